This design comes from an exercise in tuning for small area and a short achievable clock period on the open sky130 flow, not from production work.
Only simulation tests tie the RTL to the original design; equivalence was not proved.
Runs are listed by start time; runs that overlapped did not see each other's results, and the first one shown may already differ from the original design.
The series may have gaps, and a smaller design here may also do less where the tests do not look.
No activity file was given, so power comes from the tool's default toggle rates.

==> design/flow/design.v <==
module adder(
	a, 
	b, 
	ci, 
	sum,
	N,
	Z,
	C,
	V
);
	input [31:0] a, b;
	input ci;
	output [31:0] sum;
	output N, Z, C, V;
	wire c_msb;
	wire c_30;
	wire [2:0] w_carry;
	cla_8bit CLA_8bit_01 (.a(a[7:0]), .b(b[7:0]), .ci(ci), .s(sum[7:0]), .co(w_carry[0]), .c_30());
	cla_8bit CLA_8bit_02 (.a(a[15:8]),  .b(b[15:8]),  .ci(w_carry[0]), .s(sum[15:8]), .co(w_carry[1]), .c_30());
	cla_8bit CLA_8bit_03 (.a(a[23:16]), .b(b[23:16]), .ci(w_carry[1]), .s(sum[23:16]), .co(w_carry[2]), .c_30());
	cla_8bit CLA_8bit_04 (.a(a[31:24]), .b(b[31:24]), .ci(w_carry[2]), .s(sum[31:24]), .co(c_msb), .c_30(c_30));
	assign N = sum[31];
	assign Z = (sum == 32'h0) ? 1'b1 : 1'b0;
	assign C = c_msb;
	assign V = c_msb ^ c_30;
endmodule
module cla_8bit(
	a, 
	b, 
	ci, 
	s, 
	co,
	c_30
);
	input [7:0] a, b;
	input ci;
	output [7:0] s;
	output co, c_30;
	wire [7:0] g, p;
	wire [7:0] c;
	full_adder fa0(.a(a[0]), .b(b[0]), .ci(ci), .s(s[0]), .g(g[0]), .p(p[0]));
	full_adder fa1(.a(a[1]), .b(b[1]), .ci(c[0]), .s(s[1]), .g(g[1]), .p(p[1]));
	full_adder fa2(.a(a[2]), .b(b[2]), .ci(c[1]), .s(s[2]), .g(g[2]), .p(p[2]));
	full_adder fa3(.a(a[3]), .b(b[3]), .ci(c[2]), .s(s[3]), .g(g[3]), .p(p[3]));
	full_adder fa4(.a(a[4]), .b(b[4]), .ci(c[3]), .s(s[4]), .g(g[4]), .p(p[4]));
	full_adder fa5(.a(a[5]), .b(b[5]), .ci(c[4]), .s(s[5]), .g(g[5]), .p(p[5]));
	full_adder fa6(.a(a[6]), .b(b[6]), .ci(c[5]), .s(s[6]), .g(g[6]), .p(p[6]));
	full_adder fa7(.a(a[7]), .b(b[7]), .ci(c[6]), .s(s[7]), .g(g[7]), .p(p[7]));
	cla_unit_8bit u_cla_unit(
		.g(g), 
		.p(p), 
		.ci(ci), 
		.c(c)
	);
	assign co = c[7];
	assign c_30 = c[6];
endmodule
module cla_unit_8bit(
	g, 
	p, 
	ci, 
	c
);
	input [7:0] g, p;
	input ci;
	output [7:0] c;
	assign c[0] = g[0] | (p[0]&ci);
	assign c[1] = g[1] | (p[1]&c[0]);
	assign c[2] = g[2] | (p[2]&c[1]);
	assign c[3] = g[3] | (p[3]&c[2]);   
	assign c[4] = g[4] | (p[4]&c[3]);   
	assign c[5] = g[5] | (p[5]&c[4]);   
	assign c[6] = g[6] | (p[6]&c[5]);   
	assign c[7] = g[7] | (p[7]&c[6]); 
endmodule 
module full_adder(
	a, 
	b, 
	ci, 
	s, 
	g, 
	p
);
	input a, b, ci;
	output s, g, p;
	assign s = p^ci;
	assign g = a&b;
	assign p = a^b;
endmodule
module alu(
    a_in,
    b_in,
    ALUControl,
    result,
    NZCV
);
    input [31:0] a_in, b_in;
    input [4:0] ALUControl;
    output reg [31:0] result; 
    output [3:0] NZCV;
    reg aN, aZ, aC, aV;            
    wire N, Z, C, V;
    wire [31:0] add_sub_b;
    wire [31:0] adder_result, and_result, or_result, slt_result, xor_result, sll_result, srl_result, sra_result, sltu_result;
    assign add_sub_b = (ALUControl == 5'b1_0000 || ALUControl == 5'b1_1000 || ALUControl == 5'b1_0111) ? ~b_in + 32'h1 : b_in;
    adder u_add_32bit_add(
        .a(a_in),
        .b(add_sub_b),
        .ci(1'b0),
        .sum(adder_result),
        .N(N),
        .Z(Z),
        .C(C),
        .V(V)
    );    
    always@(*)begin
        if (ALUControl == 5'b0_0000 || ALUControl == 5'b1_0111 || ALUControl == 5'b1_1000 || ALUControl == 5'b1_0000) begin
            {aN, aZ, aC, aV} = {N, Z, C, V};
        end
        else if ((ALUControl == 5'b1_0001) || (ALUControl == 5'b1_0010)) begin  
            aN = N;
            aZ = Z;
            aC = (a_in >= b_in) ? 1'b1 : 1'b0;
            aV = 1'b0;
        end
        else if (ALUControl == 5'b0_0001) begin
            aN = and_result[31];
            aZ = (and_result == 32'h0) ? 1'b1 : 1'b0;
            aC = 1'b0;
            aV = 1'b0;
        end
        else if (ALUControl == 5'b0_0010) begin
            aN = or_result[31];
            aZ = (or_result == 32'h0) ? 1'b1 : 1'b0;
            aC = 1'b0;
            aV = 1'b0;
        end
        else if (ALUControl == 5'b0_0011) begin
            aN = xor_result[31];
            aZ = (xor_result == 32'h0) ? 1'b1 : 1'b0;
            aC = 1'b0;
            aV = 1'b0;
        end
        else if (ALUControl == 5'b0_0100) begin
            aN = sll_result[31];
            aZ = (sll_result == 32'h0) ? 1'b1 : 1'b0;
            aC = 1'b0;
            aV = 1'b0;
        end
        else if (ALUControl == 5'b0_0101) begin
            aN = srl_result[31];
            aZ = (srl_result == 32'h0) ? 1'b1 : 1'b0;
            aC = 1'b0;
            aV = 1'b0;
        end
        else if (ALUControl == 5'b0_0110) begin
            aN = sra_result[31];
            aZ = (sra_result == 32'h0) ? 1'b1 : 1'b0;
            aC = 1'b0;
            aV = 1'b0;
        end
        else begin
            {aN, aZ, aC, aV} = 4'h0;	
        end
    end
    assign and_result = a_in & b_in;
    assign or_result = a_in | b_in;
    assign xor_result = a_in ^ b_in;
    assign slt_result = aN ^ aV;
    assign sltu_result = (a_in < b_in)? 32'h1 : 32'h0;
    assign sll_result = a_in << b_in[4:0];
    assign srl_result = a_in >> b_in[4:0];
    assign sra_result = $signed(a_in) >>> b_in[4:0];
    always@(*) begin
        case(ALUControl)
            5'b0_0000 : result = adder_result;         
            5'b1_0000 : result = adder_result;         
            5'b0_0001 : result = and_result;           
            5'b0_0010 : result = or_result;            
            5'b0_0011 : result = xor_result;           
            5'b1_0111 : result = slt_result;           
            5'b1_1000 : result = sltu_result;          
            5'b0_0100 : result = sll_result;           
            5'b0_0101 : result = srl_result;           
            5'b0_0110 : result = sra_result;           
            default : result = 32'h0;
        endcase
    end
    assign NZCV = {aN, aZ, aC, aV};
endmodule
module aludec(
    opcode,
    funct3,
    funct7,
    ALUop,
    ALUControl
);
    input [6:0] opcode;
    input [2:0] funct3;
    input [1:0] ALUop;
    input funct7;
    output reg [4:0] ALUControl;
always@(*)begin                 
        if (ALUop == 2'b00) begin
                ALUControl = 5'b0_0000;
        end
        else if (ALUop == 2'b01) begin           
                if (funct3 == 3'b111)  
                    ALUControl = 5'b1_0001;
                else if (funct3 == 3'b110)  
                    ALUControl = 5'b1_0010;
                else 
                    ALUControl = 5'b1_0000;        
        end
        else if (ALUop == 2'b10) begin
                if (funct3 == 3'b000 && ({opcode[5], funct7} == 2'b00 || {opcode[5], funct7} == 2'b01 || {opcode[5], funct7} == 2'b10))                                             
                    ALUControl = 5'b0_0000;  
                else if (funct3 == 3'b000 && funct7 == 1'b1)	
                    ALUControl = 5'b1_0000;  
                else if (funct3 == 3'b100)
                    ALUControl = 5'b0_0011;  
                else if (funct3 == 3'b001)                     
                    ALUControl = 5'b0_0100;  
                else if (funct3 == 3'b101 && funct7 == 1'b0)
                    ALUControl = 5'b0_0101;  
                else if (funct3 == 3'b101 && funct7 == 1'b1) 
                    ALUControl = 5'b0_0110;  
                else if (funct3 == 3'b010)
                    ALUControl = 5'b1_0111;  
                else if (funct3 == 3'b011)
                    ALUControl = 5'b1_1000;  
                else if (funct3 == 3'b110)
                    ALUControl = 5'b0_0010;  
                else if (funct3 == 3'b111)
                    ALUControl = 5'b0_0001;  
                else if (funct3 == 3'b001 && funct7 == 1'b0)    
                    ALUControl = 5'b0_0100;  
                else 
                    ALUControl = 5'h0;     
        end        
        else begin
            ALUControl = 5'h0;
        end
    end
endmodule
module be_logic(  
    w_d,
    r_d,
    addr_last2,
    funct3,
    be_wd,
    be_rd,
    byte_enable
);
    input [31:0] w_d, r_d;
    input [1:0] addr_last2;
    input [2:0] funct3;
    output reg [31:0] be_wd, be_rd;
    output reg [3:0] byte_enable;
    always @(*) begin
        case (funct3)
            3'b000 : begin  
                case (addr_last2)
                    2'b00 : begin
                        be_rd = {{24{r_d[7]}}, r_d[7:0]};
                        be_wd = {{24'b0}, w_d[7:0]};
                        byte_enable = 4'b0001;
                    end
                    2'b01 : begin
                        be_rd = {{24{r_d[15]}}, r_d[15:8]};
                        be_wd = {{16'b0}, w_d[7:0], {8'b0}};
                        byte_enable = 4'b0010;
                    end
                    2'b10 : begin
                        be_rd = {{24{r_d[23]}}, r_d[23:16]};
                        be_wd = {{8'b0}, w_d[7:0], {16'b0}};
                        byte_enable = 4'b0100;
                    end
                    2'b11 : begin
                        be_rd = {{24{r_d[31]}}, r_d[31:24]};
                        be_wd = {w_d[7:0], {24'b0}};
                        byte_enable = 4'b1000;
                    end
                    default : begin
                        be_rd = 32'h0;
                        be_wd = 32'h0;
                        byte_enable = 4'b0000;
                    end
                endcase
            end
            3'b001 : begin  
                case (addr_last2)
                    2'b00 : begin
                        be_rd = {{16{r_d[15]}}, r_d[15:0]};
                        be_wd = {{16'b0}, w_d[15:0]};
                        byte_enable = 4'b0011;
                    end
                    2'b10 : begin
                        be_rd = {{16{r_d[31]}}, r_d[31:16]};
                        be_wd = {w_d[15:0], {16'b0}};
                        byte_enable = 4'b1100;
                    end
                    default : begin
                        be_rd = 32'h0;
                        be_wd = 32'h0;
                        byte_enable = 4'b0000;
                    end
                endcase
            end
            3'b010 : begin  
                case (addr_last2)
                    2'b00 : begin
                        be_rd = r_d;
                        be_wd = w_d;
                        byte_enable = 4'b1111;
                    end
                    default : begin
                        be_rd = 32'h0;
                        be_wd = 32'h0;
                        byte_enable = 4'b0000;
                    end
                endcase
            end
            3'b100 : begin  
                case (addr_last2)
                    2'b00 : begin
                        be_rd = {{24'b0}, r_d[7:0]};
                        be_wd = {{24'b0}, w_d[7:0]};
                        byte_enable = 4'b0001;
                    end
                    2'b01 : begin
                        be_rd = {{24'b0}, r_d[15:8]};
                        be_wd = {{16'b0}, w_d[7:0], {8'b0}};
                        byte_enable = 4'b0010;
                    end
                    2'b10 : begin
                        be_rd = {{24'b0}, r_d[23:16]};
                        be_wd = {{8'b0}, w_d[7:0], {16'b0}};
                        byte_enable = 4'b0100;
                    end
                    2'b11 : begin
                        be_rd = {{24'b0}, r_d[31:24]};
                        be_wd = {w_d[7:0], {24'b0}};
                        byte_enable = 4'b1000;
                    end
                    default : begin
                        be_rd = 32'h0;
                        be_wd = 32'h0;
                        byte_enable = 4'b0000;
                    end
                endcase
            end
            3'b101 : begin  
                case (addr_last2)
                    2'b00 : begin
                        be_rd = {{16'b0}, r_d[15:0]};
                        be_wd = {{16'b0}, w_d[15:0]};
                        byte_enable = 4'b0011;
                    end
                    2'b10 : begin
                        be_rd = {{16'b0}, r_d[31:16]};
                        be_wd = {w_d[31:16], {16'b0}};
                        byte_enable = 4'b1100;
                    end
                    default : begin
                        be_rd = 32'h0;
                        be_wd = 32'h0;
                        byte_enable = 4'b0000;
                    end
                endcase
            end
            3'b110 : begin  
                case (addr_last2)    
                    2'b00 : begin
                        be_rd = r_d;
                        be_wd = w_d;
                        byte_enable = 4'b1111;
                    end
                    default : begin
                        be_rd = 32'h0;
                        be_wd = 32'h0;
                        byte_enable = 4'b0000;
                    end
                endcase
            end
            default : begin
                be_rd = 32'h0;
                be_wd = 32'h0;
                byte_enable = 4'b0000;
            end
        endcase
    end
endmodule
module blogic(
    funct3,
    opcode,
    N,
    Z,
    C,
    V,
    Branch,
    Jal,
    Jalr,
    PCSrc
);
input [2:0] funct3;
input [6:0] opcode;
input N, Z, C, V;
input Branch, Jal, Jalr;
output reg [1:0] PCSrc;
reg Btaken;
always @(*) begin
    Btaken = 1'b0;
    if (Branch == 1'b1) begin
        if (funct3 == 3'b000) begin
            Btaken = (Z == 1'b1)? 1'b1 : 1'b0;  
        end
        else if (funct3 == 3'b001) begin
            Btaken = (Z == 1'b0)? 1'b1 : 1'b0;  
        end
        else if (funct3 == 3'b100) begin
            Btaken = (N != V)? 1'b1 : 1'b0;  
        end
        else if (funct3 == 3'b110) begin
            Btaken = (C == 1'b0)? 1'b1 : 1'b0;  
        end
        else if (funct3 == 3'b111) begin
            Btaken = (C == 1'b1)? 1'b1 : 1'b0;  
        end
        else if (funct3 == 3'b101) begin
            Btaken = ((N == V)) ? 1'b1 : 1'b0;  
        end
    end
    else begin
        Btaken = 1'b0;
    end
end
always @(*) begin
    if ((Btaken == 1'b1) && (opcode == 7'b110_0011)) begin
        PCSrc = 2'b01;
    end
    else if (Jal == 1'b1) begin  
        PCSrc = 2'b01;
    end
    else if (Jalr == 1'b1) begin  
        PCSrc = 2'b10;
    end
    else begin
        PCSrc = 2'b00;
    end
end
endmodule
module controller(
    opcode,
    funct3,
    funct7,
    ResultSrc,
    MemWrite,
    ALUSrc_A,
    ALUSrc_B,
    ImmSrc,
    RegWrite,
    ALUControl,
    Branch,
    Jal,
    Jalr,
    Csr
);
    input [6:0] opcode;
    input [2:0] funct3;
    input funct7;
    output MemWrite, ALUSrc_B, RegWrite;
    output [1:0] ResultSrc, ALUSrc_A;
    output Branch, Jal, Jalr;
    output [2:0] ImmSrc;
    output [4:0] ALUControl;
    output Csr;
    wire [1:0] ALUop;
    wire MemWrite, ALUSrc_B, RegWrite, Branch, BranchE, Jal, Jalr;
    wire [1:0] ResultSrc, ALUSrc_A;
    wire [2:0] ImmSrc;
    wire [4:0] ALUControl;
    wire [31:0] InstrD;
    wire [2:0] funct3E;
    maindec mdec(
        .opcode(opcode),
        .Branch(Branch),
        .ResultSrc(ResultSrc),
        .MemWrite(MemWrite),
        .ALUSrc_A(ALUSrc_A),
        .ALUSrc_B(ALUSrc_B),
        .ImmSrc(ImmSrc),
        .RegWrite(RegWrite),
        .Jal(Jal),
        .Jalr(Jalr),
        .ALUop(ALUop),
        .Csr(Csr)
    );
    aludec adec(
        .opcode(opcode),
        .funct3(funct3),
        .funct7(funct7),
        .ALUop(ALUop),
        .ALUControl(ALUControl)
    );
endmodule
module datapath(
    clk,
    n_rst,
    Instr,          
    ReadData,       
    PCSrc,          
    ResultSrcW,
    ResultSrcE0,
    ALUControlE,
    ALUSrc_AE,
    ALUSrc_BE,
    ImmSrcD,
    RegWriteM,
    RegWriteW,
    Csr,
    PCF,             
    ALUResult,      
    WriteData,      
    NZCV,  
    byte_enable,
    opcode,
    funct3,
    funct7,
    FlushE,
    funct3E
);
    parameter   RESET_PC = 32'h1000_0000;
    input clk, n_rst, ALUSrc_BE, RegWriteM, RegWriteW, Csr, ResultSrcE0;
    input [31:0] Instr, ReadData;
    input [1:0] ResultSrcW, PCSrc, ALUSrc_AE;
    input [2:0] ImmSrcD;
    input [4:0] ALUControlE;
    output [31:0] PCF, ALUResult;
    output [31:0] WriteData;
    output [3:0] NZCV;
    output [3:0] byte_enable;
    output [6:0] opcode;
    output [2:0] funct3;
    output funct7;
    output FlushE;
    output [2:0] funct3E;
    wire [31:0] PC_next, PC_target, PC_Plus4;
    wire [31:0] ImmExt, be_rd, be_wd, ReadDataW;
    wire [31:0] SrcA, bef_SrcB;
    wire [31:0] SrcB, bef_SrcA;
    wire [31:0] Result;
    wire [4:0] uImm;
    wire [31:0] PC_Plus4F, PC_Plus4D, PC_Plus4E, PC_Plus4M, PC_Plus4W;
    wire [31:0] PC_targetE;
    wire [31:0] PCD, PCE;
    wire [31:0] ALUResultE, ALUResultM, ALUResultW;
    wire [31:0] ResultW, ImmExtE, InstrD, WriteDataM, WriteDataW, InstrF;
    wire [2:0] funct3D, funct3E, funct3M, funct3W;
    wire [31:0] RD1E, RD2E;
    wire [4:0] RdE, RdW, RdM;
    wire [1:0] ResultSrcE;
    wire [4:0] Rs1D = InstrD[19:15];
    wire [4:0] Rs2D = InstrD[24:20];
    wire [4:0] Rs1E, Rs2E;
    wire StallF, StallD, FlushD, FlushE;
    reg [31:0] tohost_csr;
    assign WriteData = be_wd;
    assign uImm = Instr[19:15];
    always @(*) begin
        if (Csr == 1'b1) begin
            case (Instr[14:12])
                3'b001 : tohost_csr = bef_SrcA;
                3'b101 : tohost_csr = {27'b0, {uImm}};
                default : tohost_csr = 32'h0;
            endcase
        end
        else
            tohost_csr = 32'h0;
    end
    mux3 u_pc_mux3(
        .in0(PC_Plus4F),
        .in1(PC_targetE),
        .in2(ALUResultE),
        .sel(PCSrc),
        .out(PC_next)
    );
    flopenr # (
        .RESET_VALUE (RESET_PC),
        .WIDTH(32)
    ) u_pc_register(
        .clk(clk),
        .n_rst(n_rst),
        .en(~StallF),
        .clr(1'b0),
        .d(PC_next),
        .q(PCF)
    );
    adder u_pc_plus4(
        .a(PCF), 
        .b(32'h4), 
        .ci(1'b0), 
        .sum(PC_Plus4F),
        .N(),
        .Z(),
        .C(),
        .V()
    );
    pipeline_FD # (
        .RESET_PC(RESET_PC)
    ) u_pipeline_FD(
        .clk(clk),
        .n_rst(n_rst),
        .en(~StallD),
        .clr(FlushD),
        .InstrF(Instr),
        .PCF(PCF),
        .PC_Plus4F(PC_Plus4F),
        .InstrD(InstrD),
        .PCD(PCD),
        .PC_Plus4D(PC_Plus4D)
    );
    assign opcode = InstrD[6:0];
    assign funct3 = InstrD[14:12];
    assign funct7 = InstrD[30];
    extend u_Extend(
        .ImmSrc(ImmSrcD),
        .in(InstrD[31:7]),
        .out(ImmExt)
    );
    reg_file_async rf (
        .clk        (clk),
        .clkb       (clk),
        .we         (RegWriteW),
        .ra1        (InstrD[19:15]),
        .ra2        (InstrD[24:20]),
        .wa         (RdW),
        .wd         (ResultW),
        .rd1        (bef_SrcA),
        .rd2        (bef_SrcB)
    );
    wire [31:0] RD1D, RD2D;
    wire [1:0]  ForwardAE, ForwardBE, ForwardAD, ForwardBD;
    mux3 u_SrcA_mux3(
        .in0(bef_SrcA),
        .in1(ResultW),
        .in2(ALUResultM),
        .sel(ForwardAD),
        .out(RD1D)
    );
    mux3 u_SrcB_mux3(
        .in0(bef_SrcB),
        .in1(ResultW),
        .in2(ALUResultM),
        .sel(ForwardBD),
        .out(RD2D)
    );
    pipeline_DE # (
        .RESET_PC(RESET_PC)
    ) u_pipeline_DE(
        .clk(clk),
        .n_rst(n_rst),
        .clr(FlushE),
        .bef_SrcA(RD1D),
        .bef_SrcB(RD2D),
        .PCD(PCD),
        .Rs1D(InstrD[19:15]),
        .Rs2D(InstrD[24:20]),
        .RdD(InstrD[11:7]),
        .funct3D(InstrD[14:12]),
        .ImmExtD(ImmExt),
        .PC_Plus4D(PC_Plus4D),
        .RD1E(RD1E),
        .RD2E(RD2E),
        .PCE(PCE),
        .Rs1E(Rs1E),
        .Rs2E(Rs2E),
        .RdE(RdE),
        .funct3E(funct3E),
        .ImmExtE(ImmExtE),
        .PC_Plus4E(PC_Plus4E)
    );
    adder u_pc_target(
        .a(PCE), 
        .b(ImmExtE), 
        .ci(1'b0), 
        .sum(PC_targetE),
        .N(),
        .Z(),
        .C(),
        .V()
    );
    wire [31:0] SrcAE, SrcBE;
    mux3 u_RD1E_mux3(
        .in0(RD1E),
        .in1(ResultW),
        .in2(ALUResultM),
        .sel(ForwardAE),
        .out(SrcA)
    );
    mux3 u_RD2E_mux3(
        .in0(RD2E),
        .in1(ResultW),
        .in2(ALUResultM),
        .sel(ForwardBE),
        .out(SrcB)
    );
    mux2 u_alu_mux2(
        .in0(SrcB),
        .in1(ImmExtE),
        .sel(ALUSrc_BE),
        .out(SrcBE)
    );
    mux3 u_alu_mux3(
        .in0(SrcA),
        .in1(PCE),
        .in2(32'd0),
        .sel(ALUSrc_AE),
        .out(SrcAE)
    );
    alu u_ALU(
        .a_in(SrcAE),
        .b_in(SrcBE),
        .ALUControl(ALUControlE),
        .result(ALUResultE),
        .NZCV(NZCV)
    );
    pipeline_EM  # (
        .RESET_PC(RESET_PC)
    ) u_pipeline_EM(
        .clk(clk),
        .n_rst(n_rst),
        .ALUResultE(ALUResultE),
        .WriteDataE(SrcB),
        .RdE(RdE),
        .funct3E(funct3E),
        .PC_Plus4E(PC_Plus4E),
        .ALUResultM(ALUResultM),
        .WriteDataM(WriteDataM),
        .RdM(RdM),
        .funct3M(funct3M),
        .PC_Plus4M(PC_Plus4M)
    );
    be_logic u_be_logic_m(  
        .w_d(WriteDataM),
        .r_d(),
        .addr_last2(ALUResultM[1:0]),
        .funct3(funct3M),
        .be_wd(be_wd),
        .be_rd(),
        .byte_enable(byte_enable)
    );
    be_logic u_be_logic_w(  
        .w_d(),
        .r_d(ReadDataW),
        .addr_last2(ALUResultW[1:0]),
        .funct3(funct3W),
        .be_wd(),
        .be_rd(be_rd),
        .byte_enable()
    );
    pipeline_MW  # (
        .RESET_PC(RESET_PC)
    ) u_pipeline_MW(
        .clk(clk),
        .n_rst(n_rst),
        .ALUResultM(ALUResultM),
        .ReadData(ReadData),
        .RdM(RdM),
        .PC_Plus4M(PC_Plus4M),
        .funct3M(funct3M),
        .ALUResultW(ALUResultW),
        .ReadDataW(ReadDataW),
        .RdW(RdW),
        .PC_Plus4W(PC_Plus4W),
        .funct3W(funct3W)
    );
    assign ALUResult = ALUResultM;
    hazard_unit u_hazard_unit(
        .Rs1D(InstrD[19:15]),
        .Rs2D(InstrD[24:20]),
        .RdE(RdE),
        .Rs1E(Rs1E),
        .Rs2E(Rs2E),
        .RdM(RdM),
        .RdW(RdW),
        .RegWriteM(RegWriteM),
        .RegWriteW(RegWriteW),
        .ResultSrcE0(ResultSrcE0),
        .PCSrcE(PCSrc),
        .ForwardAE(ForwardAE),
        .ForwardBE(ForwardBE),
        .ForwardAD(ForwardAD),
        .ForwardBD(ForwardBD),
        .StallF(StallF),
        .StallD(StallD),
        .FlushE(FlushE),
        .FlushD(FlushD)
    );
    mux3 u_result_mux3(
        .in0(ALUResultW),
        .in1(be_rd),
        .in2(PC_Plus4W),
        .sel(ResultSrcW),
        .out(ResultW)
    );
endmodule
module extend(
    ImmSrc,
    in,
    out
);
    input [2:0] ImmSrc;
    input [24:0] in;      
    output reg [31:0] out;
    always@(*) begin
        if (ImmSrc == 3'b000)                                          
           out = {{20{in[24]}}, in[24:13]};           		 
        else if (ImmSrc == 3'b001)                                     
            out = {{20{in[24]}}, in[24:18], in[4:0]};		
        else if (ImmSrc == 3'b010)                                     
            out = {{20{in[24]}}, in[0], in[23:18], in[4:1], 1'b0};	 
        else if (ImmSrc == 3'b011)                                     
            out = {{12{in[24]}}, in[12:5], in[13], in[23:14], 1'b0};   	
        else if (ImmSrc == 3'b100)                                     
            out = {{{in[24:5]}}, 12'b0};
        else
            out = 32'h0;
    end
endmodule
module flopenr(
	clk,
	n_rst,
	en,
	clr,
	d,
	q
);
    parameter RESET_VALUE = 32'h0000_0000;
	parameter WIDTH = 32;
	input clk, n_rst, en, clr;
	input [WIDTH - 1:0] d;
	output reg [WIDTH - 1:0] q;	
	always@(posedge clk) begin
		if(!n_rst | clr) begin
			q <= 32'h0;
		end
		else begin
			if(en)
				q <= d;
			else 
				q <= q;
		end		
	end
endmodule
module flopr(
	clk,
	n_rst,
	clr,
	d,
	q
);
    parameter RESET_VALUE = 32'h0000_0000;
	parameter WIDTH = 32;
	input clk, n_rst, clr;
	input [WIDTH - 1:0] d;
	output reg [WIDTH - 1:0] q;	
	always@(posedge clk) begin 
		if(!n_rst | clr) begin
			q <= RESET_VALUE;
		end
		else begin
			q <= d;
		end		
	end
endmodule
module hazard_unit(   
    Rs1D,
    Rs2D,
    RdE,
    Rs1E,
    Rs2E,
    RdM,
    RdW,
    RegWriteM,
    RegWriteW,
    ResultSrcE0,
    PCSrcE,
    ForwardAE,
    ForwardBE,
    ForwardAD,
    ForwardBD,
    StallF,
    StallD,
    FlushE,
    FlushD
);
input [4:0] Rs1D, Rs2D, Rs1E, Rs2E, RdM, RdW, RdE;
input RegWriteM, RegWriteW, ResultSrcE0;
input [1:0] PCSrcE;
output [1:0] ForwardAE, ForwardBE, ForwardAD, ForwardBD;
output StallF, StallD, FlushE, FlushD;
wire lwStall;
assign ForwardAE = ((Rs1E == RdM) && RegWriteM) && (Rs1E != 0) ? 2'b10 :
                    ((Rs1E == RdW) && RegWriteW) && (Rs1E != 0) ? 2'b01 : 2'b00;
assign ForwardBE = ((Rs2E == RdM) && RegWriteM) && (Rs2E != 0) ? 2'b10 :
                    ((Rs2E == RdW) && RegWriteW) && (Rs2E != 0) ? 2'b01 : 2'b00;
assign ForwardAD = ((Rs1D == RdM) && RegWriteM) && (Rs1D != 0) ? 2'b10 :
                    ((Rs1D == RdW) && RegWriteW) && (Rs1D != 0) ? 2'b01 : 2'b00;
assign ForwardBD = ((Rs2D == RdM) && RegWriteM) && (Rs2D != 0) ? 2'b10 :
                    ((Rs2D == RdW) && RegWriteW) && (Rs2D != 0) ? 2'b01 : 2'b00;
assign lwStall = (ResultSrcE0 && ((Rs1D == RdE) || (Rs2D == RdE))) ? 1'b1 : 1'b0;
assign StallF = lwStall;
assign StallD = lwStall;
assign FlushE = (lwStall | (PCSrcE != 2'b00)) ? 1'b1 : 1'b0;
assign FlushD = (PCSrcE != 2'b00) ? 1'b1 : 1'b0;
endmodule
module maindec(
    opcode,
    Branch,
    ResultSrc,
    MemWrite,
    ALUSrc_A,
    ALUSrc_B,
    ImmSrc,
    RegWrite,
    Jal,
    Jalr,
    ALUop,
    Csr
);
    input [6:0] opcode;
    output reg MemWrite, RegWrite, Jal, Jalr, ALUSrc_B, Branch;
    output reg [1:0] ALUSrc_A, ALUop;
    output reg [1:0] ResultSrc;
    output reg [2:0] ImmSrc;
    output Csr;
    always@(*) begin     
        case(opcode) 
            7'b000_0011 : {RegWrite, ImmSrc, ALUSrc_A, ALUSrc_B, MemWrite, ResultSrc, Branch, ALUop, Jal, Jalr} = 15'b100_0001_0010_0000;      
            7'b010_0011 : {RegWrite, ImmSrc, ALUSrc_A, ALUSrc_B, MemWrite, ResultSrc, Branch, ALUop, Jal, Jalr} = 15'b000_1001_1000_0000;      
            7'b011_0011 : {RegWrite, ImmSrc, ALUSrc_A, ALUSrc_B, MemWrite, ResultSrc, Branch, ALUop, Jal, Jalr} = 15'b100_0000_0000_1000;      
            7'b011_0111 : {RegWrite, ImmSrc, ALUSrc_A, ALUSrc_B, MemWrite, ResultSrc, Branch, ALUop, Jal, Jalr} = 15'b110_0101_0000_0000;      
            7'b110_0011 : {RegWrite, ImmSrc, ALUSrc_A, ALUSrc_B, MemWrite, ResultSrc, Branch, ALUop, Jal, Jalr} = 15'b001_0000_0001_0100;	   
            7'b001_0011 : {RegWrite, ImmSrc, ALUSrc_A, ALUSrc_B, MemWrite, ResultSrc, Branch, ALUop, Jal, Jalr} = 15'b100_0001_0000_1000;      
            7'b110_1111 : {RegWrite, ImmSrc, ALUSrc_A, ALUSrc_B, MemWrite, ResultSrc, Branch, ALUop, Jal, Jalr} = 15'b101_1000_0100_0010;      
            7'b110_0111 : {RegWrite, ImmSrc, ALUSrc_A, ALUSrc_B, MemWrite, ResultSrc, Branch, ALUop, Jal, Jalr} = 15'b100_0001_0100_0001;      
            7'b001_0111 : {RegWrite, ImmSrc, ALUSrc_A, ALUSrc_B, MemWrite, ResultSrc, Branch, ALUop, Jal, Jalr} = 15'b110_0011_0000_0000;      
            7'b111_0011 : {RegWrite, ImmSrc, ALUSrc_A, ALUSrc_B, MemWrite, ResultSrc, Branch, ALUop, Jal, Jalr} = 15'b100_0001_0000_0000;      
            default : {RegWrite, ImmSrc, ALUSrc_A, ALUSrc_B, MemWrite, ResultSrc, Branch, ALUop, Jal, Jalr} = 15'h0;
        endcase
    end
    assign Csr = (opcode == 7'b111_0011)? 1'b1 : 1'b0;
endmodule
module mux2(
	in0,
	in1,
	sel,
	out
);
	input [31:0] in0, in1; 
	input sel;
	output [31:0] out;
	assign out = (sel) ? in1 : in0;
endmodule
module mux3(
	in0,
	in1,
	in2,
	sel,
	out
);
	input [31:0] in0, in1, in2; 
	input [1:0] sel;
	output reg [31:0] out;
	always@(*)begin
		if(sel == 2'b00)
			out = in0;
		else if(sel == 2'b01)
			out = in1;
		else if(sel == 2'b10)
			out = in2;
		else
			out = 32'h0;
	end
endmodule
module pipeline_DE(
    clk,
    n_rst,
    clr,
    bef_SrcA,
    bef_SrcB,
    PCD,
    Rs1D,
    Rs2D,
    RdD,
    funct3D,
    ImmExtD,
    PC_Plus4D,
    RD1E,
    RD2E,
    PCE,
    Rs1E,
    Rs2E,
    RdE,
    funct3E,
    ImmExtE,
    PC_Plus4E
);
parameter   RESET_PC = 32'h1000_0000;
input clk, n_rst, clr;
input [31:0] bef_SrcA, bef_SrcB, PCD, ImmExtD, PC_Plus4D;
input [4:0] Rs1D, Rs2D, RdD;
input [2:0] funct3D;
output [31:0] RD1E, RD2E, PCE, ImmExtE, PC_Plus4E;
output [4:0] RdE, Rs1E, Rs2E;
output [2:0] funct3E;
flopr # (
        .RESET_VALUE (0),
        .WIDTH(32)
) u_RD1_DE(
        .clk(clk),
        .n_rst(n_rst),
        .clr(clr),
        .d(bef_SrcA),
        .q(RD1E)
    );
flopr # (
        .RESET_VALUE (0),
        .WIDTH(32)
) u_RD2_DE(
        .clk(clk),
        .n_rst(n_rst),
        .clr(clr),
        .d(bef_SrcB),
        .q(RD2E)
    );
flopr # (
        .RESET_VALUE (RESET_PC),
        .WIDTH(32)
) u_PC_DE(
        .clk(clk),
        .n_rst(n_rst),
        .clr(clr),
        .d(PCD),
        .q(PCE)
    );
flopr # (
        .RESET_VALUE (0),
        .WIDTH(32)
) u_ImmExt_DE(
        .clk(clk),
        .n_rst(n_rst),
        .clr(clr),
        .d(ImmExtD),
        .q(ImmExtE)
    );
flopr # (
        .RESET_VALUE (RESET_PC + 32'h4),
        .WIDTH(32)
) u_PCPlus4_DE(
        .clk(clk),
        .n_rst(n_rst),
        .clr(clr),
        .d(PC_Plus4D),
        .q(PC_Plus4E)
    );
flopr # (
        .RESET_VALUE (0),
        .WIDTH(5)
) u_Rd_DE(
        .clk(clk),
        .n_rst(n_rst),
        .clr(clr),
        .d(RdD),
        .q(RdE)
    );
flopr #(
        .RESET_VALUE(0),
        .WIDTH(3)
    ) u_funct3_DE
    (
        .clk(clk),
        .n_rst(n_rst),
        .clr(clr),
        .d(funct3D),
        .q(funct3E)
    );
flopr #(
        .RESET_VALUE(0),
        .WIDTH(5)
    ) u_Rs1_DE
    (
        .clk(clk),
        .n_rst(n_rst),
        .clr(clr),
        .d(Rs1D),
        .q(Rs1E)
    );
flopr #(
        .RESET_VALUE(0),
        .WIDTH(5)
    ) u_Rs2_DE
    (
        .clk(clk),
        .n_rst(n_rst),
        .clr(clr),
        .d(Rs2D),
        .q(Rs2E)
    );
endmodule
module pipeline_EM(
    clk,
    n_rst,
    ALUResultE,
    WriteDataE,
    RdE,
    funct3E,
    PC_Plus4E,
    ALUResultM,
    WriteDataM,
    RdM,
    funct3M,
    PC_Plus4M
);
parameter   RESET_PC = 32'h1000_0000;
input clk, n_rst;
input [31:0] ALUResultE, WriteDataE, PC_Plus4E;
input [4:0] RdE;
input [2:0] funct3E;
output [31:0] ALUResultM, WriteDataM, PC_Plus4M;
output [4:0] RdM;
output [2:0] funct3M;
flopr # (
        .RESET_VALUE(0),
        .WIDTH(32)
) u_ALUResult_EM(
        .clk(clk),
        .n_rst(n_rst),
        .clr(1'b0),
        .d(ALUResultE),
        .q(ALUResultM)
    );
flopr # (
        .RESET_VALUE (0),
        .WIDTH(32)
) u_WriteData_EM(
        .clk(clk),
        .n_rst(n_rst),
        .clr(1'b0),
        .d(WriteDataE),
        .q(WriteDataM)
    );
flopr # (
        .RESET_VALUE (RESET_PC + 32'h4),
        .WIDTH(32)
) u_PCPlus4_EM(
        .clk(clk),
        .n_rst(n_rst),
        .clr(1'b0),
        .d(PC_Plus4E),
        .q(PC_Plus4M)
    );
flopr # (
        .RESET_VALUE (0),
        .WIDTH(5)
) u_Rd_EM(
        .clk(clk),
        .n_rst(n_rst),
        .clr(1'b0),
        .d(RdE),
        .q(RdM)
    );
flopr #(
        .RESET_VALUE(0),
        .WIDTH(3)
    ) u_funct3_EM
    (
        .clk(clk),
        .n_rst(n_rst),
        .clr(1'b0),
        .d(funct3E),
        .q(funct3M)
    );
endmodule
module pipeline_FD(
    clk,
    n_rst,
    en,
    clr,
    InstrF,
    PCF,
    PC_Plus4F,
    InstrD,
    PCD,
    PC_Plus4D
);
parameter   RESET_PC = 32'h1000_0000;
input clk, n_rst, en, clr;
input [31:0] InstrF, PCF, PC_Plus4F;
output [31:0] InstrD, PCD, PC_Plus4D;
flopenr # (
        .RESET_VALUE (32'h0000_0033),
        .WIDTH(32)
) u_Instr_FD(
        .clk(clk),
        .n_rst(n_rst),
        .en(en),
        .clr(clr),
        .d(InstrF),
        .q(InstrD)
    );
flopenr # (
        .RESET_VALUE (RESET_PC),
        .WIDTH(32)
) u_PC_FD(
        .clk(clk),
        .n_rst(n_rst),
        .en(en),
        .clr(clr),
        .d(PCF),
        .q(PCD)
    );
flopenr # (
        .RESET_VALUE (RESET_PC + 32'h4),
        .WIDTH(32)
) u_PCPlus4_FD(
        .clk(clk),
        .n_rst(n_rst),
        .en(en),
        .clr(clr),
        .d(PC_Plus4F),
        .q(PC_Plus4D)
    );
endmodule
module pipeline_MW(
    clk,
    n_rst,
    ALUResultM,
    ReadData,
    RdM,
    PC_Plus4M,
    funct3M,
    ALUResultW,
    ReadDataW,
    RdW,
    PC_Plus4W,
    funct3W
);
parameter   RESET_PC = 32'h1000_0000;
input clk, n_rst;
input [31:0] ALUResultM, ReadData, PC_Plus4M;
input [4:0] RdM;
input [2:0] funct3M;
output [31:0] ALUResultW, ReadDataW, PC_Plus4W;
output [4:0] RdW;
output [2:0] funct3W;
flopr # (
        .RESET_VALUE (0),
        .WIDTH(32)
) u_ALUResult_MW(
        .clk(clk),
        .n_rst(n_rst),
        .clr(1'b0),
        .d(ALUResultM),
        .q(ALUResultW)
    );
flopr # (
        .RESET_VALUE (0),
        .WIDTH(32)
) u_ReadData_MW(
        .clk(clk),
        .n_rst(n_rst),
        .clr(1'b0),
        .d(ReadData),
        .q(ReadDataW)
    );
flopr # (
        .RESET_VALUE (RESET_PC + 32'h4),
        .WIDTH(32)
) u_PCPlus4_MW(
        .clk(clk),
        .n_rst(n_rst),
        .clr(1'b0),
        .d(PC_Plus4M),
        .q(PC_Plus4W)
    );
flopr # (
        .RESET_VALUE (RESET_PC),
        .WIDTH(5)
) u_Rd_MW(
        .clk(clk),
        .n_rst(n_rst),
        .clr(1'b0),
        .d(RdM),
        .q(RdW)
    );
flopr #(
        .RESET_VALUE(0),
        .WIDTH(3)
) u_func3_MW(
        .clk(clk),
        .n_rst(n_rst),
        .clr(1'b0),
        .d(funct3M),
        .q(funct3W)
    );
endmodule
module pipeline_cDE(
    clk,
    n_rst,
    clr,
    RegWriteD,
    ResultSrcD,
    MemWriteD,
    ALUControlD,
    ALUSrc_AD,
    ALUSrc_BD,
    BranchD,
    JalD,
    JalrD,
    RegWriteE,
    ResultSrcE,
    MemWriteE,
    ALUControlE,
    ALUSrc_AE,
    ALUSrc_BE,
    BranchE,
    JalE,
    JalrE
);
input clk, n_rst, clr;
input RegWriteD,  MemWriteD, ALUSrc_BD;
input [4:0] ALUControlD;
input [1:0] ALUSrc_AD, ResultSrcD;
input BranchD, JalD, JalrD;
output RegWriteE, MemWriteE, ALUSrc_BE;
output [4:0] ALUControlE;
output [1:0] ALUSrc_AE, ResultSrcE;
output BranchE, JalE, JalrE;
flopr # (
        .RESET_VALUE (0),
        .WIDTH(1)
) u_Regwrite_DE(
        .clk(clk),
        .n_rst(n_rst),
        .clr(clr),
        .d(RegWriteD),
        .q(RegWriteE)
    );
flopr # (
        .RESET_VALUE (0),
        .WIDTH(2)
) u_ResultSrc_DE(
        .clk(clk),
        .n_rst(n_rst),
        .clr(clr),
        .d(ResultSrcD),
        .q(ResultSrcE)
    );
flopr # (
        .RESET_VALUE (0),
        .WIDTH(1)
) u_Memwrite_DE(
        .clk(clk),
        .n_rst(n_rst),
        .clr(clr),
        .d(MemWriteD),
        .q(MemWriteE)
    );
flopr # (
        .RESET_VALUE (0),
        .WIDTH(5)
) u_ALUControl_DE(
        .clk(clk),
        .n_rst(n_rst),
        .clr(clr),
        .d(ALUControlD),
        .q(ALUControlE)
    );
flopr # (
        .RESET_VALUE (0),
        .WIDTH(2)
) u_ALUSrcA_DE(
        .clk(clk),
        .n_rst(n_rst),
        .clr(clr),
        .d(ALUSrc_AD),
        .q(ALUSrc_AE)
    );
flopr # (
        .RESET_VALUE (0),
        .WIDTH(1)
) u_ALUSrcB_DE(
        .clk(clk),
        .n_rst(n_rst),
        .clr(clr),
        .d(ALUSrc_BD),
        .q(ALUSrc_BE)
    );
flopr # (
        .RESET_VALUE (0),
        .WIDTH(3)
) u_Jump_DE(
        .clk(clk),
        .n_rst(n_rst),
        .clr(clr),
        .d({BranchD, JalD, JalrD}),
        .q({BranchE, JalE, JalrE})
    );
endmodule
module pipeline_cEM(
    clk,
    n_rst,
    RegWriteE,  
    ResultSrcE,  
    MemWriteE,  
    RegWriteM,  
    ResultSrcM,  
    MemWriteM  
);
parameter   RESET_PC = 32'h1000_0000;
input clk, n_rst;
input RegWriteE, MemWriteE;
input [1:0] ResultSrcE;
output RegWriteM, MemWriteM;
output [1:0] ResultSrcM;
flopr # (
        .RESET_VALUE (0),
        .WIDTH(1)
) u_Regwrite_EM(
        .clk(clk),
        .n_rst(n_rst),
        .clr(1'b0),
        .d(RegWriteE),
        .q(RegWriteM)
    );
flopr # (
        .RESET_VALUE (0),
        .WIDTH(2)
) u_ResultSrc_EM(
        .clk(clk),
        .n_rst(n_rst),
        .clr(1'b0),
        .d(ResultSrcE),
        .q(ResultSrcM)
    );
flopr # (
        .RESET_VALUE (0),
        .WIDTH(1)
) u_MemWrite_EM(
        .clk(clk),
        .n_rst(n_rst),
        .clr(1'b0),
        .d(MemWriteE),
        .q(MemWriteM)
    );
endmodule
module pipeline_cMW(
    clk,
    n_rst,
    RegWriteM,
    ResultSrcM,
    RegWriteW,
    ResultSrcW
);
parameter   RESET_PC = 32'h1000_0000;
input clk, n_rst;
input RegWriteM;
input [1:0] ResultSrcM;
output RegWriteW;
output [1:0] ResultSrcW;
flopr # (
        .RESET_VALUE (0),
        .WIDTH(1)
) u_Regwrite_MW(
        .clk(clk),
        .n_rst(n_rst),
        .clr(1'b0),
        .d(RegWriteM),
        .q(RegWriteW)
    );
flopr # (
        .RESET_VALUE (0),
        .WIDTH(2)
) u_ResultSrc_MW(
        .clk(clk),
        .n_rst(n_rst),
        .clr(1'b0),
        .d(ResultSrcM),
        .q(ResultSrcW)
    );
endmodule
module reg_file_async (
    input clk,
    input clkb,
    input we,
    input [4:0] ra1, ra2, wa,
    input [31:0] wd,
    output [31:0] rd1, rd2
);
    parameter DEPTH = 32;
    reg [31:0] mem [0:31];
    assign rd1 = (ra1 != 5'd0) ? mem[ra1] : 32'd0;
    assign rd2 = (ra2 != 5'd0) ? mem[ra2] : 32'd0;
    genvar i;
    generate
        for(i = 1; i < 32 ; i = i+1) begin : REG_FILE
            always @(posedge clkb) begin
                if(i == wa && we) begin
                    mem[i] <= wd;                    
                end
            end
        end
    endgenerate
endmodule
module riscvsingle(
	clk,
	n_rst,
	PC,
	Instr,
	MemWrite,
	ALUResult,
	WriteData,
	ReadData,
    byte_enable
);
	parameter   RESET_PC = 32'h1000_0000;
	input clk, n_rst;
	input [31:0] Instr, ReadData;
	output MemWrite;
	output [31:0] PC, ALUResult, WriteData;
    output [3:0] byte_enable;
	wire [3:0] NZCV;
    wire ALUSrc_BD, RegWriteD, Csr;
    wire [1:0] ResultSrcD, ALUSrc_AD;
    wire BranchD, JalD, JalrD;
	wire [2:0] ImmSrcD;
	wire [4:0] ALUControlD;
	wire MemWriteD;
    wire [6:0] opcode;
    wire [2:0] funct3;
    wire funct7;
	controller u_controller(
        .opcode(opcode),
        .funct3(funct3),
        .funct7(funct7),
        .ResultSrc(ResultSrcD),
        .MemWrite(MemWriteD),
        .ALUSrc_A(ALUSrc_AD),
        .ALUSrc_B(ALUSrc_BD),
        .ImmSrc(ImmSrcD),
        .RegWrite(RegWriteD),
        .ALUControl(ALUControlD),
        .Branch(BranchD),
        .Jal(JalD),
        .Jalr(JalrD),
        .Csr(Csr)
	);
    wire ALUSrc_BE, RegWriteE;
    wire [1:0] ResultSrcE, ALUSrc_AE, PCSrcE;
    wire BranchE, JalE, JalrE;
    wire [2:0] funct3E;
	wire [4:0] ALUControlE;
	wire MemWriteE, FlushE;
    pipeline_cDE u_pipeline_cDE(
        .clk(clk),
        .n_rst(n_rst),
        .clr(FlushE),
        .RegWriteD(RegWriteD),
        .ResultSrcD(ResultSrcD),
        .MemWriteD(MemWriteD),
        .ALUControlD(ALUControlD),
        .ALUSrc_AD(ALUSrc_AD),
        .ALUSrc_BD(ALUSrc_BD),
        .BranchD(BranchD),
        .JalD(JalD),
        .JalrD(JalrD),
        .RegWriteE(RegWriteE),
        .ResultSrcE(ResultSrcE),
        .MemWriteE(MemWriteE),
        .ALUControlE(ALUControlE),
        .ALUSrc_AE(ALUSrc_AE),
        .ALUSrc_BE(ALUSrc_BE),
        .BranchE(BranchE),
        .JalE(JalE),
        .JalrE(JalrE)
    );
    blogic u_blogic(
        .funct3(funct3E),
        .opcode(7'b110_0011),
        .N(NZCV[3]),
        .Z(NZCV[2]),
        .C(NZCV[1]),
        .V(NZCV[0]),
        .Branch(BranchE),
        .Jal(JalE),
        .Jalr(JalrE),
        .PCSrc(PCSrcE)
    );
    wire RegWriteM, MemWriteM;
    wire [1:0] ResultSrcM;
    wire ResultSrcE0 = ResultSrcE[0];
    pipeline_cEM u_pipeline_cEM(
        .clk(clk),
        .n_rst(n_rst),
        .RegWriteE(RegWriteE),  
        .ResultSrcE(ResultSrcE),  
        .MemWriteE(MemWriteE),  
        .RegWriteM(RegWriteM),  
        .ResultSrcM(ResultSrcM),  
        .MemWriteM(MemWriteM)  
    );
    assign MemWrite = MemWriteM;
    wire RegWriteW;
    wire [1:0] ResultSrcW;
    pipeline_cMW u_pipeline_cMW(
        .clk(clk),
        .n_rst(n_rst),
        .RegWriteM(RegWriteM),
        .ResultSrcM(ResultSrcM),
        .RegWriteW(RegWriteW),
        .ResultSrcW(ResultSrcW)
    );
    datapath #(
		.RESET_PC(RESET_PC)
	) i_datapath(
		.clk(clk),
        .n_rst(n_rst),
        .Instr(Instr),        
        .ReadData(ReadData),
        .PCSrc(PCSrcE),
        .ResultSrcW(ResultSrcW),
        .ResultSrcE0(ResultSrcE0),
        .ALUControlE(ALUControlE),
        .ALUSrc_AE(ALUSrc_AE),
        .ALUSrc_BE(ALUSrc_BE),
        .ImmSrcD(ImmSrcD),
        .RegWriteW(RegWriteW),
        .RegWriteM(RegWriteM),
        .Csr(Csr),
        .PCF(PC), 
        .ALUResult(ALUResult),   
        .WriteData(WriteData),      
        .NZCV(NZCV),
        .byte_enable(byte_enable),
        .opcode(opcode),
        .funct3(funct3),
        .funct7(funct7),
        .FlushE(FlushE),
        .funct3E(funct3E)
	);
endmodule
==> design/flow/run.sh <==
#!/bin/bash
# synth_recipe.tcl (not shown) runs the flow's synth.tcl, then flattens the netlist and writes it again
# the make line also repeats each setting of config.mk as NAME=value (left out here)
make -C /OpenROAD-flow-scripts/flow DESIGN_CONFIG=/design/flow/config.mk WORK_HOME=/design/flow/orfs CLKGATE_MAP_FILE= SYNTH_SCRIPT=/design/flow/synth_recipe.tcl finish
==> design/flow/config.mk <==
export PLATFORM = sky130hd
export DESIGN_NAME = riscvsingle
export DESIGN_NICKNAME = riscvsingle
export VERILOG_FILES = /design/flow/design.v
export SDC_FILE = /design/flow/constraint.sdc
export NUM_CORES = 4
export LEC_CHECK = 0
export CAP_MARGIN = 20
export CORE_MARGIN = 2
export CORE_UTILIZATION = 40
export SLEW_MARGIN = 20
==> design/flow/constraint.sdc <==
create_clock -name core_clock -period 16.5 [get_ports {clk}]
set_input_delay 3.3000 -clock core_clock [delete_from_list [all_inputs] [get_ports {clk}]]
set_output_delay 3.3000 -clock core_clock [all_outputs]
set_load 0.01 [all_outputs]
==> summary.txt, run 1 <==
Layout
  • Multi-input gate area: 31700 um^2
  • Fin nets: 7032
  • Area grow syn2layout: 16.7%
  • Reg area: roughly 40000 um^2
  • Fill cell count: between 15000 and 20000
  • Share of cells above drive strength 1: 14.4%

Global routing
  • Total global routing overflow: 0
  • Gr usage total: 41.4%
  • First-pass GRT wire length: 536000 um
  • Number of global-route vias before repair: between 60000 and 70000
  • Largest net degree at the start of global routing: between 100 and 150
  • Busiest grt layer: met2
  • Initial antenna violation count: 37
  • Met1 Resource Use GR: 53.8%
  • Met2 Usage GRT: 56.9%
  • Met3 Resource Use GR: ~16%

Die
  • Die footprint: 188000 um^2
  • Die W: between 400 and 500 um
  • CORE AREA: 183000 um^2
  • IO Pins: 167
  • Die Ht: 434 um
  • Starting density of the core: about two fifths
  • Std cell rows: 157

Critical path
  • WP buf/inv: 7
  • Most used cell, CP: fa_2
  • Highest fanout seen on the critical path: 6
  • Startpoint class of the critical path: register
  • Family with the most delay on the worst path: adder cells
  • Worst setup path startpoint: i_datapath.u_pipeline_DE.u_Rs2_DE.q[4]$_SDFF_PP0_
  • Crit-path slowest cell: or4_4
  • Worst path max stage delay: 0.54 ns
  • R2r endpoint: i_datapath.u_pc_register.q[22]$_SDFFE_PN0N_
  • Path depth of the worst reg2reg path: 55
  • Worst Path Arrival: 16.96 ns
  • R2r setup slk: between 0.2 and 0.3 ns
  • Worst Path Required: about 17 ns
  • Crit. End Element: register
  • WS Path Type: reg2reg
  • Reg2reg start: i_datapath.u_pipeline_DE.u_Rs2_DE.q[4]$_SDFF_PP0_

Clock network
  • CTS Buffer Depth: 3
  • Clock root cell: clkbuf_16
  • Latest clock arrival within the worst-skew pair: 0.86 ns
  • Hold-fix buffers, CTS: 0
  • Sink Count: 1524
  • H-Tree Depth: 4
  • CTS tree: done
  • Clk pin slew, worst setup/hold paths: 0.06 ns
  • Num CTS Buffers: 160

Yosys
  • Synth Net Count: 6880
  • Ys Warns: 53
  • Syn Area/Cell: 11.1 um^2
  • Dominant synthesized flop cell: edfxtp_1
  • Number of synthesized flops with an enable pin: a little under 1000
  • Cells after Synth: between 6000 and 7000
  • Post-Synthesis Cell Area: 73900 um^2
  • Seq cells post-synth: 1524
  • Distinct cell type count after synthesis: 104
  • Async set-reset flop share out of synthesis: 0%
  • Register area share after synthesis: 54.7%

Pwr
  • Pint: 6.77 mW
  • Pwr/cell area: 111 nW/um^2
  • Sw frac: roughly 30%
  • Psw: about 2.8 mW
  • Logic gate share of total power: 16.7%
  • Leak pwr: 30.1 nW
  • Sequential Power Share: between 40% and 50%
  • Tot Pwr: 9.61 mW
  • Peak supply drop: 0.000122 V
  • Clock power share: 39.3%

STA
  • Hold Fails Final Rpt: 0
  • RSZ-0062 raised after global routing: yes
  • Fmax: 0.0615 GHz
  • Final period utilization: 98.5%
  • Hold WS: 0.413 ns
  • Slew Viols, Final: 0
  • Period minus WS final: 16.25 ns
  • # setup viols final: 0
  • Slew HR: a little under a tenth
  • Slew @ Worst Pin: around 1.4 ns
  • Final worst slack: approximately 0.25 ns
  • Clock Skew: ~0.057 ns

Routing
  • Total vias in the final route: roughly 69000
  • Drt total wl: 403000 um
  • Detailed Routing Iterations Pass 1: 10
  • Antenna viol nets, final: 0
  • Vias per std cell: around 7.3
  • # DRC: 0
  • Drt initial violations: 14567
  • Detailed-route wire length per cell: 42.9 um

Worst hold path
  • Worst hold endpoint: i_datapath.u_pipeline_EM.u_PCPlus4_EM.q[28]$_SDFF_PN1_
  • Hold Crit Class: reg2reg
  • Hold depth: 1
  • Hold Crit Start: i_datapath.u_pipeline_DE.u_PCPlus4_DE.q[28]$_SDFF_PP1_

Outcome
  • Run status: complete, no violations

Placement
  • Worst slack, placed: -0.0571 ns
  • Port Buf Inserts: 166
  • Gpl congestion: about 1
  • Post-DP HPWL: 260000 um

Job
  • MaxCap Viol Count: 0
-- how the worst max path moves through the flow --
| stage | to | slack [ns] | cells after the start |
|---|---|---|---|
| 2_1_floorplan | i_datapath.u_pipeline_DE.u_RD1_DE.q[24]$_SDFF_PP0_ | 0.01 | 60 |
| 3_3_place_gp | i_datapath.u_pc_register.q[2]$_SDFFE_PN0N_ | 0.1 | 54 |
| 3_5_place_dp | i_datapath.u_pipeline_DE.u_RD1_DE.q[4]$_SDFF_PP0_ | -0.06 | 54 |
| 4_1_cts | i_datapath.u_pipeline_DE.u_PCPlus4_DE.q[28]$_SDFF_PP1_ | 0.005 | 54 |
| 5_1_grt | i_datapath.u_pc_register.q[28]$_SDFFE_PN0N_ | -0.11 | 54 |
| 6_report | i_datapath.u_pc_register.q[22]$_SDFFE_PN0N_ | 0.25 | 55 |
-- routing by layer --
layer | up-vias | part of all wire [%]
met5 | - | 0.046
met4 | 20 | 8.1
met3 | 1850 | 15
met2 | 6925 | 40
met1 | 33541 | 37
li1 | 26329 | -
-- cells by family after synthesis --
group	count (synthesis)	share of synthesized area, %
AND/OR/NAND/NOR	1890	13.1
multiplexers	155	2.14
flip-flops	1524	54.7
XOR/XNOR	87	1.03
AO/OA/AOI/OAI	2074	21.1
buffers and inverters	707	4.06
adder cells (fa/ha/maj)	189	3.82
-- repair_timing --
action / 4_1_cts / 5_1_grt
pin swaps: 7 / 54
setup buffers: 5 / 9
hold endpoints to repair: 0 / 0
resized for setup: 2 / 58
setup endpoints to repair: 89 / 317
gates cloned: 2 / 4
-- synthesized netlist by cell type (all sizes together) (53+ instances only) --
| master | n | share of area [%] |
|---|---|---|
| a211oi | 57 | 0.59 |
| clkbuf | 406 | 2.1 |
| a22o | 256 | 3.0 |
| edfxtp | 992 | 40 |
| and2 | 220 | 1.9 |
| ha | 127 | 2.2 |
| o21ai | 221 | 1.5 |
| fa | 61 | 1.7 |
| inv | 130 | 0.66 |
| and3 | 88 | 0.75 |
| nand3 | 133 | 0.90 |
| a21oi | 315 | 2.1 |
| xnor2 | 62 | 0.74 |
| nand4 | 158 | 1.4 |
| nor4 | 68 | 0.68 |
| a222oi | 100 | 1.4 |
| a31oi | 53 | 0.45 |
| dfxtp | 532 | 14 |
| nand2 | 437 | 2.2 |
| mux2i | 135 | 1.8 |
| nor2 | 369 | 1.9 |
| buf | 170 | 1.3 |
| a22oi | 384 | 3.9 |
| a221oi | 319 | 3.8 |
| nor3 | 276 | 2.1 |
-- sequential cells by signal, summed over array words and instances (netlist names), 5 cells and up --
signal	count
i_datapath.rf.mem	992
i_datapath.u_pc_register.q	32
i_datapath.u_pipeline_DE.u_ImmExt_DE.q	32
i_datapath.u_pipeline_DE.u_PC_DE.q	32
i_datapath.u_pipeline_DE.u_RD1_DE.q	32
i_datapath.u_pipeline_DE.u_RD2_DE.q	32
i_datapath.u_pipeline_EM.u_ALUResult_EM.q	32
i_datapath.u_pipeline_EM.u_PCPlus4_EM.q	32
i_datapath.u_pipeline_EM.u_WriteData_EM.q	32
i_datapath.u_pipeline_FD.u_Instr_FD.q	32
i_datapath.u_pipeline_FD.u_PCPlus4_FD.q	32
i_datapath.u_pipeline_MW.u_ALUResult_MW.q	32
i_datapath.u_pipeline_MW.u_PCPlus4_MW.q	32
i_datapath.u_pipeline_MW.u_ReadData_MW.q	32
i_datapath.u_pipeline_DE.u_PCPlus4_DE.q	30
i_datapath.u_pipeline_FD.u_PC_FD.q	30
i_datapath.u_pipeline_DE.u_Rd_DE.q	5
i_datapath.u_pipeline_DE.u_Rs1_DE.q	5
i_datapath.u_pipeline_DE.u_Rs2_DE.q	5
i_datapath.u_pipeline_EM.u_Rd_EM.q	5
i_datapath.u_pipeline_MW.u_Rd_MW.q	5
u_pipeline_cDE.u_ALUControl_DE.q	5
-- final cells by class --
class,instances,area share [%]
Clock buffer,201,5.11
Inverter,131,0.573
Multi-Input combinational cell,4395,36.7
Antenna cell,30,0.0871
Sequential cell,1524,46.9
Tap cell,2464,3.58
Clock inverter,96,1.19
Timing Repair Buffer,566,5.82
-- through the flow --
step | instance area (um^2) | instances | utilization [%] | setup TNS, ns
floorplan | 74000 | 6626 | - | 0
global placement | 80100 | 9060 | 43.7 | 0
detailed placement | 80100 | 9061 | 43.7 | -2.33
CTS | 85700 | 9365 | 46.8 | 0
global route | 86200 | 9382 | 47.0 | -12.85
finish | 86200 | 9407 | 47.0 | 0
-- power groups by stage --
stage / combinational, mW / sequential (mW) / clock (mW)
floorplan: 0.757 / 4.25 / 0
global placement: 1.50 / 4.31 / 0
detailed placement: 1.49 / 4.31 / 0
CTS: 1.50 / 4.22 / 3.78
global route: 1.62 / 4.23 / 3.92
finish: 1.60 / 4.23 / 3.78
-- cells in the final DEF, fill, tap and decap left out, types with 44 or more instances in the layout --
cell	synthesis	layout
edfxtp_1	992	992
dfxtp_1	532	528
nand2_1	437	436
a22oi_1	384	384
buf_4	41	367
a221oi_1	316	316
a21oi_1	314	310
nor2_1	365	267
a22o_1	256	256
nor3_1	239	229
and2_1	219	217
o21ai_0	208	203
clkbuf_16	0	172
clkdlybuf4s50_1	0	165
nand4_1	157	157
mux2i_1	134	133
nand3_1	133	132
ha_1	127	126
inv_1	125	119
a222oi_1	100	100
nor2_4	0	95
and3_1	88	84
xnor2_1	62	61
nor4_1	58	54
a31oi_1	53	52
a211oi_1	55	51
nor3_2	37	44
==> run 2, diff against run 1 <==
==> design/flow/design.v (replaced) <==
module riscvsingle(
	clk,
	n_rst,
	PC,
	Instr,
	MemWrite,
	ALUResult,
	WriteData,
	ReadData,
	byte_enable
);
	input clk, n_rst;
	input [31:0] Instr, ReadData;
	output MemWrite;
	output [31:0] PC, ALUResult, WriteData;
	output [3:0] byte_enable;
	reg  [31:0] PCF;
	reg  [31:0] InstrD;
	reg         validD, jalD;
	reg  [31:0] AE;            
	reg  [31:0] BE;            
	reg  [31:0] XE;            
	reg  [4:0]  shE;           
	reg  [4:0]  RdE;
	reg  [2:0]  f3E;
	reg         validE, regWE, memWE, loadE, jumpE, jalE, jalrE;
	reg         brEqE, brNeE, brLtE, brGeE, brLtuE, brGeuE;
	reg         subE, selSumE, selAndE, selOrE, selXorE, selSllE, selSrE, selSraE, selSltE, selSltuE;
	reg  [31:0] ALUResultM, WDM;
	reg  [3:0]  beM;
	reg  [4:0]  RdM;
	reg  [2:0]  f3M;
	reg  [1:0]  ldOfsM;        
	reg         regWM, memWM, loadM, jumpM;
	reg  [31:0] ResultW;
	reg  [4:0]  RdW;
	reg         regWW;
	reg  [31:0] rf [1:31];
	wire [31:0] a = AE;
	wire [32:0] sum = {1'b0, a} + {1'b0, BE} + {32'b0, subE};
	wire        ltu = ~sum[32];                               
	wire        lt  = (ltu ^ a[31] ^ ~BE[31]) | (BE == 32'h7fff_ffff);  
	wire        eq  = &(a ^ BE);
	function [31:0] rev32(input [31:0] x);
		integer k;
		for (k = 0; k < 32; k = k + 1) rev32[k] = x[31 - k];
	endfunction
	wire [31:0] sh_in = selSllE ? rev32(a) : a;
	wire [32:0] sh_x  = {selSraE & a[31], sh_in};
	wire [32:0] sh_o  = $signed(sh_x) >>> shE;
	wire [31:0] ALUResultE =
		({32{selSumE & validE}} & sum[31:0]) |
		({32{selAndE & validE}} & (a & BE)) |        
		({32{selOrE & validE}}  & (a | BE)) |
		({32{selXorE & validE}} & (a ^ BE)) |
		({32{selSllE & validE}} & rev32(sh_o[31:0])) |
		({32{selSrE & validE}}  & sh_o[31:0]) |
		{31'b0, (selSltE & validE & lt) | (selSltuE & validE & ltu)};
	wire taken = (brEqE & validE & eq) | (brNeE & validE & ~eq) | (brLtE & validE & lt) |
	             (brGeE & validE & ~lt) | (brLtuE & validE & ltu) | (brGeuE & validE & ~ltu);
	wire pcsrc1 = taken | (jalE & validE);       
	wire pcsrc2 = jalrE & validE;                
	wire redirect = pcsrc1 | pcsrc2;
	wire [1:0] ofs = sum[1:0];
	wire [31:0] sd = XE;
	reg  [31:0] st_wd;
	reg  [3:0]  st_be;
	always @(*) begin
		st_wd = 32'h0;
		st_be = 4'b0000;
		case (f3E)
			3'b000, 3'b100: begin
				st_wd = {4{sd[7:0]}} & {{8{ofs == 2'd3}}, {8{ofs == 2'd2}}, {8{ofs == 2'd1}}, {8{ofs == 2'd0}}};
				st_be = {ofs == 2'd3, ofs == 2'd2, ofs == 2'd1, ofs == 2'd0};
			end
			3'b001: begin
				if (ofs == 2'd0) begin st_wd = {16'b0, sd[15:0]}; st_be = 4'b0011; end
				else if (ofs == 2'd2) begin st_wd = {sd[15:0], 16'b0}; st_be = 4'b1100; end
			end
			3'b101: begin
				if (ofs == 2'd0) begin st_wd = {16'b0, sd[15:0]}; st_be = 4'b0011; end
				else if (ofs == 2'd2) begin st_wd = {sd[31:16], 16'b0}; st_be = 4'b1100; end
			end
			3'b010, 3'b110: begin
				if (ofs == 2'd0) begin st_wd = sd; st_be = 4'b1111; end
			end
			default: ;
		endcase
	end
	wire [1:0] ofsM = ldOfsM;
	reg  [31:0] ld;
	always @(*) begin
		ld = 32'h0;
		case (f3M)
			3'b000: case (ofsM)
				2'd0: ld = {{24{ReadData[7]}},  ReadData[7:0]};
				2'd1: ld = {{24{ReadData[15]}}, ReadData[15:8]};
				2'd2: ld = {{24{ReadData[23]}}, ReadData[23:16]};
				2'd3: ld = {{24{ReadData[31]}}, ReadData[31:24]};
			endcase
			3'b100: case (ofsM)
				2'd0: ld = {24'b0, ReadData[7:0]};
				2'd1: ld = {24'b0, ReadData[15:8]};
				2'd2: ld = {24'b0, ReadData[23:16]};
				2'd3: ld = {24'b0, ReadData[31:24]};
			endcase
			3'b001: case (ofsM)
				2'd0: ld = {{16{ReadData[15]}}, ReadData[15:0]};
				2'd2: ld = {{16{ReadData[31]}}, ReadData[31:16]};
				default: ;
			endcase
			3'b101: case (ofsM)
				2'd0: ld = {16'b0, ReadData[15:0]};
				2'd2: ld = {16'b0, ReadData[31:16]};
				default: ;
			endcase
			3'b010, 3'b110: if (ofsM == 2'd0) ld = ReadData;
			default: ;
		endcase
	end
	wire [31:0] ResultM = loadM ? ld : (jumpM ? WDM : ALUResultM);
	wire [6:0] op  = InstrD[6:0];
	wire [2:0] f3  = InstrD[14:12];
	wire       f7b = InstrD[30];
	wire [4:0] rs1 = InstrD[19:15];
	wire [4:0] rs2 = InstrD[24:20];
	wire [4:0] rd  = InstrD[11:7];
	wire isLoad  = (op == 7'b000_0011);
	wire isStore = (op == 7'b010_0011);
	wire isR     = (op == 7'b011_0011);
	wire isLui   = (op == 7'b011_0111);
	wire isBr    = (op == 7'b110_0011);
	wire isI     = (op == 7'b001_0011);
	wire isJalr  = (op == 7'b110_0111);
	wire isAuipc = (op == 7'b001_0111);
	wire isSys   = (op == 7'b111_0011);
	wire regWD = isLoad | isR | isLui | isI | jalD | isJalr | isAuipc | isSys;
	wire useImmB = isLoad | isStore | isLui | isI | isJalr | isAuipc | isSys;
	wire aluRI = isR | isI;
	wire isShift = aluRI & (f3[1:0] == 2'b01);
	wire subD = isBr | (isR & (f3 == 3'b000) & f7b) | (aluRI & (f3[2:1] == 2'b01));
	wire [31:0] immI = {{20{InstrD[31]}}, InstrD[31:20]};
	wire [31:0] immS = {{20{InstrD[31]}}, InstrD[31:25], InstrD[11:7]};
	wire [31:0] immB = {{20{InstrD[31]}}, InstrD[7], InstrD[30:25], InstrD[11:8], 1'b0};
	wire [31:0] immJ = {{12{InstrD[31]}}, InstrD[19:12], InstrD[20], InstrD[30:21], 1'b0};
	wire [31:0] immU = {InstrD[31:12], 12'b0};
	wire [31:0] immBop = isStore ? immS : ((isLui | isAuipc) ? immU : immI);
	wire [31:0] pcm4   = PCF - 32'd4;
	wire [31:0] timm   = jalD ? immJ : immB;
	wire [31:0] tx     = PCF ^ timm ^ 32'hffff_fffc;
	wire [31:0] tc     = (PCF & timm) | ((PCF | timm) & 32'hffff_fffc);
	wire [31:0] target = tx + {tc[30:0], 1'b0};
	wire hitE1 = validE & regWE & (RdE == rs1) & (rs1 != 5'd0);
	wire hitE2 = validE & regWE & (RdE == rs2) & (rs2 != 5'd0);
	wire hitM1 = regWM & (RdM == rs1) & (rs1 != 5'd0);
	wire hitM2 = regWM & (RdM == rs2) & (rs2 != 5'd0);
	wire hitW1 = regWW & (RdW == rs1) & (rs1 != 5'd0);
	wire hitW2 = regWW & (RdW == rs2) & (rs2 != 5'd0);
	wire [31:0] rf1 = (rs1 == 5'd0) ? 32'h0 : rf[rs1];
	wire [31:0] rf2 = (rs2 == 5'd0) ? 32'h0 : rf[rs2];
	wire [31:0] rv1 = hitE1 ? ALUResultE : (hitM1 ? ResultM : (hitW1 ? ResultW : rf1));
	wire [31:0] rv2 = hitE2 ? ALUResultE : (hitM2 ? ResultM : (hitW2 ? ResultW : rf2));
	wire lwStall = validE & loadE & ((rs1 == RdE) | (rs2 == RdE));
	wire flushE  = lwStall | redirect;
	always @(posedge clk) begin
		if (!n_rst)
			PCF <= 32'h0;
		else if (pcsrc1)
			PCF <= XE;
		else if (pcsrc2)
			PCF <= sum[31:0];
		else if (!lwStall)
			PCF <= PCF + 32'd4;
		if (!lwStall) begin
			InstrD <= Instr;
			jalD   <= (Instr[6:0] == 7'b110_1111);
		end
		if (!n_rst | redirect)
			validD <= 1'b0;
		else if (!lwStall)
			validD <= 1'b1;
		AE  <= isLui ? 32'h0 : (isAuipc ? pcm4 : rv1);
		BE  <= (useImmB ? immBop : rv2) ^ {32{subD}};
		XE  <= isStore ? rv2 : target;
		shE <= isR ? rv2[4:0] : InstrD[24:20];
		RdE <= rd;
		f3E <= f3;
		validE <= n_rst & validD & ~flushE;
		regWE  <= regWD;
		memWE  <= isStore;
		loadE  <= isLoad;
		jumpE  <= jalD | isJalr;
		jalE   <= jalD;
		jalrE  <= isJalr;
		brEqE  <= isBr & (f3 == 3'b000);
		brNeE  <= isBr & (f3 == 3'b001);
		brLtE  <= isBr & (f3 == 3'b100);
		brGeE  <= isBr & (f3 == 3'b101);
		brLtuE <= isBr & (f3 == 3'b110);
		brGeuE <= isBr & (f3 == 3'b111);
		subE     <= subD;
		selSumE  <= (~aluRI & ~(isBr & (f3[2:1] == 2'b11))) | (aluRI & (f3 == 3'b000));
		selAndE  <= aluRI & (f3 == 3'b111);
		selOrE   <= aluRI & (f3 == 3'b110);
		selXorE  <= aluRI & (f3 == 3'b100);
		selSllE  <= aluRI & (f3 == 3'b001);
		selSrE   <= aluRI & (f3 == 3'b101);
		selSraE  <= aluRI & (f3 == 3'b101) & f7b;
		selSltE  <= aluRI & (f3 == 3'b010);
		selSltuE <= aluRI & (f3 == 3'b011);
		ALUResultM <= n_rst ? ALUResultE : 32'h0;
		WDM   <= jumpE ? pcm4 : st_wd;    
		beM   <= st_be;
		RdM   <= RdE;
		f3M   <= f3E;
		ldOfsM <= loadE ? sum[1:0] : 2'b00;
		regWM <= n_rst & validE & regWE;
		memWM <= n_rst & validE & memWE;
		loadM <= loadE;
		jumpM <= jumpE;
		ResultW <= ResultM;
		RdW     <= RdM;
		regWW   <= n_rst & regWM;
	end
	genvar i;
	generate
		for (i = 1; i < 32; i = i + 1) begin : RF
			always @(posedge clk) begin
				if (regWW && RdW == i)
					rf[i] <= ResultW;
			end
		end
	endgenerate
	assign PC = PCF;
	assign MemWrite = memWM;
	assign ALUResult = ALUResultM;
	assign WriteData = WDM;
	assign byte_enable = beM;
endmodule
==> design/flow/flow/run.sh (new file) <==
#!/bin/bash
# The standard layout (standard.sh, unchanged synthesis and steps),
# with one change: the buffers that ORFS puts on every input and output port
# are buf_2 cells instead of the default choice.
set -euo pipefail
bash standard.sh 'BUFFER_PORTS_ARGS=-buffer_cell sky130_fd_sc_hd__buf_2' finish > orfs_make.log 2>&1
==> design/flow/standard.sh (new file) <==
#!/bin/bash
# synth_recipe.tcl (not shown) runs the flow's synth.tcl, then flattens the netlist and writes it again
# the make line also repeats each setting of config.mk as NAME=value (left out here)
make -C /OpenROAD-flow-scripts/flow DESIGN_CONFIG=/design/flow/config.mk WORK_HOME=/design/flow/orfs CLKGATE_MAP_FILE= SYNTH_SCRIPT=/design/flow/synth_recipe.tcl "${@:-finish}"
--- a/design/flow/config.mk
+++ b/design/flow/config.mk
@@ -7,5 +7,8 @@
 export LEC_CHECK = 0
 export CAP_MARGIN = 20
 export CORE_MARGIN = 2
-export CORE_UTILIZATION = 40
+export CORE_UTILIZATION = 45
+export CTS_CLUSTER_DIAMETER = 150
+export CTS_CLUSTER_SIZE = 20
+export PLACE_DENSITY = 0.6
 export SLEW_MARGIN = 20
removed: design/flow/run.sh
==> summary.txt, run 2 <==
Outcome
  • Run status: complete, no violations

Die
  • Die Ht: 386 um (-11%)
  • CORE AREA: 145000 um^2 (-21%)
  • Starting density of the core: 45.2% (+4.9 points)
  • Std cell rows: 140 (-11%)
  • Die footprint: 149000 um^2 (-21%)
  • Die W: 386 um (-11%)
  • IO Pins: 167 (unchanged)

Yosys
  • Async set-reset flop share out of synthesis: 0% (unchanged)
  • Syn Area/Cell: 11.2 um^2 (+0.62%)
  • Synth top area share: 47.0% (+6.6 points)
  • Synth Net Count: 6035 (-12%)
  • Top-count cell post-synth: edfxtp_1
  • Post-synth top cells: 1025 x edfxtp_1, 785 x a22oi_1, 346 x nand2_1
  • Top cells by area, synth: edfxtp_1 47%, a22oi_1 9.0%, dfxtp_1 8.7%
  • Number of synthesized flops with an enable pin: 1025 (+3.3%)
  • Yosys top cell by area: edfxtp_1
  • Register area share after synthesis: 55.7% (+0.94 points)
  • Distinct cell type count after synthesis: 97 (-6.7%)
  • Post-Synthesis Cell Area: 65500 um^2 (-11%)
  • Seq cells post-synth: 1310 (-14%)
  • Dominant synthesized flop cell: edfxtp_1
  • Cells after Synth: 5841 (-12%)
  • Ys Warns: 34 (-36%)

Clock network
  • Num CTS Buffers: 76 (-53%)
  • CTS Buffer Depth: 3 (unchanged)
  • CTS tree: done
  • Latest clock arrival within the worst-skew pair: 0.78 ns (-0.08 ns)
  • Hold-fix buffers, CTS: 0 (unchanged)
  • Clk pin slew, worst setup/hold paths: 0.10 ns (+0.04 ns)
  • H-Tree Depth: 3 (-1)
  • Setup Buffers After CTS: 0 (-5)
  • CTS resizes: 0 (-2)
  • Clock root cell: clkbuf_16
  • Sink Count: 1310 (-14%)

Layout
  • Final core occ: 49.4% (+2.4 points)
  • Commonest cells after routing, fill and taps aside: 1025 x edfxtp_1, 785 x a22oi_1, 344 x nand2_1, 321 x a21oi_1, 270 x dfxtp_1
  • Commonest non-fill, non-tap cell in the layout: edfxtp_1
  • Fill cell count: 13107 (-21%)
  • Fin nets: 6066 (-14%)
  • Max reg flops: 992 (unchanged)
  • Largest Register: rf
  • Area grow syn2layout: 9.34%
  • Share of cells above drive strength 1: 12.3% (-2.1 points)

Worst hold path
  • Hold depth: 0 (-1)
  • Hold Crit Class: reg2reg

Pwr
  • Tot Pwr: 7.89 mW (-18%)
  • Pint: 5.10 mW (-25%)
  • Psw: 2.79 mW (-1.7%)
  • Clock power share: 26.6% (-13 points)
  • Peak supply drop: 0.000109 V (-11%)
  • Leak pwr: 25.2 nW (-16%)
  • Sw frac: 35.4% (+5.8 points)
  • Logic gate share of total power: 22.0% (+5.3 points)
  • Pwr/cell area: 110 nW/um^2 (-1.2%)
  • Sequential Power Share: 51.5% (+7.5 points)

Routing
  • Drt total wl: 380000 um (-5.8%)
  • # DRC: 0 (unchanged)
  • Vias per std cell: 7.79 (+6.7%)
  • Antenna viol nets, final: 0 (unchanged)
  • Detailed-route wire length per cell: 48.3 um (+13%)
  • Total vias in the final route: 61175 (-11%)
  • Detailed Routing Iterations Pass 1: 12 (+2)
  • Drt initial violations: 13221 (-9.2%)

STA
  • Period minus WS final: 5.59 ns (-10.66 ns)
  • Clock Skew: 0.0753 ns (+0.0186 ns)
  • Slew @ Worst Pin: 1.33 ns (-0.0204 ns)
  • Final worst slack: 10.91 ns (+10.66 ns)
  • Final period utilization: 33.9% (-65 points)
  • Hold Fails Final Rpt: 0 (unchanged)
  • Fmax: 0.179 GHz (+190%)
  • # setup viols final: 0 (unchanged)
  • RSZ-0062 raised after global routing: no
  • Setup TNS Final: 0 ns (unchanged)
  • Slew HR: 10.4% (+1.4 points)
  • Slew Viols, Final: 0 (unchanged)

Critical path
  • WP buf/inv: 1 (-6)
  • Worst Path Arrival: 6.21 ns (-10.75 ns)
  • Crit. End Element: register
  • Crit-path slowest cell: a21boi_0
  • Family with the most delay on the worst path: compound AO/OA/AOI/OAI gates
  • Most used cell, CP: o21ai_0
  • Startpoint class of the critical path: input port
  • WS Path Type: in2reg
  • Worst path cell trace: buf_2, mux4_2, nor2b_1, o21ai_0, a21boi_0, o22ai_1, o21ai_0, a21o_1, nand2b_1, o31ai_1, xnor2_1
  • Path depth of the worst reg2reg path: 12 (-78%)
  • Worst path max stage delay: 0.57 ns (+0.03 ns)
  • Worst path depth: 11 (-80%)
  • Worst Path Required: 17.13 ns (-0.08 ns)
  • Highest fanout seen on the critical path: 3 (-3)

Global routing
  • Total global routing overflow: 0 (unchanged)
  • Gr usage total: 49.7% (+8.3 points)
  • Number of global-route vias before repair: 55591 (-12%)
  • First-pass GRT wire length: 498000 um (-7.1%)
  • Largest net degree at the start of global routing: 59 (-50%)
  • Initial antenna violation count: 33 (-11%)

Job
  • MaxCap Viol Count: 0 (unchanged)

Placement
  • Port Buf Inserts: 166 (unchanged)
  • Gpl congestion: 1.09 (+6.9%)
  • Post-DP HPWL: 255000 um (-1.9%)
  • Worst slack, placed: 10.32 ns (+10.38 ns)
[run 2: cell types whose count changed after synthesis, sizes merged, moves of 58 or more]
cell	previous run	this run
fa	61	3
buf	170	99
inv	130	198
a22oi	384	785
a221oi	319	49
clkbuf	406	346
nor3	276	120
nand2	437	346
dfxtp	532	285
a22o	256	17
and2	220	71
xnor2	62	129
[run 2: worst paths after layout]
check / start / to / slack (ns)
max: ReadData[31] / BE[31]$_DFF_P_ / 10.91
min: RdE[4]$_DFF_P_ / RdM[4]$_DFF_P_ / 0.40
max reg2reg: InstrD[23]$_DFFE_PN_ / BE[3]$_DFF_P_ / 10.94
min reg2reg: RdE[4]$_DFF_P_ / RdM[4]$_DFF_P_ / 0.40
[run 2: kinds of logic (layout without fill, tap and decap cells)]
| kind of cell | Yosys count | after routing | synth area share (%) |
|---|---|---|---|
| fa+ha+maj | 128 | 128 | 2.48 |
| compound gates | 1917 | 1917 | 20.5 |
| mux | 189 | 189 | 3.99 |
| other cells | 0 | 24 | 0 |
| buf+inv | 651 | 724 | 3.90 |
| flops | 1310 | 1310 | 55.7 |
| xor+xnor | 163 | 163 | 2.18 |
| simple gates | 1483 | 1483 | 11.3 |
[run 2: through the flow]
stage | instances | hold WS [ns] | cell area [um^2]
finish | 7855 | 0.401 | 71700
global route | 7832 | 0.419 | 71600
CTS | 7829 | 0.398 | 71600
detailed placement | 7709 | 0.386 | 69400
global placement | 7709 | 0.388 | 69300
floorplan | 5841 | 0.329 | 65500
[run 2: power by group through the flow]
stage	clock network (mW)	registers, mW	logic [mW]
floorplan	0	3.92	0.843
global route	2.17	4.05	1.76
detailed placement	0	4.11	1.65
CTS	2.07	4.04	1.66
finish	2.10	4.06	1.74
global placement	0	4.12	1.66
[run 2: area by class of cell]
type | instances | area, um^2 | share of cell area (%)
clock inverter | 10 | 170 | 0.237
multi-input combinational | 3880 | 27100 | 37.9
timing repair buffer | 398 | 2570 | 3.59
inverter | 206 | 773 | 1.08
clock buffer | 110 | 2030 | 2.83
sequential | 1310 | 36500 | 50.9
antenna | 24 | 60.1 | 0.0838
tap | 1917 | 2400 | 3.35
[run 2: layer usage]
layer / global-route usage [%] / wire length [um]
met4: 36.9 / 36100
met2: 68.1 / 150000
met1: 63.3 / 134000
met3: 19.2 / 59100
met5: 0.0975 / 248
==> run 3, diff against run 2 <==
--- a/design/flow/config.mk
+++ b/design/flow/config.mk
@@ -11,4 +11,4 @@
 export CTS_CLUSTER_DIAMETER = 150
 export CTS_CLUSTER_SIZE = 20
 export PLACE_DENSITY = 0.6
-export SLEW_MARGIN = 20
+export SLEW_MARGIN = 50
==> summary.txt, run 3 <==
Yosys
  • Syn Area/Cell: 11.2 um^2 (unchanged)
  • Post-Synthesis Cell Area: 65500 um^2 (unchanged)
  • Yosys top cell by area: edfxtp_1
  • Post-synth top cells: 1025 x edfxtp_1, 785 x a22oi_1, 346 x nand2_1
  • Async set-reset flop share out of synthesis: 0% (unchanged)
  • Top cells by area, synth: edfxtp_1 47%, a22oi_1 9.0%, dfxtp_1 8.7%
  • Number of synthesized flops with an enable pin: 1025 (unchanged)
  • Synth top area share: 47.0% (unchanged)
  • Seq cells post-synth: 1310 (unchanged)
  • Register area share after synthesis: 55.7% (unchanged)
  • Synth Net Count: 6035 (unchanged)
  • Dominant synthesized flop cell: edfxtp_1
  • Ys Warns: 34 (unchanged)
  • Cells after Synth: 5841 (unchanged)
  • Distinct cell type count after synthesis: 97 (unchanged)
  • Top-count cell post-synth: edfxtp_1

Critical path
  • Startpoint class of the critical path: input port
  • R2r endpoint: PCF[27]$_SDFFE_PN0P_
  • Worst Path Required: 17.19 ns (+0.06 ns)
  • Highest fanout seen on the critical path: 3 (unchanged)
  • Crit. End Element: register
  • WS Path Type: in2reg
  • Most used cell, CP: o21ai_0
  • Worst path cell trace: buf_2, mux4_2, nor2b_1, o21ai_0, a21boi_0, o22ai_1, o21ai_0, a21o_1, nand2b_1, o31ai_1, xnor2_1
  • Reg2reg start: AE[0]$_SDFF_PP0_
  • Worst path max stage delay: 0.57 ns (about the same)
  • Worst Path Arrival: 6.19 ns (-0.02 ns)
  • R2r setup slk: 11.05 ns (+0.11 ns)
  • Path depth of the worst reg2reg path: 15 (+3)
  • Crit-path slowest cell: a21boi_0

Placement
  • Placed cell count: 7734 (+0.32%)
  • Post-DP HPWL: 257000 um (+0.99%)
  • Port Buf Inserts: 166 (unchanged)
  • Gpl congestion: 1.09 (unchanged)

Pwr
  • Peak supply drop: 0.000109 V (+0.30%)
  • Leak pwr: 25.7 nW (+1.8%)
  • Pwr/cell area: 109 nW/um^2 (-0.70%)

Global routing
  • Number of global-route vias before repair: 55631 (+0.072%)
  • Largest net degree at the start of global routing: 59 (unchanged)
  • Total global routing overflow: 0 (unchanged)
  • Initial antenna violation count: 28 (-15%)
  • First-pass GRT wire length: 500000 um (+0.30%)
  • Gr usage total: 49.8% (+0.088 points)

Die
  • CORE AREA: 145000 um^2 (unchanged)
  • Std cell rows: 140 (unchanged)
  • IO Pins: 167 (unchanged)
  • Starting density of the core: 45.2% (unchanged)
  • Die Ht: 386 um (unchanged)
  • Die footprint: 149000 um^2 (unchanged)
  • Die W: 386 um (unchanged)

STA
  • Slew @ Worst Pin: 0.875 ns (-0.455 ns)
  • Clock Skew: 0.0760 ns (+0.000702 ns)
  • Period minus WS final: 5.50 ns (-0.0875 ns)
  • RSZ-0062 raised after global routing: no
  • Setup TNS Final: 0 ns (unchanged)
  • # setup viols final: 0 (unchanged)
  • Final period utilization: 33.3% (-0.53 points)
  • Slew HR: 41.4% (+31 points)
  • Fmax: 0.182 GHz (+1.6%)
  • Hold Fails Final Rpt: 0 (unchanged)
  • Slew Viols, Final: 0 (unchanged)

Clock network
  • Num CTS Buffers: 76 (unchanged)
  • CTS tree: done
  • Sink Count: 1310 (unchanged)
  • CTS resizes: 0 (unchanged)
  • H-Tree Depth: 3 (unchanged)
  • Setup Buffers After CTS: 0 (unchanged)
  • CTS Buffer Depth: 3 (unchanged)
  • Clk pin slew, worst setup/hold paths: 0.10 ns (about the same)
  • Hold-fix buffers, CTS: 0 (unchanged)
  • Latest clock arrival within the worst-skew pair: 0.77 ns (about the same)
  • Clock root cell: clkbuf_16

Layout
  • Share of cells above drive strength 1: 14.0% (+1.7 points)
  • Max reg flops: 992 (unchanged)
  • Final std cells w/o fill: 7885 (+0.38%)
  • Commonest cells after routing, fill and taps aside: 1025 x edfxtp_1, 785 x a22oi_1, 342 x nand2_1, 315 x a21oi_1, 262 x dfxtp_1
  • Commonest non-fill, non-tap cell in the layout: edfxtp_1
  • Fin nets: 6096 (+0.49%)
  • Largest Register: rf
  • Area grow syn2layout: 11.0%

Routing
  • Total vias in the final route: 61406 (+0.38%)
  • Drt initial violations: 13839 (+4.7%)
  • Detailed-route wire length per cell: 48.3 um (about the same)
  • # DRC: 0 (unchanged)
  • Vias per std cell: 7.79 (about the same)
  • Detailed Routing Iterations Pass 1: 21 (+9)
  • Drt total wl: 381000 um (+0.29%)
  • Antenna viol nets, final: 0 (unchanged)

Worst hold path
  • Worst hold endpoint: RdM[0]$_DFF_P_
  • Hold depth: 0 (unchanged)
  • Hold Crit Start: RdE[0]$_DFF_P_
  • Hold Crit Class: reg2reg

Job
  • MaxCap Viol Count: 0 (unchanged)

Outcome
  • Run status: complete, no violations
run 3: cell families (layout without fill, tap and decap cells):
kind of cell	after synthesis	in the layout	share of synthesized area [%]
other	0	16	0
xor gates and xnor gates	163	163	2.18
adders and majority gates	128	128	2.48
and+or+nand+nor	1483	1483	11.3
buffers and inverters	651	762	3.90
AOI/OAI and AO/OA	1917	1917	20.5
muxes	189	189	3.99
DFF	1310	1310	55.7
run 3: metal layers:
| layer | share of wire [%] | wire length (um) | vias up | GRT usage [%] |
|---|---|---|---|---|
| met5 | 0.081 | 308 | - | 0.0325 |
| met1 | 36 | 135000 | 29762 | 64.0 |
| met4 | 9.6 | 36500 | 30 | 36.3 |
| li1 | - | - | 23031 | - |
| met2 | 40 | 151000 | 6667 | 68.6 |
| met3 | 15 | 57800 | 1916 | 18.2 |
run 3: per-stage QoR:
| step | utilization (%) | hold slack, ns | total power [mW] | area, um^2 | worst slack [ns] |
|---|---|---|---|---|---|
| floorplan | - | 0.329 | 4.76 | 65500 | 11.01 |
| global placement | 47.8 | 0.388 | 5.78 | 69300 | 10.28 |
| detailed placement | 48.4 | 0.388 | 5.80 | 70200 | 10.34 |
| CTS | 50.0 | 0.412 | 7.82 | 72500 | 11.10 |
| global route | 50.1 | 0.419 | 8.04 | 72700 | 10.90 |
| finish | 50.1 | 0.409 | 7.95 | 72700 | 11.00 |
run 3: worst max-delay path by stage:
stage                                 to                 start  slack (ns)
final                     BE[31]$_DFF_P_          ReadData[31]       11.00
after global routing      XE[29]$_DFF_P_  InstrD[31]$_DFFE_PN_       10.90
after CTS                 BE[31]$_DFF_P_          ReadData[31]       11.10
after detailed placement  BE[31]$_DFF_P_          ReadData[31]       10.34
after global placement    BE[31]$_DFF_P_          ReadData[31]       10.28
after floorplan           BE[18]$_DFF_P_          ReadData[31]       11.01
run 3: where the power goes:
| group | switching [mW] | total (mW) | internal (mW) | leakage (nW) |
|---|---|---|---|---|
| Clock | 1.22 | 2.11 | 0.888 | 1.08 |
| Combinational | 1.25 | 1.78 | 0.530 | 12.8 |
| Sequential | 0.344 | 4.06 | 3.72 | 11.9 |
run 3: layout make-up:
cell class	instances	area (um^2)
Timing Repair Buffer	428	3150
Sequential cell	1310	36500
Fill cell	12967	72300
Multi-Input combinational cell	3880	27500
Antenna cell	16	40.0
Clock inverter	10	223
Clock buffer	118	2060
Tap cell	1917	2400
Inverter	206	774
run 3: worst max-delay path, delay by kind of cell:
kind            cells  cell delay, ns
compound gates      6            1.83
mux                 1            0.52
simple gates        2            0.23
buf+inv             1            0.16
xor+xnor            1            0.15
==> run 4, diff against run 3 <==
--- a/design/flow/design.v
+++ b/design/flow/design.v
@@ -32,9 +32,6 @@
 	reg  [2:0]  f3M;
 	reg  [1:0]  ldOfsM;        
 	reg         regWM, memWM, loadM, jumpM;
-	reg  [31:0] ResultW;
-	reg  [4:0]  RdW;
-	reg         regWW;
 	reg  [31:0] rf [1:31];
 	wire [31:0] a = AE;
 	wire [32:0] sum = {1'b0, a} + {1'b0, BE} + {32'b0, subE};
@@ -154,12 +151,10 @@
 	wire hitE2 = validE & regWE & (RdE == rs2) & (rs2 != 5'd0);
 	wire hitM1 = regWM & (RdM == rs1) & (rs1 != 5'd0);
 	wire hitM2 = regWM & (RdM == rs2) & (rs2 != 5'd0);
-	wire hitW1 = regWW & (RdW == rs1) & (rs1 != 5'd0);
-	wire hitW2 = regWW & (RdW == rs2) & (rs2 != 5'd0);
 	wire [31:0] rf1 = (rs1 == 5'd0) ? 32'h0 : rf[rs1];
 	wire [31:0] rf2 = (rs2 == 5'd0) ? 32'h0 : rf[rs2];
-	wire [31:0] rv1 = hitE1 ? ALUResultE : (hitM1 ? ResultM : (hitW1 ? ResultW : rf1));
-	wire [31:0] rv2 = hitE2 ? ALUResultE : (hitM2 ? ResultM : (hitW2 ? ResultW : rf2));
+	wire [31:0] rv1 = hitE1 ? ALUResultE : (hitM1 ? ResultM : rf1);
+	wire [31:0] rv2 = hitE2 ? ALUResultE : (hitM2 ? ResultM : rf2);
 	wire lwStall = validE & loadE & ((rs1 == RdE) | (rs2 == RdE));
 	wire flushE  = lwStall | redirect;
 	always @(posedge clk) begin
@@ -218,16 +213,14 @@
 		memWM <= n_rst & validE & memWE;
 		loadM <= loadE;
 		jumpM <= jumpE;
-		ResultW <= ResultM;
-		RdW     <= RdM;
-		regWW   <= n_rst & regWM;
 	end
+	wire wenM = regWM & n_rst;
 	genvar i;
 	generate
 		for (i = 1; i < 32; i = i + 1) begin : RF
 			always @(posedge clk) begin
-				if (regWW && RdW == i)
-					rf[i] <= ResultW;
+				if (wenM && RdM == i)
+					rf[i] <= ResultM;
 			end
 		end
 	endgenerate
--- a/design/flow/config.mk
+++ b/design/flow/config.mk
@@ -11,4 +11,4 @@
 export CTS_CLUSTER_DIAMETER = 150
 export CTS_CLUSTER_SIZE = 20
 export PLACE_DENSITY = 0.6
-export SLEW_MARGIN = 50
+export SLEW_MARGIN = 20
==> summary.txt, run 4 <==
Outcome
  • Run status: complete, no violations

Yosys
  • Distinct cell type count after synthesis: 104 (+7.2%)
  • Post-synth top cells: 1025 x edfxtp_1, 799 x a22oi_1, 423 x nand2_1
  • Dominant synthesized flop cell: edfxtp_1
  • Post-Synthesis Cell Area: 63900 um^2 (-2.6%)
  • Yosys top cell by area: edfxtp_1
  • Register area share after synthesis: 55.9% (+0.27 points)
  • Async set-reset flop share out of synthesis: 0% (unchanged)
  • Ys Warns: 34 (unchanged)
  • Synth top area share: 48.2% (+1.2 points)
  • Top-count cell post-synth: edfxtp_1
  • Cells after Synth: 5698 (-2.4%)
  • Number of synthesized flops with an enable pin: 1025 (unchanged)
  • Syn Area/Cell: 11.2 um^2 (-0.11%)
  • Top cells by area, synth: edfxtp_1 48%, a22oi_1 9.4%, dfxtp_1 7.7%
  • Seq cells post-synth: 1272 (-2.9%)
  • Synth Net Count: 5892 (-2.4%)

Routing
  • Antenna viol nets, final: 0 (unchanged)
  • Detailed-route wire length per cell: 47.7 um (-1.3%)
  • Drt initial violations: 12878 (-6.9%)
  • Vias per std cell: 7.77 (-0.20%)
  • Total vias in the final route: 59737 (-2.7%)
  • Detailed Routing Iterations Pass 1: 13 (-38%)
  • # DRC: 0 (unchanged)
  • Drt total wl: 366000 um (-3.8%)

STA
  • Hold Fails Final Rpt: 0 (unchanged)
  • # setup viols final: 0 (unchanged)
  • Final worst slack: 10.15 ns (-0.849 ns)
  • Final period utilization: 38.5% (+5.1 points)
  • RSZ-0062 raised after global routing: no
  • Clock Skew: 0.0786 ns (+0.00262 ns)
  • Fmax: 0.158 GHz (-13%)
  • Slew HR: 10.5% (-31 points)
  • Setup TNS Final: 0 ns (unchanged)
  • Period minus WS final: 6.35 ns (+0.849 ns)
  • Slew Viols, Final: 0 (unchanged)
  • Slew @ Worst Pin: 1.34 ns (+0.463 ns)

Clock network
  • Hold-fix buffers, CTS: 0 (unchanged)
  • Latest clock arrival within the worst-skew pair: 0.79 ns (+0.02 ns)
  • CTS resizes: 0 (unchanged)
  • Clk pin slew, worst setup/hold paths: 0.10 ns (about the same)
  • CTS Buffer Depth: 3 (unchanged)
  • Sink Count: 1272 (-2.9%)
  • Setup Buffers After CTS: 0 (unchanged)
  • H-Tree Depth: 3 (unchanged)
  • CTS tree: done
  • Num CTS Buffers: 74 (-2.6%)
  • Clock root cell: clkbuf_16

Layout
  • Final core occ: 49.7% (-0.41 points)
  • Fin nets: 5943 (-2.5%)
  • Share of cells above drive strength 1: 13.0% (-0.97 points)
  • Commonest non-fill, non-tap cell in the layout: edfxtp_1
  • Multi-input gate area: 26500 um^2 (-3.8%)
  • Reg area: 35700 um^2 (-2.1%)
  • Max reg flops: 992 (unchanged)
  • Largest Register: rf
  • Fill cell count: 12772 (-1.5%)
  • Area grow syn2layout: 9.98%
  • Commonest cells after routing, fill and taps aside: 1025 x edfxtp_1, 799 x a22oi_1, 422 x nand2_1, 317 x a21oi_1, 251 x nor2_1

Critical path
  • WS Path Type: in2reg
  • Worst path cell trace: buf_2, mux4_2, nor2b_1, a31oi_1, o21ai_0, a21oi_1, clkinv_1, a21oi_1, a21oi_1, a21oi_1, xnor2_1
  • WP buf/inv: 2 (+1)
  • Worst Path Arrival: 6.96 ns (+0.77 ns)
  • Highest fanout seen on the critical path: 32 (+29)
  • Crit. End Element: register
  • Family with the most delay on the worst path: compound AO/OA/AOI/OAI gates
  • Worst path max stage delay: 1.09 ns (+0.52 ns)
  • Crit-path slowest cell: clkinv_1
  • Most used cell, CP: a21oi_1
  • Startpoint class of the critical path: input port
  • Worst Path Required: 17.11 ns (-0.08 ns)

Die
  • Die Ht: 381 um (-1.3%)
  • Starting density of the core: 45.2% (about the same)
  • CORE AREA: 141000 um^2 (-2.6%)
  • IO Pins: 167 (unchanged)
  • Die footprint: 145000 um^2 (-2.5%)
  • Die W: 381 um (-1.3%)
  • Std cell rows: 138 (-1.4%)

Pwr
  • Tot Pwr: 7.40 mW (-6.9%)
  • Peak supply drop: 0.0000961 V (-12%)
  • Pwr/cell area: 105 nW/um^2 (-3.6%)
  • Leak pwr: 24.6 nW (-4.3%)

Global routing
  • Largest net degree at the start of global routing: 72 (+22%)
  • First-pass GRT wire length: 485000 um (-2.9%)
  • Gr usage total: 49.0% (-0.79 points)
  • Initial antenna violation count: 46 (+64%)
  • Total global routing overflow: 0 (unchanged)
  • Number of global-route vias before repair: 54476 (-2.1%)

Placement
  • Gpl congestion: 1.10 (+0.73%)
  • Port Buf Inserts: 166 (unchanged)
  • Worst slack, placed: 9.74 ns (-0.603 ns)
  • Post-DP HPWL: 239000 um (-7.2%)

Worst hold path
  • Hold Crit Class: reg2reg

Job
  • MaxCap Viol Count: 0 (unchanged)
==> run 4: changes by cell type after synthesis, sizes merged, moves of 31 or more <==
cell,delta
a22o,+33
and3,-60
nand2,+77
nand4,-31
dfxtp,-38
nand3,-39
==> run 4: path summary, 6_finish.rpt <==
| path | to | slack [ns] | start | cells past startpoint |
|---|---|---|---|---|
| setup / recovery | BE[7]$_DFF_P_ | 10.15 | ReadData[31] | 11 |
| hold / removal | RdM[3]$_DFF_P_ | 0.40 | RdE[3]$_DFF_P_ | 0 |
| setup reg to reg | PCF[3]$_SDFFE_PN0P_ | 10.71 | AE[0]$_SDFF_PP0_ | 16 |
| hold reg to reg | RdM[3]$_DFF_P_ | 0.40 | RdE[3]$_DFF_P_ | 0 |
==> run 4: logic make-up after synthesis <==
logic type,count (synthesis),synth area share [%]
XOR/XNOR,154,2.11
flip-flops,1272,55.9
buffers and inverters,635,3.92
multiplexers,154,3.38
AO/OA/AOI/OAI,1917,21.2
adder cells (fa/ha/maj),128,2.54
AND/OR/NAND/NOR,1438,10.9
==> run 4: layer usage <==
metal,track usage [%],up-vias,wire length [um]
li1,-,22335,-
met1,57.8,28832,121000
met5,0,-,302
met3,19.4,1968,55600
met2,69.5,6566,149000
met4,42.1,36,40400
==> run 4: power by group <==
group | leakage [nW] | internal (mW) | switching, mW
sequential | 11.5 | 3.59 | 0.196
combinational | 12.0 | 0.447 | 1.16
clock | 1.02 | 0.844 | 1.17
total | 24.6 | 4.88 | 2.53
==> run 4: per-stage QoR <==
step                      cells  hold slack, ns  cell area [um^2]
after floorplan            5698           0.329             63900
after global placement     7557           0.387             67900
after detailed placement   7559           0.384             67900
after CTS                  7660           0.400             70100
after global routing       7667           0.408             70200
final                      7686           0.400             70200
==> run 4: cell type report <==
class,instances,share of cell area [%]
antenna,22,0.0784
clock inverter,9,0.312
tap,1890,3.37
multi-input combinational,3791,37.7
inverter,209,1.12
sequential,1272,50.9
clock buffer,92,2.73
timing repair buffer,401,3.78
==> run 5, diff against run 4 <==
--- a/design/flow/design.v
+++ b/design/flow/design.v
@@ -32,12 +32,40 @@
 	reg  [2:0]  f3M;
 	reg  [1:0]  ldOfsM;        
 	reg         regWM, memWM, loadM, jumpM;
+	reg  [31:0] ResultW;
+	reg  [4:0]  RdW;
+	reg         regWW;
 	reg  [31:0] rf [1:31];
 	wire [31:0] a = AE;
 	wire [32:0] sum = {1'b0, a} + {1'b0, BE} + {32'b0, subE};
-	wire        ltu = ~sum[32];                               
+	wire [31:0] clt0 = ~(a | BE);
+	wire [31:0] ceq0 = a ^ BE;
+	wire [15:0] clt1, ceq1;
+	wire [7:0]  clt2, ceq2;
+	wire [3:0]  clt3, ceq3;
+	wire [1:0]  clt4, ceq4;
+	genvar c;
+	generate
+		for (c = 0; c < 16; c = c + 1) begin : CMP1
+			assign clt1[c] = clt0[2*c+1] | (ceq0[2*c+1] & clt0[2*c]);
+			assign ceq1[c] = ceq0[2*c+1] & ceq0[2*c];
+		end
+		for (c = 0; c < 8; c = c + 1) begin : CMP2
+			assign clt2[c] = clt1[2*c+1] | (ceq1[2*c+1] & clt1[2*c]);
+			assign ceq2[c] = ceq1[2*c+1] & ceq1[2*c];
+		end
+		for (c = 0; c < 4; c = c + 1) begin : CMP3
+			assign clt3[c] = clt2[2*c+1] | (ceq2[2*c+1] & clt2[2*c]);
+			assign ceq3[c] = ceq2[2*c+1] & ceq2[2*c];
+		end
+		for (c = 0; c < 2; c = c + 1) begin : CMP4
+			assign clt4[c] = clt3[2*c+1] | (ceq3[2*c+1] & clt3[2*c]);
+			assign ceq4[c] = ceq3[2*c+1] & ceq3[2*c];
+		end
+	endgenerate
+	wire        ltu = clt4[1] | (ceq4[1] & clt4[0]);                
+	wire        eq  = ceq4[1] & ceq4[0];
 	wire        lt  = (ltu ^ a[31] ^ ~BE[31]) | (BE == 32'h7fff_ffff);  
-	wire        eq  = &(a ^ BE);
 	function [31:0] rev32(input [31:0] x);
 		integer k;
 		for (k = 0; k < 32; k = k + 1) rev32[k] = x[31 - k];
@@ -151,10 +179,12 @@
 	wire hitE2 = validE & regWE & (RdE == rs2) & (rs2 != 5'd0);
 	wire hitM1 = regWM & (RdM == rs1) & (rs1 != 5'd0);
 	wire hitM2 = regWM & (RdM == rs2) & (rs2 != 5'd0);
+	wire hitW1 = regWW & (RdW == rs1) & (rs1 != 5'd0);
+	wire hitW2 = regWW & (RdW == rs2) & (rs2 != 5'd0);
 	wire [31:0] rf1 = (rs1 == 5'd0) ? 32'h0 : rf[rs1];
 	wire [31:0] rf2 = (rs2 == 5'd0) ? 32'h0 : rf[rs2];
-	wire [31:0] rv1 = hitE1 ? ALUResultE : (hitM1 ? ResultM : rf1);
-	wire [31:0] rv2 = hitE2 ? ALUResultE : (hitM2 ? ResultM : rf2);
+	wire [31:0] rv1 = hitE1 ? ALUResultE : (hitM1 ? ResultM : (hitW1 ? ResultW : rf1));
+	wire [31:0] rv2 = hitE2 ? ALUResultE : (hitM2 ? ResultM : (hitW2 ? ResultW : rf2));
 	wire lwStall = validE & loadE & ((rs1 == RdE) | (rs2 == RdE));
 	wire flushE  = lwStall | redirect;
 	always @(posedge clk) begin
@@ -213,14 +243,16 @@
 		memWM <= n_rst & validE & memWE;
 		loadM <= loadE;
 		jumpM <= jumpE;
+		ResultW <= ResultM;
+		RdW     <= RdM;
+		regWW   <= n_rst & regWM;
 	end
-	wire wenM = regWM & n_rst;
 	genvar i;
 	generate
 		for (i = 1; i < 32; i = i + 1) begin : RF
 			always @(posedge clk) begin
-				if (wenM && RdM == i)
-					rf[i] <= ResultM;
+				if (regWW && RdW == i)
+					rf[i] <= ResultW;
 			end
 		end
 	endgenerate
--- a/design/flow/config.mk
+++ b/design/flow/config.mk
@@ -11,4 +11,4 @@
 export CTS_CLUSTER_DIAMETER = 150
 export CTS_CLUSTER_SIZE = 20
 export PLACE_DENSITY = 0.6
-export SLEW_MARGIN = 20
+export SLEW_MARGIN = 50
==> summary.txt, run 5 <==
Pwr
  • Sequential Power Share: 49.9% (-1.2 points)
  • Clock power share: 24.8% (-2.4 points)
  • Leak pwr: 25.4 nW (+3.3%)
  • Sw frac: 36.2% (+2.1 points)
  • Psw: 2.96 mW (+17%)
  • Logic gate share of total power: 25.3% (+3.5 points)
  • Pwr/cell area: 113 nW/um^2 (+7.0%)
  • Peak supply drop: 0.0000985 V (+2.5%)
  • Pint: 5.21 mW (+6.8%)
  • Tot Pwr: 8.16 mW (+10%)

Yosys
  • Cells after Synth: 5836 (+2.4%)
  • Register area share after synthesis: 55.8% (-0.16 points)
  • Yosys top cell by area: edfxtp_1
  • Top-count cell post-synth: edfxtp_1
  • Post-Synthesis Cell Area: 65400 um^2 (+2.4%)
  • Distinct cell type count after synthesis: 88 (-15%)
  • Number of synthesized flops with an enable pin: 1025 (unchanged)
  • Ys Warns: 34 (unchanged)
  • Seq cells post-synth: 1310 (+3.0%)
  • Synth Net Count: 6030 (+2.3%)
  • Async set-reset flop share out of synthesis: 0% (unchanged)
  • Top cells by area, synth: edfxtp_1 47%, a22oi_1 9.3%, dfxtp_1 8.7%
  • Syn Area/Cell: 11.2 um^2 (about the same)
  • Post-synth top cells: 1025 x edfxtp_1, 808 x a22oi_1, 404 x nor2_1
  • Dominant synthesized flop cell: edfxtp_1
  • Synth top area share: 47.1% (-1.1 points)

Critical path
  • Highest fanout seen on the critical path: 27 (-16%)
  • R2r endpoint: PCF[18]$_SDFFE_PN0P_
  • Path depth of the worst reg2reg path: 12 (-4)
  • Reg2reg start: AE[11]$_SDFF_PP0_
  • Startpoint class of the critical path: register
  • WS Path Type: reg2reg
  • Worst Path Required: 17.19 ns (+0.08 ns)
  • R2r setup slk: 11.06 ns (+0.35 ns)
  • Crit. End Element: register
  • Worst Path Arrival: 6.13 ns (-0.83 ns)

Layout
  • Fill cell count: 12860 (+0.69%)
  • Area grow syn2layout: 10.6%
  • Reg area: 36500 um^2 (+2.2%)
  • Largest Register: rf
  • Multi-input gate area: 27500 um^2 (+4.0%)
  • Commonest non-fill, non-tap cell in the layout: edfxtp_1
  • Design area: 72400 um^2 (+3.0%)
  • Final core occ: 50.3% (+0.53 points)
  • Max reg flops: 992 (unchanged)
  • Commonest cells after routing, fill and taps aside: 1025 x edfxtp_1, 808 x a22oi_1, 373 x nand2_1, 345 x nor2_1, 290 x a21oi_1
  • Fin nets: 6082 (+2.3%)
  • Share of cells above drive strength 1: 14.0% (+1.1 points)

Routing
  • Drt total wl: 379000 um (+3.5%)
  • Detailed-route wire length per cell: 48.4 um (+1.5%)
  • Vias per std cell: 7.81 (+0.42%)
  • Antenna viol nets, final: 0 (unchanged)
  • Total vias in the final route: 61145 (+2.4%)
  • # DRC: 0 (unchanged)
  • Detailed Routing Iterations Pass 1: 14 (+1)
  • Drt initial violations: 12945 (+0.52%)

Worst hold path
  • Hold Crit Start: RdE[0]$_DFF_P_
  • Worst hold endpoint: RdM[0]$_DFF_P_
  • Hold depth: 0 (unchanged)
  • Hold Crit Class: reg2reg

Die
  • Std cell rows: 139 (+0.72%)
  • Die footprint: 148000 um^2 (+2.4%)
  • IO Pins: 167 (unchanged)
  • CORE AREA: 144000 um^2 (+2.0%)
  • Starting density of the core: 45.4% (+0.21 points)
  • Die Ht: 385 um (+1.2%)
  • Die W: 385 um (+1.2%)

Global routing
  • Number of global-route vias before repair: 55798 (+2.4%)
  • Gr usage total: 49.9% (+0.88 points)
  • First-pass GRT wire length: 499000 um (+2.9%)
  • Largest net degree at the start of global routing: 48 (-33%)
  • Total global routing overflow: 0 (unchanged)
  • Initial antenna violation count: 25 (-46%)

Clock network
  • Setup Buffers After CTS: 0 (unchanged)
  • H-Tree Depth: 3 (unchanged)
  • Hold-fix buffers, CTS: 0 (unchanged)
  • Clock root cell: clkbuf_16
  • Clk pin slew, worst setup/hold paths: 0.10 ns (about the same)
  • CTS resizes: 0 (unchanged)
  • CTS tree: done
  • CTS Buffer Depth: 3 (unchanged)
  • Sink Count: 1310 (+3.0%)
  • Num CTS Buffers: 75 (+1.4%)
  • Latest clock arrival within the worst-skew pair: 0.75 ns (-0.04 ns)

Placement
  • Post-placement cell area: 70100 um^2 (+3.1%)
  • Post-DP HPWL: 248000 um (+3.7%)
  • Port Buf Inserts: 166 (unchanged)
  • Gpl congestion: 1.04 (-5.9%)

STA
  • Setup TNS Final: 0 ns (unchanged)
  • Final period utilization: 33.0% (-5.5 points)
  • Slew @ Worst Pin: 0.877 ns (-0.462 ns)
  • # setup viols final: 0 (unchanged)
  • Hold Fails Final Rpt: 0 (unchanged)
  • Slew HR: 41.5% (+31 points)
  • Period minus WS final: 5.44 ns (-0.905 ns)
  • RSZ-0062 raised after global routing: no
  • Fmax: 0.184 GHz (+17%)
  • Clock Skew: 0.0408 ns (-0.0378 ns)
  • Slew Viols, Final: 0 (unchanged)
  • Hold WS: 0.385 ns (-0.0149 ns)

Outcome
  • Run status: complete, no violations

Job
  • MaxCap Viol Count: 0 (unchanged)
run 5: area by class of cell:
class / count / share of cell area, %
tap: 1903 / 3.29
antenna: 14 / 0.0484
clock buffer: 100 / 2.75
timing repair buffer: 415 / 4.21
sequential: 1310 / 50.5
clock inverter: 6 / 0.109
inverter: 205 / 1.07
multi-input combinational: 3881 / 38.1
run 5: power groups by stage:
stage,clock network (mW),registers [mW],logic [mW]
after floorplan,0,3.94,1.00
after global placement,0,4.14,1.90
after detailed placement,0,4.13,1.94
after CTS,2.00,4.06,1.95
after global routing,2.11,4.06,2.10
final,2.02,4.08,2.06
run 5: cells by family (layout without fill, tap and decap cells):
group                      after synthesis  after routing  synth area share [%]
AOI/OAI and AO/OA                     1875           1875                  20.3
and+or+nand+nor                       1511           1511                  11.2
DFF                                   1310           1310                  55.8
buffers and inverters                  645            726                  3.83
muxes                                  195            195                  4.07
xor gates and xnor gates               172            172                  2.30
adders and majority gates              128            128                  2.48
other                                    0             14                     0
run 5: worst max-delay path, cell delays in order, from the launching register on:
cell and delay (ns):
dfxtp_1 0.82, inv_1 0.11, ha_1 0.56, nand4_1 0.36
o21ai_0 0.44, a221oi_1 0.22, a2111oi_4 0.66, nor3_1 0.10
o21bai_1 0.35, a31o_2 0.61, nand2_1 0.36, nor2_1 0.56
a221o_1 0.23
run 5: metal layers:
metal	GRT usage (%)	up-vias	part of all wire, %
li1	-	22917	-
met1	60.3	29661	33
met2	71.1	6514	41
met3	17.6	2029	15
met4	41.8	24	11
met5	0	-	0.043
run 5: worst max-delay path by stage:
stage / startpoint / end / cells after the start
2_1_floorplan: ReadData[31] / BE[14]$_DFF_P_ / 9
3_3_place_gp: ReadData[31] / BE[23]$_DFF_P_ / 11
3_5_place_dp: ReadData[31] / BE[23]$_DFF_P_ / 11
4_1_cts: ReadData[31] / BE[23]$_DFF_P_ / 11
5_1_grt: AE[11]$_SDFF_PP0_ / PCF[25]$_SDFFE_PN0P_ / 12
6_report: AE[11]$_SDFF_PP0_ / PCF[18]$_SDFFE_PN0P_ / 12
run 5: through the flow:
step,setup slack [ns],std cells
after detailed placement,10.47,7707
after global placement,10.21,7674
after floorplan,11.25,5836
after CTS,11.22,7813
after global routing,10.87,7820
final,11.06,7834
==> run 6, diff against run 5 <==
--- a/design/flow/config.mk
+++ b/design/flow/config.mk
@@ -11,4 +11,4 @@
 export CTS_CLUSTER_DIAMETER = 150
 export CTS_CLUSTER_SIZE = 20
 export PLACE_DENSITY = 0.6
-export SLEW_MARGIN = 50
+export SLEW_MARGIN = 20
==> summary.txt, run 6 <==
Yosys
  • Area share of xor/xnor cells in the synthesized design: 2.30% (unchanged)
  • Number of synthesized flops with an enable pin: 1025 (unchanged)
  • Top-count cell post-synth: edfxtp_1
  • Top cells by area, synth: edfxtp_1 47%, a22oi_1 9.3%, dfxtp_1 8.7%
  • Distinct cell type count after synthesis: 88 (unchanged)
  • Synth Area in Compound Gates: 20.3% (unchanged)
  • Yosys top cell by area: edfxtp_1
  • Dominant synthesized flop cell: edfxtp_1
  • Post-Synthesis Cell Area: 65400 um^2 (unchanged)
  • Cells after Synth: 5836 (unchanged)
  • Main combinational cell family by area after synthesis: compound AO/OA/AOI/OAI gates
  • Ys Warns: 34 (unchanged)
  • Synth top area share: 47.1% (unchanged)
  • Syn Area/Cell: 11.2 um^2 (unchanged)
  • Post-Synth Simple-Gate Area: 11.2% (unchanged)
  • Seq cells post-synth: 1310 (unchanged)
  • Adder-Cell Fraction of Synth Area: 2.48% (unchanged)
  • Mux share of post-synthesis cell area: 4.07% (unchanged)
  • Register area share after synthesis: 55.8% (unchanged)
  • Synth Net Count: 6030 (unchanged)
  • Post-synth top cells: 1025 x edfxtp_1, 808 x a22oi_1, 404 x nor2_1
  • Async set-reset flop share out of synthesis: 0% (unchanged)

Layout
  • Commonest cells after routing, fill and taps aside: 1025 x edfxtp_1, 808 x a22oi_1, 374 x nand2_1, 349 x nor2_1, 294 x a21oi_1
  • Largest Register: rf
  • Final std cells w/o fill: 7794 (-0.51%)
  • Commonest non-fill, non-tap cell in the layout: edfxtp_1
  • Share of cells above drive strength 1: 12.4% (-1.7 points)
  • Fin nets: 6045 (-0.61%)
  • Max reg flops: 992 (unchanged)
  • Area grow syn2layout: 9.07%

Die
  • IO Pins: 167 (unchanged)
  • CORE AREA: 144000 um^2 (unchanged)
  • Die W: 385 um (unchanged)
  • Std cell rows: 139 (unchanged)
  • Die footprint: 148000 um^2 (unchanged)
  • Die Ht: 385 um (unchanged)
  • Starting density of the core: 45.4% (unchanged)

Pwr
  • Peak supply drop: 0.0000977 V (-0.81%)
  • Leak pwr: 25.0 nW (-1.5%)
  • Pwr/cell area: 114 nW/um^2 (+1.1%)
  • Tot Pwr: 8.14 mW (-0.31%)

STA
  • Fmax: 0.176 GHz (-4.3%)
  • Setup TNS Final: 0 ns (unchanged)
  • Hold WS: 0.375 ns (-0.00971 ns)
  • Hold Fails Final Rpt: 0 (unchanged)
  • Slew Viols, Final: 0 (unchanged)
  • Final period utilization: 34.5% (+1.5 points)
  • RSZ-0062 raised after global routing: no
  • # setup viols final: 0 (unchanged)
  • Period minus WS final: 5.69 ns (+0.247 ns)
  • Slew HR: 11.5% (-30 points)
  • Clock Skew: 0.0702 ns (+0.0294 ns)
  • Slew @ Worst Pin: 1.32 ns (+0.442 ns)

Clock network
  • Num CTS Buffers: 75 (unchanged)
  • Hold-fix buffers, CTS: 0 (unchanged)
  • Sink Count: 1310 (unchanged)
  • CTS Buffer Depth: 3 (unchanged)
  • CTS tree: done
  • H-Tree Depth: 3 (unchanged)
  • Clock root cell: clkbuf_16
  • Setup Buffers After CTS: 0 (unchanged)
  • Clk pin slew, worst setup/hold paths: 0.10 ns (about the same)
  • Latest clock arrival within the worst-skew pair: 0.77 ns (+0.02 ns)
  • CTS resizes: 0 (unchanged)

Critical path
  • Crit-path slowest cell: a21oi_1
  • Highest fanout seen on the critical path: 16 (-41%)
  • Worst path depth: 11 (-1)
  • Crit. End Element: register
  • Worst Path Arrival: 6.28 ns (+0.15 ns)
  • WP buf/inv: 1 (unchanged)
  • Reg2reg start: AE[11]$_SDFF_PP0_
  • Worst path max stage delay: 0.65 ns (-0.17 ns)
  • WS Path Type: in2reg
  • R2r setup slk: 10.84 ns (-0.22 ns)
  • R2r endpoint: PCF[31]$_SDFFE_PN0P_
  • CP Capture Point: BE[23]$_DFF_P_
  • Family with the most delay on the worst path: compound AO/OA/AOI/OAI gates
  • Worst Path Required: 17.09 ns (-0.10 ns)
  • Worst setup path startpoint: ReadData[31]
  • Startpoint class of the critical path: input port
  • Worst path cell trace: buf_2, mux4_2, nor2b_1, o21a_1, a21oi_1, o22ai_1, nand2_1, o21ai_0, mux2i_1, a21oi_1, xor2_1
  • Most used cell, CP: a21oi_1
  • Path depth of the worst reg2reg path: 12 (unchanged)

Routing
  • Detailed Routing Iterations Pass 1: 14 (unchanged)
  • Total vias in the final route: 61403 (+0.42%)
  • Drt total wl: 379000 um (about the same)
  • Drt initial violations: 12887 (-0.45%)
  • Vias per std cell: 7.88 (+0.94%)
  • Detailed-route wire length per cell: 48.6 um (+0.52%)
  • # DRC: 0 (unchanged)
  • Antenna viol nets, final: 0 (unchanged)

Global routing
  • First-pass GRT wire length: 498000 um (-0.18%)
  • Initial antenna violation count: 22 (-12%)
  • Gr usage total: 49.7% (-0.17 points)
  • Total global routing overflow: 0 (unchanged)
  • Number of global-route vias before repair: 55915 (+0.21%)
  • Largest net degree at the start of global routing: 48 (unchanged)

Job
  • MaxCap Viol Count: 0 (unchanged)

Placement
  • Port Buf Inserts: 166 (unchanged)
  • Gpl congestion: 1.04 (unchanged)
  • Placed cell count: 7676 (-0.40%)
  • Post-DP HPWL: 244000 um (-1.5%)

Worst hold path
  • Hold depth: 0 (unchanged)
  • Hold Crit Class: reg2reg

Outcome
  • Run status: complete, no violations
==> run 6: cell counts after synthesis <==
Identical to the previous run, type by type.
==> run 6: per-layer routing <==
metal / GRT usage [%] / routed length [um] / part of all wire, %
met5: 0.227 / 230 / 0.061
met2: 71.2 / 155000 / 41
met1: 59.9 / 126000 / 33
met3: 17.7 / 56400 / 15
met4: 41.3 / 41400 / 11
==> run 6: worst reg2reg max path, stage by stage, from the launching register on <==
cell       delay (ns)
dfxtp_1          0.79
inv_1            0.12
ha_1             0.56
nand4_1          0.34
o21ai_0          0.50
a221oi_1         0.24
a2111oi_4        0.71
nor3_1           0.12
o21bai_1         0.36
a31o_2           0.62
nand2_1          0.40
nor2_1           0.59
a221o_1          0.23
==> run 6: cell families (layout without fill, tap and decap cells) <==
| logic type | count (synthesis) | count (layout) |
|---|---|---|
| adders and majority gates | 128 | 128 |
| AOI/OAI and AO/OA | 1875 | 1875 |
| xor gates and xnor gates | 172 | 172 |
| muxes | 195 | 195 |
| DFF | 1310 | 1310 |
| other | 0 | 18 |
| and+or+nand+nor | 1511 | 1511 |
| buffers and inverters | 645 | 682 |
==> run 6: worst min-delay path by stage <==
| stage | slack [ns] | to | start |
|---|---|---|---|
| 2_1_floorplan | 0.33 | f3M[0]$_DFF_P_ | f3E[0]$_DFF_P_ |
| 3_3_place_gp | 0.39 | RdW[1]$_DFF_P_ | RdM[1]$_DFF_P_ |
| 3_5_place_dp | 0.38 | RdM[2]$_DFF_P_ | RdE[2]$_DFF_P_ |
| 4_1_cts | 0.36 | RdW[2]$_DFF_P_ | RdM[2]$_DFF_P_ |
| 5_1_grt | 0.38 | RdW[2]$_DFF_P_ | RdM[2]$_DFF_P_ |
| 6_report | 0.38 | RdW[2]$_DFF_P_ | RdM[2]$_DFF_P_ |
==> run 6: final cells by class <==
| cell class | instances | area (um^2) |
|---|---|---|
| diodes | 18 | 45.0 |
| clock buffers | 91 | 1960 |
| clock inverters | 8 | 188 |
| fillers | 12911 | 72700 |
| inverters | 205 | 769 |
| multi-input cells | 3881 | 27100 |
| flip-flops and latches | 1310 | 36500 |
| well taps | 1903 | 2380 |
| repair buffers | 378 | 2420 |
==> run 6: through the flow <==
stage	utilization, %	instance area, um^2	worst slack (ns)
floorplan	-	65400	11.25
global placement	47.9	69000	10.21
detailed placement	48.0	69100	10.19
CTS	49.5	71200	10.94
global route	49.5	71300	10.78
finish	49.5	71300	10.81
==> run 6: where the power goes <==
group          internal (mW)  switching [mW]
registers               3.73           0.344
clock network          0.858            1.19
logic                  0.593            1.42
total                   5.18            2.96
==> run 7, diff against run 6 <==
--- a/design/flow/config.mk
+++ b/design/flow/config.mk
@@ -11,4 +11,4 @@
 export CTS_CLUSTER_DIAMETER = 150
 export CTS_CLUSTER_SIZE = 20
 export PLACE_DENSITY = 0.6
-export SLEW_MARGIN = 20
+export SLEW_MARGIN = 60
==> summary.txt, run 7 <==
Yosys
  • Area share of xor/xnor cells in the synthesized design: 2.30% (unchanged)
  • Yosys top cell by area: edfxtp_1
  • Post-synth top cells: 1025 x edfxtp_1, 808 x a22oi_1, 404 x nor2_1
  • Post-Synth Simple-Gate Area: 11.2% (unchanged)
  • Top cells by area, synth: edfxtp_1 47%, a22oi_1 9.3%, dfxtp_1 8.7%
  • Dominant synthesized flop cell: edfxtp_1
  • Main combinational cell family by area after synthesis: compound AO/OA/AOI/OAI gates
  • Cells after Synth: 5836 (unchanged)
  • Mux share of post-synthesis cell area: 4.07% (unchanged)
  • Register area share after synthesis: 55.8% (unchanged)
  • Syn Area/Cell: 11.2 um^2 (unchanged)
  • Adder-Cell Fraction of Synth Area: 2.48% (unchanged)
  • Synth top area share: 47.1% (unchanged)
  • Seq cells post-synth: 1310 (unchanged)
  • Synth Area in Compound Gates: 20.3% (unchanged)
  • Distinct cell type count after synthesis: 88 (unchanged)
  • Number of synthesized flops with an enable pin: 1025 (unchanged)
  • Synth Net Count: 6030 (unchanged)
  • Ys Warns: 34 (unchanged)
  • Async set-reset flop share out of synthesis: 0% (unchanged)
  • Top-count cell post-synth: edfxtp_1
  • Post-Synthesis Cell Area: 65400 um^2 (unchanged)

Pwr
  • Pwr/cell area: 112 nW/um^2 (-1.8%)
  • Leak pwr: 25.8 nW (+3.1%)
  • Peak supply drop: 0.0000993 V (+1.6%)

Clock network
  • CTS tree: done
  • CTS resizes: 0 (unchanged)
  • Clock root cell: clkbuf_16
  • Setup Buffers After CTS: 0 (unchanged)
  • Num CTS Buffers: 75 (unchanged)
  • Hold-fix buffers, CTS: 0 (unchanged)
  • Clk pin slew, worst setup/hold paths: 0.10 ns (about the same)
  • Sink Count: 1310 (unchanged)
  • H-Tree Depth: 3 (unchanged)
  • CTS Buffer Depth: 3 (unchanged)
  • Latest clock arrival within the worst-skew pair: 0.75 ns (-0.02 ns)

Routing
  • Drt initial violations: 12812 (-0.58%)
  • Antenna viol nets, final: 0 (unchanged)
  • Total vias in the final route: 61298 (-0.17%)
  • # DRC: 0 (unchanged)
  • Drt total wl: 380000 um (+0.19%)
  • Detailed Routing Iterations Pass 1: 14 (unchanged)
  • Vias per std cell: 7.78 (-1.2%)
  • Detailed-route wire length per cell: 48.2 um (-0.83%)

Placement
  • Post-DP HPWL: 249000 um (+2.2%)
  • Gpl congestion: 1.04 (unchanged)
  • Port Buf Inserts: 166 (unchanged)
  • Post-placement cell area: 71000 um^2 (+2.7%)
  • Worst slack, placed: 10.48 ns (+0.292 ns)

Layout
  • Fin nets: 6117 (+1.2%)
  • Area grow syn2layout: 12.2%
  • Commonest non-fill, non-tap cell in the layout: edfxtp_1
  • Commonest cells after routing, fill and taps aside: 1025 x edfxtp_1, 805 x a22oi_1, 369 x nand2_1, 336 x nor2_1, 287 x a21oi_1
  • Max reg flops: 992 (unchanged)
  • Share of cells above drive strength 1: 15.9% (+3.6 points)
  • Design area: 73400 um^2 (+2.9%)
  • Fill cell count: 12658 (-2.0%)
  • Largest Register: rf

Critical path
  • Worst Path Required: 17.12 ns (+0.03 ns)
  • Worst Path Arrival: 6.04 ns (-0.24 ns)
  • Startpoint class of the critical path: input port
  • Path depth of the worst reg2reg path: 15 (+3)
  • R2r endpoint: BE[31]$_DFF_P_
  • Worst setup path startpoint: ReadData[31]
  • Crit. End Element: register
  • R2r setup slk: 11.44 ns (+0.60 ns)
  • WS Path Type: in2reg
  • Reg2reg start: InstrD[23]$_DFFE_PN_
  • Highest fanout seen on the critical path: 16 (unchanged)

Global routing
  • Gr usage total: 49.9% (+0.20 points)
  • First-pass GRT wire length: 500000 um (+0.34%)
  • Largest net degree at the start of global routing: 48 (unchanged)
  • Total global routing overflow: 0 (unchanged)
  • Initial antenna violation count: 22 (unchanged)
  • Number of global-route vias before repair: 56377 (+0.83%)

Die
  • Die footprint: 148000 um^2 (unchanged)
  • Starting density of the core: 45.4% (unchanged)
  • IO Pins: 167 (unchanged)
  • Std cell rows: 139 (unchanged)
  • CORE AREA: 144000 um^2 (unchanged)
  • Die Ht: 385 um (unchanged)
  • Die W: 385 um (unchanged)

STA
  • Clock Skew: 0.0502 ns (-0.0200 ns)
  • Setup TNS Final: 0 ns (unchanged)
  • # setup viols final: 0 (unchanged)
  • Final worst slack: 11.08 ns (+0.266 ns)
  • Hold Fails Final Rpt: 0 (unchanged)
  • Slew HR: 52.3% (+41 points)
  • Slew @ Worst Pin: 0.714 ns (-0.605 ns)
  • Period minus WS final: 5.42 ns (-0.266 ns)
  • Slew Viols, Final: 0 (unchanged)
  • Fmax: 0.184 GHz (+4.9%)
  • Final period utilization: 32.9% (-1.6 points)
  • RSZ-0062 raised after global routing: no

Job
  • MaxCap Viol Count: 0 (unchanged)

Worst hold path
  • Hold depth: 0 (unchanged)
  • Worst hold endpoint: RdM[0]$_DFF_P_
  • Hold Crit Class: reg2reg
  • Hold Crit Start: RdE[0]$_DFF_P_

Outcome
  • Run status: complete, no violations
[run 7: area by class of cell]
class	instances	area [um^2]	share of cell area, %
diodes	15	37.5	0.0511
clock buffers	104	2020	2.75
clock inverters	6	76.3	0.104
inverters	205	777	1.06
multi-input cells	3881	27900	38.1
flip-flops and latches	1310	36600	49.8
well taps	1903	2380	3.24
repair buffers	450	3590	4.89
[run 7: metal layers]
layer | share of wire (%) | track usage, %
met1 | 33 | 59.1
met2 | 41 | 71.7
met3 | 15 | 18.6
met4 | 11 | 42.3
met5 | 0.039 | 0.195
[run 7: worst max-delay path by stage]
stage	to	slack, ns	cells after the start
floorplan	BE[14]$_DFF_P_	11.25	9
global placement	BE[23]$_DFF_P_	10.21	11
detailed placement	BE[23]$_DFF_P_	10.48	11
CTS	BE[23]$_DFF_P_	11.24	11
global route	BE[23]$_DFF_P_	11.15	11
finish	BE[23]$_DFF_P_	11.08	11
[run 7: worst max-delay path, cell delays in order]
cell and delay (ns):
buf_2 0.12, mux4_2 0.50, nor2b_1 0.15, o21a_2 0.40
a21oi_1 0.61, o22ai_1 0.24, nand2_1 0.12, o21ai_0 0.09
mux2i_1 0.22, a21oi_1 0.12, xor2_1 0.17
[run 7: metrics by stage]
stage                     std cells  utilization, %  hold slack (ns)  power, mW
after global placement         7674            47.9            0.389       6.04
after detailed placement       7740            49.3            0.384       6.12
after floorplan                5836               -            0.329       4.95
after CTS                      7850            50.7            0.393       8.07
after global routing           7859            50.9            0.403       8.33
final                          7874            51.0            0.383       8.23
[run 7: cells by family (layout without fill, tap and decap cells)]
| kind of cell | Yosys count | after routing |
|---|---|---|
| muxes | 195 | 195 |
| AOI/OAI and AO/OA | 1875 | 1875 |
| other | 0 | 15 |
| and+or+nand+nor | 1511 | 1511 |
| xor gates and xnor gates | 172 | 172 |
| adders and majority gates | 128 | 128 |
| buffers and inverters | 645 | 765 |
| DFF | 1310 | 1310 |
[run 7: report_power, final]
group / internal, mW / switching [mW] / total, mW
Combinational: 0.650 / 1.46 / 2.11
Clock: 0.863 / 1.17 / 2.03
Sequential: 3.73 / 0.347 / 4.08
Total: 5.24 / 2.98 / 8.23
==> run 8, diff against run 7 <==
--- a/design/flow/config.mk
+++ b/design/flow/config.mk
@@ -5,10 +5,10 @@
 export SDC_FILE = /design/flow/constraint.sdc
 export NUM_CORES = 4
 export LEC_CHECK = 0
-export CAP_MARGIN = 20
+export CAP_MARGIN = 50
 export CORE_MARGIN = 2
 export CORE_UTILIZATION = 45
 export CTS_CLUSTER_DIAMETER = 150
 export CTS_CLUSTER_SIZE = 20
 export PLACE_DENSITY = 0.6
-export SLEW_MARGIN = 60
+export SLEW_MARGIN = 50
==> summary.txt, run 8 <==
Outcome
  • Run status: complete, no violations

Critical path
  • Path depth of the worst reg2reg path: 12 (-3)
  • Worst Path Arrival: 6.24 ns (+0.20 ns)
  • WS Path Type: reg2reg
  • R2r endpoint: PCF[18]$_SDFFE_PN0P_
  • Reg2reg start: AE[11]$_SDFF_PP0_
  • Worst path cell trace: inv_1, ha_1, nand4_1, o21ai_0, a221oi_1, a2111oi_4, nor3_1, o21bai_1, a31o_2, nand2_1, nor2_1, a221o_1
  • Highest fanout seen on the critical path: 27 (+11)
  • Crit. End Element: register
  • Startpoint class of the critical path: register
  • Worst Path Required: 17.20 ns (+0.08 ns)
  • R2r setup slk: 10.96 ns (-0.48 ns)
  • Worst path max stage delay: 0.85 ns (+0.24 ns)
  • Crit-path slowest cell: dfxtp_1

Pwr
  • Sequential Power Share: 49.9% (+0.3 points)
  • Pwr/cell area: 113 nW/um^2 (+0.72%)
  • Leak pwr: 25.4 nW (-1.4%)
  • Pint: 5.21 mW (-0.71%)
  • Peak supply drop: 0.000100 V (+1.2%)
  • Sw frac: 36.3% (+0.038 points)
  • Psw: 2.97 mW (-0.55%)
  • Logic gate share of total power: 25.1% (-0.6 points)
  • Clock power share: 25.0% (+0.3 points)

Clock network
  • Latest clock arrival within the worst-skew pair: 0.77 ns (+0.02 ns)
  • Clk pin slew, worst setup/hold paths: 0.10 ns (about the same)
  • CTS Buffer Depth: 3 (unchanged)
  • CTS tree: done
  • CTS resizes: 0 (unchanged)
  • Hold-fix buffers, CTS: 0 (unchanged)
  • Sink Count: 1310 (unchanged)
  • Setup Buffers After CTS: 0 (unchanged)
  • H-Tree Depth: 3 (unchanged)
  • Clock root cell: clkbuf_16
  • Num CTS Buffers: 75 (unchanged)

Job
  • MaxCap Viol Count: 0 (unchanged)

Yosys
  • Dominant synthesized flop cell: edfxtp_1
  • Ys Warns: 34 (unchanged)
  • Post-Synthesis Cell Area: 65400 um^2 (unchanged)
  • Adder-Cell Fraction of Synth Area: 2.48% (unchanged)
  • Async set-reset flop share out of synthesis: 0% (unchanged)
  • Yosys top cell by area: edfxtp_1
  • Number of synthesized flops with an enable pin: 1025 (unchanged)
  • Seq cells post-synth: 1310 (unchanged)
  • Main combinational cell family by area after synthesis: compound AO/OA/AOI/OAI gates
  • Top cells by area, synth: edfxtp_1 47%, a22oi_1 9.3%, dfxtp_1 8.7%
  • Distinct cell type count after synthesis: 88 (unchanged)
  • Top-count cell post-synth: edfxtp_1
  • Synth Area in Compound Gates: 20.3% (unchanged)
  • Register area share after synthesis: 55.8% (unchanged)
  • Syn Area/Cell: 11.2 um^2 (unchanged)
  • Post-synth top cells: 1025 x edfxtp_1, 808 x a22oi_1, 404 x nor2_1
  • Synth Net Count: 6030 (unchanged)
  • Synth top area share: 47.1% (unchanged)
  • Post-Synth Simple-Gate Area: 11.2% (unchanged)
  • Mux share of post-synthesis cell area: 4.07% (unchanged)
  • Area share of xor/xnor cells in the synthesized design: 2.30% (unchanged)
  • Cells after Synth: 5836 (unchanged)

Layout
  • Largest Register: rf
  • Commonest cells after routing, fill and taps aside: 1025 x edfxtp_1, 808 x a22oi_1, 373 x nand2_1, 345 x nor2_1, 290 x a21oi_1
  • Share of cells above drive strength 1: 14.1% (-1.9 points)
  • Max reg flops: 992 (unchanged)
  • Commonest non-fill, non-tap cell in the layout: edfxtp_1
  • Fin nets: 6082 (-0.57%)
  • Area grow syn2layout: 10.7%
  • Final core occ: 50.3% (-0.69 points)

STA
  • Final worst slack: 10.96 ns (-0.112 ns)
  • Slew Viols, Final: 0 (unchanged)
  • Period minus WS final: 5.54 ns (+0.112 ns)
  • Slew @ Worst Pin: 0.842 ns (+0.128 ns)
  • # setup viols final: 0 (unchanged)
  • RSZ-0062 raised after global routing: no
  • Hold WS: 0.388 ns (+0.00460 ns)
  • Hold Fails Final Rpt: 0 (unchanged)
  • Setup TNS Final: 0 ns (unchanged)
  • Slew HR: 43.9% (-8.4 points)
  • Final period utilization: 33.5% (+0.68 points)
  • Clock Skew: 0.0677 ns (+0.0175 ns)
  • Fmax: 0.181 GHz (-2.0%)

Routing
  • Detailed Routing Iterations Pass 1: 10 (-4)
  • Drt total wl: 378000 um (-0.37%)
  • Detailed-route wire length per cell: 48.4 um (+0.29%)
  • Antenna viol nets, final: 0 (unchanged)
  • Drt initial violations: 13304 (+3.8%)
  • Vias per std cell: 7.81 (+0.36%)
  • Total vias in the final route: 61113 (-0.30%)
  • # DRC: 0 (unchanged)

Global routing
  • Largest net degree at the start of global routing: 48 (unchanged)
  • Gr usage total: 49.7% (-0.18 points)
  • Initial antenna violation count: 30 (+36%)
  • Number of global-route vias before repair: 55963 (-0.73%)
  • Total global routing overflow: 0 (unchanged)
  • First-pass GRT wire length: 498000 um (-0.34%)

Placement
  • Port Buf Inserts: 166 (unchanged)
  • Gpl congestion: 1.04 (unchanged)
  • Post-DP HPWL: 248000 um (-0.72%)
  • Worst slack, placed: 10.45 ns (-0.0368 ns)

Worst hold path
  • Hold Crit Class: reg2reg
  • Hold depth: 0 (unchanged)
  • Worst hold endpoint: RdW[2]$_DFF_P_
  • Hold Crit Start: RdM[2]$_DFF_P_

Die
  • Die Ht: 385 um (unchanged)
  • Die footprint: 148000 um^2 (unchanged)
  • CORE AREA: 144000 um^2 (unchanged)
  • IO Pins: 167 (unchanged)
  • Starting density of the core: 45.4% (unchanged)
  • Std cell rows: 139 (unchanged)
  • Die W: 385 um (unchanged)
[run 8: cell type report]
cell class,instances,area [um^2]
multi-input cells,3881,27500
clock buffers,92,1960
diodes,9,22.5
flip-flops and latches,1310,36500
well taps,1903,2380
clock inverters,7,170
inverters,205,774
fillers,12859,71600
repair buffers,415,3050
[run 8: routing by layer]
layer | share of wire, % | vias up | GRT usage [%]
met2 | 41 | 6471 | 71.6
li1 | - | 22915 | -
met4 | 11 | 16 | 40.8
met5 | 0.027 | - | 0
met1 | 34 | 29792 | 59.7
met3 | 15 | 1919 | 17.8
[run 8: power by group through the flow]
stage | logic (mW) | clock network (mW) | registers [mW]
5_1_grt | 2.09 | 2.13 | 4.06
3_3_place_gp | 1.90 | 0 | 4.14
3_5_place_dp | 1.94 | 0 | 4.13
4_1_cts | 1.95 | 2.02 | 4.06
2_1_floorplan | 1.00 | 0 | 3.94
6_report | 2.05 | 2.04 | 4.08
[run 8: stage by stage]
| step | power [mW] | std cells | area, um^2 |
|---|---|---|---|
| after CTS | 8.03 | 7806 | 72200 |
| after floorplan | 4.95 | 5836 | 65400 |
| after global routing | 8.29 | 7813 | 72400 |
| after global placement | 6.04 | 7674 | 69000 |
| final | 8.17 | 7822 | 72400 |
| after detailed placement | 6.07 | 7707 | 70100 |
[run 8: worst max path at each step]
stage / slack [ns] / cells past startpoint / startpoint / end
after floorplan: 11.25 / 9 / ReadData[31] / BE[14]$_DFF_P_
after global placement: 10.21 / 11 / ReadData[31] / BE[23]$_DFF_P_
after detailed placement: 10.45 / 11 / ReadData[31] / BE[23]$_DFF_P_
after CTS: 11.24 / 11 / ReadData[31] / BE[23]$_DFF_P_
after global routing: 10.79 / 12 / AE[11]$_SDFF_PP0_ / PCF[25]$_SDFFE_PN0P_
final: 10.96 / 12 / AE[11]$_SDFF_PP0_ / PCF[18]$_SDFFE_PN0P_
[run 8: cells by family after synthesis]
logic type      after synthesis
compound gates             1875
simple gates               1511
flops                      1310
buf+inv                     645
mux                         195
xor+xnor                    172
fa+ha+maj                   128
[run 8: critical path: cells and delay by family (launching register included)]
kind,cells,cell delay (ns)
buffers and inverters,1,0.11
AOI/OAI and AO/OA,6,2.54
adders and majority gates,1,0.54
DFF,1,0.85
and+or+nand+nor,4,1.39
==> run 9, diff against run 8 <==
--- a/design/flow/design.v
+++ b/design/flow/design.v
@@ -37,9 +37,10 @@
 	reg         regWW;
 	reg  [31:0] rf [1:31];
 	wire [31:0] a = AE;
-	wire [32:0] sum = {1'b0, a} + {1'b0, BE} + {32'b0, subE};
-	wire [31:0] clt0 = ~(a | BE);
-	wire [31:0] ceq0 = a ^ BE;
+	wire [31:0] bx  = subE ? ~BE : BE;
+	wire [32:0] sum = {1'b0, a} + {1'b0, bx} + {32'b0, subE};
+	wire [31:0] clt0 = ~a & BE;
+	wire [31:0] ceq0 = ~(a ^ BE);
 	wire [15:0] clt1, ceq1;
 	wire [7:0]  clt2, ceq2;
 	wire [3:0]  clt3, ceq3;
@@ -65,7 +66,7 @@
 	endgenerate
 	wire        ltu = clt4[1] | (ceq4[1] & clt4[0]);                
 	wire        eq  = ceq4[1] & ceq4[0];
-	wire        lt  = (ltu ^ a[31] ^ ~BE[31]) | (BE == 32'h7fff_ffff);  
+	wire        lt  = (ltu ^ a[31] ^ BE[31]) | (BE == 32'h8000_0000);   
 	function [31:0] rev32(input [31:0] x);
 		integer k;
 		for (k = 0; k < 32; k = k + 1) rev32[k] = x[31 - k];
@@ -75,7 +76,7 @@
 	wire [32:0] sh_o  = $signed(sh_x) >>> shE;
 	wire [31:0] ALUResultE =
 		({32{selSumE & validE}} & sum[31:0]) |
-		({32{selAndE & validE}} & (a & BE)) |        
+		({32{selAndE & validE}} & (a & BE)) |
 		({32{selOrE & validE}}  & (a | BE)) |
 		({32{selXorE & validE}} & (a ^ BE)) |
 		({32{selSllE & validE}} & rev32(sh_o[31:0])) |
@@ -205,7 +206,7 @@
 		else if (!lwStall)
 			validD <= 1'b1;
 		AE  <= isLui ? 32'h0 : (isAuipc ? pcm4 : rv1);
-		BE  <= (useImmB ? immBop : rv2) ^ {32{subD}};
+		BE  <= useImmB ? immBop : rv2;
 		XE  <= isStore ? rv2 : target;
 		shE <= isR ? rv2[4:0] : InstrD[24:20];
 		RdE <= rd;
--- a/design/flow/config.mk
+++ b/design/flow/config.mk
@@ -5,10 +5,10 @@
 export SDC_FILE = /design/flow/constraint.sdc
 export NUM_CORES = 4
 export LEC_CHECK = 0
-export CAP_MARGIN = 50
+export CAP_MARGIN = 20
 export CORE_MARGIN = 2
 export CORE_UTILIZATION = 45
 export CTS_CLUSTER_DIAMETER = 150
 export CTS_CLUSTER_SIZE = 20
 export PLACE_DENSITY = 0.6
-export SLEW_MARGIN = 50
+export SLEW_MARGIN = 60
==> summary.txt, run 9 <==
Outcome
  • Run status: complete, no violations

Yosys
  • Synth top area share: 46.9% (-0.13 points)
  • Ys Warns: 34 (unchanged)
  • Post-synth top cells: 1025 x edfxtp_1, 796 x a22oi_1, 347 x clkbuf_1
  • Cells after Synth: 5810 (-0.45%)
  • Post-Synthesis Cell Area: 65600 um^2 (+0.27%)
  • Number of synthesized flops with an enable pin: 1025 (unchanged)
  • Register area share after synthesis: 55.6% (-0.15 points)
  • Seq cells post-synth: 1310 (unchanged)
  • Distinct cell type count after synthesis: 84 (-4.5%)
  • Dominant synthesized flop cell: edfxtp_1
  • Synth Net Count: 6065 (+0.58%)
  • Yosys top cell by area: edfxtp_1
  • Async set-reset flop share out of synthesis: 0% (unchanged)
  • Top cells by area, synth: edfxtp_1 47%, a22oi_1 9.1%, dfxtp_1 8.7%
  • Syn Area/Cell: 11.3 um^2 (+0.72%)
  • Top-count cell post-synth: edfxtp_1

Pwr
  • Peak supply drop: 0.000116 V (+15%)
  • Tot Pwr: 7.71 mW (-5.7%)
  • Leak pwr: 26.0 nW (+2.2%)
  • Pwr/cell area: 104 nW/um^2 (-7.8%)

STA
  • Slew @ Worst Pin: 0.706 ns (-0.135 ns)
  • Slew HR: 52.6% (+8.7 points)
  • RSZ-0062 raised after global routing: no
  • Slew Viols, Final: 0 (unchanged)
  • Hold WS: 0.416 ns (+0.0287 ns)
  • Final period utilization: 33.7% (+0.11 points)
  • Fmax: 0.180 GHz (-0.33%)
  • Period minus WS final: 5.55 ns (+0.0182 ns)
  • Hold Fails Final Rpt: 0 (unchanged)
  • Clock Skew: 0.0580 ns (-0.00974 ns)
  • Setup TNS Final: 0 ns (unchanged)
  • # setup viols final: 0 (unchanged)

Global routing
  • Met2 Usage GRT: 71.9% (+0.32 points)
  • Number of global-route vias before repair: 56439 (+0.85%)
  • Met1 Resource Use GR: 59.4% (-0.31 points)
  • First-pass GRT wire length: 504000 um (+1.1%)
  • Gr usage total: 50.3% (+0.61 points)
  • Initial antenna violation count: 21 (-30%)
  • Total global routing overflow: 0 (unchanged)
  • Busiest grt layer: met2
  • Largest net degree at the start of global routing: 48 (unchanged)
  • Met3 Resource Use GR: 19.5% (+1.7 points)

Layout
  • Area grow syn2layout: 12.9%
  • Commonest cells after routing, fill and taps aside: 1025 x edfxtp_1, 796 x a22oi_1, 341 x nand2_1, 300 x a21oi_1, 277 x nor2_1
  • Fin nets: 6207 (+2.1%)
  • Share of cells above drive strength 1: 16.4% (+2.4 points)
  • Max reg flops: 992 (unchanged)
  • Final core occ: 51.0% (+0.70 points)
  • Fill cell count: 12823 (-0.28%)
  • Final std cells w/o fill: 7925 (+1.3%)
  • Largest Register: rf
  • Commonest non-fill, non-tap cell in the layout: edfxtp_1

Clock network
  • Num CTS Buffers: 75 (unchanged)
  • CTS tree: done
  • Latest clock arrival within the worst-skew pair: 0.77 ns (about the same)
  • Clk pin slew, worst setup/hold paths: 0.11 ns (about the same)
  • CTS resizes: 0 (unchanged)
  • H-Tree Depth: 3 (unchanged)
  • Sink Count: 1310 (unchanged)
  • Setup Buffers After CTS: 0 (unchanged)
  • Hold-fix buffers, CTS: 0 (unchanged)
  • Clock root cell: clkbuf_16
  • CTS Buffer Depth: 3 (unchanged)

Die
  • Std cell rows: 140 (+0.72%)
  • IO Pins: 167 (unchanged)
  • Starting density of the core: 45.2% (-0.26 points)
  • Die Ht: 386 um (+0.13%)
  • Die footprint: 149000 um^2 (+0.26%)
  • CORE AREA: 145000 um^2 (+0.84%)
  • Die W: 386 um (+0.13%)

Placement
  • Post-DP HPWL: 253000 um (+2.3%)
  • Gpl congestion: 1.05 (+1.9%)
  • Placed cell count: 7779 (+0.93%)
  • Port Buf Inserts: 166 (unchanged)

Routing
  • Drt initial violations: 13469 (+1.2%)
  • Drt total wl: 384000 um (+1.6%)
  • Total vias in the final route: 61456 (+0.56%)
  • Vias per std cell: 7.75 (-0.75%)
  • Antenna viol nets, final: 0 (unchanged)
  • # DRC: 0 (unchanged)
  • Detailed Routing Iterations Pass 1: 12 (+2)
  • Detailed-route wire length per cell: 48.5 um (+0.24%)

Critical path
  • Crit. End Element: register
  • Worst Path Arrival: 6.23 ns (about the same)
  • Worst Path Required: 17.18 ns (-0.02 ns)
  • Highest fanout seen on the critical path: 22 (-19%)
  • WS Path Type: reg2reg
  • Startpoint class of the critical path: register

Worst hold path
  • Hold Crit Class: reg2reg

Job
  • MaxCap Viol Count: 0 (unchanged)
## run 9: cell count changes after synthesis, sizes merged, moves of 21 or more
cell    before  now
and3        92   51
nand2      376  346
xnor2      122  101
clkbuf     327  348
a211oi      70  109
ha         125  187
nor2       404  346
buf        113   68
## run 9: cell families after synthesis
family	share of synthesized area (%)
DFF	55.6
xor gates and xnor gates	2.18
buffers and inverters	3.63
adders and majority gates	3.63
AOI/OAI and AO/OA	20.7
muxes	3.57
and+or+nand+nor	10.6
## run 9: area by class of cell
type                       instances  area, um^2  share of cell area (%)
antenna                           18        45.0                  0.0609
clock buffer                     107        2000                    2.70
clock inverter                     8         135                   0.183
inverter                         214         805                    1.09
multi-input combinational       3870       28400                    38.3
sequential                      1310       36600                    49.4
tap                             1917        2400                    3.24
timing repair buffer             481        3720                    5.02
## run 9: power breakdown
group	leakage [nW]	total (mW)	switching, mW	internal, mW
sequential	11.9	3.92	0.237	3.69
clock	1.02	2.05	1.19	0.858
combinational	13.1	1.73	1.22	0.516
total	26.0	7.71	2.65	5.06
## run 9: worst paths after layout
path                     startpoint                   end  slack (ns)  cells after the start
setup / recovery  AE[10]$_SDFF_PP0_  PCF[14]$_SDFFE_PN0P_       10.95                     13
hold / removal       RdM[1]$_DFF_P_        RdW[1]$_DFF_P_        0.42                      0
setup reg to reg  AE[10]$_SDFF_PP0_  PCF[14]$_SDFFE_PN0P_       10.95                     13
hold reg to reg      RdM[1]$_DFF_P_        RdW[1]$_DFF_P_        0.42                      0
## run 9: through the flow
step,setup WS (ns),area [um^2]
floorplan,11.39,65600
global placement,10.66,69800
detailed placement,10.62,71500
CTS,10.93,73600
global route,10.76,74000
finish,10.95,74000
## run 9: worst max-delay path, stage by stage, from the launching register on
cell and delay (ns):
dfxtp_1 0.69, inv_1 0.16, ha_1 0.37, or4_1 0.55, or4_1 0.66, nor4_1 0.45, buf_4 0.20, mux2_2 0.35
a2111oi_4 0.54, nand3_4 0.38, nor3_4 0.43, buf_4 0.34, a21oi_1 0.07, o32ai_1 0.26
## run 9: per-layer routing
layer  up-vias  wire (um)
li1      23037          -
met1     29568     126000
met2      6748     157000
met3      2083      57700
met4        20      42600
met5         -        325
==> run 10, diff against run 9 <==
--- a/design/flow/config.mk
+++ b/design/flow/config.mk
@@ -11,4 +11,4 @@
 export CTS_CLUSTER_DIAMETER = 150
 export CTS_CLUSTER_SIZE = 20
 export PLACE_DENSITY = 0.6
-export SLEW_MARGIN = 60
+export SLEW_MARGIN = 50
==> summary.txt, run 10 <==
Placement
  • Post-DP HPWL: 251000 um (-0.80%)
  • Port Buf Inserts: 166 (unchanged)
  • Gpl congestion: 1.05 (unchanged)

Outcome
  • Run status: complete, no violations

STA
  • Hold WS: 0.419 ns (+0.00282 ns)
  • Period minus WS final: 5.74 ns (+0.182 ns)
  • Slew Viols, Final: 0 (unchanged)
  • Fmax: 0.174 GHz (-3.2%)
  • Slew HR: 38.2% (-14 points)
  • Setup TNS Final: 0 ns (unchanged)
  • Clock Skew: 0.0392 ns (-0.0187 ns)
  • # setup viols final: 0 (unchanged)
  • Slew @ Worst Pin: 0.922 ns (+0.215 ns)
  • Hold Fails Final Rpt: 0 (unchanged)
  • Final period utilization: 34.8% (+1.1 points)
  • RSZ-0062 raised after global routing: no

Yosys
  • Top cells by area, synth: edfxtp_1 47%, a22oi_1 9.1%, dfxtp_1 8.7%
  • Syn Area/Cell: 11.3 um^2 (unchanged)
  • Async set-reset flop share out of synthesis: 0% (unchanged)
  • Synth Net Count: 6065 (unchanged)
  • Distinct cell type count after synthesis: 84 (unchanged)
  • Register area share after synthesis: 55.6% (unchanged)
  • Number of synthesized flops with an enable pin: 1025 (unchanged)
  • Ys Warns: 34 (unchanged)
  • Cells after Synth: 5810 (unchanged)
  • Post-Synthesis Cell Area: 65600 um^2 (unchanged)
  • Post-synth top cells: 1025 x edfxtp_1, 796 x a22oi_1, 347 x clkbuf_1
  • Synth top area share: 46.9% (unchanged)
  • Dominant synthesized flop cell: edfxtp_1
  • Seq cells post-synth: 1310 (unchanged)
  • Top-count cell post-synth: edfxtp_1
  • Yosys top cell by area: edfxtp_1

Critical path
  • Crit. End Element: register
  • Worst Path Arrival: 6.40 ns (+0.17 ns)
  • WS Path Type: reg2reg
  • Highest fanout seen on the critical path: 22 (unchanged)
  • Startpoint class of the critical path: register
  • Worst Path Required: 17.17 ns (about the same)

Global routing
  • Number of global-route vias before repair: 55819 (-1.1%)
  • Initial antenna violation count: 29 (+38%)
  • Gr usage total: 50.2% (-0.19 points)
  • Largest net degree at the start of global routing: 48 (unchanged)
  • Total global routing overflow: 0 (unchanged)
  • First-pass GRT wire length: 501000 um (-0.58%)

Clock network
  • Num CTS Buffers: 75 (unchanged)
  • Sink Count: 1310 (unchanged)
  • Clk pin slew, worst setup/hold paths: 0.10 ns (about the same)
  • Hold-fix buffers, CTS: 0 (unchanged)
  • Clock root cell: clkbuf_16
  • CTS tree: done
  • H-Tree Depth: 3 (unchanged)
  • CTS resizes: 0 (unchanged)
  • Setup Buffers After CTS: 0 (unchanged)
  • CTS Buffer Depth: 3 (unchanged)
  • Latest clock arrival within the worst-skew pair: 0.76 ns (about the same)

Routing
  • Total vias in the final route: 61410 (-0.075%)
  • Antenna viol nets, final: 0 (unchanged)
  • Drt initial violations: 13632 (+1.2%)
  • Detailed Routing Iterations Pass 1: 10 (-2)
  • # DRC: 0 (unchanged)
  • Detailed-route wire length per cell: 48.6 um (+0.27%)
  • Vias per std cell: 7.80 (+0.53%)
  • Drt total wl: 383000 um (-0.33%)

Layout
  • Largest Register: rf
  • Commonest non-fill, non-tap cell in the layout: edfxtp_1
  • Area grow syn2layout: 11.1%
  • Share of cells above drive strength 1: 14.4% (-2.1 points)
  • Commonest cells after routing, fill and taps aside: 1025 x edfxtp_1, 796 x a22oi_1, 343 x nand2_1, 304 x a21oi_1, 282 x nor2_1
  • Max reg flops: 992 (unchanged)
  • Fin nets: 6165 (-0.68%)
  • Fill cell count: 12835 (+0.094%)

Job
  • MaxCap Viol Count: 0 (unchanged)

Die
  • IO Pins: 167 (unchanged)
  • Std cell rows: 140 (unchanged)
  • Die Ht: 386 um (unchanged)
  • Die W: 386 um (unchanged)
  • Starting density of the core: 45.2% (unchanged)
  • CORE AREA: 145000 um^2 (unchanged)
  • Die footprint: 149000 um^2 (unchanged)

Pwr
  • Tot Pwr: 7.63 mW (-0.97%)
  • Leak pwr: 25.5 nW (-1.6%)
  • Pwr/cell area: 105 nW/um^2 (+0.64%)
  • Peak supply drop: 0.000113 V (-2.2%)

Worst hold path
  • Hold Crit Class: reg2reg
[run 10: cell type report]
cell class,instances,area [um^2],share of cell area (%)
inverter,214,803,1.10
clock inverter,8,128,0.175
tap,1917,2400,3.29
antenna,22,55.1,0.0756
timing repair buffer,439,3100,4.25
clock buffer,97,1980,2.72
multi-input combinational,3870,27800,38.2
sequential,1310,36500,50.1
[run 10: logic make-up (layout without fill, tap and decap cells)]
| logic type | after synthesis | after routing | synth area share (%) |
|---|---|---|---|
| mux | 175 | 175 | 3.57 |
| compound gates | 1925 | 1925 | 20.7 |
| buf+inv | 630 | 758 | 3.63 |
| xor+xnor | 163 | 163 | 2.18 |
| other cells | 0 | 22 | 0 |
| fa+ha+maj | 189 | 189 | 3.63 |
| flops | 1310 | 1310 | 55.6 |
| simple gates | 1418 | 1418 | 10.6 |
[run 10: worst max-delay path, stage by stage, from the launching register on]
cell	delay, ns
dfxtp_1	0.78
inv_1	0.22
ha_1	0.40
or3_1	0.40
or4_1	0.71
nor4_1	0.48
buf_4	0.21
mux2_2	0.35
a2111oi_4	0.54
nand3_4	0.38
nor3_4	0.46
buf_4	0.35
a211oi_1	0.11
a211oi_1	0.24
[run 10: path summary, 6_finish.rpt]
path	end	from	slack, ns	depth (start not counted)
max	PCF[2]$_SDFFE_PN0P_	AE[15]$_SDFF_PP0_	10.76	13
max reg2reg	PCF[2]$_SDFFE_PN0P_	AE[15]$_SDFF_PP0_	10.76	13
min reg2reg	RdM[0]$_DFF_P_	RdE[0]$_DFF_P_	0.42	0
min	RdM[0]$_DFF_P_	RdE[0]$_DFF_P_	0.42	0
[run 10: metrics by stage]
stage	instance area, um^2	std cells	util [%]	setup WS, ns
floorplan	65600	5810	-	11.39
global placement	69800	7729	48.1	10.66
detailed placement	70500	7747	48.6	10.59
CTS	72600	7852	50.0	10.90
global route	72800	7858	50.1	10.71
finish	72800	7877	50.2	10.76
[run 10: routing by layer]
metal  part of all wire (%)  vias to the layer above  GRT usage, %
li1                       -                    22958             -
met1                     33                    29651          59.6
met2                     41                     6683          71.2
met3                     15                     2092          19.3
met4                     11                       26          42.8
met5                  0.064                        -         0.682
[run 10: power by group]
group | switching [mW] | total [mW] | internal (mW)
logic | 1.18 | 1.67 | 0.487
registers | 0.239 | 3.92 | 3.68
clock network | 1.18 | 2.04 | 0.857
==> run 11, diff against run 10 <==
--- a/design/flow/design.v
+++ b/design/flow/design.v
@@ -37,10 +37,9 @@
 	reg         regWW;
 	reg  [31:0] rf [1:31];
 	wire [31:0] a = AE;
-	wire [31:0] bx  = subE ? ~BE : BE;
-	wire [32:0] sum = {1'b0, a} + {1'b0, bx} + {32'b0, subE};
-	wire [31:0] clt0 = ~a & BE;
-	wire [31:0] ceq0 = ~(a ^ BE);
+	wire [32:0] sum = {1'b0, a} + {1'b0, BE} + {32'b0, subE};
+	wire [31:0] clt0 = ~(a | BE);
+	wire [31:0] ceq0 = a ^ BE;
 	wire [15:0] clt1, ceq1;
 	wire [7:0]  clt2, ceq2;
 	wire [3:0]  clt3, ceq3;
@@ -66,7 +65,7 @@
 	endgenerate
 	wire        ltu = clt4[1] | (ceq4[1] & clt4[0]);                
 	wire        eq  = ceq4[1] & ceq4[0];
-	wire        lt  = (ltu ^ a[31] ^ BE[31]) | (BE == 32'h8000_0000);   
+	wire        lt  = (ltu ^ a[31] ^ ~BE[31]) | (BE == 32'h7fff_ffff);  
 	function [31:0] rev32(input [31:0] x);
 		integer k;
 		for (k = 0; k < 32; k = k + 1) rev32[k] = x[31 - k];
@@ -76,7 +75,7 @@
 	wire [32:0] sh_o  = $signed(sh_x) >>> shE;
 	wire [31:0] ALUResultE =
 		({32{selSumE & validE}} & sum[31:0]) |
-		({32{selAndE & validE}} & (a & BE)) |
+		({32{selAndE & validE}} & (a & BE)) |        
 		({32{selOrE & validE}}  & (a | BE)) |
 		({32{selXorE & validE}} & (a ^ BE)) |
 		({32{selSllE & validE}} & rev32(sh_o[31:0])) |
@@ -206,7 +205,7 @@
 		else if (!lwStall)
 			validD <= 1'b1;
 		AE  <= isLui ? 32'h0 : (isAuipc ? pcm4 : rv1);
-		BE  <= useImmB ? immBop : rv2;
+		BE  <= (useImmB ? immBop : rv2) ^ {32{subD}};
 		XE  <= isStore ? rv2 : target;
 		shE <= isR ? rv2[4:0] : InstrD[24:20];
 		RdE <= rd;
--- a/design/flow/config.mk
+++ b/design/flow/config.mk
@@ -11,4 +11,4 @@
 export CTS_CLUSTER_DIAMETER = 150
 export CTS_CLUSTER_SIZE = 20
 export PLACE_DENSITY = 0.6
-export SLEW_MARGIN = 50
+export SLEW_MARGIN = 70
==> summary.txt, run 11 <==
Outcome
  • Run status: complete, no violations

STA
  • Final period utilization: 30.4% (-4.4 points)
  • Slew HR: 64.9% (+27 points)
  • Clock Skew: 0.0367 ns (-0.00250 ns)
  • Fmax: 0.200 GHz (+15%)
  • RSZ-0062 raised after global routing: no
  • # setup viols final: 0 (unchanged)
  • Final worst slack: 11.49 ns (+0.728 ns)
  • Hold Fails Final Rpt: 0 (unchanged)
  • Slew Viols, Final: 0 (unchanged)
  • Slew @ Worst Pin: 0.527 ns (-0.395 ns)
  • Setup TNS Final: 0 ns (unchanged)
  • Hold WS: 0.409 ns (-0.0102 ns)
  • Period minus WS final: 5.01 ns (-0.728 ns)

Clock network
  • CTS Buffer Depth: 3 (unchanged)
  • Clock root cell: clkbuf_16
  • Hold-fix buffers, CTS: 0 (unchanged)
  • CTS tree: done
  • Num CTS Buffers: 75 (unchanged)
  • Sink Count: 1310 (unchanged)
  • CTS resizes: 0 (unchanged)
  • Latest clock arrival within the worst-skew pair: 0.75 ns (about the same)
  • H-Tree Depth: 3 (unchanged)
  • Clk pin slew, worst setup/hold paths: 0.10 ns (about the same)
  • Setup Buffers After CTS: 0 (unchanged)

Yosys
  • Cells after Synth: 5836 (+0.45%)
  • Seq cells post-synth: 1310 (unchanged)
  • Top-count cell post-synth: edfxtp_1
  • Ys Warns: 34 (unchanged)
  • Synth Net Count: 6030 (-0.58%)
  • Syn Area/Cell: 11.2 um^2 (-0.71%)
  • Distinct cell type count after synthesis: 88 (+4.8%)
  • Top cells by area, synth: edfxtp_1 47%, a22oi_1 9.3%, dfxtp_1 8.7%
  • Async set-reset flop share out of synthesis: 0% (unchanged)
  • Post-Synthesis Cell Area: 65400 um^2 (-0.27%)
  • Synth top area share: 47.1% (+0.13 points)
  • Dominant synthesized flop cell: edfxtp_1
  • Number of synthesized flops with an enable pin: 1025 (unchanged)
  • Post-synth top cells: 1025 x edfxtp_1, 808 x a22oi_1, 404 x nor2_1
  • Yosys top cell by area: edfxtp_1
  • Register area share after synthesis: 55.8% (+0.15 points)

Placement
  • Port Buf Inserts: 166 (unchanged)
  • Worst slack, placed: 10.81 ns (+0.220 ns)
  • Gpl congestion: 1.04 (-1.8%)
  • Post-DP HPWL: 259000 um (+3.2%)
  • Placed cell count: 7870 (+1.6%)

Routing
  • Vias per std cell: 7.75 (-0.61%)
  • Detailed-route wire length per cell: 47.6 um (-2.1%)
  • Drt total wl: 381000 um (-0.47%)
  • Total vias in the final route: 62059 (+1.1%)
  • Drt initial violations: 13134 (-3.7%)
  • # DRC: 0 (unchanged)
  • Detailed Routing Iterations Pass 1: 10 (unchanged)
  • Antenna viol nets, final: 0 (unchanged)

Global routing
  • Busiest grt layer: met2
  • Met3 Resource Use GR: 17.8% (-1.5 points)
  • Number of global-route vias before repair: 57139 (+2.4%)
  • First-pass GRT wire length: 502000 um (+0.26%)
  • Total global routing overflow: 0 (unchanged)
  • Largest net degree at the start of global routing: 48 (unchanged)
  • Gr usage total: 50.1% (-0.061 points)
  • Met1 Resource Use GR: 60.2% (+0.65 points)
  • Met2 Usage GRT: 71.5% (+0.33 points)
  • Initial antenna violation count: 17 (-41%)

Pwr
  • Clock power share: 24.4% (-2.3 points)
  • Sw frac: 36.3% (+2.2 points)
  • Pint: 5.33 mW (+6.0%)
  • Leak pwr: 27.0 nW (+5.7%)
  • Logic gate share of total power: 26.9% (+5.0 points)
  • Peak supply drop: 0.000105 V (-7.1%)
  • Psw: 3.04 mW (+17%)
  • Pwr/cell area: 110 nW/um^2 (+4.6%)
  • Sequential Power Share: 48.8% (-2.6 points)

Layout
  • Commonest cells after routing, fill and taps aside: 1025 x edfxtp_1, 802 x a22oi_1, 367 x nand2_1, 329 x nor2_1, 275 x a21oi_1
  • Fin nets: 6262 (+1.6%)
  • Share of cells above drive strength 1: 20.4% (+6.0 points)
  • Final std cells w/o fill: 8009 (+1.7%)
  • Commonest non-fill, non-tap cell in the layout: edfxtp_1
  • Max reg flops: 992 (unchanged)
  • Fill cell count: 12471 (-2.8%)
  • Area grow syn2layout: 16.7%
  • Largest Register: rf

Die
  • Starting density of the core: 45.4% (+0.26 points)
  • CORE AREA: 144000 um^2 (-0.83%)
  • Die Ht: 385 um (-0.13%)
  • Die W: 385 um (-0.13%)
  • Std cell rows: 139 (-0.71%)
  • Die footprint: 148000 um^2 (-0.26%)
  • IO Pins: 167 (unchanged)

Critical path
  • Startpoint class of the critical path: input port
  • R2r setup slk: 11.59 ns (+0.83 ns)
  • Worst Path Arrival: 5.64 ns (-0.76 ns)
  • Crit. End Element: register
  • WS Path Type: in2reg
  • Path depth of the worst reg2reg path: 15 (+2)
  • R2r endpoint: PCF[18]$_SDFFE_PN0P_
  • Highest fanout seen on the critical path: 16 (-27%)
  • Reg2reg start: BE[11]$_DFF_P_
  • Worst Path Required: 17.13 ns (-0.04 ns)

Worst hold path
  • Worst hold endpoint: RdM[2]$_DFF_P_
  • Hold depth: 0 (unchanged)
  • Hold Crit Class: reg2reg
  • Hold Crit Start: RdE[2]$_DFF_P_

Job
  • MaxCap Viol Count: 0 (unchanged)
run 11: changes by cell type after synthesis, moves of 21 or more:
cell,delta
nand2_1,+30
ha_1,-62
nor2_1,+58
buf_2,+34
xnor2_1,+21
clkbuf_1,-21
and3_1,+41
a211oi_1,-40
run 11: cell type report:
type                    instances  area [um^2]  share of cell area (%)
flip-flops and latches       1310        36600                    48.0
multi-input cells            3881        28900                    37.9
repair buffers                595         5490                    7.19
well taps                    1903         2380                    3.12
clock buffers                  96         1990                    2.60
inverters                     205          786                    1.03
clock inverters                 8          126                   0.166
diodes                         11         27.5                  0.0361
run 11: metal layers:
metal	wire length [um]	part of all wire [%]	vias to the layer above
li1	-	-	23275
met1	127000	33	30097
met2	156000	41	6675
met3	56100	15	2004
met4	41900	11	8
met5	47	0.012	-
run 11: critical path, stage by stage:
cell and delay [ns]:
buf_2 0.13, mux4_2 0.50, nor2b_1 0.16, o21a_4 0.32
a21oi_2 0.34, o22ai_1 0.19, nand2_1 0.10, o21ai_0 0.08
mux2i_1 0.23, a21oi_1 0.12, xor2_1 0.16
run 11: cells by family after synthesis:
kind of cell	count (synthesis)	share of synthesized area (%)
and+or+nand+nor	1511	11.2
adders and majority gates	128	2.48
xor gates and xnor gates	172	2.30
DFF	1310	55.8
muxes	195	4.07
AOI/OAI and AO/OA	1875	20.3
buffers and inverters	645	3.83
run 11: worst max-delay path by stage:
stage | slack [ns] | depth (start not counted) | startpoint | end
6_report | 11.49 | 11 | ReadData[15] | BE[23]$_DFF_P_
2_1_floorplan | 11.25 | 9 | ReadData[31] | BE[14]$_DFF_P_
3_3_place_gp | 10.21 | 11 | ReadData[31] | BE[23]$_DFF_P_
4_1_cts | 11.59 | 10 | ReadData[15] | BE[15]$_DFF_P_
3_5_place_dp | 10.81 | 10 | ReadData[15] | BE[15]$_DFF_P_
5_1_grt | 11.41 | 10 | ReadData[15] | BE[15]$_DFF_P_
run 11: power by group through the flow:
stage | Sequential (mW) | Clock, mW | Combinational [mW]
floorplan | 3.94 | 0 | 1.00
global placement | 4.14 | 0 | 1.90
detailed placement | 4.13 | 0 | 2.11
CTS | 4.06 | 2.02 | 2.12
global route | 4.06 | 2.13 | 2.29
finish | 4.08 | 2.04 | 2.25
run 11: through the flow:
| stage | power, mW | utilization, % | instance area (um^2) |
|---|---|---|---|
| 3_3_place_gp | 6.04 | 47.9 | 69000 |
| 3_5_place_dp | 6.25 | 51.0 | 73500 |
| 6_report | 8.36 | 53.0 | 76300 |
| 2_1_floorplan | 4.95 | - | 65400 |
| 4_1_cts | 8.20 | 52.5 | 75600 |
| 5_1_grt | 8.48 | 53.0 | 76300 |
==> run 12, diff against run 11 <==
--- a/design/flow/config.mk
+++ b/design/flow/config.mk
@@ -7,8 +7,8 @@
 export LEC_CHECK = 0
 export CAP_MARGIN = 20
 export CORE_MARGIN = 2
-export CORE_UTILIZATION = 45
+export CORE_UTILIZATION = 50
 export CTS_CLUSTER_DIAMETER = 150
 export CTS_CLUSTER_SIZE = 20
-export PLACE_DENSITY = 0.6
-export SLEW_MARGIN = 70
+export PLACE_DENSITY = 0.65
+export SLEW_MARGIN = 60
==> summary.txt, run 12 <==
Clock network
  • Clk pin slew, worst setup/hold paths: 0.10 ns (about the same)
  • CTS Buffer Depth: 3 (unchanged)
  • CTS resizes: 0 (unchanged)
  • H-Tree Depth: 3 (unchanged)
  • Latest clock arrival within the worst-skew pair: 0.75 ns (about the same)
  • Sink Count: 1310 (unchanged)
  • Setup Buffers After CTS: 0 (unchanged)
  • Hold-fix buffers, CTS: 0 (unchanged)
  • Clock root cell: clkbuf_16
  • Num CTS Buffers: 75 (unchanged)
  • CTS tree: done

Global routing
  • First-pass GRT wire length: 479000 um (-4.6%)
  • Total global routing overflow: 0 (unchanged)
  • Largest net degree at the start of global routing: 49 (+2.1%)
  • Initial antenna violation count: 19 (+2)
  • Number of global-route vias before repair: 56292 (-1.5%)
  • Gr usage total: 52.9% (+2.9 points)

Yosys
  • Syn Area/Cell: 11.2 um^2 (unchanged)
  • Synth Area in Compound Gates: 20.3% (unchanged)
  • Ys Warns: 34 (unchanged)
  • Top cells by area, synth: edfxtp_1 47%, a22oi_1 9.3%, dfxtp_1 8.7%
  • Yosys top cell by area: edfxtp_1
  • Seq cells post-synth: 1310 (unchanged)
  • Mux share of post-synthesis cell area: 4.07% (unchanged)
  • Post-Synth Simple-Gate Area: 11.2% (unchanged)
  • Register area share after synthesis: 55.8% (unchanged)
  • Distinct cell type count after synthesis: 88 (unchanged)
  • Cells after Synth: 5836 (unchanged)
  • Post-Synthesis Cell Area: 65400 um^2 (unchanged)
  • Number of synthesized flops with an enable pin: 1025 (unchanged)
  • Synth top area share: 47.1% (unchanged)
  • Adder-Cell Fraction of Synth Area: 2.48% (unchanged)
  • Main combinational cell family by area after synthesis: compound AO/OA/AOI/OAI gates
  • Synth Net Count: 6030 (unchanged)
  • Async set-reset flop share out of synthesis: 0% (unchanged)
  • Dominant synthesized flop cell: edfxtp_1
  • Area share of xor/xnor cells in the synthesized design: 2.30% (unchanged)
  • Post-synth top cells: 1025 x edfxtp_1, 808 x a22oi_1, 404 x nor2_1
  • Top-count cell post-synth: edfxtp_1

Layout
  • Largest Register: rf
  • Fill cell count: 10894 (-13%)
  • Area grow syn2layout: 11.6%
  • Design area: 73000 um^2 (-4.3%)
  • Max reg flops: 992 (unchanged)
  • Fin nets: 6108 (-2.5%)
  • Share of cells above drive strength 1: 15.5% (-4.9 points)
  • Commonest cells after routing, fill and taps aside: 1025 x edfxtp_1, 804 x a22oi_1, 372 x nand2_1, 336 x nor2_1, 286 x a21oi_1
  • Commonest non-fill, non-tap cell in the layout: edfxtp_1

Placement
  • Port Buf Inserts: 166 (unchanged)
  • Post-placement cell area: 70600 um^2 (-4.0%)
  • Post-DP HPWL: 236000 um (-9.1%)
  • Gpl congestion: 1.08 (+4.2%)
  • Worst slack, placed: 10.56 ns (-0.249 ns)

STA
  • Fmax: 0.189 GHz (-5.4%)
  • Slew HR: 52.6% (-12 points)
  • Slew Viols, Final: 0 (unchanged)
  • Clock Skew: 0.0324 ns (-0.00436 ns)
  • Setup TNS Final: 0 ns (unchanged)
  • Final worst slack: 11.20 ns (-0.289 ns)
  • # setup viols final: 0 (unchanged)
  • Slew @ Worst Pin: 0.705 ns (+0.178 ns)
  • Hold Fails Final Rpt: 0 (unchanged)
  • RSZ-0062 raised after global routing: no
  • Final period utilization: 32.1% (+1.7 points)
  • Period minus WS final: 5.30 ns (+0.289 ns)

Die
  • Die W: 366 um (-5.1%)
  • Std cell rows: 132 (-5.0%)
  • Die footprint: 134000 um^2 (-9.9%)
  • CORE AREA: 130000 um^2 (-10%)
  • Starting density of the core: 50.4% (+5.0 points)
  • Die Ht: 366 um (-5.1%)
  • IO Pins: 167 (unchanged)

Routing
  • Drt total wl: 362000 um (-5.2%)
  • Total vias in the final route: 61464 (-0.96%)
  • Drt initial violations: 13954 (+6.2%)
  • Detailed Routing Iterations Pass 1: 10 (unchanged)
  • # DRC: 0 (unchanged)
  • Detailed-route wire length per cell: 47.0 um (-1.3%)
  • Antenna viol nets, final: 0 (unchanged)
  • Vias per std cell: 7.99 (+3.1%)

Critical path
  • Worst Path Required: 17.11 ns (-0.02 ns)
  • Highest fanout seen on the critical path: 16 (unchanged)
  • Startpoint class of the critical path: input port
  • WS Path Type: in2reg
  • Worst Path Arrival: 5.90 ns (+0.26 ns)
  • Crit. End Element: register

Outcome
  • Run status: complete, no violations

Worst hold path
  • Hold Crit Class: reg2reg

Pwr
  • Leak pwr: 25.7 nW (-4.8%)
  • Peak supply drop: 0.0000981 V (-6.8%)
  • Tot Pwr: 8.13 mW (-2.8%)
  • Pwr/cell area: 111 nW/um^2 (+1.7%)

Job
  • MaxCap Viol Count: 0 (unchanged)
-- run 12: cell counts after synthesis --
No cell type changed its count.
-- run 12: report_power, final --
part | internal [mW] | total [mW] | switching [mW]
clock network | 0.839 | 1.99 | 1.15
logic | 0.646 | 2.07 | 1.42
registers | 3.73 | 4.07 | 0.340
-- run 12: layout make-up --
| cell class | instances | area (um^2) | area share (%) |
|---|---|---|---|
| diodes | 13 | 32.5 | 0.0446 |
| clock buffers | 93 | 1940 | 2.66 |
| clock inverters | 6 | 77.6 | 0.106 |
| inverters | 205 | 776 | 1.06 |
| multi-input cells | 3881 | 27900 | 38.2 |
| flip-flops and latches | 1310 | 36600 | 50.1 |
| well taps | 1742 | 2180 | 2.98 |
| repair buffers | 441 | 3520 | 4.82 |
-- run 12: logic make-up (layout without fill, tap and decap cells) --
family	Yosys count	count (layout)
mux	195	195
flops	1310	1310
compound gates	1875	1875
simple gates	1511	1511
fa+ha+maj	128	128
buf+inv	645	745
other cells	0	13
xor+xnor	172	172
-- run 12: final timing paths --
kind | from | end | slack [ns] | cells after the start
worst max-delay path | ReadData[23] | BE[23]$_DFF_P_ | 11.20 | 11
worst min-delay path | RdM[1]$_DFF_P_ | RdW[1]$_DFF_P_ | 0.40 | 0
worst max register to register | InstrD[22]$_DFFE_PN_ | XE[30]$_DFF_P_ | 11.48 | 16
worst min register to register | RdM[1]$_DFF_P_ | RdW[1]$_DFF_P_ | 0.40 | 0
-- run 12: per-layer routing --
layer  wire length, um  GRT usage [%]
met1            116000           61.4
met4             42500           48.6
met3             58400           23.1
met5               566           2.61
met2            144000           73.2
-- run 12: through the flow --
step | hold WS [ns] | instances | util [%]
after detailed placement | 0.384 | 7566 | 54.4
final | 0.399 | 7691 | 56.3
after CTS | 0.401 | 7665 | 56.0
after floorplan | 0.329 | 5836 | -
after global routing | 0.404 | 7678 | 56.3
after global placement | 0.384 | 7516 | 53.1
-- run 12: critical path, cell delays in order --
cell,delay [ns]
buf_2,0.13
mux4_2,0.47
nor2b_1,0.15
o21a_2,0.40
a21oi_1,0.54
o22ai_1,0.21
nand2_1,0.10
o21ai_0,0.09
mux2i_1,0.24
a21oi_1,0.12
xor2_1,0.16
==> run 13, diff against run 12 <==
--- a/design/flow/config.mk
+++ b/design/flow/config.mk
@@ -11,4 +11,4 @@
 export CTS_CLUSTER_DIAMETER = 150
 export CTS_CLUSTER_SIZE = 20
 export PLACE_DENSITY = 0.65
-export SLEW_MARGIN = 60
+export SLEW_MARGIN = 70
==> summary.txt, run 13 <==
Outcome
  • Run status: complete, no violations

Global routing
  • Initial antenna violation count: 35 (+16)
  • Number of global-route vias before repair: 57295 (+1.8%)
  • Gr usage total: 53.3% (+0.38 points)
  • Total global routing overflow: 0 (unchanged)
  • Busiest grt layer: met2
  • Largest net degree at the start of global routing: 49 (unchanged)
  • Met3 Resource Use GR: 24.4% (+1.3 points)
  • Met1 Resource Use GR: 61.2% (-0.22 points)
  • Met2 Usage GRT: 73.9% (+0.78 points)
  • First-pass GRT wire length: 483000 um (+0.92%)

Placement
  • Post-placement cell area: 72900 um^2 (+3.4%)
  • Placed cell count: 7687 (+1.6%)
  • Gpl congestion: 1.08 (unchanged)
  • Worst slack, placed: 10.80 ns (+0.240 ns)
  • Post-DP HPWL: 243000 um (+3.2%)
  • Port Buf Inserts: 166 (unchanged)

Yosys
  • Synth Net Count: 6030 (unchanged)
  • Yosys top cell by area: edfxtp_1
  • Top cells by area, synth: edfxtp_1 47%, a22oi_1 9.3%, dfxtp_1 8.7%
  • Distinct cell type count after synthesis: 88 (unchanged)
  • Seq cells post-synth: 1310 (unchanged)
  • Synth top area share: 47.1% (unchanged)
  • Post-synth top cells: 1025 x edfxtp_1, 808 x a22oi_1, 404 x nor2_1
  • Ys Warns: 34 (unchanged)
  • Register area share after synthesis: 55.8% (unchanged)
  • Post-Synthesis Cell Area: 65400 um^2 (unchanged)
  • Dominant synthesized flop cell: edfxtp_1
  • Number of synthesized flops with an enable pin: 1025 (unchanged)
  • Cells after Synth: 5836 (unchanged)
  • Top-count cell post-synth: edfxtp_1
  • Syn Area/Cell: 11.2 um^2 (unchanged)
  • Async set-reset flop share out of synthesis: 0% (unchanged)

Die
  • Die Ht: 366 um (unchanged)
  • Die W: 366 um (unchanged)
  • Die footprint: 134000 um^2 (unchanged)
  • Std cell rows: 132 (unchanged)
  • CORE AREA: 130000 um^2 (unchanged)
  • Starting density of the core: 50.4% (unchanged)
  • IO Pins: 167 (unchanged)

Job
  • MaxCap Viol Count: 0 (unchanged)

Routing
  • Vias per std cell: 7.95 (-0.49%)
  • Drt initial violations: 14074 (+0.86%)
  • Antenna viol nets, final: 0 (unchanged)
  • Total vias in the final route: 62405 (+1.5%)
  • Detailed-route wire length per cell: 46.5 um (-1.1%)
  • Detailed Routing Iterations Pass 1: 12 (+2)
  • Drt total wl: 365000 um (+0.89%)
  • # DRC: 0 (unchanged)

Critical path
  • Most used cell, CP: buf_2
  • Highest fanout seen on the critical path: 8 (-8)
  • Worst path max stage delay: 0.48 ns (-0.06 ns)
  • Crit-path slowest cell: mux4_2
  • Worst Path Required: 17.10 ns (about the same)
  • Worst path cell trace: buf_2, mux4_2, and3b_1, a211oi_4, buf_2, o22ai_1, nand2_1, o21ai_0, mux2i_1, a221oi_1, xor2_1
  • Crit. End Element: register
  • WS Path Type: in2reg
  • Worst Path Arrival: 5.67 ns (-0.23 ns)
  • Startpoint class of the critical path: input port

Clock network
  • CTS Buffer Depth: 3 (unchanged)
  • Sink Count: 1310 (unchanged)
  • Hold-fix buffers, CTS: 0 (unchanged)
  • CTS resizes: 0 (unchanged)
  • Latest clock arrival within the worst-skew pair: 0.77 ns (+0.02 ns)
  • CTS tree: done
  • Setup Buffers After CTS: 0 (unchanged)
  • Num CTS Buffers: 76 (+1.3%)
  • Clk pin slew, worst setup/hold paths: 0.10 ns (about the same)
  • Clock root cell: clkbuf_16
  • H-Tree Depth: 3 (unchanged)

Layout
  • Fin nets: 6253 (+2.4%)
  • Commonest cells after routing, fill and taps aside: 1025 x edfxtp_1, 803 x a22oi_1, 367 x nand2_1, 326 x nor2_1, 281 x a21oi_1
  • Max reg flops: 992 (unchanged)
  • Area grow syn2layout: 16.1%
  • Largest Register: rf
  • Final std cells w/o fill: 7847 (+2.0%)
  • Share of cells above drive strength 1: 19.9% (+4.4 points)
  • Design area: 76000 um^2 (+4.0%)
  • Commonest non-fill, non-tap cell in the layout: edfxtp_1

STA
  • Slew Viols, Final: 0 (unchanged)
  • # setup viols final: 0 (unchanged)
  • Setup TNS Final: 0 ns (unchanged)
  • Fmax: 0.197 GHz (+4.5%)
  • Slew HR: 64.4% (+12 points)
  • Period minus WS final: 5.07 ns (-0.229 ns)
  • Final worst slack: 11.43 ns (+0.229 ns)
  • RSZ-0062 raised after global routing: no
  • Clock Skew: 0.0768 ns (+0.0445 ns)
  • Hold Fails Final Rpt: 0 (unchanged)
  • Final period utilization: 30.7% (-1.4 points)
  • Slew @ Worst Pin: 0.534 ns (-0.171 ns)
  • Hold WS: 0.356 ns (-0.0433 ns)

Pwr
  • Peak supply drop: 0.000101 V (+3.3%)
  • Pwr/cell area: 110 nW/um^2 (-1.4%)
  • Leak pwr: 26.9 nW (+4.7%)

Worst hold path
  • Hold Crit Class: reg2reg
[run 13: cell counts after synthesis]
Identical to the previous run, type by type.
[run 13: area by class of cell]
type	instances	area, um^2
fillers	10660	53700
flip-flops and latches	1310	36600
multi-input cells	3881	28800
repair buffers	585	5330
well taps	1742	2180
clock buffers	96	1980
inverters	205	778
clock inverters	9	174
diodes	19	47.5
[run 13: kinds of logic after synthesis]
logic type	Yosys count	synth area share [%]
muxes	195	4.07
xor gates and xnor gates	172	2.30
buffers and inverters	645	3.83
AOI/OAI and AO/OA	1875	20.3
and+or+nand+nor	1511	11.2
DFF	1310	55.8
adders and majority gates	128	2.48
[run 13: per-layer routing]
layer  vias to the layer above  wire length [um]  share of wire (%)
met5                         -               569               0.16
met4                        42             44200                 12
met3                      2358             60000                 16
met2                      7001            145000                 40
met1                     29758            115000                 32
li1                      23246                 -                  -
[run 13: stage by stage]
step	power [mW]	util [%]
finish	8.34	58.6
global route	8.43	58.6
global placement	5.97	53.1
floorplan	4.95	-
detailed placement	6.17	56.3
CTS	8.11	57.9
[run 13: final timing paths]
check	cells after the start	slack, ns	startpoint	endpoint
min	0	0.36	RdE[4]$_DFF_P_	RdM[4]$_DFF_P_
max reg2reg	13	11.65	AE[11]$_SDFF_PP0_	PCF[28]$_SDFFE_PN0P_
min reg2reg	0	0.36	RdE[4]$_DFF_P_	RdM[4]$_DFF_P_
max	11	11.43	ReadData[15]	BE[15]$_DFF_P_
[run 13: power breakdown]
part / switching, mW / internal [mW] / leakage (nW)
registers: 0.343 / 3.74 / 11.9
logic: 1.48 / 0.726 / 14.0
clock network: 1.19 / 0.864 / 1.04
[run 13: worst max-delay path, delay by kind of cell]
kind,cells,cell delay (ns)
buffers and inverters,2,0.39
AND/OR/NAND/NOR,2,0.44
XOR/XNOR,1,0.18
AO/OA/AOI/OAI,4,0.66
multiplexers,2,0.71
==> run 14, diff against run 13 <==
--- a/design/flow/config.mk
+++ b/design/flow/config.mk
@@ -7,8 +7,8 @@
 export LEC_CHECK = 0
 export CAP_MARGIN = 20
 export CORE_MARGIN = 2
-export CORE_UTILIZATION = 50
+export CORE_UTILIZATION = 45
 export CTS_CLUSTER_DIAMETER = 150
 export CTS_CLUSTER_SIZE = 20
-export PLACE_DENSITY = 0.65
-export SLEW_MARGIN = 70
+export PLACE_DENSITY = 0.6
+export SLEW_MARGIN = 75
==> summary.txt, run 14 <==
STA
  • # setup viols final: 0 (unchanged)
  • Slew HR: 69.5% (+5.1 points)
  • RSZ-0062 raised after global routing: no
  • Setup TNS Final: 0 ns (unchanged)
  • Clock Skew: 0.0369 ns (-0.0399 ns)
  • Fmax: 0.199 GHz (+0.82%)
  • Final worst slack: 11.47 ns (+0.0413 ns)
  • Period minus WS final: 5.03 ns (-0.0413 ns)
  • Hold Fails Final Rpt: 0 (unchanged)
  • Slew @ Worst Pin: 0.457 ns (-0.0768 ns)
  • Slew Viols, Final: 0 (unchanged)
  • Final period utilization: 30.5% (-0.25 points)

Clock network
  • CTS resizes: 0 (unchanged)
  • CTS Buffer Depth: 3 (unchanged)
  • Sink Count: 1310 (unchanged)
  • Clk pin slew, worst setup/hold paths: 0.10 ns (about the same)
  • CTS tree: done
  • Setup Buffers After CTS: 0 (unchanged)
  • Hold-fix buffers, CTS: 0 (unchanged)
  • Latest clock arrival within the worst-skew pair: 0.75 ns (-0.02 ns)
  • Num CTS Buffers: 75 (-1.3%)
  • Clock root cell: clkbuf_16
  • H-Tree Depth: 3 (unchanged)

Outcome
  • Run status: complete, no violations

Routing
  • Drt initial violations: 13591 (-3.4%)
  • Total vias in the final route: 62904 (+0.80%)
  • Detailed Routing Iterations Pass 1: 8 (-4)
  • # DRC: 0 (unchanged)
  • Drt total wl: 385000 um (+5.4%)
  • Detailed-route wire length per cell: 47.1 um (+1.2%)
  • Vias per std cell: 7.70 (-3.2%)
  • Antenna viol nets, final: 0 (unchanged)

Layout
  • Share of cells above drive strength 1: 24.7% (+4.8 points)
  • Reg area: 36700 um^2 (+0.12%)
  • Area grow syn2layout: 21.6%
  • Commonest non-fill, non-tap cell in the layout: edfxtp_1
  • Max reg flops: 992 (unchanged)
  • Fin nets: 6419 (+2.7%)
  • Multi-input gate area: 30000 um^2 (+4.0%)
  • Commonest cells after routing, fill and taps aside: 1025 x edfxtp_1, 801 x a22oi_1, 360 x nand2_1, 321 x nor2_1, 268 x a21oi_1
  • Largest Register: rf
  • Final core occ: 55.2% (-3.4 points)
  • Fill cell count: 12110 (+14%)

Worst hold path
  • Hold Crit Start: RdE[4]$_DFF_P_
  • Hold Crit Class: reg2reg

Yosys
  • Syn Area/Cell: 11.2 um^2 (unchanged)
  • Top cells by area, synth: edfxtp_1 47%, a22oi_1 9.3%, dfxtp_1 8.7%
  • Yosys top cell by area: edfxtp_1
  • Synth Net Count: 6030 (unchanged)
  • Async set-reset flop share out of synthesis: 0% (unchanged)
  • Post-synth top cells: 1025 x edfxtp_1, 808 x a22oi_1, 404 x nor2_1
  • Post-Synthesis Cell Area: 65400 um^2 (unchanged)
  • Number of synthesized flops with an enable pin: 1025 (unchanged)
  • Dominant synthesized flop cell: edfxtp_1
  • Top-count cell post-synth: edfxtp_1
  • Register area share after synthesis: 55.8% (unchanged)
  • Ys Warns: 34 (unchanged)
  • Synth top area share: 47.1% (unchanged)
  • Distinct cell type count after synthesis: 88 (unchanged)
  • Seq cells post-synth: 1310 (unchanged)
  • Cells after Synth: 5836 (unchanged)

Placement
  • Gpl congestion: 1.04 (-4.0%)
  • Worst slack, placed: 10.80 ns (unchanged)
  • Post-DP HPWL: 270000 um (+11%)
  • Port Buf Inserts: 166 (unchanged)

Global routing
  • Gr usage total: 50.5% (-2.8 points)
  • Total global routing overflow: 0 (unchanged)
  • Largest net degree at the start of global routing: 46 (-6.1%)
  • Number of global-route vias before repair: 57934 (+1.1%)
  • Initial antenna violation count: 30 (-14%)
  • First-pass GRT wire length: 508000 um (+5.0%)

Critical path
  • CP Capture Point: BE[30]$_DFF_P_
  • Path depth of the worst reg2reg path: 17 (+4)
  • WS Path Type: in2reg
  • R2r endpoint: XE[31]$_DFF_P_
  • Highest fanout seen on the critical path: 16 (+8)
  • Worst setup path startpoint: ReadData[15]
  • Reg2reg start: InstrD[24]$_DFFE_PN_
  • Worst Path Required: 17.16 ns (+0.06 ns)
  • Worst Path Arrival: 5.69 ns (+0.02 ns)
  • Crit. End Element: register
  • R2r setup slk: 11.84 ns (+0.19 ns)
  • Startpoint class of the critical path: input port

Pwr
  • Leak pwr: 28.2 nW (+5.0%)
  • Pwr/cell area: 108 nW/um^2 (-2.0%)
  • Peak supply drop: 0.000104 V (+2.7%)

Die
  • Die footprint: 148000 um^2 (+11%)
  • Die Ht: 385 um (+5.4%)
  • Die W: 385 um (+5.4%)
  • Std cell rows: 139 (+5.3%)
  • Starting density of the core: 45.4% (-5.0 points)
  • IO Pins: 167 (unchanged)
  • CORE AREA: 144000 um^2 (+11%)

Job
  • MaxCap Viol Count: 0 (unchanged)
run 14: changes by cell type in the layout (fill, tap and decap cells not counted), moves of 19 or more:
cell / before / now
buf_12: 33 / 55
dfxtp_2: 53 / 86
buf_8: 51 / 133
buf_1: 20 / 50
ha_2: 4 / 23
ha_1: 121 / 101
buf_2: 206 / 253
dfxtp_1: 213 / 179
run 14: area by class of cell:
class,instances,share of cell area (%)
antenna,9,0.0283
multi-input combinational,3881,37.7
inverter,205,1.00
tap,1903,3.00
clock buffer,105,2.54
clock inverter,6,0.157
timing repair buffer,752,9.41
sequential,1310,46.1
run 14: report_power, final:
part	total (mW)	switching (mW)	internal (mW)
sequential	4.06	0.321	3.74
combinational	2.43	1.60	0.823
clock	2.07	1.17	0.894
run 14: how the worst min path moves through the flow:
stage / slack [ns] / endpoint / cells after the start
3_3_place_gp: 0.39 / RdW[1]$_DFF_P_ / 0
4_1_cts: 0.39 / RdM[4]$_DFF_P_ / 0
3_5_place_dp: 0.38 / RdW[3]$_DFF_P_ / 0
2_1_floorplan: 0.33 / f3M[0]$_DFF_P_ / 0
6_report: 0.40 / RdM[4]$_DFF_P_ / 0
5_1_grt: 0.41 / RdM[4]$_DFF_P_ / 0
run 14: layer usage:
layer	wire length, um	global-route usage (%)	vias to the layer above
met5	414	1.04	-
met4	43100	43.6	32
met3	56100	18.1	2117
met2	157000	72.2	6709
met1	128000	60.2	30479
li1	-	-	23567
run 14: kinds of logic after synthesis:
kind of cell / after synthesis / share of synthesized area, %
AO/OA/AOI/OAI: 1875 / 20.3
AND/OR/NAND/NOR: 1511 / 11.2
flip-flops: 1310 / 55.8
buffers and inverters: 645 / 3.83
multiplexers: 195 / 4.07
XOR/XNOR: 172 / 2.30
adder cells (fa/ha/maj): 128 / 2.48
run 14: worst max-delay path, cell delays in order:
cell and delay, ns:
buf_2 0.14, mux4_2 0.50, nor2b_1 0.16, o21a_4 0.32
a21oi_1 0.17, o22ai_1 0.14, or2_2 0.30, o211a_1 0.16
o31ai_1 0.31, xnor2_1 0.15
run 14: stage by stage:
step,cell area (um^2),hold WS (ns),cells,power [mW]
2_1_floorplan,65400,0.329,5836,4.95
3_3_place_gp,69000,0.389,7674,6.04
3_5_place_dp,76300,0.381,8017,6.37
4_1_cts,78500,0.391,8128,8.35
5_1_grt,79500,0.406,8162,8.67
6_report,79500,0.400,8171,8.56

[static timing again, ports no longer ideal]
The results above use ideal ports. As a check the final layouts listed here were re-extracted and re-timed, cells and wires unchanged.
Step 1: set_driving_cell puts a clkbuf_16 on clk and a buf_2 on each other input, an assumption about the parent block.
Step 2 also shifts input and output timing later by t, the mid clock arrival at the registers, as if the neighbouring blocks saw the same clock.
Three values: ideal ports, drivers, drivers and shift; two values: the first two.
run | t, ns | slack for setup (ns) | latest minus earliest clock arrival (ns)
run 1 | 0.918 | 0.253 / 0.253 / 0.253 | 0.057 / 0.057
run 2 | 0.832 | 10.912 / 10.939 / 10.142 | 0.078 / 0.078
run 3 | 0.823 | 11.000 / 11.046 / 10.239 | 0.077 / 0.076
run 4 | 0.837 | 10.151 / 10.206 / 9.369 | 0.083 / 0.083
run 5 | 0.820 | 11.057 / 11.057 / 10.411 | 0.044 / 0.044
run 6 | 0.820 | 10.810 / 10.843 / 10.049 | 0.072 / 0.072
run 7 | 0.812 | 11.076 / 11.135 / 10.323 | 0.055 / 0.055
run 8 | 0.824 | 10.965 / 10.965 / 10.398 | 0.070 / 0.070
run 9 | 0.820 | 10.946 / 10.946 / 10.537 | 0.058 / 0.058
run 10 | 0.820 | 10.764 / 10.764 / 10.488 | 0.041 / 0.041
run 11 | 0.823 | 11.492 / 11.521 / 10.728 | 0.053 / 0.052
run 12 | 0.807 | 11.203 / 11.248 / 10.441 | 0.034 / 0.034
run 13 | 0.812 | 11.433 / 11.474 / 10.662 | 0.084 / 0.084
run 14 | 0.814 | 11.474 / 11.514 / 10.718 | 0.044 / 0.043
After both steps setup and hold are still met in every run listed. For run 4, which loses most, drivers alone change the setup slack by +0.055 ns; drivers and shift together by -0.782 ns.
